What follows belongs to an exercise in optimizing a design on an open flow for small area and a short achievable clock period; a production flow would make more cautious choices. Where RTL was checked, it was by simulation tests only, not by an equivalence proof against the original. The runs stand in the order in which they began. Some may have run side by side, so a run need not build on the results above it, and the first need not be the original design. Not every run is shown, and edits may drop behaviour that the tests do not exercise. Only the layout flow was run in runs 7, 9 to 12, 18 and 24; the RTL was not checked for function there. Power and IR drop assume default switching activity.

[design/flow/design.v]
module bcr # (parameter FIFO_WIDTH = 384, parameter ADDR_W = 15, parameter EDGE_W = 48, parameter Bank_Num_W = 3)
(
	input wire 						clk,	
	input wire						rst,
	input wire						input_valid,
	input wire	[FIFO_WIDTH-1:0]	input_data,
	input wire						stall,
	output reg 	[EDGE_W-1:0]		output_data0,
	output reg 	[EDGE_W-1:0]		output_data1,
	output reg 	[EDGE_W-1:0]		output_data2,
	output reg 	[EDGE_W-1:0]		output_data3,
	output reg 	[EDGE_W-1:0]		output_data4,
	output reg 	[EDGE_W-1:0]		output_data5,
	output reg 	[EDGE_W-1:0]		output_data6,
	output reg 	[EDGE_W-1:0]		output_data7,
	output reg						output_valid0,
	output reg						output_valid1,
	output reg						output_valid2,
	output reg						output_valid3,
	output reg						output_valid4,
	output reg						output_valid5,
	output reg						output_valid6,
	output reg						output_valid7,	
	output reg						inc
);
reg	data0_outputed;
reg	data1_outputed;
reg	data2_outputed;
reg	data3_outputed;
reg	data4_outputed;
reg	data5_outputed;
reg	data6_outputed;
reg	data7_outputed;
reg input_valid_reg;
reg [EDGE_W*8-1:0] input_data_reg;
wire valid0, valid1, valid2, valid3, valid4, valid5, valid6, valid7, inc_wire;
always @(posedge clk) begin
	if(rst) begin
		input_valid_reg 	<= 1'b0;		 
		input_data_reg 		<= {(EDGE_W*8){1'b0}};		
	end else begin 	
		if(stall) begin
			input_valid_reg <= input_valid_reg;
			input_data_reg <= input_data_reg;
		end else begin
			input_valid_reg <= input_valid;
			input_data_reg <= input_data;		
		end
	end
end
wire [EDGE_W-1:0] data0;
wire [EDGE_W-1:0] data1;
wire [EDGE_W-1:0] data2;
wire [EDGE_W-1:0] data3;
wire [EDGE_W-1:0] data4;
wire [EDGE_W-1:0] data5;
wire [EDGE_W-1:0] data6;
wire [EDGE_W-1:0] data7;
assign	data0 = input_data_reg[EDGE_W-1:0];
assign	data1 = input_data_reg[EDGE_W*2-1:EDGE_W*1];
assign	data2 = input_data_reg[EDGE_W*3-1:EDGE_W*2];
assign	data3 = input_data_reg[EDGE_W*4-1:EDGE_W*3];
assign	data4 = input_data_reg[EDGE_W*5-1:EDGE_W*4];
assign	data5 = input_data_reg[EDGE_W*6-1:EDGE_W*5];
assign	data6 = input_data_reg[EDGE_W*7-1:EDGE_W*6];
assign	data7 = input_data_reg[EDGE_W*8-1:EDGE_W*7];
wire conflict01, conflict02, conflict03, conflict04, conflict05, conflict06, conflict07;
wire conflict12, conflict13, conflict14, conflict15, conflict16, conflict17;
wire conflict23, conflict24, conflict25, conflict26, conflict27;
wire conflict34, conflict35, conflict36, conflict37;
wire conflict45, conflict46, conflict47;
wire conflict56, conflict57;
wire conflict67;
wire conflict_free;
assign conflict01 = (data0[Bank_Num_W-1:0] == data1[Bank_Num_W-1:0] || data0[Bank_Num_W-1+ADDR_W:ADDR_W] == data1[Bank_Num_W-1+ADDR_W:ADDR_W]);
assign conflict02 = (data0[Bank_Num_W-1:0] == data2[Bank_Num_W-1:0] || data0[Bank_Num_W-1+ADDR_W:ADDR_W] == data2[Bank_Num_W-1+ADDR_W:ADDR_W]);
assign conflict03 = (data0[Bank_Num_W-1:0] == data3[Bank_Num_W-1:0] || data0[Bank_Num_W-1+ADDR_W:ADDR_W] == data3[Bank_Num_W-1+ADDR_W:ADDR_W]);
assign conflict04 = (data0[Bank_Num_W-1:0] == data4[Bank_Num_W-1:0] || data0[Bank_Num_W-1+ADDR_W:ADDR_W] == data4[Bank_Num_W-1+ADDR_W:ADDR_W]);
assign conflict05 = (data0[Bank_Num_W-1:0] == data5[Bank_Num_W-1:0] || data0[Bank_Num_W-1+ADDR_W:ADDR_W] == data5[Bank_Num_W-1+ADDR_W:ADDR_W]);
assign conflict06 = (data0[Bank_Num_W-1:0] == data6[Bank_Num_W-1:0] || data0[Bank_Num_W-1+ADDR_W:ADDR_W] == data6[Bank_Num_W-1+ADDR_W:ADDR_W]);
assign conflict07 = (data0[Bank_Num_W-1:0] == data7[Bank_Num_W-1:0] || data0[Bank_Num_W-1+ADDR_W:ADDR_W] == data7[Bank_Num_W-1+ADDR_W:ADDR_W]);
assign conflict12 = (data1[Bank_Num_W-1:0] == data2[Bank_Num_W-1:0] || data1[Bank_Num_W-1+ADDR_W:ADDR_W] == data2[Bank_Num_W-1+ADDR_W:ADDR_W]);
assign conflict13 = (data1[Bank_Num_W-1:0] == data3[Bank_Num_W-1:0] || data1[Bank_Num_W-1+ADDR_W:ADDR_W] == data3[Bank_Num_W-1+ADDR_W:ADDR_W]);
assign conflict14 = (data1[Bank_Num_W-1:0] == data4[Bank_Num_W-1:0] || data1[Bank_Num_W-1+ADDR_W:ADDR_W] == data4[Bank_Num_W-1+ADDR_W:ADDR_W]);
assign conflict15 = (data1[Bank_Num_W-1:0] == data5[Bank_Num_W-1:0] || data1[Bank_Num_W-1+ADDR_W:ADDR_W] == data5[Bank_Num_W-1+ADDR_W:ADDR_W]);
assign conflict16 = (data1[Bank_Num_W-1:0] == data6[Bank_Num_W-1:0] || data1[Bank_Num_W-1+ADDR_W:ADDR_W] == data6[Bank_Num_W-1+ADDR_W:ADDR_W]);
assign conflict17 = (data1[Bank_Num_W-1:0] == data7[Bank_Num_W-1:0] || data1[Bank_Num_W-1+ADDR_W:ADDR_W] == data7[Bank_Num_W-1+ADDR_W:ADDR_W]);
assign conflict23 = (data2[Bank_Num_W-1:0] == data3[Bank_Num_W-1:0] || data2[Bank_Num_W-1+ADDR_W:ADDR_W] == data3[Bank_Num_W-1+ADDR_W:ADDR_W]);
assign conflict24 = (data2[Bank_Num_W-1:0] == data4[Bank_Num_W-1:0] || data2[Bank_Num_W-1+ADDR_W:ADDR_W] == data4[Bank_Num_W-1+ADDR_W:ADDR_W]);
assign conflict25 = (data2[Bank_Num_W-1:0] == data5[Bank_Num_W-1:0] || data2[Bank_Num_W-1+ADDR_W:ADDR_W] == data5[Bank_Num_W-1+ADDR_W:ADDR_W]);
assign conflict26 = (data2[Bank_Num_W-1:0] == data6[Bank_Num_W-1:0] || data2[Bank_Num_W-1+ADDR_W:ADDR_W] == data6[Bank_Num_W-1+ADDR_W:ADDR_W]);
assign conflict27 = (data2[Bank_Num_W-1:0] == data7[Bank_Num_W-1:0] || data2[Bank_Num_W-1+ADDR_W:ADDR_W] == data7[Bank_Num_W-1+ADDR_W:ADDR_W]);
assign conflict34 = (data3[Bank_Num_W-1:0] == data4[Bank_Num_W-1:0] || data3[Bank_Num_W-1+ADDR_W:ADDR_W] == data4[Bank_Num_W-1+ADDR_W:ADDR_W]);
assign conflict35 = (data3[Bank_Num_W-1:0] == data5[Bank_Num_W-1:0] || data3[Bank_Num_W-1+ADDR_W:ADDR_W] == data5[Bank_Num_W-1+ADDR_W:ADDR_W]);
assign conflict36 = (data3[Bank_Num_W-1:0] == data6[Bank_Num_W-1:0] || data3[Bank_Num_W-1+ADDR_W:ADDR_W] == data6[Bank_Num_W-1+ADDR_W:ADDR_W]);
assign conflict37 = (data3[Bank_Num_W-1:0] == data7[Bank_Num_W-1:0] || data3[Bank_Num_W-1+ADDR_W:ADDR_W] == data7[Bank_Num_W-1+ADDR_W:ADDR_W]);
assign conflict45 = (data4[Bank_Num_W-1:0] == data5[Bank_Num_W-1:0] || data4[Bank_Num_W-1+ADDR_W:ADDR_W] == data5[Bank_Num_W-1+ADDR_W:ADDR_W]);
assign conflict46 = (data4[Bank_Num_W-1:0] == data6[Bank_Num_W-1:0] || data4[Bank_Num_W-1+ADDR_W:ADDR_W] == data6[Bank_Num_W-1+ADDR_W:ADDR_W]);
assign conflict47 = (data4[Bank_Num_W-1:0] == data7[Bank_Num_W-1:0] || data4[Bank_Num_W-1+ADDR_W:ADDR_W] == data7[Bank_Num_W-1+ADDR_W:ADDR_W]);
assign conflict56 = (data5[Bank_Num_W-1:0] == data6[Bank_Num_W-1:0] || data5[Bank_Num_W-1+ADDR_W:ADDR_W] == data6[Bank_Num_W-1+ADDR_W:ADDR_W]);
assign conflict57 = (data5[Bank_Num_W-1:0] == data7[Bank_Num_W-1:0] || data5[Bank_Num_W-1+ADDR_W:ADDR_W] == data7[Bank_Num_W-1+ADDR_W:ADDR_W]);
assign conflict67 = (data6[Bank_Num_W-1:0] == data7[Bank_Num_W-1:0] || data6[Bank_Num_W-1+ADDR_W:ADDR_W] == data7[Bank_Num_W-1+ADDR_W:ADDR_W]);
assign conflict_free =(~conflict01 && ~conflict02 && ~conflict03 && ~conflict04 && ~conflict05 && ~conflict06 && ~conflict07 && 
					   ~conflict12 && ~conflict13 && ~conflict14 && ~conflict15 && ~conflict16 && ~conflict17 &&  
					   ~conflict23 && ~conflict24 && ~conflict25 && ~conflict26 && ~conflict27 &&
					   ~conflict34 && ~conflict35 && ~conflict36 && ~conflict37 &&
					   ~conflict45 && ~conflict46 && ~conflict47 && ~conflict56 && ~conflict57 && ~conflict67);
assign	inc_wire = ~input_valid_reg ? 1'b0 :
			   (valid0 || data0_outputed) && (valid1 || data1_outputed) && (valid2 || data2_outputed)&&(valid3 || data3_outputed) && (valid4 || data4_outputed) && (valid5 || data5_outputed) && (valid6 || data6_outputed)	
			   && (valid7 || data7_outputed) ? 1'b1 :
			   conflict_free ? 1'b1 : 1'b0;	 
assign	valid0 = input_valid_reg && ~data0_outputed;
assign	valid1 = input_valid_reg && ~data1_outputed && (~valid0 || (valid0 && ~conflict01));
assign	valid2 = input_valid_reg && ~data2_outputed && (~valid0 || (valid0 && ~conflict02)) && (~valid1 || (valid1 && ~conflict12));
assign	valid3 = input_valid_reg && ~data3_outputed && (~valid0 || (valid0 && ~conflict03)) && (~valid1 || (valid1 && ~conflict13)) && (~valid2 || (valid2 && ~conflict23));
assign	valid4 = input_valid_reg && ~data4_outputed && (~valid0 || (valid0 && ~conflict04)) && (~valid1 || (valid1 && ~conflict14)) && (~valid2 || (valid2 && ~conflict24)) && (~valid3 || (valid3 && ~conflict34));
assign	valid5 = input_valid_reg && ~data5_outputed && (~valid0 || (valid0 && ~conflict05)) && (~valid1 || (valid1 && ~conflict15)) && (~valid2 || (valid2 && ~conflict25)) && (~valid3 || (valid3 && ~conflict35))
			 && (~valid4 || (valid4 && ~conflict45));
assign	valid6 = input_valid_reg && ~data6_outputed && (~valid0 || (valid0 && ~conflict06)) && (~valid1 || (valid1 && ~conflict16)) && (~valid2 || (valid2 && ~conflict26)) && (~valid3 || (valid3 && ~conflict36))
			 && (~valid4 || (valid4 && ~conflict46)) && (~valid5 || (valid5 && ~conflict56));		 
assign	valid7 = input_valid_reg && ~data7_outputed && (~valid0 || (valid0 && ~conflict07)) && (~valid1 || (valid1 && ~conflict17)) && (~valid2 || (valid2 && ~conflict27)) && (~valid3 || (valid3 && ~conflict37))
			 && (~valid4 || (valid4 && ~conflict47)) && (~valid5 || (valid5 && ~conflict57)) && (~valid6 || (valid6 && ~conflict67));			 
always @(posedge clk) begin
	if(rst) begin
		output_data0 	<= 1'b0;		 
		output_data1 	<= 1'b0;
		output_data2 	<= 1'b0;		 
		output_data3 	<= 1'b0;
		output_data4 	<= 1'b0;		 
		output_data5 	<= 1'b0;
		output_data6 	<= 1'b0;		 
		output_data7 	<= 1'b0;
		output_valid0 	<= 1'b0;
		output_valid1	<= 1'b0;
		output_valid2 	<= 1'b0;
		output_valid3	<= 1'b0;
		output_valid4 	<= 1'b0;
		output_valid5	<= 1'b0;
		output_valid6 	<= 1'b0;
		output_valid7	<= 1'b0;
		data0_outputed 	<= 1'b0;
		data1_outputed  <= 1'b0;
		data2_outputed 	<= 1'b0;
		data3_outputed  <= 1'b0;
		data4_outputed 	<= 1'b0;
		data5_outputed  <= 1'b0;
		data6_outputed 	<= 1'b0;
		data7_outputed  <= 1'b0;
	end else begin 	
		output_data0 <= data0;
		output_data1 <= data1;
		output_data2 <= data2;
		output_data3 <= data3;
		output_data4 <= data4;
		output_data5 <= data5;
		output_data6 <= data6;
		output_data7 <= data7;		
		if(~stall) begin
			inc			 	<= inc_wire;
			output_valid0 	<= valid0;
			output_valid1 	<= valid1;
			output_valid2 	<= valid2;
			output_valid3 	<= valid3;
			output_valid4 	<= valid4;
			output_valid5 	<= valid5;
			output_valid6 	<= valid6;
			output_valid7 	<= valid7;
			data0_outputed  <= inc_wire ? 1'b0 : valid0   ? 1'b1 : data0_outputed;
			data1_outputed  <= inc_wire ? 1'b0 : valid1   ? 1'b1 : data1_outputed;
			data2_outputed  <= inc_wire ? 1'b0 : valid2   ? 1'b1 : data2_outputed;
			data3_outputed  <= inc_wire ? 1'b0 : valid3   ? 1'b1 : data3_outputed;
			data4_outputed  <= inc_wire ? 1'b0 : valid4   ? 1'b1 : data4_outputed;
			data5_outputed  <= inc_wire ? 1'b0 : valid5   ? 1'b1 : data5_outputed;
			data6_outputed  <= inc_wire ? 1'b0 : valid6   ? 1'b1 : data6_outputed;
			data7_outputed  <= inc_wire ? 1'b0 : valid7   ? 1'b1 : data7_outputed;			
		end else begin  
			output_valid0 	<= 1'b0;
			output_valid1	<= 1'b0;
			output_valid2 	<= 1'b0;
			output_valid3	<= 1'b0;
			output_valid4 	<= 1'b0;
			output_valid5	<= 1'b0;
			output_valid6 	<= 1'b0;
			output_valid7	<= 1'b0;
			data0_outputed 	<= data0_outputed;
			data1_outputed  <= data1_outputed;
			data2_outputed 	<= data2_outputed;
			data3_outputed  <= data3_outputed;
			data4_outputed 	<= data4_outputed;
			data5_outputed  <= data5_outputed;
			data6_outputed 	<= data6_outputed;
			data7_outputed  <= data7_outputed;
			inc				<= 1'b0;
		end
	end
end	
endmodule
[design/flow/run.sh]
#!/bin/bash
# synth_recipe.tcl (not shown) runs the flow's synth.tcl, then flattens the netlist and writes it again
# the make line also repeats each setting of config.mk as NAME=value (left out here)
make -C /OpenROAD-flow-scripts/flow DESIGN_CONFIG=/design/flow/config.mk WORK_HOME=/design/flow/orfs CLKGATE_MAP_FILE= SYNTH_SCRIPT=/design/flow/synth_recipe.tcl finish
[design/flow/config.mk]
export PLATFORM = sky130hd
export DESIGN_NAME = bcr
export DESIGN_NICKNAME = bcr
export VERILOG_FILES = /design/flow/design.v
export SDC_FILE = /design/flow/constraint.sdc
export NUM_CORES = 4
export LEC_CHECK = 0
export CAP_MARGIN = 20
export CORE_MARGIN = 2
export CORE_UTILIZATION = 40
export SLEW_MARGIN = 20
[design/flow/constraint.sdc]
create_clock -name core_clock -period 3.0 [get_ports {clk}]
set_input_delay 0.6000 -clock core_clock [delete_from_list [all_inputs] [get_ports {clk}]]
set_output_delay 0.6000 -clock core_clock [all_outputs]
set_load 0.01 [all_outputs]
==> results.yml, run 1 <==
cells_and_area:
  ff_latch_area_sq_um: 15800
  final_cell_mix: "778 x clkdlybuf4s50_1, 765 x dfxtp_1, 403 x nor2_1, 385 x mux2i_1, 385 x nor2b_1"
  largest_reg_flops: 384
  layout_commonest_cell: "clkdlybuf4s50_1"
  syn2layout_area_growth_pct: 44.1
  fillers: 5630
  stdcell_area_sq_um: 38600
  multi_input_area_sq_um: 10300
  fin_nets: 3627
  layout-drive-gt1-share_pct: 8.17
clock_network:
  clockBufferDepth: 3
  clock_latency_ns: 0.63
  cts_tree: "done"
  htree_levels: 3
  clk_pin_slew_worst_paths_ns: 0.06
  cts_buffers: 84
  clk_root_buffer_cell: "clkbuf_16"
  cts_sinks: 786
sta:
  rsz0062_at_grt: "true"
  report.final.slew_viol_count: 0
  max_slew_margin_pct: 30.0
  period_needed_ns: 2.85
  fin_skew_ns: 0.0199
  timing.hold.ws_ns: 0.312
  worst_pin_slew_ns: 1.05
  max_freq_ghz: 0.351
  fin_crit_sh_pct: 95.0
  hold_viol: 0
  finalSetupViolations: 0
detailed_routing:
  dr.first_iter.drc_count: 1062
  num_vias: 19500
  drtAntennaViolNets: 0
  drc_errors: 0
  wirelength_mm: 84.8
  routedWlPerCell_um: 20.3
  first_pass_iters: 5
  vias_per_cell: 4.66
power:
  clkPwrFrac_pct: 41.7
  finalPower_mw: 24.1
  intPower_mw: 18.4
  pwr-share-seq_pct: 46.6
  power_density_nw_per_um2: 623
  combPwrFrac_pct: 11.7
  peakVddDrop_mv: 0.516
  leakagePower_nw: 16.1
  power.switching_mw: 5.64
  p_sw_share_pct: 23.4
setup_path:
  crit_cells: 11
  r2r_cells: 11
  slowest_delay_ns: 0.49
  start_kind: "register"
  end_kind: "register"
  crit_family: "compound AO/OA/AOI/OAI gates"
  rr_startpoint: "input_data_reg[0]"
  cpMaxStageDelayCell: "or3_2"
  crit_fanout: 7
  cp_num_buf_inv: 2
  reg2reg_slack_ns: 0.15
  critPathKind: "reg2reg"
  path_cells: "buf_12, xnor2_4, nand4_2, and3_4, a2111oi_2, a211oi_2, buf_4, o211a_1, or3_2, o221a_2, o21ba_1"
  crit_required_ns: 3.51
  worstSetupStartpoint: "input_data_reg[0]"
  worst_ep_arrival_time_ns: 3.36
global_routing:
  globalRoute.totalOverflow: 0
  grt_pass1_vias: 19500
  antenna_found_initial: 18
  gr-usage-all-layers_pct: 23.9
  grt_pass1_wl_mm: 125
  grt_max_degree: 223
logic_synthesis:
  synth_compound_area_share_pct: 2.02
  synth_xor_area_share_pct: 5.78
  synthArstFlopShare_pct: 0
  synth_top_family_by_area: "simple AND/OR/NAND/NOR gates"
  ys_warn_count: 1
  synth_top_area_share_pct: 58.6
  synthTopCellsByArea: "dfxtp_1 59%, mux2i_1 14%, nor2b_1 9.0%, nor2_1 5.6%, xnor2_1 2.9%"
  synth_top_area_cell: "dfxtp_1"
  synthSimpleGateAreaFrac_pct: 16.1
  yosysUniqueCellTypes: 56
  synthFlopType: "dfxtp_1"
  synth.avg_cell_area_sq_um: 10.9
  ys_ff_latch: 786
  synth_edf_count: 1
  synth_fa_ha_area_share_pct: 0
  synth_cells: 2450
  synth.area.mux_share_pct: 14.4
  ys_seq_area_share_pct: 58.7
  synth.cell_area_sq_um: 26800
min_path:
  hold_path_startpoint: "rst"
  hp-class: "in2reg"
  hold_path_depth: 2
placement:
  gp_congestion: 0.837
  dpl_cell_area_sq_um: 35800
  portBuffers: 780
  post-dp-hpwl_mm: 63.3
die:
  die_x_um: 263
  start_util_pct: 40.6
  rows: 94
  io_pins: 781
  coreArea_sq_um: 66100
  dieArea_sq_um: 69100
  die_h_um: 263
flow_run:
  maxCapViolations: 0
status:
  status: "no timing/DRC/antenna violations"
cells in the mapped netlist, types with 2 or more instances:
cell	number
nand3_1	25
a31oi_1	10
a211oi_1	2
a21oi_1	7
xnor2_1	90
nor3_1	14
o211ai_1	3
mux2i_1	385
nor2b_1	385
o21ai_0	4
clkbuf_1	103
nand4_1	5
a2111o_1	2
inv_1	7
o31ai_1	13
a221oi_1	3
buf_4	8
buf_6	8
o221ai_1	2
xnor2_2	3
dfxtp_1	785
o211a_1	2
buf_1	44
xnor2_4	3
a2111oi_4	2
buf_2	16
xor2_1	72
nor2_1	403
nor4_1	4
a211o_1	2
nand2_1	13
cell families after synthesis:
| family | count (synthesis) |
|---|---|
| buffers and inverters | 188 |
| and+or+nand+nor | 858 |
| xor gates and xnor gates | 168 |
| DFF | 786 |
| muxes | 385 |
| AOI/OAI and AO/OA | 65 |
path summary, 6_finish.rpt:
kind                                            end
worst max-delay path                 data7_outputed
worst min-delay path            input_data_reg[144]
worst max register to register       data7_outputed
worst min register to register     output_data0[19]
power groups by stage:
stage | clock network (mW) | logic [mW] | registers [mW]
detailed placement | 0 | 2.80 | 11.4
global placement | 0 | 2.78 | 11.4
finish | 10.1 | 2.81 | 11.2
CTS | 10.3 | 2.82 | 11.2
global route | 10.8 | 3.02 | 11.3
floorplan | 0 | 1.35 | 11.4
worst reg2reg max path, stage by stage (launching register included):
cell and delay [ns]:
dfxtp_2 0.33, buf_12 0.15, xnor2_4 0.17, nand4_2 0.14
and3_4 0.23, a2111oi_2 0.42, a211oi_2 0.08, buf_4 0.16
o211a_1 0.13, or3_2 0.49, o221a_2 0.25, o21ba_1 0.18
layer usage:
metal  global-route usage, %  vias to the layer above  routed length, um  part of all wire, %
met5                       0                        -                107                 0.13
li1                        -                     9488                  -                    -
met2                    42.8                      523              43200                   51
met4                    6.04                       16               1600                  1.9
met1                    27.0                     9307              33400                   39
met3                    8.58                      119               6480                  7.6
layout make-up:
| type | instances | share of cell area (%) |
|---|---|---|
| multi-input combinational | 1476 | 26.7 |
| clock buffer | 135 | 6.54 |
| timing repair buffer | 882 | 22.6 |
| inverter | 9 | 0.0906 |
| sequential | 786 | 40.8 |
| clock inverter | 15 | 0.427 |
| antenna | 9 | 0.0583 |
| tap | 864 | 2.80 |
through the flow:
step                worst slack, ns  util [%]  cells  TNS, ns
global placement            -0.0383      54.2   4016  -0.0657
global route                -0.0220      58.5   4173  -0.0226
floorplan                     0.173         -   2450        0
detailed placement          -0.0889      54.2   4016   -0.200
finish                        0.150      58.5   4176        0
CTS                         0.00113      58.3   4166        0
repair_timing:
action / 4_1_cts / 5_1_grt
pin swaps: 0 / 5
setup buffers: 0 / 1
cloned: 0 / 0
hold buffers: 0 / 0
setup endpoints to repair: 8 / 9
gates resized for setup: 5 / 31
==> run 2: changes to the inputs <==
==> design/flow/design.v (replaced) <==
module bcr # (parameter FIFO_WIDTH = 384, parameter ADDR_W = 15, parameter EDGE_W = 48, parameter Bank_Num_W = 3)
(
	input wire 						clk,
	input wire						rst,
	input wire						input_valid,
	input wire	[FIFO_WIDTH-1:0]	input_data,
	input wire						stall,
	output reg 	[EDGE_W-1:0]		output_data0,
	output reg 	[EDGE_W-1:0]		output_data1,
	output reg 	[EDGE_W-1:0]		output_data2,
	output reg 	[EDGE_W-1:0]		output_data3,
	output reg 	[EDGE_W-1:0]		output_data4,
	output reg 	[EDGE_W-1:0]		output_data5,
	output reg 	[EDGE_W-1:0]		output_data6,
	output reg 	[EDGE_W-1:0]		output_data7,
	output reg						output_valid0,
	output reg						output_valid1,
	output reg						output_valid2,
	output reg						output_valid3,
	output reg						output_valid4,
	output reg						output_valid5,
	output reg						output_valid6,
	output reg						output_valid7,
	output reg						inc
);
localparam W8 = EDGE_W*8;
reg [W8-1:0] data_in_q;
reg          stall_q;
reg          rst_q;
always @(posedge clk) begin
	data_in_q <= input_data;
	stall_q   <= stall;
	rst_q     <= rst;
end
wire [W8-1:0] out_q = {output_data7, output_data6, output_data5, output_data4,
                       output_data3, output_data2, output_data1, output_data0};
wire [W8-1:0] w_held = stall_q ? out_q : data_in_q;
wire [W8-1:0] out_d  = (rst | rst_q) ? {W8{1'b0}} : w_held;
always @(posedge clk) begin
	{output_data7, output_data6, output_data5, output_data4,
	 output_data3, output_data2, output_data1, output_data0} <= out_d;
end
function conf_in;
	input integer i;
	input integer j;
	begin
		conf_in = (input_data[EDGE_W*i +: Bank_Num_W] == input_data[EDGE_W*j +: Bank_Num_W]) ||
		          (input_data[EDGE_W*i+ADDR_W +: Bank_Num_W] == input_data[EDGE_W*j+ADDR_W +: Bank_Num_W]);
	end
endfunction
reg        v_q;
reg [7:0]  o_q;
reg [63:0] c_q;          
integer a, b;
always @(posedge clk) begin
	if (!stall) begin
		for (a = 0; a < 8; a = a + 1)
			for (b = 0; b < 8; b = b + 1)
				if (a < b) c_q[8*a+b] <= conf_in(a, b);
	end
end
reg [7:0] g;
reg       blk;
always @(*) begin
	for (a = 0; a < 8; a = a + 1) begin
		blk = 1'b0;
		for (b = 0; b < 8; b = b + 1)
			if (b < a) blk = blk | (g[b] & c_q[8*b+a]);
		g[a] = ~o_q[a] & ~blk;
	end
end
reg all_done;
always @(*) begin
	all_done = 1'b1;
	for (a = 0; a < 8; a = a + 1)
		for (b = 0; b < 8; b = b + 1)
			if (a < b) all_done = all_done & (~c_q[8*a+b] | o_q[a] | o_q[b]);
end
wire [7:0] valid    = {8{v_q}} & g;
wire       inc_wire = v_q & all_done;
always @(posedge clk) begin
	if (rst) begin
		v_q <= 1'b0;
		o_q <= 8'd0;
		{output_valid7, output_valid6, output_valid5, output_valid4,
		 output_valid3, output_valid2, output_valid1, output_valid0} <= 8'd0;
	end else if (stall) begin
		{output_valid7, output_valid6, output_valid5, output_valid4,
		 output_valid3, output_valid2, output_valid1, output_valid0} <= 8'd0;
		inc <= 1'b0;
	end else begin
		v_q <= input_valid;
		o_q <= inc_wire ? 8'd0 : (o_q | valid);
		{output_valid7, output_valid6, output_valid5, output_valid4,
		 output_valid3, output_valid2, output_valid1, output_valid0} <= valid;
		inc <= inc_wire;
	end
end
endmodule
==> results.yml, run 2 <==
sta:
  finalSetupViolations: 0
  rsz0062_at_grt: "false"
  fin_ws_ns: 0.621
  fin_skew_ns: 0.0235
  fin_crit_sh_pct: 79.3
  max_slew_margin_pct: 51.6
  worst_pin_slew_ns: 0.725
  hold_viol: 0
  period_needed_ns: 2.38
  report.final.slew_viol_count: 0
  max_freq_ghz: 0.420
  finalSetupTns_ns: 0
logic_synthesis:
  synthFlopType: "dfxtp_1"
  synth.avg_cell_area_sq_um: 12.2
  yosysMostFrequentCell: "dfxtp_1"
  synth_cells: 2038
  synth_top_area_cell: "dfxtp_1"
  synth.cell_area_sq_um: 24900
  synthArstFlopShare_pct: 0
  ys_seq_area_share_pct: 66.9
  synthTopCellsByCount: "787 x dfxtp_1, 396 x nor2_1, 385 x mux2i_1, 91 x clkbuf_1"
  ys_ff_latch: 816
  synth_top_area_share_pct: 63.4
  synthTopCellsByArea: "dfxtp_1 63%, mux2i_1 16%, nor2_1 6.0%, edfxtp_1 3.5%, xnor2_1 3.0%"
  ys_warn_count: 1
  synth_edf_count: 29
  yosysUniqueCellTypes: 39
cells_and_area:
  largest_reg_flops: 384
  final_cell_mix: "786 x dfxtp_1, 780 x clkdlybuf4s50_1, 396 x nor2_1, 385 x mux2i_1, 88 x clkbuf_16"
  syn2layout_area_growth_pct: 46.3
  layout-drive-gt1-share_pct: 5.74
  fillers: 5098
  layout_commonest_cell: "dfxtp_1"
  fin_nets: 3176
detailed_routing:
  drc_errors: 0
  routedWlPerCell_um: 20.5
  num_vias: 17000
  wirelength_mm: 75.8
  drtAntennaViolNets: 0
  vias_per_cell: 4.58
  first_pass_iters: 5
  dr.first_iter.drc_count: 924
die:
  die_x_um: 253
  coreArea_sq_um: 61600
  die_h_um: 253
  dieArea_sq_um: 64200
  io_pins: 781
  rows: 91
  start_util_pct: 40.4
global_routing:
  grt_pass1_wl_mm: 109
  globalRoute.totalOverflow: 0
  grt_pass1_vias: 17100
  grt_max_degree: 109
  antenna_found_initial: 8
  gr-usage-all-layers_pct: 22.7
placement:
  post-dp-hpwl_mm: 55.5
  place_ws_ns: 0.561
  portBuffers: 780
  gp_congestion: 0.921
flow_run:
  maxCapViolations: 0
clock_network:
  post_cts_resized: 0
  clock_latency_ns: 0.62
  hold_buffers: 0
  clockBufferDepth: 3
  cts_setup_buffers: 0
  cts_buffers: 85
  cts_tree: "done"
  clk_pin_slew_worst_paths_ns: 0.06
  cts_sinks: 816
  htree_levels: 3
  clk_root_buffer_cell: "clkbuf_16"
power:
  pwr-share-seq_pct: 47.4
  combPwrFrac_pct: 8.7
  leakagePower_nw: 14.9
  finalPower_mw: 24.5
  power_density_nw_per_um2: 674
  clkPwrFrac_pct: 43.8
  p_sw_share_pct: 22.1
  power.switching_mw: 5.43
  intPower_mw: 19.1
  peakVddDrop_mv: 0.407
min_path:
  hold_path_startpoint: "input_data[330]"
  hp-class: "in2reg"
  hold_path_end: "data_in_q[330]"
  hold_path_depth: 1
setup_path:
  crit_required_ns: 3.49
  crit_fanout: 8
  critPathKind: "reg2reg"
  start_kind: "register"
  reg2reg_slack_ns: 0.62
  rr_startpoint: "o_q[1]"
  worst_ep_arrival_time_ns: 2.87
  r2r_cells: 7
  end_kind: "register"
  rr_endpoint: "o_q[7]"
status:
  status: "no timing/DRC/antenna violations"
==> run 2: through the flow <==
| stage | util, % | std cells | hold WS (ns) | cell area (sq um) |
|---|---|---|---|---|
| global route | 59.0 | 3699 | 0.395 | 36400 |
| detailed placement | 54.3 | 3538 | 0.449 | 33400 |
| CTS | 59.0 | 3693 | 0.381 | 36400 |
| finish | 59.1 | 3701 | 0.416 | 36400 |
| global placement | 54.3 | 3538 | 0.440 | 33400 |
| floorplan | - | 2038 | 0.437 | 24900 |
==> run 2: power by group through the flow <==
stage / sequential [mW] / clock, mW / combinational, mW
after floorplan: 11.9 / 0 / 0.944
after global placement: 11.8 / 0 / 2.10
after detailed placement: 11.9 / 0 / 2.14
after CTS: 11.6 / 11.0 / 2.15
after global routing: 11.7 / 11.4 / 2.29
final: 11.6 / 10.7 / 2.13
==> run 2: metal layers <==
metal | routed length [um] | track usage, % | up-vias
met2 | 39800 | 41.2 | 515
met3 | 5230 | 6.72 | 118
met5 | 23 | 0 | -
li1 | - | - | 8204
met1 | 28600 | 24.9 | 8128
met4 | 2100 | 8.57 | 4
==> run 2: worst max-delay path, cell delays in order (launching register included) <==
cell,delay (ns)
dfxtp_1,0.52
nor2b_1,0.12
a211oi_1,0.26
a21boi_4,0.34
a221oi_1,0.18
a311oi_1,0.51
a221o_1,0.27
a21oi_1,0.07
==> run 2: cells by family (layout without fill, tap and decap cells) <==
kind of cell	after synthesis	after routing	share of synthesized area [%]
AND/OR/NAND/NOR	458	458	7.40
buffers and inverters	145	963	2.19
multiplexers	385	385	15.5
XOR/XNOR	168	168	5.92
other	0	8	0
flip-flops	816	816	66.9
AO/OA/AOI/OAI	66	66	2.11
==> run 2: how the worst max path moves through the flow <==
| stage | to | depth (start not counted) | start |
|---|---|---|---|
| floorplan | o_q[7] | 7 | stall |
| global placement | o_q[7] | 8 | stall |
| detailed placement | o_q[7] | 8 | stall |
| CTS | o_q[7] | 7 | register |
| global route | o_q[7] | 7 | o_q[1] |
| finish | o_q[7] | 7 | o_q[1] |
==> run 2: layout make-up <==
type	instances	area [sq um]	area share, %
Antenna cell	8	20.0	0.0550
Clock buffer	125	2530	6.96
Clock inverter	30	378	1.04
Inverter	10	37.5	0.103
Multi-Input combinational cell	1077	7690	21.1
Sequential cell	816	16600	45.7
Tap cell	837	1050	2.88
Timing Repair Buffer	798	8040	22.1
==> run 3: changes to the inputs <==
==> design/flow/flow/run.sh (new file) <==
#!/bin/bash
# Standard layout, except that the port buffers are plain buffers instead of
# the delay cells buffer_ports picks by default.
set -euo pipefail
export BUFFER_PORTS_ARGS="-buffer_cell sky130_fd_sc_hd__buf_2"
bash standard.sh > standard.log 2>&1
==> design/flow/standard.sh (new file) <==
#!/bin/bash
# synth_recipe.tcl (not shown) runs the flow's synth.tcl, then flattens the netlist and writes it again
# the make line also repeats each setting of config.mk as NAME=value (left out here)
make -C /OpenROAD-flow-scripts/flow DESIGN_CONFIG=/design/flow/config.mk WORK_HOME=/design/flow/orfs CLKGATE_MAP_FILE= SYNTH_SCRIPT=/design/flow/synth_recipe.tcl "${@:-finish}"
--- a/design/flow/config.mk
+++ b/design/flow/config.mk
@@ -9,3 +9,4 @@
 export CORE_MARGIN = 2
 export CORE_UTILIZATION = 40
+export SETUP_SLACK_MARGIN = 1.3
 export SLEW_MARGIN = 20
removed: design/flow/run.sh
==> results.yml, run 3 <==
logic_synthesis:
  synth_top_area_share_pct: 63.4
  synth_edf_count: 29
  synthFlopType: "dfxtp_1"
  ys_ff_latch: 816
  yosysUniqueCellTypes: 39
  synth_cells: 2038
  yosysMostFrequentCell: "dfxtp_1"
  ys_seq_area_share_pct: 66.9
  synth.avg_cell_area_sq_um: 12.2
  ys_warn_count: 1
  synthTopCellsByArea: "dfxtp_1 63%, mux2i_1 16%, nor2_1 6.0%, edfxtp_1 3.5%, xnor2_1 3.0%"
  synth_top_area_cell: "dfxtp_1"
  synthArstFlopShare_pct: 0
  synthTopCellsByCount: "787 x dfxtp_1, 396 x nor2_1, 385 x mux2i_1, 91 x clkbuf_1"
  synth.cell_area_sq_um: 24900
die:
  coreArea_sq_um: 61600
  start_util_pct: 40.4
  io_pins: 781
  die_h_um: 253
  rows: 91
  die_x_um: 253
  dieArea_sq_um: 64200
placement:
  dp.cells: 3546
  place_ws_ns: 0.768
  post-dp-hpwl_mm: 52.3
  portBuffers: 780
  gp_congestion: 0.836
clock_network:
  clockBufferDepth: 3
  cts_tree: "done"
  clk_pin_slew_worst_paths_ns: 0.06
  clk_root_buffer_cell: "clkbuf_16"
  cts_sinks: 816
  hold_buffers: 0
  clock_latency_ns: 0.62
  htree_levels: 3
  cts_buffers: 84
setup_path:
  end_kind: "register"
  path_cells: "and2b_2, nor2_2, a211o_1, a211o_1, and2_4, a221o_1, a21oi_1"
  slowest_delay_ns: 0.38
  cpMaxStageDelayCell: "a221o_1"
  crit_fanout: 5
  rr_endpoint: "o_q[7]"
  reg2reg_slack_ns: 0.97
  worst_ep_arrival_time_ns: 2.57
  r2r_cells: 7
  critPathKind: "reg2reg"
  start_kind: "register"
  crit_required_ns: 3.54
  cpMostUsedCell: "a211o_1"
sta:
  fin_skew_ns: 0.0213
  rsz0062_at_grt: "true"
  fin_ws_ns: 0.969
  worst_pin_slew_ns: 0.545
  fin_crit_sh_pct: 67.7
  max_freq_ghz: 0.492
  period_needed_ns: 2.03
  report.final.slew_viol_count: 0
  timing.hold.ws_ns: 0.0682
  finalSetupViolations: 0
  hold_viol: 0
  max_slew_margin_pct: 63.4
  finalSetupTns_ns: 0
min_path:
  hp-class: "in2reg"
  hold_path_startpoint: "input_data[322]"
  hold_path_depth: 1
  hold_path_end: "data_in_q[322]"
detailed_routing:
  num_vias: 17300
  vias_per_cell: 4.62
  drtAntennaViolNets: 0
  dr.first_iter.drc_count: 633
  first_pass_iters: 5
  routedWlPerCell_um: 19.3
  drc_errors: 0
  wirelength_mm: 72.5
power:
  combPwrFrac_pct: 8.2
  power.switching_mw: 5.43
  peakVddDrop_mv: 0.537
  leakagePower_nw: 16.4
  clkPwrFrac_pct: 43.4
  intPower_mw: 18.8
  power_density_nw_per_um2: 675
  p_sw_share_pct: 22.5
  pwr-share-seq_pct: 48.3
cells_and_area:
  layout-drive-gt1-share_pct: 48.6
  fin_nets: 3232
  fin_cells: 3755
  fin_util_pct: 58.2
  syn2layout_area_growth_pct: 44.3
  largest_reg_flops: 384
  fillers: 5093
  final_cell_mix: "394 x nor2_1, 394 x dfxtp_1, 392 x buf_2, 391 x buf_6, 389 x dfxtp_2"
status:
  status: "no timing/DRC/antenna violations"
global_routing:
  gr-usage-all-layers_pct: 21.5
  antenna_found_initial: 16
  globalRoute.totalOverflow: 0
  grt_pass1_wl_mm: 105
  grt_max_degree: 96
  grt_pass1_vias: 17400
flow_run:
  maxCapViolations: 0
run 3: through the flow:
step / cell area (sq um) / power [mW]
floorplan: 24900 / 12.8
global placement: 29600 / 13.6
detailed placement: 29600 / 13.6
CTS: 35600 / 24.4
global route: 35900 / 25.1
finish: 35900 / 24.2
run 3: worst max-delay path by stage:
stage | to | slack, ns | cells past startpoint
2_1_floorplan | o_q[7] | 0.99 | 7
3_3_place_gp | o_q[7] | 0.77 | 7
3_5_place_dp | o_q[7] | 0.77 | 7
4_1_cts | o_q[7] | 0.99 | 8
5_1_grt | o_q[7] | 0.87 | 7
6_report | o_q[7] | 0.97 | 7
run 3: critical path, delay by kind of cell (launching register included):
| kind | cells | cell delay [ns] |
|---|---|---|
| AOI/OAI and AO/OA | 4 | 1.08 |
| and+or+nand+nor | 3 | 0.50 |
| DFF | 1 | 0.36 |
run 3: layout make-up:
cell class	count	area, sq um	share of cell area (%)
clock inverter	34	375	1.05
antenna	13	32.5	0.0907
tap	837	1050	2.92
clock buffer	113	2470	6.88
inverter	10	41.3	0.115
multi-input combinational	1077	7750	21.6
sequential	816	17100	47.8
timing repair buffer	855	7030	19.6
run 3: per-layer routing:
layer | vias up | track usage [%] | routed length [um]
li1 | 8305 | - | -
met1 | 8316 | 24.6 | 28000
met2 | 535 | 37.2 | 37000
met3 | 168 | 5.95 | 4620
met4 | 6 | 10.1 | 2810
met5 | - | 0 | 33
run 3: logic make-up (layout without fill, tap and decap cells):
| logic type | count (synthesis) | after routing | share of synthesized area [%] |
|---|---|---|---|
| simple gates | 458 | 458 | 7.40 |
| compound gates | 66 | 66 | 2.11 |
| other cells | 0 | 13 | 0 |
| mux | 385 | 385 | 15.5 |
| xor+xnor | 168 | 168 | 5.92 |
| buf+inv | 145 | 1012 | 2.19 |
| flops | 816 | 816 | 66.9 |
run 3: power by group through the flow:
| stage | clock network [mW] | logic (mW) | registers, mW |
|---|---|---|---|
| after floorplan | 0 | 0.952 | 11.9 |
| after global placement | 0 | 1.71 | 11.8 |
| after detailed placement | 0 | 1.74 | 11.9 |
| after CTS | 10.8 | 1.99 | 11.7 |
| after global routing | 11.2 | 2.15 | 11.7 |
| final | 10.5 | 1.99 | 11.7 |
run 3: timing repair:
item	4_1_cts	5_1_grt
setup buffers	35	14
setup endpoints to repair	458	300
resized for setup	860	30
pin swaps	15	3
==> run 4: changes to the inputs <==
--- a/design/flow/config.mk
+++ b/design/flow/config.mk
@@ -6,7 +6,8 @@
 export NUM_CORES = 4
 export LEC_CHECK = 0
+export ABC_CLOCK_PERIOD_IN_PS = 1500
 export CAP_MARGIN = 20
 export CORE_MARGIN = 2
-export CORE_UTILIZATION = 40
+export CORE_UTILIZATION = 55
 export SETUP_SLACK_MARGIN = 1.3
 export SLEW_MARGIN = 20
==> results.yml, run 4 <==
logic_synthesis:
  synthFlopType: "dfxtp_1"
  synthSimpleGateAreaFrac_pct: 7.40
  synth.avg_cell_area_sq_um: 12.2
  synthTopCellsByArea: "dfxtp_1 63%, mux2i_1 16%, nor2_1 6.0%, edfxtp_1 3.5%, xnor2_1 3.0%"
  synth_top_area_cell: "dfxtp_1"
  synth_edf_count: 29
  ys_seq_area_share_pct: 66.9
  synth_cells: 2038
  synth_fa_ha_area_share_pct: 0
  yosysUniqueCellTypes: 39
  synthTopCellsByCount: "787 x dfxtp_1, 396 x nor2_1, 385 x mux2i_1, 91 x clkbuf_1"
  synth_xor_area_share_pct: 5.92
  synth_top_family_by_area: "multiplexers"
  synth.area.mux_share_pct: 15.5
  synth.cell_area_sq_um: 24900
  synth_compound_area_share_pct: 2.11
  synthArstFlopShare_pct: 0
  ys_warn_count: 1
  synth_top_area_share_pct: 63.4
  ys_ff_latch: 816
  yosysMostFrequentCell: "dfxtp_1"
die:
  die_x_um: 217
  rows: 77
  start_util_pct: 56.0
  die_h_um: 217
status:
  lastStage: "3_2_place_iop"
  status: "aborted with a tool error"
  firstError: "[ERROR PPL-0024] Number of IO pins (781) exceeds maximum number of available positions (778). Increase the die perimeter from 866.42um to 1062.16um."
-- run 4: cell families after synthesis --
| logic type | Yosys count |
|---|---|
| AO/OA/AOI/OAI | 66 |
| flip-flops | 816 |
| XOR/XNOR | 168 |
| AND/OR/NAND/NOR | 458 |
| buffers and inverters | 145 |
| multiplexers | 385 |
==> run 5: changes to the inputs <==
==> design/flow/config.mk (replaced) <==
export PLATFORM = sky130hd
export DESIGN_NAME = bcr
export DESIGN_NICKNAME = bcr
export VERILOG_FILES = /design/flow/design.v
export SDC_FILE = /design/flow/constraint.sdc
export NUM_CORES = 4
export LEC_CHECK = 0
export CAP_MARGIN = 20
export CORE_MARGIN = 2
export CORE_UTILIZATION = 40
export CTS_BUF_LIST = sky130_fd_sc_hd__clkbuf_8 sky130_fd_sc_hd__clkbuf_16
export CTS_CLUSTER_DIAMETER = 60
export CTS_CLUSTER_SIZE = 30
export SETUP_SLACK_MARGIN = 1.2
export SLEW_MARGIN = 20
==> results.yml, run 5 <==
setup_path:
  crit_fanout: 7
  crit_required_ns: 3.54
  slowest_delay_ns: 0.37
  start_kind: "register"
  crit_family: "compound AO/OA/AOI/OAI gates"
  worst_ep_arrival_time_ns: 2.57
  path_cells: "nor2b_2, a211oi_2, a21boi_4, a21oi_2, a221o_1, a221o_1, a21oi_2"
  end_kind: "register"
  cpMaxStageDelayCell: "edfxtp_1"
  critPathKind: "reg2reg"
  cp_num_buf_inv: 0
placement:
  gp_congestion: 0.862
  place_ws_ns: 0.801
  post-dp-hpwl_mm: 53.3
  portBuffers: 780
clock_network:
  htree_levels: 2
  hold_buffers: 0
  clk_root_buffer_cell: "clkbuf_16"
  clock_latency_ns: 0.61
  cts_buffers: 48
  clk_pin_slew_worst_paths_ns: 0.10
  cts_tree: "done"
  clockBufferDepth: 3
  cts_sinks: 816
global_routing:
  grt_pass1_wl_mm: 103
  gr-usage-all-layers_pct: 21.0
  top_usage_layer: "met2"
  grt_max_degree: 85
  antenna_found_initial: 12
  grt_pass1_vias: 17000
  globalRoute.totalOverflow: 0
  grtUsageMet3_pct: 5.01
  gr-usage-met1_pct: 24.3
  met2_usage_pct: 38.0
cells_and_area:
  fin_nets: 3166
  layout-drive-gt1-share_pct: 33.5
  layout_commonest_cell: "dfxtp_1"
  largest_reg_flops: 384
  fin_util_pct: 51.5
  syn2layout_area_growth_pct: 27.6
  final_cell_mix: "778 x dfxtp_1, 777 x buf_2, 395 x nor2_1, 385 x mux2i_1"
die:
  io_pins: 781
  dieArea_sq_um: 64200
  die_x_um: 253
  coreArea_sq_um: 61600
  rows: 91
  start_util_pct: 40.4
  die_h_um: 253
flow_run:
  maxCapViolations: 0
logic_synthesis:
  ys_ff_latch: 816
  synth_top_area_cell: "dfxtp_1"
  yosysMostFrequentCell: "dfxtp_1"
  synth_fa_ha_area_share_pct: 0
  yosysUniqueCellTypes: 39
  synth_edf_count: 29
  synth_cells: 2038
  synth.cell_area_sq_um: 24900
  ys_warn_count: 1
  synth.avg_cell_area_sq_um: 12.2
  synthTopCellsByCount: "787 x dfxtp_1, 396 x nor2_1, 385 x mux2i_1, 91 x clkbuf_1"
  synthSimpleGateAreaFrac_pct: 7.40
  ys_seq_area_share_pct: 66.9
  synth_xor_area_share_pct: 5.92
  synthFlopType: "dfxtp_1"
  synthTopCellsByArea: "dfxtp_1 63%, mux2i_1 16%, nor2_1 6.0%, edfxtp_1 3.5%, xnor2_1 3.0%"
  synth.area.mux_share_pct: 15.5
  synthArstFlopShare_pct: 0
  synth_compound_area_share_pct: 2.11
  synth_top_area_share_pct: 63.4
  synth_top_family_by_area: "multiplexers"
status:
  status: "no timing/DRC/antenna violations"
power:
  peakVddDrop_mv: 0.479
  power.switching_mw: 5.16
  finalPower_mw: 21.0
  combPwrFrac_pct: 8.6
  intPower_mw: 15.8
  leakagePower_nw: 15.2
  p_sw_share_pct: 24.6
  pwr-share-seq_pct: 55.3
  clkPwrFrac_pct: 36.0
  power_density_nw_per_um2: 662
detailed_routing:
  drtAntennaViolNets: 0
  dr.first_iter.drc_count: 816
  num_vias: 16900
  first_pass_iters: 7
  vias_per_cell: 4.60
  drc_errors: 0
  wirelength_mm: 70.8
  routedWlPerCell_um: 19.3
sta:
  finalSetupViolations: 0
  rsz0062_at_grt: "true"
  hold_viol: 0
  fin_ws_ns: 0.967
  timing.hold.ws_ns: 0.0810
  fin_crit_sh_pct: 67.8
  max_slew_margin_pct: 63.7
  fin_skew_ns: 0.0222
  max_freq_ghz: 0.492
  worst_pin_slew_ns: 0.540
  period_needed_ns: 2.03
  report.final.slew_viol_count: 0
  finalSetupTns_ns: 0
min_path:
  hp-class: "in2reg"
==> run 5: cell counts after synthesis <==
No cell type changed its count.
==> run 5: cell families after synthesis <==
family,count (synthesis)
xor gates and xnor gates,168
DFF,816
muxes,385
and+or+nand+nor,458
AOI/OAI and AO/OA,66
buffers and inverters,145
==> run 5: worst register-to-register path: stages (launching register included) <==
cell      delay [ns]
edfxtp_1        0.37
nor2b_2         0.17
a211oi_2        0.21
a21boi_4        0.36
a21oi_2         0.12
a221o_1         0.32
a221o_1         0.31
a21oi_2         0.13
==> run 5: final timing paths <==
kind | from | end | slack (ns) | depth (start not counted)
setup reg to reg | c_q[11] | o_q[7] | 0.97 | 7
setup / recovery | c_q[11] | o_q[7] | 0.97 | 7
hold / removal | input_data[222] | data_in_q[222] | 0.08 | 1
hold reg to reg | data_in_q[179] | output_data3[35] | 0.47 | 2
==> run 5: power groups by stage <==
stage | Sequential [mW] | Clock [mW] | Combinational, mW
2_1_floorplan | 11.9 | 0 | 0.949
3_3_place_gp | 11.9 | 0 | 1.71
3_5_place_dp | 11.9 | 0 | 1.74
4_1_cts | 11.6 | 7.77 | 1.80
5_1_grt | 11.7 | 8.18 | 1.96
6_report | 11.6 | 7.56 | 1.81
==> run 5: what timing repair did <==
item | CTS | global route
pin swaps | 15 | 11
setup endpoints to repair | 19 | 71
resized for setup | 22 | 11
buffers inserted | 11 | 2
==> run 5: final cells by class <==
| class | instances | area [sq um] |
|---|---|---|
| diodes | 13 | 32.5 |
| clock buffers | 49 | 1230 |
| clock inverters | 37 | 524 |
| fillers | 5538 | 29900 |
| inverters | 10 | 41.3 |
| multi-input cells | 1077 | 7790 |
| flip-flops and latches | 816 | 16600 |
| well taps | 837 | 1050 |
| repair buffers | 825 | 4410 |
==> run 5: layer usage <==
metal / vias to the layer above / wire, um
li1: 8158 / -
met1: 8097 / 28200
met2: 482 / 36700
met3: 121 / 4070
met4: 2 / 1750
met5: - / 13
==> run 5: metrics by stage <==
stage                     std cells  area [sq um]
after floorplan                2038         24900
after global placement         3552         29700
after detailed placement       3552         29700
after CTS                      3649         31600
after global routing           3660         31700
final                          3664         31700
==> run 6: changes to the inputs <==
==> design/flow/flow/run.sh (replaced) <==
#!/bin/bash
# Standard layout, except that the port buffers are plain buffers instead of
# the delay cells buffer_ports picks by default.
set -euo pipefail
export BUFFER_PORTS_ARGS="-buffer_cell sky130_fd_sc_hd__buf_1"
bash standard.sh > standard.log 2>&1
==> design/flow/config.mk (replaced) <==
export PLATFORM = sky130hd
export DESIGN_NAME = bcr
export DESIGN_NICKNAME = bcr
export VERILOG_FILES = /design/flow/design.v
export SDC_FILE = /design/flow/constraint.sdc
export NUM_CORES = 4
export LEC_CHECK = 0
export ABC_CLOCK_PERIOD_IN_PS = 1000
export CAP_MARGIN = 20
export CORE_MARGIN = 2
export CORE_UTILIZATION = 40
export SETUP_SLACK_MARGIN = 1.2
export SLEW_MARGIN = 20
==> results.yml, run 6 <==
logic_synthesis:
  synth_xor_area_share_pct: 5.92
  synth_top_area_cell: "dfxtp_1"
  synth_top_family_by_area: "multiplexers"
  yosysMostFrequentCell: "dfxtp_1"
  synth_fa_ha_area_share_pct: 0
  ys_ff_latch: 816
  synth_top_area_share_pct: 63.4
  synthTopCellsByCount: "787 x dfxtp_1, 396 x nor2_1, 385 x mux2i_1, 91 x clkbuf_1"
  yosysUniqueCellTypes: 39
  synth_compound_area_share_pct: 2.11
  synthSimpleGateAreaFrac_pct: 7.40
  synthTopCellsByArea: "dfxtp_1 63%, mux2i_1 16%, nor2_1 6.0%, edfxtp_1 3.5%, xnor2_1 3.0%"
  synth.cell_area_sq_um: 24900
  ys_warn_count: 1
  synthFlopType: "dfxtp_1"
  synth_edf_count: 29
  synthArstFlopShare_pct: 0
  synth.area.mux_share_pct: 15.5
  ys_seq_area_share_pct: 66.9
  synth.avg_cell_area_sq_um: 12.2
  synth_cells: 2038
global_routing:
  grt_max_degree: 78
  gr-usage-all-layers_pct: 21.0
  antenna_found_initial: 9
  globalRoute.totalOverflow: 0
  grt_pass1_wl_mm: 103
  grt_pass1_vias: 17400
sta:
  worst_pin_slew_ns: 0.926
  period_needed_ns: 1.97
  finalSetupTns_ns: 0
  max_freq_ghz: 0.508
  report.final.slew_viol_count: 0
  fin_ws_ns: 1.03
  max_slew_margin_pct: 38.3
  fin_skew_ns: 0.0266
  finalSetupViolations: 0
  fin_crit_sh_pct: 65.6
  hold_viol: 0
  rsz0062_at_grt: "true"
power:
  power.switching_mw: 5.42
  clkPwrFrac_pct: 42.7
  power_density_nw_per_um2: 730
  leakagePower_nw: 13.5
  combPwrFrac_pct: 7.3
  intPower_mw: 17.8
  pwr-share-seq_pct: 50.1
  p_sw_share_pct: 23.3
  peakVddDrop_mv: 0.548
setup_path:
  rr_endpoint: "o_q[7]"
  cpMaxStageDelayCell: "edfxtp_1"
  end_kind: "register"
  crit_required_ns: 3.56
  worst_ep_arrival_time_ns: 2.52
  reg2reg_slack_ns: 1.03
  cpMostUsedCell: "a221o_1"
  start_kind: "register"
  path_cells: "and2b_2, nor2_2, a2111oi_2, nand2_1, a221o_1, a221o_1, a21oi_2"
  slowest_delay_ns: 0.41
  rr_startpoint: "c_q[1]"
  r2r_cells: 7
  critPathKind: "reg2reg"
  crit_fanout: 5
placement:
  place_ws_ns: 0.837
  portBuffers: 780
  post-dp-hpwl_mm: 52.2
  gp_congestion: 0.919
  dpl_cell_area_sq_um: 28800
min_path:
  hold_path_startpoint: "input_data[27]"
  hold_path_depth: 1
  hp-class: "in2reg"
  hold_path_end: "data_in_q[27]"
die:
  die_x_um: 253
  rows: 91
  dieArea_sq_um: 64200
  io_pins: 781
  die_h_um: 253
  coreArea_sq_um: 61600
  start_util_pct: 40.4
clock_network:
  htree_levels: 3
  clock_latency_ns: 0.63
  cts_tree: "done"
  cts_sinks: 816
  clockBufferDepth: 3
  cts_buffers: 84
  clk_pin_slew_worst_paths_ns: 0.06
  hold_buffers: 0
  clk_root_buffer_cell: "clkbuf_16"
detailed_routing:
  vias_per_cell: 4.62
  num_vias: 17200
  first_pass_iters: 6
  dr.first_iter.drc_count: 844
  drc_errors: 0
  drtAntennaViolNets: 0
  wirelength_mm: 71.0
  routedWlPerCell_um: 19.1
cells_and_area:
  final_cell_mix: "776 x dfxtp_1, 641 x buf_1, 394 x nor2_1, 385 x mux2i_1, 104 x buf_2"
  stdcell_area_sq_um: 31900
  layout-drive-gt1-share_pct: 12.1
  syn2layout_area_growth_pct: 28.2
  fillers: 5513
  largest_reg_flops: 384
  layout_commonest_cell: "dfxtp_1"
  fin_util_pct: 51.7
  fin_nets: 3207
status:
  status: "no timing/DRC/antenna violations"
flow_run:
  maxCapViolations: 0
==> run 6: worst max-delay path by stage <==
stage	slack [ns]	depth (start not counted)	end	start
global placement	0.89	7	o_q[7]	register
finish	1.03	7	o_q[7]	c_q[1]
detailed placement	0.84	7	o_q[7]	register
CTS	1.08	7	o_q[7]	register
global route	0.96	7	o_q[7]	register
floorplan	0.99	7	o_q[7]	stall
==> run 6: power by group through the flow <==
stage          clock network, mW  registers, mW  logic [mW]
2_1_floorplan                  0           11.9       0.949
3_3_place_gp                   0           11.9        1.60
3_5_place_dp                   0           11.9        1.63
4_1_cts                     10.2           11.6        1.69
5_1_grt                     10.6           11.7        1.84
6_report                    9.92           11.6        1.69
==> run 6: area by class of cell <==
cell class                      instances  area, sq um  share of cell area (%)
Antenna cell                           12         30.0                  0.0943
Timing Repair Buffer                  830         3680                    11.6
Multi-Input combinational cell       1077         7750                    24.3
Inverter                               10         41.3                   0.130
Tap cell                              837         1050                    3.29
Clock inverter                         30          283                   0.888
Sequential cell                       816        16700                    52.3
Clock buffer                          114         2380                    7.47
==> run 6: cell families after synthesis <==
| group | Yosys count |
|---|---|
| AOI/OAI and AO/OA | 66 |
| xor gates and xnor gates | 168 |
| buffers and inverters | 145 |
| DFF | 816 |
| muxes | 385 |
| and+or+nand+nor | 458 |
==> run 6: per-stage QoR <==
step | std cells | power, mW | hold slack, ns
final | 3726 | 23.3 | 0.0500
after CTS | 3713 | 23.6 | 0.00604
after global routing | 3723 | 24.1 | 0.0246
after global placement | 3559 | 13.5 | 0.439
after detailed placement | 3559 | 13.5 | 0.448
after floorplan | 2038 | 12.8 | 0.437
==> run 6: what timing repair did <==
| item | 4_1_cts | 5_1_grt |
|---|---|---|
| pin swaps | 18 | 2 |
| gates resized for setup | 138 | 33 |
| hold endpoints to repair | 0 | 0 |
| buffers inserted | 10 | 1 |
| setup endpoints to repair | 122 | 65 |
==> run 6: critical path: cells and delay by family (launching register included) <==
family	cells	cell delay (ns)
flip-flops	1	0.41
AO/OA/AOI/OAI	4	1.10
AND/OR/NAND/NOR	3	0.40
==> run 6: metal layers <==
metal	vias up	global-route usage, %	share of wire [%]
met2	598	36.9	51
li1	8267	-	-
met1	8187	24.1	39
met3	156	4.91	6.2
met4	0	10.1	3.4
met5	-	0	0
==> run 7: changes to the inputs <==
--- a/design/flow/design.v
+++ b/design/flow/design.v
@@ -61,11 +61,11 @@
 end
 reg [7:0] g;
-reg       blk;
+reg [7:0] early;
 always @(*) begin
 	for (a = 0; a < 8; a = a + 1) begin
-		blk = 1'b0;
+		early[a] = o_q[a];
 		for (b = 0; b < 8; b = b + 1)
-			if (b < a) blk = blk | (g[b] & c_q[8*b+a]);
-		g[a] = ~o_q[a] & ~blk;
+			if (b < a-2) early[a] = early[a] | (g[b] & c_q[8*b+a]);
+		g[a] = ~(early[a] | (a>=1 ? (g[a-1] & c_q[8*(a-1)+a]) : 1'b0) | (a>=2 ? (g[a-2] & c_q[8*(a-2)+a]) : 1'b0));
 	end
 end
--- a/design/flow/config.mk
+++ b/design/flow/config.mk
@@ -10,4 +10,4 @@
 export CORE_MARGIN = 2
 export CORE_UTILIZATION = 40
-export SETUP_SLACK_MARGIN = 1.2
+export SETUP_SLACK_MARGIN = 1.3
 export SLEW_MARGIN = 20
==> results.yml, run 7 <==
clock_network:
  hold_buffers: 0
  clock_latency_ns: 0.64
  clk_pin_slew_worst_paths_ns: 0.06
  clk_root_buffer_cell: "clkbuf_16"
  cts_tree: "done"
  htree_levels: 3
  clockBufferDepth: 3
  cts_sinks: 816
  cts_buffers: 83
logic_synthesis:
  synthTopCellsByArea: "dfxtp_1 63%, mux2i_1 16%, nor2_1 6.0%, edfxtp_1 3.5%, xnor2_1 3.0%"
  synth.cell_area_sq_um: 24800
  ys_warn_count: 1
  ys_seq_area_share_pct: 66.9
  ys_ff_latch: 816
  synthArstFlopShare_pct: 0
  synth_top_area_cell: "dfxtp_1"
  synth.avg_cell_area_sq_um: 12.2
  yosysUniqueCellTypes: 43
  synth_edf_count: 29
  yosysMostFrequentCell: "dfxtp_1"
  synthTopCellsByCount: "787 x dfxtp_1, 396 x nor2_1, 385 x mux2i_1, 96 x clkbuf_1"
  synthFlopType: "dfxtp_1"
  synth_top_area_share_pct: 63.4
  synth_cells: 2036
sta:
  report.final.slew_viol_count: 0
  fin_crit_sh_pct: 70.3
  fin_skew_ns: 0.0427
  hold_viol: 0
  finalSetupTns_ns: 0
  period_needed_ns: 2.11
  max_slew_margin_pct: 42.3
  rsz0062_at_grt: "true"
  worst_pin_slew_ns: 0.866
  max_freq_ghz: 0.474
  finalSetupViolations: 0
  timing.hold.ws_ns: 0.0484
  fin_ws_ns: 0.891
detailed_routing:
  routedWlPerCell_um: 19.1
  wirelength_mm: 72.0
  first_pass_iters: 4
  num_vias: 17400
  dr.first_iter.drc_count: 722
  vias_per_cell: 4.61
  drc_errors: 0
  drtAntennaViolNets: 0
setup_path:
  end_kind: "register"
  crit_family: "compound AO/OA/AOI/OAI gates"
  worst_ep_arrival_time_ns: 2.67
  crit_required_ns: 3.56
  start_kind: "register"
  cp_num_buf_inv: 0
  slowest_delay_ns: 0.39
  path_cells: "and2b_2, nor2_1, a211o_1, a211o_1, and2_1, a221o_1, a21oi_2"
  crit_fanout: 6
  cpMaxStageDelayCell: "a221o_1"
  critPathKind: "reg2reg"
  cpMostUsedCell: "a211o_1"
cells_and_area:
  largest_reg_flops: 384
  syn2layout_area_growth_pct: 42.7
  fin_nets: 3250
  fillers: 5079
  layout-drive-gt1-share_pct: 35.2
  final_cell_mix: "395 x nor2_1, 395 x dfxtp_1, 390 x dfxtp_2, 387 x buf_1, 385 x mux2i_1"
  multi_input_area_sq_um: 7750
  stdcell_area_sq_um: 35400
  ff_latch_area_sq_um: 17100
die:
  dieArea_sq_um: 64100
  start_util_pct: 40.3
  coreArea_sq_um: 61600
  rows: 91
  io_pins: 781
  die_h_um: 253
  die_x_um: 253
placement:
  post-dp-hpwl_mm: 52.0
  dpl_cell_area_sq_um: 28700
  gp_congestion: 0.883
  portBuffers: 780
  place_ws_ns: 0.778
min_path:
  hp-class: "in2reg"
status:
  status: "no timing/DRC/antenna violations"
global_routing:
  gr-usage-all-layers_pct: 21.4
  globalRoute.totalOverflow: 0
  antenna_found_initial: 17
  grt_pass1_wl_mm: 104
  grt_pass1_vias: 17800
  grt_max_degree: 63
flow_run:
  maxCapViolations: 0
power:
  leakagePower_nw: 15.4
  peakVddDrop_mv: 0.549
  power_density_nw_per_um2: 678
## run 7: per-stage QoR
stage / instances / util, % / power, mW
after floorplan: 2036 / - / 12.8
after global placement: 3549 / 46.6 / 13.4
after detailed placement: 3549 / 46.6 / 13.5
after CTS: 3734 / 57.0 / 24.3
after global routing: 3776 / 57.5 / 24.9
final: 3778 / 57.5 / 24.0
## run 7: cell families after synthesis
group / count (synthesis) / share of synthesized area (%)
compound gates: 64 / 2.05
xor+xnor: 168 / 5.92
buf+inv: 145 / 2.19
flops: 816 / 66.9
mux: 385 / 15.5
simple gates: 458 / 7.39
## run 7: worst paths after layout
kind	from	endpoint	slack (ns)	cells past startpoint
setup reg to reg	register	o_q[7]	0.89	7
hold reg to reg	data_in_q[65]	output_data1[17]	0.43	2
hold / removal	input_data[271]	data_in_q[271]	0.05	1
setup / recovery	register	o_q[7]	0.89	7
## run 7: layer usage
layer,GRT usage [%],routed length (um),up-vias
li1,-,-,8346
met1,23.4,27400,8269
met2,36.9,36100,618
met3,6.72,5470,183
met4,11.2,3070,4
met5,0,29,-
## run 7: power by group
group          switching [mW]  total (mW)  internal [mW]
Sequential              0.243        11.7           11.5
Clock                    4.33        10.4           6.10
Combinational           0.960        1.92          0.956
Total                    5.53        24.0           18.5
## run 7: worst reg2reg max path, stage by stage, from the launching register on
cell and delay (ns):
dfxtp_4 0.35, and2b_2 0.31, nor2_1 0.07, a211o_1 0.33, a211o_1 0.30, and2_1 0.17, a221o_1 0.39, a21oi_2 0.13
## run 7: final cells by class
class / instances / area share [%]
diodes: 16 / 0.113
clock buffers: 117 / 6.67
clock inverters: 31 / 1.26
inverters: 10 / 0.113
multi-input cells: 1075 / 21.9
flip-flops and latches: 816 / 48.3
well taps: 837 / 2.95
repair buffers: 876 / 18.7
## run 7: timing repair
item	in CTS	in global routing
buffers inserted	37	28
gates resized for setup	1228	21
endpoints found under the setup margin	414	358
pin swaps	4	8
==> run 8: changes to the inputs <==
--- a/design/flow/design.v
+++ b/design/flow/design.v
@@ -60,14 +60,33 @@
 	end
 end
-reg [7:0] g;
-reg [7:0] early;
-always @(*) begin
-	for (a = 0; a < 8; a = a + 1) begin
-		early[a] = o_q[a];
-		for (b = 0; b < 8; b = b + 1)
-			if (b < a-2) early[a] = early[a] | (g[b] & c_q[8*b+a]);
-		g[a] = ~(early[a] | (a>=1 ? (g[a-1] & c_q[8*(a-1)+a]) : 1'b0) | (a>=2 ? (g[a-2] & c_q[8*(a-2)+a]) : 1'b0));
+wire [7:0] g, ng;
+wire [7:0] e, ne;                  
+wire [63:0] nc_q = ~c_q;
+wire [7:0] no_q = ~o_q;
+assign g[0]  = no_q[0];
+assign ng[0] = o_q[0];
+bcr_a21oi u_g1  (.a(g[0]),  .b(c_q[8*0+1]),  .c(o_q[1]),  .y(g[1]));
+bcr_o21ai u_ng1 (.a(ng[0]), .b(nc_q[8*0+1]), .c(no_q[1]), .y(ng[1]));
+bcr_a21oi u_ne2 (.a(g[0]),  .b(c_q[8*0+2]),  .c(o_q[2]),  .y(ne[2]));
+bcr_o21ai u_e2  (.a(ng[0]), .b(nc_q[8*0+2]), .c(no_q[2]), .y(e[2]));
+genvar k, j;
+generate
+	for (k = 3; k < 8; k = k + 1) begin : lane
+		wire [k-3:0] gt, ct;
+		for (j = 0; j <= k-3; j = j + 1) begin : t
+			assign gt[j] = g[j];
+			assign ct[j] = c_q[8*j+k];
+		end
+		wire f, nf;
+		bcr_orterms  #(.N(k-2)) u_f  (.o(o_q[k]), .g(gt), .c(ct), .y(f));
+		bcr_norterms #(.N(k-2)) u_nf (.o(o_q[k]), .g(gt), .c(ct), .y(nf));
+		bcr_a21oi u_ne (.a(g[k-2]),  .b(c_q[8*(k-2)+k]),  .c(f),  .y(ne[k]));
+		bcr_o21ai u_e  (.a(ng[k-2]), .b(nc_q[8*(k-2)+k]), .c(nf), .y(e[k]));
 	end
-end
+	for (k = 2; k < 8; k = k + 1) begin : fin
+		bcr_a21oi u_g  (.a(g[k-1]),  .b(c_q[8*(k-1)+k]),  .c(e[k]),  .y(g[k]));
+		bcr_o21ai u_ng (.a(ng[k-1]), .b(nc_q[8*(k-1)+k]), .c(ne[k]), .y(ng[k]));
+	end
+endgenerate
 reg all_done;
 always @(*) begin
@@ -77,23 +96,42 @@
 			if (a < b) all_done = all_done & (~c_q[8*a+b] | o_q[a] | o_q[b]);
 end
+wire       inc_wire = v_q & all_done;
 wire [7:0] valid    = {8{v_q}} & g;
-wire       inc_wire = v_q & all_done;
+wire       upd_b = ~rst & ~stall & ~inc_wire & v_q;
+wire [7:0] upd_a = {8{~rst}} & o_q & {8{stall | ~inc_wire}};
+wire [7:0] o_d;
+wire       ov_p  = ~rst & ~stall & v_q;
+wire [7:0] ov_d;
+generate
+	for (k = 0; k < 8; k = k + 1) begin : upd
+		bcr_o21ai u_o  (.a(ng[k]), .b(~upd_b), .c(~upd_a[k]), .y(o_d[k]));
+		bcr_nor2  u_ov (.a(ng[k]), .b(~ov_p), .y(ov_d[k]));
+	end
+endgenerate
 always @(posedge clk) begin
-	if (rst) begin
+	o_q <= o_d;
+	{output_valid7, output_valid6, output_valid5, output_valid4,
+	 output_valid3, output_valid2, output_valid1, output_valid0} <= ov_d;
+	if (rst)
 		v_q <= 1'b0;
-		o_q <= 8'd0;
-		{output_valid7, output_valid6, output_valid5, output_valid4,
-		 output_valid3, output_valid2, output_valid1, output_valid0} <= 8'd0;
-	end else if (stall) begin
-		{output_valid7, output_valid6, output_valid5, output_valid4,
-		 output_valid3, output_valid2, output_valid1, output_valid0} <= 8'd0;
-		inc <= 1'b0;
-	end else begin
+	else if (!stall)
 		v_q <= input_valid;
-		o_q <= inc_wire ? 8'd0 : (o_q | valid);
-		{output_valid7, output_valid6, output_valid5, output_valid4,
-		 output_valid3, output_valid2, output_valid1, output_valid0} <= valid;
-		inc <= inc_wire;
-	end
+	if (!rst)
+		inc <= stall ? 1'b0 : inc_wire;
 end
 endmodule
+module bcr_a21oi (input wire a, input wire b, input wire c, output wire y);
+	assign y = ~((a & b) | c);
+endmodule
+module bcr_o21ai (input wire a, input wire b, input wire c, output wire y);
+	assign y = ~((a | b) & c);
+endmodule
+module bcr_nor2 (input wire a, input wire b, output wire y);
+	assign y = ~(a | b);
+endmodule
+module bcr_orterms #(parameter N = 1) (input wire o, input wire [N-1:0] g, input wire [N-1:0] c, output wire y);
+	assign y = o | (|(g & c));
+endmodule
+module bcr_norterms #(parameter N = 1) (input wire o, input wire [N-1:0] g, input wire [N-1:0] c, output wire y);
+	assign y = ~(o | (|(g & c)));
+endmodule
--- a/design/flow/config.mk
+++ b/design/flow/config.mk
@@ -10,4 +10,5 @@
 export CORE_MARGIN = 2
 export CORE_UTILIZATION = 40
-export SETUP_SLACK_MARGIN = 1.3
+export SETUP_SLACK_MARGIN = 1.45
 export SLEW_MARGIN = 20
+export SYNTH_HIERARCHICAL = 1
==> results.yml, run 8 <==
status:
  status: "no timing/DRC/antenna violations"
global_routing:
  grt_max_degree: 93
  gr-usage-all-layers_pct: 22.2
  grt_pass1_vias: 18300
  grt_pass1_wl_mm: 109
  globalRoute.totalOverflow: 0
  antenna_found_initial: 14
sta:
  hold_viol: 0
  finalSetupViolations: 0
  fin_crit_sh_pct: 61.1
  rsz0062_at_grt: "true"
  worst_pin_slew_ns: 0.900
  report.final.slew_viol_count: 0
  timing.hold.ws_ns: 0.0566
  fin_skew_ns: 0.0290
  period_needed_ns: 1.83
  max_slew_margin_pct: 40.0
  max_freq_ghz: 0.546
  finalSetupTns_ns: 0
power:
  finalPower_mw: 24.4
  leakagePower_nw: 15.7
  power_density_nw_per_um2: 675
  peakVddDrop_mv: 0.574
logic_synthesis:
  ys_ff_latch: 816
  synth_cells: 2065
  synthFlopType: "dfxtp_1"
  synth.avg_cell_area_sq_um: 12.1
  synth.cell_area_sq_um: 25000
  synthTopCellsByArea: "dfxtp_1 63%, mux2i_1 15%, nor2_1 5.9%, edfxtp_1 3.5%, xnor2_1 2.9%"
  synthArstFlopShare_pct: 0
  synth_top_area_share_pct: 63.0
  synth_top_area_cell: "dfxtp_1"
  yosysUniqueCellTypes: 33
  ys_warn_count: 71
  synthTopCellsByCount: "787 x dfxtp_1, 394 x nor2_1, 385 x mux2i_1, 84 x xnor2_1, 84 x xor2_1"
  synth_edf_count: 29
  yosysMostFrequentCell: "dfxtp_1"
  ys_seq_area_share_pct: 66.4
setup_path:
  worst_ep_arrival_time_ns: 2.35
  crit_fanout: 5
  cpMaxStageDelayCell: "edfxtp_1"
  cp_num_buf_inv: 0
  crit_required_ns: 3.52
  end_kind: "register"
  rr_startpoint: "c_q[1]"
  critPathKind: "reg2reg"
  slowest_delay_ns: 0.46
  path_cells: "a21oi_4, a21oi_4, a222oi_1, nand2_1, a21oi_2, o21ai_2, o21ai_2, o21ai_1"
  rr_endpoint: "o_q[7]"
  start_kind: "register"
  crit_family: "compound AO/OA/AOI/OAI gates"
  reg2reg_slack_ns: 1.17
  r2r_cells: 8
clock_network:
  htree_levels: 3
  clockBufferDepth: 3
  clock_latency_ns: 0.63
  clk_pin_slew_worst_paths_ns: 0.06
  cts_tree: "done"
  cts_sinks: 816
  clk_root_buffer_cell: "clkbuf_16"
  cts_buffers: 83
detailed_routing:
  drtAntennaViolNets: 0
  dr.first_iter.drc_count: 932
  vias_per_cell: 4.69
  drc_errors: 0
  num_vias: 18000
  routedWlPerCell_um: 19.6
  wirelength_mm: 75.4
  first_pass_iters: 5
die:
  coreArea_sq_um: 61800
  die_h_um: 254
  dieArea_sq_um: 64600
  rows: 91
  start_util_pct: 40.5
  io_pins: 781
  die_x_um: 254
placement:
  gp_congestion: 0.919
  dp.cells: 3581
  post-dp-hpwl_mm: 52.7
  portBuffers: 780
flow_run:
  maxCapViolations: 0
cells_and_area:
  fin_util_pct: 58.5
  layout_commonest_cell: "buf_6"
  syn2layout_area_growth_pct: 44.6
  final_cell_mix: "393 x buf_6, 392 x nor2_1, 391 x dfxtp_2, 389 x dfxtp_1, 386 x buf_1"
  largest_reg_flops: 384
  fin_nets: 3310
  layout-drive-gt1-share_pct: 37.0
  fin_cells: 3839
  multi_input_area_sq_um: 7960
  fillers: 4992
  ff_latch_area_sq_um: 17100
min_path:
  hold_path_startpoint: "input_data[122]"
  hp-class: "in2reg"
  hold_path_end: "data_in_q[122]"
  hold_path_depth: 1
[run 8: repair_timing]
action | CTS | global route
cloned | 2 | 0
pin swaps | 19 | 5
setup endpoints to repair | 775 | 422
buffers inserted | 60 | 31
hold buffers | 0 | 0
resized for setup | 1282 | 18
[run 8: logic make-up after synthesis]
kind of cell,share of synthesized area (%)
XOR/XNOR,5.88
buffers and inverters,2.52
flip-flops,66.4
multiplexers,15.4
AO/OA/AOI/OAI,2.45
AND/OR/NAND/NOR,7.31
[run 8: power by group]
part           internal (mW)  switching, mW
registers               11.4          0.273
logic                   1.03           1.04
clock network           6.29           4.35
total                   18.8           5.67
[run 8: cell type report]
class / instances / share of cell area [%]
Antenna cell: 13 / 0.0899
Clock buffer: 118 / 6.78
Clock inverter: 34 / 1.17
Inverter: 21 / 0.249
Multi-Input combinational cell: 1095 / 22.0
Sequential cell: 816 / 47.4
Tap cell: 837 / 2.89
Timing Repair Buffer: 904 / 19.5
Timing Repair inverter: 1 / 0.0207
[run 8: worst max-delay path by stage]
stage / startpoint / endpoint / slack (ns) / depth (start not counted)
6_report: c_q[1] / o_q[7] / 1.17 / 8
3_5_place_dp: stall / o_q[2] / 0.60 / 5
3_3_place_gp: stall / o_q[5] / 0.64 / 5
4_1_cts: inc / inc / 1.15 / 1
5_1_grt: o_q[0] / o_q[7] / 1.04 / 11
2_1_floorplan: c_q[1] / o_q[7] / 1.27 / 8
[run 8: modules after synthesis, one instance, submodules excluded, a selection]
module / flip-flops and latches / times used
bcr: 816 / 1
bcr_a21oi: 0 / 11
bcr_nor2: 0 / 8
bcr_o21ai: 0 / 19
[run 8: routing by layer]
| metal | global-route usage (%) | share of wire, % |
|---|---|---|
| met4 | 8.57 | 2.9 |
| met1 | 25.3 | 39 |
| met5 | 0 | 0.070 |
| met2 | 39.6 | 52 |
| met3 | 5.66 | 6.7 |
[run 8: metrics by stage]
step                      setup WS [ns]  instance area (sq um)
after global routing               1.04                  36200
after CTS                          1.15                  35900
after floorplan                    1.27                  25100
after detailed placement          0.605                  28900
after global placement            0.638                  28900
final                              1.17                  36200
==> run 9: changes to the inputs <==
--- a/design/flow/design.v
+++ b/design/flow/design.v
@@ -53,11 +53,18 @@
 reg [63:0] c_q;          
 integer a, b;
-always @(posedge clk) begin
-	if (!stall) begin
-		for (a = 0; a < 8; a = a + 1)
-			for (b = 0; b < 8; b = b + 1)
-				if (a < b) c_q[8*a+b] <= conf_in(a, b);
+wire [63:0] c_in;
+wire [63:0] c_d;
+genvar k, j;
+generate
+	for (k = 0; k < 8; k = k + 1) begin : cin_k
+		for (j = 0; j < 8; j = j + 1) begin : cin_j
+			if (k < j) begin : p
+				assign c_in[8*k+j] = conf_in(k, j);
+				bcr_mux2 u_m (.s(stall), .a0(c_in[8*k+j]), .a1(c_q[8*k+j]), .y(c_d[8*k+j]));
+				always @(posedge clk) c_q[8*k+j] <= c_d[8*k+j];
+			end
+		end
 	end
-end
+endgenerate
 wire [7:0] g, ng;
 wire [7:0] e, ne;                  
@@ -70,5 +77,4 @@
 bcr_a21oi u_ne2 (.a(g[0]),  .b(c_q[8*0+2]),  .c(o_q[2]),  .y(ne[2]));
 bcr_o21ai u_e2  (.a(ng[0]), .b(nc_q[8*0+2]), .c(no_q[2]), .y(e[2]));
-genvar k, j;
 generate
 	for (k = 3; k < 8; k = k + 1) begin : lane
@@ -136,2 +142,5 @@
 	assign y = ~(o | (|(g & c)));
 endmodule
+module bcr_mux2 (input wire s, input wire a0, input wire a1, output wire y);
+	assign y = s ? a1 : a0;
+endmodule
--- a/design/flow/config.mk
+++ b/design/flow/config.mk
@@ -10,5 +10,5 @@
 export CORE_MARGIN = 2
 export CORE_UTILIZATION = 40
-export SETUP_SLACK_MARGIN = 1.45
+export SETUP_SLACK_MARGIN = 1.2
 export SLEW_MARGIN = 20
 export SYNTH_HIERARCHICAL = 1
==> results.yml, run 9 <==
status:
  status: "no timing/DRC/antenna violations"
die:
  io_pins: 781
  dieArea_sq_um: 65000
  rows: 91
  coreArea_sq_um: 61900
  start_util_pct: 40.7
  die_x_um: 255
  die_h_um: 255
logic_synthesis:
  synth.cell_area_sq_um: 25200
  yosysUniqueCellTypes: 38
  synthSimpleGateAreaFrac_pct: 6.87
  synth_top_area_share_pct: 64.8
  synth_top_family_by_area: "multiplexers"
  synthTopCellsByArea: "dfxtp_1 65%, mux2i_1 15%, nor2_1 5.9%, xnor2_1 2.9%, xor2_1 2.9%"
  synthFlopType: "dfxtp_1"
  synth_cells: 2086
  ys_seq_area_share_pct: 64.9
  synthTopCellsByCount: "815 x dfxtp_1, 394 x nor2_1, 385 x mux2i_1, 88 x clkbuf_1"
  synth_fa_ha_area_share_pct: 0
  synth_compound_area_share_pct: 2.88
  synthArstFlopShare_pct: 0
  ys_warn_count: 71
  synth_top_area_cell: "dfxtp_1"
  synth_edf_count: 1
  synth_xor_area_share_pct: 5.84
  yosysMostFrequentCell: "dfxtp_1"
  synth.avg_cell_area_sq_um: 12.1
  synth.area.mux_share_pct: 17.0
  ys_ff_latch: 816
placement:
  portBuffers: 780
  gp_congestion: 0.878
  post-dp-hpwl_mm: 56.1
  place_ws_ns: 0.783
cells_and_area:
  layout_commonest_cell: "dfxtp_1"
  syn2layout_area_growth_pct: 28.7
  layout-drive-gt1-share_pct: 15.6
  fin_nets: 3258
  fillers: 5613
  largest_reg_flops: 384
  final_cell_mix: "800 x dfxtp_1, 594 x buf_1, 393 x nor2_1, 385 x mux2i_1, 131 x buf_2"
sta:
  fin_skew_ns: 0.0474
  finalSetupViolations: 0
  hold_viol: 0
  max_freq_ghz: 0.516
  rsz0062_at_grt: "true"
  worst_pin_slew_ns: 0.878
  fin_ws_ns: 1.06
  fin_crit_sh_pct: 64.7
  period_needed_ns: 1.94
  max_slew_margin_pct: 41.5
  report.final.slew_viol_count: 0
  finalSetupTns_ns: 0
power:
  clkPwrFrac_pct: 42.4
  combPwrFrac_pct: 8.9
  power.switching_mw: 5.69
  intPower_mw: 18.2
  p_sw_share_pct: 23.8
  peakVddDrop_mv: 0.420
  leakagePower_nw: 14.0
  pwr-share-seq_pct: 48.7
  power_density_nw_per_um2: 738
setup_path:
  start_kind: "register"
  rr_endpoint: "o_q[4]"
  end_kind: "register"
  reg2reg_slack_ns: 1.06
  critPathKind: "reg2reg"
  crit_fanout: 5
  r2r_cells: 6
  worst_ep_arrival_time_ns: 2.42
  crit_required_ns: 3.48
  rr_startpoint: "o_q[5]"
detailed_routing:
  num_vias: 17500
  wirelength_mm: 75.5
  first_pass_iters: 5
  routedWlPerCell_um: 19.9
  dr.first_iter.drc_count: 816
  vias_per_cell: 4.63
  drtAntennaViolNets: 0
  drc_errors: 0
global_routing:
  grt_max_degree: 68
  gr-usage-all-layers_pct: 21.7
  grt_pass1_vias: 17400
  antenna_found_initial: 20
  globalRoute.totalOverflow: 0
  grt_pass1_wl_mm: 106
clock_network:
  clock_latency_ns: 0.64
  cts_sinks: 816
  clockBufferDepth: 3
  clk_pin_slew_worst_paths_ns: 0.06
  cts_buffers: 83
  htree_levels: 3
  cts_tree: "done"
  hold_buffers: 0
  clk_root_buffer_cell: "clkbuf_16"
min_path:
  hold_path_end: "data_in_q[333]"
  hp-class: "in2reg"
  hold_path_startpoint: "input_data[333]"
  hold_path_depth: 1
flow_run:
  maxCapViolations: 0
-- run 9: repair_timing --
action | in CTS | in global routing
resized for setup | 178 | 74
pin swaps | 24 | 15
setup buffers | 7 | 11
gates cloned | 1 | 0
setup endpoints to repair | 157 | 71
-- run 9: area by class of cell --
cell class	instances	area (sq um)	share of cell area (%)
clock buffer	129	2470	7.62
clock inverter	22	251	0.776
multi-input combinational	1115	8370	25.8
inverter	20	90.1	0.278
tap	837	1050	3.23
antenna	15	37.5	0.116
timing repair buffer	834	3770	11.6
sequential	816	16400	50.5
-- run 9: metal layers --
| layer | global-route usage, % | routed length, um |
|---|---|---|
| met1 | 24.1 | 29100 |
| met2 | 36.9 | 37300 |
| met3 | 6.59 | 5440 |
| met4 | 12.5 | 3640 |
| met5 | 0 | 69 |
-- run 9: per-module statistics from Yosys, one instance, submodules excluded, a selection --
module     area, sq um  cells inside  flops+latches  times used
bcr              24400          2004            816           1
bcr_a21oi         8.76             1              0          11
bcr_mux2          15.0             1              0          28
bcr_nor2          3.75             1              0           8
bcr_o21ai         5.00             1              0          19
-- run 9: worst max path at each step --
stage	depth (start not counted)	slack, ns	from	end
final	6	1.06	o_q[5]	o_q[4]
after global routing	6	0.95	o_q[5]	o_q[4]
after CTS	6	1.08	o_q[5]	o_q[1]
after detailed placement	6	0.78	o_q[4]	o_q[1]
after global placement	6	0.77	o_q[4]	o_q[7]
after floorplan	7	1.16	c_q[14]	o_q[0]
-- run 9: cell families after synthesis --
kind of cell | Yosys count
XOR/XNOR | 168
buffers and inverters | 156
flip-flops | 816
AND/OR/NAND/NOR | 441
multiplexers | 413
AO/OA/AOI/OAI | 92
-- run 9: power groups by stage --
stage               clock network, mW  registers, mW  logic, mW
floorplan                           0           11.9       1.17
global placement                    0           11.9       1.89
detailed placement                  0           11.9       1.92
CTS                              10.4           11.6       2.02
global route                     10.8           11.7       2.31
finish                           10.1           11.6       2.14
-- run 9: per-stage QoR --
step	std cells	area [sq um]	power (mW)	util (%)	hold WS, ns
after floorplan	2086	25200	13.0	-	0.437
after global placement	3603	29100	13.8	46.9	0.441
after detailed placement	3603	29100	13.8	46.9	0.447
after CTS	3762	32100	24.1	51.8	0.00297
after global routing	3784	32400	24.8	52.3	0.0171
final	3788	32400	23.9	52.3	0.0488
-- run 9: critical path, cell delays in order, from the launching register on --
cell and delay, ns:
dfxtp_4 0.42, nor2b_4 0.05, o41ai_2 0.35, o221ai_2 0.16
or4b_4 0.56, o211ai_2 0.17, o21ai_1 0.08
==> run 10: changes to the inputs <==
--- a/design/flow/design.v
+++ b/design/flow/design.v
@@ -79,12 +79,19 @@
 generate
 	for (k = 3; k < 8; k = k + 1) begin : lane
-		wire [k-3:0] gt, ct;
-		for (j = 0; j <= k-3; j = j + 1) begin : t
-			assign gt[j] = g[j];
-			assign ct[j] = c_q[8*j+k];
+		wire f, nf, rr, nrr;
+		if (k == 3) begin : r3
+			assign rr  = o_q[k];
+			assign nrr = no_q[k];
+		end else begin : rn
+			wire [k-4:0] gt, ct;
+			for (j = 0; j <= k-4; j = j + 1) begin : t
+				assign gt[j] = g[j];
+				assign ct[j] = c_q[8*j+k];
+			end
+			bcr_orterms  #(.N(k-3)) u_r  (.o(o_q[k]), .g(gt), .c(ct), .y(rr));
+			bcr_norterms #(.N(k-3)) u_nr (.o(o_q[k]), .g(gt), .c(ct), .y(nrr));
 		end
-		wire f, nf;
-		bcr_orterms  #(.N(k-2)) u_f  (.o(o_q[k]), .g(gt), .c(ct), .y(f));
-		bcr_norterms #(.N(k-2)) u_nf (.o(o_q[k]), .g(gt), .c(ct), .y(nf));
+		bcr_a21oi u_nf (.a(g[k-3]),  .b(c_q[8*(k-3)+k]),  .c(rr),  .y(nf));
+		bcr_o21ai u_f  (.a(ng[k-3]), .b(nc_q[8*(k-3)+k]), .c(nrr), .y(f));
 		bcr_a21oi u_ne (.a(g[k-2]),  .b(c_q[8*(k-2)+k]),  .c(f),  .y(ne[k]));
 		bcr_o21ai u_e  (.a(ng[k-2]), .b(nc_q[8*(k-2)+k]), .c(nf), .y(e[k]));
@@ -95,15 +102,9 @@
 	end
 endgenerate
-reg all_done;
-always @(*) begin
-	all_done = 1'b1;
-	for (a = 0; a < 8; a = a + 1)
-		for (b = 0; b < 8; b = b + 1)
-			if (a < b) all_done = all_done & (~c_q[8*a+b] | o_q[a] | o_q[b]);
-end
-wire       inc_wire = v_q & all_done;
-wire [7:0] valid    = {8{v_q}} & g;
-wire       upd_b = ~rst & ~stall & ~inc_wire & v_q;
-wire [7:0] upd_a = {8{~rst}} & o_q & {8{stall | ~inc_wire}};
+wire       inc_wire;
+wire       nupd_b;
+wire [7:0] nupd_a;
+bcr_ctl u_ctl (.c(c_q), .o(o_q), .v(v_q), .rst(rst), .stall(stall),
+               .inc(inc_wire), .nupd_b(nupd_b), .nupd_a(nupd_a));
 wire [7:0] o_d;
 wire       ov_p  = ~rst & ~stall & v_q;
@@ -111,5 +112,5 @@
 generate
 	for (k = 0; k < 8; k = k + 1) begin : upd
-		bcr_o21ai u_o  (.a(ng[k]), .b(~upd_b), .c(~upd_a[k]), .y(o_d[k]));
+		bcr_o21ai u_o  (.a(ng[k]), .b(nupd_b), .c(nupd_a[k]), .y(o_d[k]));
 		bcr_nor2  u_ov (.a(ng[k]), .b(~ov_p), .y(ov_d[k]));
 	end
@@ -145,2 +146,16 @@
 	assign y = s ? a1 : a0;
 endmodule
+module bcr_ctl (input wire [63:0] c, input wire [7:0] o, input wire v, input wire rst,
+                input wire stall, output wire inc, output wire nupd_b, output wire [7:0] nupd_a);
+	reg bad;
+	integer i, j;
+	always @(*) begin
+		bad = 1'b0;
+		for (i = 0; i < 8; i = i + 1)
+			for (j = 0; j < 8; j = j + 1)
+				if (i < j) bad = bad | (c[8*i+j] & ~o[i] & ~o[j]);
+	end
+	assign inc    = v & ~bad;
+	assign nupd_b = ~(~rst & ~stall & ~inc & v);
+	assign nupd_a = ~({8{~rst}} & o & {8{stall | ~inc}});
+endmodule
==> results.yml, run 10 <==
status:
  status: "no timing/DRC/antenna violations"
placement:
  dpl_cell_area_sq_um: 29200
  gp_congestion: 0.912
  portBuffers: 780
  dp.cells: 3645
  post-dp-hpwl_mm: 53.5
clock_network:
  clockBufferDepth: 3
  cts_buffers: 83
  clk_root_buffer_cell: "clkbuf_16"
  clock_latency_ns: 0.63
  clk_pin_slew_worst_paths_ns: 0.06
  cts_sinks: 816
  cts_tree: "done"
  htree_levels: 3
detailed_routing:
  wirelength_mm: 72.3
  dr.first_iter.drc_count: 786
  first_pass_iters: 5
  drtAntennaViolNets: 0
  drc_errors: 0
  num_vias: 17700
  vias_per_cell: 4.62
  routedWlPerCell_um: 18.8
min_path:
  hold_path_depth: 1
  hold_path_startpoint: "input_data[179]"
  hp-class: "in2reg"
  hold_path_end: "data_in_q[179]"
global_routing:
  grt_pass1_wl_mm: 106
  grtUsageMet3_pct: 6.53
  met2_usage_pct: 36.7
  grt_pass1_vias: 18000
  top_usage_layer: "met2"
  grt_max_degree: 101
  globalRoute.totalOverflow: 0
  antenna_found_initial: 15
  gr-usage-all-layers_pct: 20.8
  gr-usage-met1_pct: 23.0
setup_path:
  crit_fanout: 5
  crit_required_ns: 3.49
  start_kind: "register"
  reg2reg_slack_ns: 1.02
  rr_endpoint: "o_q[6]"
  r2r_cells: 8
  worst_ep_arrival_time_ns: 2.46
  rr_startpoint: "o_q[5]"
  end_kind: "register"
  critPathKind: "reg2reg"
power:
  peakVddDrop_mv: 0.729
  leakagePower_nw: 14.1
  power_density_nw_per_um2: 750
sta:
  fin_skew_ns: 0.0430
  fin_crit_sh_pct: 65.9
  finalSetupViolations: 0
  timing.hold.ws_ns: 0.0619
  max_freq_ghz: 0.506
  hold_viol: 0
  period_needed_ns: 1.98
  max_slew_margin_pct: 38.4
  worst_pin_slew_ns: 0.923
  rsz0062_at_grt: "true"
  finalSetupTns_ns: 0
  report.final.slew_viol_count: 0
cells_and_area:
  fin_nets: 3293
  fillers: 5778
  fin_cells: 3839
  layout-drive-gt1-share_pct: 16.3
  layout_commonest_cell: "dfxtp_1"
  final_cell_mix: "796 x dfxtp_1, 607 x buf_1, 400 x nor2_1, 385 x mux2i_1, 86 x clkbuf_2"
  stdcell_area_sq_um: 32900
  syn2layout_area_growth_pct: 27.7
  largest_reg_flops: 384
die:
  start_util_pct: 40.2
  rows: 93
  die_h_um: 258
  coreArea_sq_um: 64100
  die_x_um: 258
  dieArea_sq_um: 66500
  io_pins: 781
logic_synthesis:
  synth_cells: 2109
  synth.cell_area_sq_um: 25800
  ys_warn_count: 80
  synth.avg_cell_area_sq_um: 12.2
flow_run:
  maxCapViolations: 0
[run 10: worst max-delay path by stage]
stage	startpoint	endpoint
after detailed placement	c_q[1]	o_q[7]
after floorplan	o_q[0]	o_q[7]
final	o_q[5]	o_q[6]
after CTS	c_q[12]	o_q[2]
after global routing	o_q[5]	o_q[7]
after global placement	o_q[5]	o_q[7]
[run 10: through the flow]
stage               utilization, %  power (mW)  setup WS (ns)
floorplan                        -        13.2           1.20
global placement              45.6        13.8          0.886
detailed placement            45.6        13.8          0.838
CTS                           50.8        24.9           1.08
global route                  51.3        25.6          0.978
finish                        51.4        24.7           1.02
[run 10: timing repair]
item                       4_1_cts  5_1_grt
resized for setup              129      121
buffers inserted                20       10
setup endpoints to repair      100      101
pin swaps                       19       16
hold buffers                     0        0
[run 10: critical path, cell delays in order, from the launching register on]
cell	delay [ns]
dfxtp_4	0.38
buf_6	0.11
and2b_4	0.18
o21ai_1	0.23
o211ai_1	0.20
buf_4	0.21
o311ai_4	0.30
buf_6	0.18
o21ai_2	0.06
[run 10: power by group]
group          switching (mW)  internal (mW)
registers               0.282           11.4
logic                    1.19           1.00
clock network            4.30           6.55
total                    5.77           18.9
[run 10: routing by layer]
| layer | up-vias | wire length [um] |
|---|---|---|
| li1 | 8530 | - |
| met1 | 8432 | 28000 |
| met2 | 588 | 36400 |
| met3 | 182 | 4950 |
| met4 | 8 | 2910 |
| met5 | - | 52 |
[run 10: area by class of cell]
type / count / area, sq um / share of cell area (%)
Multi-Input combinational cell: 1129 / 8560 / 26.0
Clock inverter: 38 / 561 / 1.70
Sequential cell: 816 / 16400 / 49.8
Antenna cell: 14 / 35.0 / 0.106
Timing Repair Buffer: 847 / 3820 / 11.6
Clock buffer: 112 / 2380 / 7.22
Inverter: 28 / 113 / 0.342
Tap cell: 855 / 1070 / 3.25
==> run 11: changes to the inputs <==
==> design/flow/flow/run.sh (replaced) <==
#!/bin/bash
# Standard layout, except that the port buffers are plain buffers instead of
# the delay cells buffer_ports picks by default, and the pins may sit on
# adjacent tracks so that the die can be smaller.
set -euo pipefail
export BUFFER_PORTS_ARGS="-buffer_cell sky130_fd_sc_hd__buf_1"
export PLACE_PINS_ARGS="-min_distance 1 -min_distance_in_tracks"
bash standard.sh > standard.log 2>&1
--- a/design/flow/config.mk
+++ b/design/flow/config.mk
@@ -9,5 +9,5 @@
 export CAP_MARGIN = 20
 export CORE_MARGIN = 2
-export CORE_UTILIZATION = 40
+export CORE_UTILIZATION = 60
 export SETUP_SLACK_MARGIN = 1.2
 export SLEW_MARGIN = 20
==> results.yml, run 11 <==
placement:
  post-dp-hpwl_mm: 47.8
  dp.cells: 3310
  place_ws_ns: 0.556
  portBuffers: 780
  gp_congestion: 0.927
detailed_routing:
  drc_errors: 0
  drtAntennaViolNets: 0
  routedWlPerCell_um: 19.4
  wirelength_mm: 68.1
  vias_per_cell: 5.17
  dr.first_iter.drc_count: 1041
  num_vias: 18100
  first_pass_iters: 5
flow_run:
  maxCapViolations: 0
clock_network:
  hold_buffers: 0
  cts_tree: "done"
  clk_root_buffer_cell: "clkbuf_16"
  htree_levels: 3
  clockBufferDepth: 3
  clock_latency_ns: 0.60
  cts_buffers: 78
  cts_sinks: 816
  clk_pin_slew_worst_paths_ns: 0.06
cells_and_area:
  layout_commonest_cell: "dfxtp_1"
  syn2layout_area_growth_pct: 23.3
  fin_cells: 3501
  multi_input_area_sq_um: 8580
  ff_latch_area_sq_um: 16400
  layout-drive-gt1-share_pct: 10.3
  fin_nets: 3270
  largest_reg_flops: 384
  fillers: 3007
  final_cell_mix: "801 x dfxtp_1, 740 x buf_1, 400 x nor2_1, 385 x mux2i_1"
logic_synthesis:
  synth_cells: 2109
  synth.avg_cell_area_sq_um: 12.2
  synth.cell_area_sq_um: 25800
  ys_warn_count: 80
die:
  start_util_pct: 61.1
  die_h_um: 211
  die_x_um: 211
  rows: 75
  coreArea_sq_um: 42200
  io_pins: 781
  dieArea_sq_um: 44600
setup_path:
  crit_required_ns: 3.47
  critPathKind: "reg2reg"
  slowest_delay_ns: 0.50
  cpMaxStageDelayCell: "a222oi_1"
  path_cells: "inv_1, a222oi_1, a31oi_4, buf_6, buf_4, o41ai_2, o21ai_2"
  crit_fanout: 5
  start_kind: "register"
  worst_ep_arrival_time_ns: 2.49
  end_kind: "register"
sta:
  max_freq_ghz: 0.496
  period_needed_ns: 2.02
  worst_pin_slew_ns: 0.757
  finalSetupTns_ns: 0
  finalSetupViolations: 0
  fin_ws_ns: 0.984
  rsz0062_at_grt: "true"
  fin_crit_sh_pct: 67.2
  max_slew_margin_pct: 49.5
  report.final.slew_viol_count: 0
  hold_viol: 0
  fin_skew_ns: 0.0129
global_routing:
  grt_pass1_vias: 17700
  antenna_found_initial: 30
  grt_pass1_wl_mm: 99.4
  gr-usage-all-layers_pct: 29.2
  globalRoute.totalOverflow: 0
  grt_max_degree: 85
power:
  peakVddDrop_mv: 0.484
  power_density_nw_per_um2: 732
  leakagePower_nw: 13.3
status:
  status: "no timing/DRC/antenna violations"
min_path:
  hp-class: "in2reg"
## run 11: final timing paths
| path | from | endpoint | slack, ns | cells past startpoint |
|---|---|---|---|---|
| setup / recovery | o_q[1] | o_q[5] | 0.98 | 7 |
| hold / removal | input_data[314] | data_in_q[314] | 0.09 | 1 |
| setup reg to reg | o_q[1] | o_q[5] | 0.98 | 7 |
| hold reg to reg | data_in_q[192] | output_data4[0] | 0.46 | 2 |
## run 11: per-stage QoR
step	area, sq um	hold slack, ns	util, %	total power, mW
finish	31800	0.0862	75.3	23.3
global route	31800	0.0575	75.2	24.1
CTS	31400	0.0605	74.4	23.3
detailed placement	28700	0.449	67.9	13.8
global placement	28700	0.440	67.9	13.7
floorplan	25800	0.437	-	13.2
## run 11: repair_timing
item                                    4_1_cts  5_1_grt
pin swaps                                    17       24
endpoints found under the setup margin       25       51
gates cloned                                  1        0
resized for setup                            45       62
setup buffers                                18       12
## run 11: routing by layer
metal  track usage [%]  share of wire (%)  vias to the layer above
met5                 0              0.038                        -
met4              25.1                8.6                        4
met2              46.9                 48                      789
li1                  -                  -                     8495
met1              31.7                 36                     8550
met3              8.65                7.3                      276
## run 11: area by class of cell
cell class | instances | share of cell area, %
sequential | 816 | 51.5
multi-input combinational | 1130 | 27.0
timing repair buffer | 828 | 11.0
clock buffer | 112 | 7.25
tap | 539 | 2.12
clock inverter | 18 | 0.531
inverter | 28 | 0.354
antenna | 30 | 0.236
## run 11: worst max-delay path: cells and delay by family, from the launching register on
family                 cells  cell delay (ns)
AO/OA/AOI/OAI              4             1.12
buffers and inverters      3             0.39
flip-flops                 1             0.38
## run 11: power breakdown
part	total (mW)	internal, mW	switching [mW]
clock	9.41	5.50	3.92
sequential	11.6	11.4	0.269
combinational	2.20	0.993	1.21
total	23.3	17.9	5.39
==> run 12: changes to the inputs <==
--- a/design/flow/design.v
+++ b/design/flow/design.v
@@ -148,14 +148,40 @@
 module bcr_ctl (input wire [63:0] c, input wire [7:0] o, input wire v, input wire rst,
                 input wire stall, output wire inc, output wire nupd_b, output wire [7:0] nupd_a);
-	reg bad;
-	integer i, j;
-	always @(*) begin
-		bad = 1'b0;
-		for (i = 0; i < 8; i = i + 1)
-			for (j = 0; j < 8; j = j + 1)
-				if (i < j) bad = bad | (c[8*i+j] & ~o[i] & ~o[j]);
+	wire [27:0] bad;
+	wire [7:0]  grp_ok;
+	genvar i, j;
+	generate
+		for (i = 0; i < 8; i = i + 1) begin : bi
+			for (j = i + 1; j < 8; j = j + 1) begin : bj
+				localparam integer N = i*7 - (i*(i-1))/2 + (j - i - 1);
+				bcr_nor3 u_bad (.a(~c[8*i+j]), .b(o[i]), .c(o[j]), .y(bad[N]));
+			end
+		end
+		for (i = 0; i < 7; i = i + 1) begin : gr
+			bcr_nor4 u_g (.a(bad[4*i]), .b(bad[4*i+1]), .c(bad[4*i+2]), .d(bad[4*i+3]), .y(grp_ok[i]));
+		end
+	endgenerate
+	assign grp_ok[7] = 1'b1;
+	wire na, nb;        
+	bcr_nand4 u_na (.a(grp_ok[0]), .b(grp_ok[1]), .c(grp_ok[2]), .d(grp_ok[3]), .y(na));
+	bcr_nand4 u_nb (.a(grp_ok[4]), .b(grp_ok[5]), .c(grp_ok[6]), .d(grp_ok[7]), .y(nb));
+	assign inc = v & ~(na | nb);
+	wire nx = ~rst & ~stall & v;
+	wire ny = ~(~stall & v);
+	bcr_o21ai u_b (.a(na), .b(nb), .c(nx), .y(nupd_b));
+	for (i = 0; i < 8; i = i + 1) begin : ua
+		bcr_o31ai u_a (.a(ny), .b(na), .c(nb), .d(~rst & o[i]), .y(nupd_a[i]));
 	end
-	assign inc    = v & ~bad;
-	assign nupd_b = ~(~rst & ~stall & ~inc & v);
-	assign nupd_a = ~({8{~rst}} & o & {8{stall | ~inc}});
 endmodule
+module bcr_nor3 (input wire a, input wire b, input wire c, output wire y);
+	assign y = ~(a | b | c);
+endmodule
+module bcr_nor4 (input wire a, input wire b, input wire c, input wire d, output wire y);
+	assign y = ~(a | b | c | d);
+endmodule
+module bcr_nand4 (input wire a, input wire b, input wire c, input wire d, output wire y);
+	assign y = ~(a & b & c & d);
+endmodule
+module bcr_o31ai (input wire a, input wire b, input wire c, input wire d, output wire y);
+	assign y = ~((a | b | c) & d);
+endmodule
==> design/flow/flow/run.sh (replaced) <==
#!/bin/bash
# Standard layout, except that the port buffers are plain buffers instead of
# the delay cells buffer_ports picks by default.
set -euo pipefail
export BUFFER_PORTS_ARGS="-buffer_cell sky130_fd_sc_hd__buf_1"
bash standard.sh > standard.log 2>&1
--- a/design/flow/config.mk
+++ b/design/flow/config.mk
@@ -9,5 +9,5 @@
 export CAP_MARGIN = 20
 export CORE_MARGIN = 2
-export CORE_UTILIZATION = 60
+export CORE_UTILIZATION = 40
 export SETUP_SLACK_MARGIN = 1.2
 export SLEW_MARGIN = 20
==> results.yml, run 12 <==
clock_network:
  htree_levels: 3
  clock_latency_ns: 0.64
  cts_sinks: 816
  cts_tree: "done"
  cts_buffers: 84
  clockBufferDepth: 3
  clk_pin_slew_worst_paths_ns: 0.06
  clk_root_buffer_cell: "clkbuf_16"
sta:
  fin_skew_ns: 0.0361
  fin_crit_sh_pct: 63.9
  worst_pin_slew_ns: 0.896
  rsz0062_at_grt: "true"
  max_slew_margin_pct: 40.3
  hold_viol: 0
  finalSetupViolations: 0
  timing.hold.ws_ns: 0.0486
  report.final.slew_viol_count: 0
  finalSetupTns_ns: 0
  max_freq_ghz: 0.522
  period_needed_ns: 1.92
cells_and_area:
  layout_commonest_cell: "dfxtp_1"
  layout-drive-gt1-share_pct: 16.7
  fillers: 5770
  fin_nets: 3321
  final_cell_mix: "800 x dfxtp_1, 597 x buf_1, 394 x nor2_1, 385 x mux2i_1, 112 x buf_2"
  syn2layout_area_growth_pct: 27.3
  largest_reg_flops: 384
global_routing:
  grt_max_degree: 77
  antenna_found_initial: 10
  globalRoute.totalOverflow: 0
  gr-usage-all-layers_pct: 21.9
  grt_pass1_vias: 18400
  grt_pass1_wl_mm: 113
detailed_routing:
  first_pass_iters: 4
  drtAntennaViolNets: 0
  drc_errors: 0
  dr.first_iter.drc_count: 884
  vias_per_cell: 4.63
  routedWlPerCell_um: 19.9
  wirelength_mm: 76.8
  num_vias: 17900
setup_path:
  crit_required_ns: 3.49
  cpMaxStageDelayCell: "dfxtp_4"
  cp_num_buf_inv: 1
  start_kind: "register"
  path_cells: "clkinvlp_4, a21oi_4, a21oi_4, a22o_1, a211oi_2, o21ai_1, a21oi_2, o21ai_2, o21ai_2, o21ai_1"
  end_kind: "register"
  slowest_delay_ns: 0.37
  crit_family: "compound AO/OA/AOI/OAI gates"
  worst_ep_arrival_time_ns: 2.41
  critPathKind: "reg2reg"
  crit_fanout: 4
die:
  start_util_pct: 40.5
  die_x_um: 259
  coreArea_sq_um: 64300
  dieArea_sq_um: 67200
  io_pins: 781
  rows: 93
  die_h_um: 259
power:
  power_density_nw_per_um2: 748
  combPwrFrac_pct: 9.0
  peakVddDrop_mv: 0.453
  p_sw_share_pct: 23.7
  intPower_mw: 18.9
  leakagePower_nw: 14.3
  pwr-share-seq_pct: 47.1
  clkPwrFrac_pct: 43.9
  power.switching_mw: 5.87
logic_synthesis:
  ys_warn_count: 79
  synth.avg_cell_area_sq_um: 12.2
  synth_cells: 2138
  synth.cell_area_sq_um: 26000
placement:
  post-dp-hpwl_mm: 56.7
  gp_congestion: 0.864
  portBuffers: 780
min_path:
  hp-class: "in2reg"
flow_run:
  maxCapViolations: 0
status:
  status: "no timing/DRC/antenna violations"
-- run 12: cell type report --
class	instances	area [sq um]	area share, %
antenna	9	22.5	0.0680
tap	855	1070	3.23
sequential	816	16400	49.5
timing repair buffer	843	3910	11.8
multi-input combinational	1139	8600	26.0
clock buffer	114	2360	7.11
clock inverter	43	602	1.82
inverter	49	188	0.566
-- run 12: through the flow --
| stage | utilization (%) | std cells | cell area (sq um) | total power, mW | worst slack [ns] |
|---|---|---|---|---|---|
| global placement | 45.9 | 3675 | 29500 | 13.9 | 0.705 |
| detailed placement | 45.9 | 3675 | 29500 | 13.9 | 0.603 |
| floorplan | - | 2138 | 26100 | 13.2 | 0.960 |
| CTS | 51.0 | 3845 | 32800 | 24.9 | 1.15 |
| finish | 51.5 | 3868 | 33100 | 24.8 | 1.08 |
| global route | 51.5 | 3866 | 33100 | 25.7 | 1.03 |
-- run 12: worst paths after layout --
| path | cells past startpoint | end | slack (ns) | from |
|---|---|---|---|---|
| max | 10 | o_q[7] | 1.08 | o_q[0] |
| min | 1 | data_in_q[272] | 0.05 | input_data[272] |
| max reg2reg | 10 | o_q[7] | 1.08 | o_q[0] |
| min reg2reg | 2 | output_data5[0] | 0.43 | data_in_q[240] |
-- run 12: power by group through the flow --
stage	clock [mW]	sequential (mW)	combinational [mW]
6_report	10.9	11.7	2.23
5_1_grt	11.6	11.7	2.41
4_1_cts	11.1	11.7	2.10
3_5_place_dp	0	11.9	2.01
3_3_place_gp	0	11.9	1.96
2_1_floorplan	0	11.9	1.34
-- run 12: what timing repair did --
item | in CTS | in global routing
hold buffers | 0 | 0
endpoints found under the setup margin | 160 | 79
gates cloned | 0 | 0
buffers inserted | 13 | 14
resized for setup | 148 | 95
pin swaps | 5 | 16
-- run 12: routing by layer --
metal / GRT usage [%] / part of all wire, % / vias to the layer above
met5: 0 / 0.016 / -
li1: - / - / 8592
met3: 6.05 / 7.1 / 168
met2: 39.2 / 51 / 609
met1: 24.4 / 38 / 8521
met4: 9.50 / 3.4 / 2
-- run 12: worst reg2reg max path: stages (launching register included) --
cell	delay, ns
dfxtp_4	0.37
clkinvlp_4	0.13
a21oi_4	0.20
a21oi_4	0.10
a22o_1	0.24
a211oi_2	0.16
o21ai_1	0.12
a21oi_2	0.13
o21ai_2	0.08
o21ai_2	0.17
o21ai_1	0.08
==> run 13: changes to the inputs <==
==> design/flow/design.v: back to that of run 8 <==
==> results.yml, run 13 <==
logic_synthesis:
  synth_fa_ha_area_share_pct: 0
  synth.area.mux_share_pct: 15.4
  synth_top_area_share_pct: 63.0
  synth_top_family_by_area: "multiplexers"
  ys_ff_latch: 816
  yosysUniqueCellTypes: 33
  ys_seq_area_share_pct: 66.4
  yosysMostFrequentCell: "dfxtp_1"
  synthSimpleGateAreaFrac_pct: 7.31
  synthFlopType: "dfxtp_1"
  synth_edf_count: 29
  synthArstFlopShare_pct: 0
  synthTopCellsByArea: "dfxtp_1 63%, mux2i_1 15%, nor2_1 5.9%, edfxtp_1 3.5%, xnor2_1 2.9%"
  ys_warn_count: 71
  synth.cell_area_sq_um: 25000
  synth_compound_area_share_pct: 2.45
  synthTopCellsByCount: "787 x dfxtp_1, 394 x nor2_1, 385 x mux2i_1, 84 x xnor2_1, 84 x xor2_1"
  synth.avg_cell_area_sq_um: 12.1
  synth_cells: 2065
  synth_top_area_cell: "dfxtp_1"
  synth_xor_area_share_pct: 5.88
global_routing:
  grt_pass1_wl_mm: 103
  globalRoute.totalOverflow: 0
  grt_pass1_vias: 17000
  grt_max_degree: 114
  gr-usage-all-layers_pct: 20.9
  antenna_found_initial: 9
detailed_routing:
  num_vias: 17300
  wl_met3_mm: 4.62
  vias_per_cell: 4.62
  wl_met2_mm: 36.9
  drtAntennaViolNets: 0
  routed.top_layer: "met5"
  wirelength_mm: 71.9
  dr.first_iter.drc_count: 909
  drc_errors: 0
  wl_met1_mm: 28.2
  first_pass_iters: 4
  routedWlPerCell_um: 19.2
setup_path:
  crit_fanout: 6
  start_kind: "register"
  end_kind: "register"
  crit_required_ns: 3.51
  cp_num_buf_inv: 1
  cpMaxStageDelayCell: "edfxtp_1"
  crit_family: "compound AO/OA/AOI/OAI gates"
  slowest_delay_ns: 0.48
  critPathKind: "reg2reg"
  path_cells: "buf_6, a21oi_4, a21oi_4, a21oi_1, nand2_1, a21oi_2, o21ai_2, o21ai_2, o21ai_1"
  worst_ep_arrival_time_ns: 2.36
cells_and_area:
  layout_commonest_cell: "dfxtp_1"
  syn2layout_area_growth_pct: 27.7
  stdcell_area_sq_um: 32000
  largest_reg_flops: 384
  fin_nets: 3219
  final_cell_mix: "780 x dfxtp_1, 659 x buf_1, 394 x nor2_1, 385 x mux2i_1, 87 x clkbuf_16"
  layout-drive-gt1-share_pct: 11.4
  fin_cells: 3737
min_path:
  hp-class: "in2reg"
sta:
  period_needed_ns: 1.85
  max_freq_ghz: 0.541
  max_slew_margin_pct: 35.6
  worst_pin_slew_ns: 0.966
  fin_crit_sh_pct: 61.6
  finalSetupTns_ns: 0
  fin_skew_ns: 0.0233
  rsz0062_at_grt: "true"
  hold_viol: 0
  finalSetupViolations: 0
  timing.hold.ws_ns: 0.0620
  report.final.slew_viol_count: 0
placement:
  post-dp-hpwl_mm: 52.9
  dp.cells: 3571
  portBuffers: 780
  gp_congestion: 0.891
  dpl_cell_area_sq_um: 28700
die:
  start_util_pct: 40.5
  die_x_um: 254
  coreArea_sq_um: 61800
  rows: 91
  die_h_um: 254
  dieArea_sq_um: 64600
  io_pins: 781
clock_network:
  htree_levels: 3
  cts_tree: "done"
  clockBufferDepth: 3
  clk_root_buffer_cell: "clkbuf_16"
  cts_buffers: 84
  clock_latency_ns: 0.63
  hold_buffers: 0
  clk_pin_slew_worst_paths_ns: 0.06
  cts_sinks: 816
power:
  peakVddDrop_mv: 0.473
  leakagePower_nw: 13.5
  finalPower_mw: 23.8
  power_density_nw_per_um2: 744
flow_run:
  maxCapViolations: 0
status:
  status: "no timing/DRC/antenna violations"
==> run 13: per-stage QoR <==
step	util, %	setup slack [ns]
final	51.7	1.15
after global routing	51.7	1.07
after global placement	46.5	0.896
after CTS	51.4	1.17
after floorplan	-	1.21
after detailed placement	46.5	0.819
==> run 13: timing repair <==
| action | CTS | global route |
|---|---|---|
| buffers inserted | 7 | 3 |
| resized for setup | 106 | 52 |
| pin swaps | 7 | 12 |
| setup endpoints to repair | 96 | 124 |
| cloned | 0 | 1 |
==> run 13: logic make-up after synthesis <==
group,Yosys count
and+or+nand+nor,457
AOI/OAI and AO/OA,84
DFF,816
buffers and inverters,155
xor gates and xnor gates,168
muxes,385
==> run 13: modules after synthesis, one instance, submodules excluded, excerpt <==
| module | flops+latches | area [sq um] | cells inside | times used |
|---|---|---|---|---|
| bcr | 816 | 24700 | 2011 | 1 |
| bcr_o21ai | 0 | 5.00 | 1 | 19 |
| bcr_a21oi | 0 | 8.76 | 1 | 11 |
| bcr_nor2 | 0 | 3.75 | 1 | 8 |
==> run 13: metal layers <==
layer | GRT usage, % | vias up
met3 | 5.24 | 130
met4 | 8.18 | 10
li1 | - | 8307
met5 | 0 | -
met1 | 24.1 | 8281
met2 | 37.1 | 534
==> run 13: where the power goes <==
part	leakage, nW	internal [mW]	switching, mW
Combinational	5.31	0.722	0.987
Clock	1.37	6.12	4.29
Sequential	6.81	11.4	0.240
Total	13.5	18.3	5.51
==> run 13: final timing paths <==
check / startpoint / endpoint / slack [ns] / depth (start not counted)
setup / recovery: c_q[10] / o_q[7] / 1.15 / 9
hold / removal: input_data[300] / data_in_q[300] / 0.06 / 1
setup reg to reg: c_q[10] / o_q[7] / 1.15 / 9
hold reg to reg: data_in_q[368] / output_data7[32] / 0.45 / 2
==> run 13: cell type report <==
type	count	area, sq um
Fill cell	5623	29900
Timing Repair Buffer	813	3440
Clock buffer	126	2480
Tap cell	837	1050
Antenna cell	4	10.0
Clock inverter	25	330
Sequential cell	816	16600
Multi-Input combinational cell	1095	7920
Inverter	21	87.6
==> run 14: changes to the inputs <==
--- a/design/flow/design.v
+++ b/design/flow/design.v
@@ -53,51 +53,42 @@
 reg [63:0] c_q;          
 integer a, b;
-always @(posedge clk) begin
-	if (!stall) begin
-		for (a = 0; a < 8; a = a + 1)
-			for (b = 0; b < 8; b = b + 1)
-				if (a < b) c_q[8*a+b] <= conf_in(a, b);
+wire [63:0] c_in;
+wire [63:0] c_d;
+genvar k, j;
+generate
+	for (k = 0; k < 8; k = k + 1) begin : cin_k
+		for (j = 0; j < 8; j = j + 1) begin : cin_j
+			if (k < j) begin : p
+				assign c_in[8*k+j] = conf_in(k, j);
+				bcr_mux2 u_m (.s(stall), .a0(c_in[8*k+j]), .a1(c_q[8*k+j]), .y(c_d[8*k+j]));
+				always @(posedge clk) c_q[8*k+j] <= c_d[8*k+j];
+			end
+		end
 	end
-end
+endgenerate
 wire [7:0] g, ng;
-wire [7:0] e, ne;                  
 wire [63:0] nc_q = ~c_q;
-wire [7:0] no_q = ~o_q;
+reg  [7:0] no_q;                   
 assign g[0]  = no_q[0];
 assign ng[0] = o_q[0];
-bcr_a21oi u_g1  (.a(g[0]),  .b(c_q[8*0+1]),  .c(o_q[1]),  .y(g[1]));
-bcr_o21ai u_ng1 (.a(ng[0]), .b(nc_q[8*0+1]), .c(no_q[1]), .y(ng[1]));
-bcr_a21oi u_ne2 (.a(g[0]),  .b(c_q[8*0+2]),  .c(o_q[2]),  .y(ne[2]));
-bcr_o21ai u_e2  (.a(ng[0]), .b(nc_q[8*0+2]), .c(no_q[2]), .y(e[2]));
-genvar k, j;
+genvar m;
 generate
-	for (k = 3; k < 8; k = k + 1) begin : lane
-		wire [k-3:0] gt, ct;
-		for (j = 0; j <= k-3; j = j + 1) begin : t
-			assign gt[j] = g[j];
-			assign ct[j] = c_q[8*j+k];
+	for (k = 1; k < 8; k = k + 1) begin : lane
+		wire [k-1:0] x, nx;        
+		bcr_a21oi u_nx0 (.a(g[0]),  .b(c_q[k]),  .c(o_q[k]),  .y(nx[0]));
+		bcr_o21ai u_x0  (.a(ng[0]), .b(nc_q[k]), .c(no_q[k]), .y(x[0]));
+		for (m = 1; m < k; m = m + 1) begin : step
+			bcr_a21oi u_nx (.a(g[m]),  .b(c_q[8*m+k]),  .c(x[m-1]),  .y(nx[m]));
+			bcr_o21ai u_x  (.a(ng[m]), .b(nc_q[8*m+k]), .c(nx[m-1]), .y(x[m]));
 		end
-		wire f, nf;
-		bcr_orterms  #(.N(k-2)) u_f  (.o(o_q[k]), .g(gt), .c(ct), .y(f));
-		bcr_norterms #(.N(k-2)) u_nf (.o(o_q[k]), .g(gt), .c(ct), .y(nf));
-		bcr_a21oi u_ne (.a(g[k-2]),  .b(c_q[8*(k-2)+k]),  .c(f),  .y(ne[k]));
-		bcr_o21ai u_e  (.a(ng[k-2]), .b(nc_q[8*(k-2)+k]), .c(nf), .y(e[k]));
-	end
-	for (k = 2; k < 8; k = k + 1) begin : fin
-		bcr_a21oi u_g  (.a(g[k-1]),  .b(c_q[8*(k-1)+k]),  .c(e[k]),  .y(g[k]));
-		bcr_o21ai u_ng (.a(ng[k-1]), .b(nc_q[8*(k-1)+k]), .c(ne[k]), .y(ng[k]));
+		assign g[k]  = nx[k-1];
+		assign ng[k] = x[k-1];
 	end
 endgenerate
-reg all_done;
-always @(*) begin
-	all_done = 1'b1;
-	for (a = 0; a < 8; a = a + 1)
-		for (b = 0; b < 8; b = b + 1)
-			if (a < b) all_done = all_done & (~c_q[8*a+b] | o_q[a] | o_q[b]);
-end
-wire       inc_wire = v_q & all_done;
-wire [7:0] valid    = {8{v_q}} & g;
-wire       upd_b = ~rst & ~stall & ~inc_wire & v_q;
-wire [7:0] upd_a = {8{~rst}} & o_q & {8{stall | ~inc_wire}};
+wire       inc_wire;
+wire       nupd_b;
+wire [7:0] nupd_a;
+bcr_ctl u_ctl (.c(c_q), .o(o_q), .v(v_q), .rst(rst), .stall(stall),
+               .inc(inc_wire), .nupd_b(nupd_b), .nupd_a(nupd_a));
 wire [7:0] o_d;
 wire       ov_p  = ~rst & ~stall & v_q;
@@ -105,5 +96,5 @@
 generate
 	for (k = 0; k < 8; k = k + 1) begin : upd
-		bcr_o21ai u_o  (.a(ng[k]), .b(~upd_b), .c(~upd_a[k]), .y(o_d[k]));
+		bcr_o21ai u_o  (.a(ng[k]), .b(nupd_b), .c(nupd_a[k]), .y(o_d[k]));
 		bcr_nor2  u_ov (.a(ng[k]), .b(~ov_p), .y(ov_d[k]));
 	end
@@ -111,4 +102,5 @@
 always @(posedge clk) begin
 	o_q <= o_d;
+	no_q <= ~o_d;
 	{output_valid7, output_valid6, output_valid5, output_valid4,
 	 output_valid3, output_valid2, output_valid1, output_valid0} <= ov_d;
@@ -130,8 +122,45 @@
 	assign y = ~(a | b);
 endmodule
-module bcr_orterms #(parameter N = 1) (input wire o, input wire [N-1:0] g, input wire [N-1:0] c, output wire y);
-	assign y = o | (|(g & c));
+module bcr_mux2 (input wire s, input wire a0, input wire a1, output wire y);
+	assign y = s ? a1 : a0;
 endmodule
-module bcr_norterms #(parameter N = 1) (input wire o, input wire [N-1:0] g, input wire [N-1:0] c, output wire y);
-	assign y = ~(o | (|(g & c)));
+module bcr_ctl (input wire [63:0] c, input wire [7:0] o, input wire v, input wire rst,
+                input wire stall, output wire inc, output wire nupd_b, output wire [7:0] nupd_a);
+	wire [27:0] bad;
+	wire [7:0]  grp_ok;
+	genvar i, j;
+	generate
+		for (i = 0; i < 8; i = i + 1) begin : bi
+			for (j = i + 1; j < 8; j = j + 1) begin : bj
+				localparam integer N = i*7 - (i*(i-1))/2 + (j - i - 1);
+				bcr_nor3 u_bad (.a(~c[8*i+j]), .b(o[i]), .c(o[j]), .y(bad[N]));
+			end
+		end
+		for (i = 0; i < 7; i = i + 1) begin : gr
+			bcr_nor4 u_g (.a(bad[4*i]), .b(bad[4*i+1]), .c(bad[4*i+2]), .d(bad[4*i+3]), .y(grp_ok[i]));
+		end
+	endgenerate
+	assign grp_ok[7] = 1'b1;
+	wire na, nb;        
+	bcr_nand4 u_na (.a(grp_ok[0]), .b(grp_ok[1]), .c(grp_ok[2]), .d(grp_ok[3]), .y(na));
+	bcr_nand4 u_nb (.a(grp_ok[4]), .b(grp_ok[5]), .c(grp_ok[6]), .d(grp_ok[7]), .y(nb));
+	assign inc = v & ~(na | nb);
+	wire nx = ~rst & ~stall & v;
+	wire ny = ~(~stall & v);
+	bcr_o21ai u_b (.a(na), .b(nb), .c(nx), .y(nupd_b));
+	for (i = 0; i < 8; i = i + 1) begin : ua
+		bcr_o31ai u_a (.a(ny), .b(na), .c(nb), .d(~rst & o[i]), .y(nupd_a[i]));
+	end
 endmodule
+module bcr_nor3 (input wire a, input wire b, input wire c, output wire y);
+	assign y = ~(a | b | c);
+endmodule
+module bcr_nor4 (input wire a, input wire b, input wire c, input wire d, output wire y);
+	assign y = ~(a | b | c | d);
+endmodule
+module bcr_nand4 (input wire a, input wire b, input wire c, input wire d, output wire y);
+	assign y = ~(a & b & c & d);
+endmodule
+module bcr_o31ai (input wire a, input wire b, input wire c, input wire d, output wire y);
+	assign y = ~((a | b | c) & d);
+endmodule
--- a/design/flow/config.mk
+++ b/design/flow/config.mk
@@ -10,4 +10,6 @@
 export CORE_MARGIN = 2
 export CORE_UTILIZATION = 40
+export CTS_CLUSTER_DIAMETER = 100
+export CTS_CLUSTER_SIZE = 30
 export SETUP_SLACK_MARGIN = 1.2
 export SLEW_MARGIN = 20
==> results.yml, run 14 <==
logic_synthesis:
  synth.cell_area_sq_um: 26200
  ys_warn_count: 79
  synth_cells: 2157
  synth.avg_cell_area_sq_um: 12.2
cells_and_area:
  stdcell_area_sq_um: 31300
  largest_reg_flops: 384
  final_cell_mix: "805 x dfxtp_1, 707 x buf_1, 393 x nor2_1, 385 x mux2i_1"
  syn2layout_area_growth_pct: 19.2
  layout-drive-gt1-share_pct: 10.7
  layout_commonest_cell: "dfxtp_1"
  fin_nets: 3291
detailed_routing:
  drc_errors: 0
  routedWlPerCell_um: 19.6
  wirelength_mm: 73.8
  first_pass_iters: 5
  drtAntennaViolNets: 0
  vias_per_cell: 4.63
  num_vias: 17400
  dr.first_iter.drc_count: 863
setup_path:
  start_kind: "register"
  end_kind: "register"
  slowest_delay_ns: 0.40
  critPathKind: "reg2reg"
  worst_ep_arrival_time_ns: 2.27
  reg2reg_slack_ns: 1.20
  path_cells: "a21oi_4, a21oi_4, a21oi_4, a21oi_2, a21oi_2, o21ai_2, o21ai_2, o21ai_4"
  crit_required_ns: 3.47
  cpMostUsedCell: "a21oi_4"
  cpMaxStageDelayCell: "dfxtp_4"
  crit_fanout: 6
status:
  status: "no timing/DRC/antenna violations"
power:
  leakagePower_nw: 13.0
  peakVddDrop_mv: 0.408
  power_density_nw_per_um2: 630
sta:
  max_freq_ghz: 0.556
  finalSetupTns_ns: 0
  max_slew_margin_pct: 43.1
  report.final.slew_viol_count: 0
  rsz0062_at_grt: "true"
  worst_pin_slew_ns: 0.853
  fin_skew_ns: 0.0344
  period_needed_ns: 1.80
  hold_viol: 0
  fin_crit_sh_pct: 59.9
  finalSetupViolations: 0
clock_network:
  clk_root_buffer_cell: "clkbuf_16"
  cts_sinks: 823
  clockBufferDepth: 3
  cts_buffers: 36
  htree_levels: 2
  clk_pin_slew_worst_paths_ns: 0.11
  clock_latency_ns: 0.57
  cts_tree: "done"
  hold_buffers: 0
die:
  die_h_um: 260
  rows: 93
  io_pins: 781
  coreArea_sq_um: 64600
  die_x_um: 260
  start_util_pct: 40.6
  dieArea_sq_um: 67600
placement:
  portBuffers: 780
  dpl_cell_area_sq_um: 29700
  gp_congestion: 0.900
  post-dp-hpwl_mm: 56.8
flow_run:
  maxCapViolations: 0
global_routing:
  grt_pass1_wl_mm: 106
  grt_pass1_vias: 17500
  globalRoute.totalOverflow: 0
  antenna_found_initial: 9
  grt_max_degree: 91
  gr-usage-all-layers_pct: 20.7
min_path:
  hp-class: "in2reg"
-- run 14: power by group --
group,switching (mW),internal [mW]
registers,0.290,11.5
clock network,3.41,2.36
logic,1.19,0.995
-- run 14: worst paths after layout --
kind / startpoint / cells past startpoint / to
max: no_q[0] / 8 / o_q[7]
min: input_data[343] / 1 / data_in_q[343]
max reg2reg: no_q[0] / 8 / o_q[7]
min reg2reg: data_in_q[159] / 2 / output_data3[15]
-- run 14: through the flow --
step | hold WS [ns] | power [mW] | utilization, % | setup WS [ns] | instances
floorplan | 0.437 | 13.3 | - | 1.16 | 2157
detailed placement | 0.447 | 14.0 | 46.0 | 0.686 | 3695
CTS | 0.0569 | 19.8 | 48.0 | 1.20 | 3755
global placement | 0.439 | 14.0 | 46.0 | 0.758 | 3695
global route | 0.0564 | 20.5 | 48.4 | 1.11 | 3768
finish | 0.104 | 19.7 | 48.4 | 1.20 | 3768
-- run 14: critical path, delay by kind of cell (launching register included) --
kind | cells | cell delay (ns)
flops | 1 | 0.40
compound gates | 8 | 1.28
-- run 14: repair_timing --
action                     in CTS  in global routing
setup endpoints to repair      62                 49
setup buffers                  13                 12
pin swaps                       4                 13
gates cloned                    0                  0
gates resized for setup        63                 61
-- run 14: cell type report --
type	instances	area (sq um)
Fill cell	6041	33300
Clock buffer	40	947
Multi-Input combinational cell	1142	8670
Tap cell	855	1070
Clock inverter	7	126
Sequential cell	823	16500
Inverter	58	218
Timing Repair Buffer	842	3700
Antenna cell	1	2.50
-- run 14: routing by layer --
metal / up-vias / global-route usage [%] / routed length, um
met5: - / 0 / 55
met4: 8 / 7.01 / 2350
met3: 115 / 5.00 / 4820
met2: 521 / 38.0 / 37700
met1: 8345 / 23.3 / 28900
li1: 8456 / - / -
==> run 15: changes to the inputs <==
--- a/design/flow/config.mk
+++ b/design/flow/config.mk
@@ -12,5 +12,5 @@
 export CTS_CLUSTER_DIAMETER = 100
 export CTS_CLUSTER_SIZE = 30
-export SETUP_SLACK_MARGIN = 1.2
+export SETUP_SLACK_MARGIN = 0.9
 export SLEW_MARGIN = 20
 export SYNTH_HIERARCHICAL = 1
==> results.yml, run 15 <==
min_path:
  hp-class: "in2reg"
status:
  status: "no timing/DRC/antenna violations"
sta:
  finalSetupTns_ns: 0
  timing.hold.ws_ns: 0.0869
  rsz0062_at_grt: "true"
  fin_crit_sh_pct: 66.5
  fin_skew_ns: 0.0387
  hold_viol: 0
  max_freq_ghz: 0.501
  report.final.slew_viol_count: 0
  finalSetupViolations: 0
  worst_pin_slew_ns: 0.834
  period_needed_ns: 1.99
  max_slew_margin_pct: 44.4
clock_network:
  cts_sinks: 823
  clk_pin_slew_worst_paths_ns: 0.11
  cts_buffers: 36
  cts_tree: "done"
  htree_levels: 2
  clock_latency_ns: 0.59
  clockBufferDepth: 3
  clk_root_buffer_cell: "clkbuf_16"
  hold_buffers: 0
cells_and_area:
  largest_reg_flops: 384
  fin_cells: 3758
  layout_commonest_cell: "dfxtp_1"
  fillers: 6068
  layout-drive-gt1-share_pct: 6.94
  fin_nets: 3274
  stdcell_area_sq_um: 30900
  final_cell_mix: "813 x dfxtp_1, 779 x buf_1, 393 x nor2_1, 385 x mux2i_1"
  multi_input_area_sq_um: 8560
  fin_util_pct: 47.8
  syn2layout_area_growth_pct: 17.7
  ff_latch_area_sq_um: 16500
detailed_routing:
  num_vias: 17500
  drc_errors: 0
  drtAntennaViolNets: 0
  routedWlPerCell_um: 19.6
  vias_per_cell: 4.65
  first_pass_iters: 5
  wirelength_mm: 73.7
  dr.first_iter.drc_count: 690
power:
  peakVddDrop_mv: 0.468
  leakagePower_nw: 12.5
  power_density_nw_per_um2: 636
global_routing:
  antenna_found_initial: 14
  grt_pass1_wl_mm: 107
  gr-usage-all-layers_pct: 20.8
  globalRoute.totalOverflow: 0
  grt_max_degree: 113
  grt_pass1_vias: 17700
setup_path:
  crit_fanout: 10
  crit_required_ns: 3.46
  slowest_delay_ns: 0.64
  path_cells: "nor3_2, nor4_2, nand4_1, buf_4, o21ai_4, o21ai_1"
  critPathKind: "reg2reg"
  worst_ep_arrival_time_ns: 2.45
  cpMaxStageDelayCell: "dfxtp_1"
  end_kind: "register"
  start_kind: "register"
logic_synthesis:
  synth_cells: 2157
  synth.cell_area_sq_um: 26200
  synth.avg_cell_area_sq_um: 12.2
  ys_warn_count: 79
placement:
  dpl_cell_area_sq_um: 29700
  post-dp-hpwl_mm: 57.1
  dp.cells: 3701
  gp_congestion: 0.923
  portBuffers: 780
die:
  start_util_pct: 40.6
  coreArea_sq_um: 64600
  die_h_um: 260
  die_x_um: 260
  dieArea_sq_um: 67600
  io_pins: 781
  rows: 93
flow_run:
  maxCapViolations: 0
[run 15: timing repair]
| item | in CTS | in global routing |
|---|---|---|
| endpoints found under the setup margin | 18 | 16 |
| buffers inserted | 1 | 1 |
| endpoints found under the hold margin | 0 | 0 |
| pin swaps | 0 | 0 |
| gates resized for setup | 10 | 9 |
[run 15: critical path: cells and delay by family, from the launching register on]
family | cells | cell delay (ns)
compound gates | 2 | 0.42
buf+inv | 1 | 0.23
simple gates | 3 | 0.57
flops | 1 | 0.64
[run 15: through the flow]
stage,setup slack [ns],power [mW]
CTS,0.921,19.8
floorplan,0.929,13.3
global placement,0.658,13.9
global route,0.863,20.5
finish,1.01,19.6
detailed placement,0.460,14.0
[run 15: metal layers]
layer	GRT usage, %	share of wire, %
met5	0	0.047
met4	8.13	3.5
met3	4.73	6.4
met2	37.5	51
met1	23.7	39
[run 15: area by class of cell]
type                            count  share of cell area (%)
Tap cell                          855                    3.47
Multi-Input combinational cell   1142                    27.7
Sequential cell                   823                    53.4
Inverter                           58                   0.705
Timing Repair Buffer              825                    11.0
Clock buffer                       40                    3.10
Clock inverter                      7                   0.466
Antenna cell                        8                  0.0648
[run 15: path summary, 6_finish.rpt]
check	start	end	slack, ns	depth (start not counted)
worst max-delay path	o_q[4]	o_q[0]	1.01	6
worst min-delay path	input_data[184]	data_in_q[184]	0.09	1
worst max register to register	o_q[4]	o_q[0]	1.01	6
worst min register to register	data_in_q[277]	output_data5[37]	0.43	2
[run 15: report_power, final]
group          internal [mW]  switching, mW
Combinational          0.906           1.15
Sequential              11.5          0.302
Clock                   2.40           3.43
Total                   14.8           4.88
==> run 16: changes to the inputs <==
--- a/design/flow/config.mk
+++ b/design/flow/config.mk
@@ -12,5 +12,5 @@
 export CTS_CLUSTER_DIAMETER = 100
 export CTS_CLUSTER_SIZE = 30
-export SETUP_SLACK_MARGIN = 0.9
+export SETUP_SLACK_MARGIN = 1.3
 export SLEW_MARGIN = 20
 export SYNTH_HIERARCHICAL = 1
==> results.yml, run 16 <==
cells_and_area:
  layout_commonest_cell: "dfxtp_1"
  multi_input_area_sq_um: 8610
  fin_nets: 3326
  layout-drive-gt1-share_pct: 35.0
  fin_util_pct: 52.9
  syn2layout_area_growth_pct: 30.4
  fillers: 5664
  ff_latch_area_sq_um: 17000
  largest_reg_flops: 384
  final_cell_mix: "438 x dfxtp_1, 392 x nor2_1, 386 x buf_1, 385 x mux2i_1, 372 x dfxtp_2"
global_routing:
  grt_pass1_wl_mm: 106
  gr-usage-all-layers_pct: 20.6
  antenna_found_initial: 9
  globalRoute.totalOverflow: 0
  grt_max_degree: 125
  grt_pass1_vias: 17500
clock_network:
  clk_root_buffer_cell: "clkbuf_16"
  cts_buffers: 36
  clockBufferDepth: 3
  clock_latency_ns: 0.59
  cts_tree: "done"
  clk_pin_slew_worst_paths_ns: 0.11
  cts_sinks: 823
  hold_buffers: 0
  htree_levels: 2
die:
  die_x_um: 260
  start_util_pct: 40.6
  coreArea_sq_um: 64600
  io_pins: 781
  rows: 93
  dieArea_sq_um: 67600
  die_h_um: 260
setup_path:
  crit_required_ns: 3.46
  slowest_delay_ns: 0.41
  cpMaxStageDelayCell: "dfxtp_4"
  critPathKind: "reg2reg"
  crit_fanout: 7
  cp_num_buf_inv: 3
  path_cells: "buf_12, nor3_4, nor4_2, nand4_1, buf_6, buf_4, o31ai_2, o21ai_1"
  end_kind: "register"
  r2r_cells: 8
  crit_family: "simple AND/OR/NAND/NOR gates"
  start_kind: "register"
  crit_cells: 8
  worst_ep_arrival_time_ns: 2.24
detailed_routing:
  first_pass_iters: 5
  routedWlPerCell_um: 19.5
  num_vias: 17700
  wirelength_mm: 74.1
  drc_errors: 0
  vias_per_cell: 4.64
  dr.first_iter.drc_count: 834
  drtAntennaViolNets: 0
sta:
  max_slew_margin_pct: 40.7
  fin_skew_ns: 0.0341
  worst_pin_slew_ns: 0.889
  fin_ws_ns: 1.22
  rsz0062_at_grt: "true"
  hold_viol: 0
  finalSetupViolations: 0
  finalSetupTns_ns: 0
  fin_crit_sh_pct: 59.4
  period_needed_ns: 1.78
  max_freq_ghz: 0.561
  report.final.slew_viol_count: 0
logic_synthesis:
  synth.avg_cell_area_sq_um: 12.2
  synth.cell_area_sq_um: 26200
  synth_cells: 2157
  ys_warn_count: 79
flow_run:
  maxCapViolations: 0
min_path:
  hold_path_depth: 1
  hp-class: "in2reg"
placement:
  post-dp-hpwl_mm: 54.7
  portBuffers: 780
  place_ws_ns: 0.651
  gp_congestion: 0.879
power:
  leakagePower_nw: 14.9
  power_density_nw_per_um2: 587
  peakVddDrop_mv: 0.456
status:
  status: "no timing/DRC/antenna violations"
run 16: metrics by stage:
stage                     area [sq um]  total power [mW]  cells  hold WS [ns]
after floorplan                  26300              13.3   2157         0.437
after global placement           29600              13.9   3689         0.441
after CTS                        33200              20.2   3773        0.0462
after detailed placement         29600              14.0   3689         0.448
final                            34200              20.1   3808        0.0839
after global routing             34200              20.9   3804        0.0513
run 16: layout make-up:
type | instances | share of cell area, %
Antenna cell | 6 | 0.0439
Clock buffer | 40 | 2.83
Clock inverter | 7 | 0.432
Inverter | 58 | 0.637
Multi-Input combinational cell | 1142 | 25.2
Sequential cell | 823 | 49.7
Tap cell | 855 | 3.13
Timing Repair Buffer | 877 | 18.0
run 16: path summary, 6_finish.rpt:
kind | start | end | slack [ns]
worst max-delay path | o_q[0] | o_q[2] | 1.22
worst min-delay path | input_data[171] | data_in_q[171] | 0.08
worst max register to register | o_q[0] | o_q[2] | 1.22
worst min register to register | data_in_q[256] | output_data5[16] | 0.46
run 16: where the power goes:
part	switching [mW]	internal, mW
Combinational	1.20	1.20
Clock	3.46	2.42
Sequential	0.315	11.5
run 16: what timing repair did:
item	CTS	global route
endpoints found under the setup margin	412	263
buffers inserted	37	29
resized for setup	1023	193
pin swaps	22	7
run 16: layer usage:
metal | global-route usage (%) | part of all wire, % | vias up
met2 | 37.9 | 52 | 530
met3 | 4.99 | 6.3 | 128
met1 | 22.7 | 38 | 8463
li1 | - | - | 8527
met4 | 7.57 | 3.6 | 10
met5 | 0 | 0.093 | -
==> run 17: changes to the inputs <==
--- a/design/flow/design.v
+++ b/design/flow/design.v
@@ -35,6 +35,13 @@
 wire [W8-1:0] out_q = {output_data7, output_data6, output_data5, output_data4,
                        output_data3, output_data2, output_data1, output_data0};
-wire [W8-1:0] w_held = stall_q ? out_q : data_in_q;
-wire [W8-1:0] out_d  = (rst | rst_q) ? {W8{1'b0}} : w_held;
+wire          sel_out = stall_q & ~(rst | rst_q);
+wire          sel_in  = ~stall_q & ~(rst | rst_q);
+wire [W8-1:0] out_d;
+genvar d;
+generate
+	for (d = 0; d < W8; d = d + 1) begin : dp
+		bcr_a22o u_d (.a(sel_out), .b(out_q[d]), .c(sel_in), .d(data_in_q[d]), .y(out_d[d]));
+	end
+endgenerate
 always @(posedge clk) begin
 	{output_data7, output_data6, output_data5, output_data4,
@@ -165,2 +172,5 @@
 	assign y = ~((a | b | c) & d);
 endmodule
+module bcr_a22o (input wire a, input wire b, input wire c, input wire d, output wire y);
+	assign y = (a & b) | (c & d);
+endmodule
--- a/design/flow/config.mk
+++ b/design/flow/config.mk
@@ -12,5 +12,5 @@
 export CTS_CLUSTER_DIAMETER = 100
 export CTS_CLUSTER_SIZE = 30
-export SETUP_SLACK_MARGIN = 1.3
+export SETUP_SLACK_MARGIN = 1.2
 export SLEW_MARGIN = 20
 export SYNTH_HIERARCHICAL = 1
==> results.yml, run 17 <==
status:
  status: "no timing/DRC/antenna violations"
sta:
  fin_skew_ns: 0.0197
  period_needed_ns: 1.83
  worst_pin_slew_ns: 0.878
  hold_viol: 0
  max_slew_margin_pct: 41.5
  max_freq_ghz: 0.547
  finalSetupViolations: 0
  rsz0062_at_grt: "true"
  fin_crit_sh_pct: 60.9
  report.final.slew_viol_count: 0
placement:
  portBuffers: 780
  post-dp-hpwl_mm: 61.1
  dpl_cell_area_sq_um: 27700
  gp_congestion: 0.965
  dp.cells: 3213
detailed_routing:
  vias_per_cell: 5.00
  dr.first_iter.drc_count: 920
  num_vias: 16600
  first_pass_iters: 5
  drc_errors: 0
  drtAntennaViolNets: 0
  wirelength_mm: 79.3
  routedWlPerCell_um: 24.0
cells_and_area:
  largest_reg_flops: 384
  layout-drive-gt1-share_pct: 15.5
  fin_cells: 3309
  layout_commonest_cell: "dfxtp_1"
  syn2layout_area_growth_pct: 23.7
  final_cell_mix: "798 x dfxtp_1, 650 x buf_1, 384 x a22o_1, 84 x xor2_1, 84 x xnor2_1"
  stdcell_area_sq_um: 29500
  fin_nets: 2899
power:
  peakVddDrop_mv: 0.578
  leakagePower_nw: 11.8
  power_density_nw_per_um2: 661
clock_network:
  hold_buffers: 0
  htree_levels: 2
  clockBufferDepth: 3
  cts_tree: "done"
  cts_buffers: 36
  clk_pin_slew_worst_paths_ns: 0.12
  cts_sinks: 823
  clock_latency_ns: 0.59
  clk_root_buffer_cell: "clkbuf_16"
setup_path:
  critPathKind: "reg2reg"
  slowest_delay_ns: 0.40
  crit_required_ns: 3.47
  worst_ep_arrival_time_ns: 2.30
  path_cells: "buf_4, a21oi_2, o21ai_2, o21ai_2, o21ai_4, o21ai_2, o21ai_2, o21ai_2, o21ai_2"
  cpMostUsedCell: "o21ai_2"
  crit_fanout: 6
  start_kind: "register"
  cpMaxStageDelayCell: "dfxtp_4"
  end_kind: "register"
die:
  dieArea_sq_um: 61600
  die_h_um: 248
  start_util_pct: 40.4
  io_pins: 781
  die_x_um: 248
  rows: 89
  coreArea_sq_um: 59000
flow_run:
  maxCapViolations: 0
logic_synthesis:
  ys_warn_count: 79
  synth.cell_area_sq_um: 23800
  synth_cells: 1688
  synth.avg_cell_area_sq_um: 14.1
min_path:
  hp-class: "in2reg"
global_routing:
  gr-usage-all-layers_pct: 24.2
  grt_max_degree: 79
  globalRoute.totalOverflow: 0
  grt_pass1_vias: 16000
  grt_pass1_wl_mm: 109
  antenna_found_initial: 53
[run 17: critical path, delay by kind of cell, from the launching register on]
family | cells | cell delay [ns]
flops | 1 | 0.40
buf+inv | 1 | 0.14
compound gates | 8 | 1.16
[run 17: layout make-up]
| type | count | area [sq um] |
|---|---|---|
| Antenna cell | 15 | 37.5 |
| Clock buffer | 39 | 922 |
| Clock inverter | 9 | 144 |
| Fill cell | 5367 | 29500 |
| Inverter | 58 | 218 |
| Multi-Input combinational cell | 759 | 6880 |
| Sequential cell | 823 | 16500 |
| Tap cell | 773 | 967 |
| Timing Repair Buffer | 833 | 3780 |
[run 17: timing repair]
item	CTS	global route
cloned	0	0
endpoints found under the setup margin	110	68
pin swaps	4	19
buffers inserted	15	18
gates resized for setup	119	84
[run 17: report_power, final]
group / internal (mW) / leakage, nW / switching (mW)
Clock: 2.33 / 0.515 / 3.50
Sequential: 11.5 / 6.84 / 0.315
Combinational: 0.848 / 4.40 / 1.05
Total: 14.6 / 11.8 / 4.86
[run 17: through the flow]
stage	util, %	hold slack (ns)	setup TNS [ns]	setup WS, ns	power (mW)
after floorplan	-	0.416	-2023.85	-5.27	13.1
after global placement	46.9	0.418	0	0.884	13.7
after detailed placement	46.9	0.421	0	0.894	13.8
after CTS	49.3	0.0516	0	1.20	19.6
after global routing	50.0	0.0552	0	1.09	20.3
final	50.0	0.0887	0	1.17	19.5
[run 17: final timing paths]
kind	from	to	slack (ns)	depth (start not counted)
worst min register to register	data_in_q[142]	output_data2[46]	0.43	1
worst max-delay path	o_q[2]	o_q[7]	1.17	9
worst min-delay path	input_data[109]	data_in_q[109]	0.09	1
worst max register to register	o_q[2]	o_q[7]	1.17	9
[run 17: per-layer routing]
metal | global-route usage (%) | share of wire (%) | vias up
met5 | 0 | 0.077 | -
li1 | - | - | 7692
met2 | 42.6 | 50 | 659
met1 | 28.1 | 38 | 8035
met4 | 9.19 | 4.0 | 10
met3 | 6.24 | 7.7 | 155
==> run 18: changes to the inputs <==
--- a/design/flow/design.v
+++ b/design/flow/design.v
@@ -77,13 +77,16 @@
 wire [63:0] nc_q = ~c_q;
 reg  [7:0] no_q;                   
+reg        g1_q, ng1_q;            
 assign g[0]  = no_q[0];
 assign ng[0] = o_q[0];
+assign g[1]  = g1_q;
+assign ng[1] = ng1_q;
 genvar m;
 generate
-	for (k = 1; k < 8; k = k + 1) begin : lane
-		wire [k-1:0] x, nx;        
-		bcr_a21oi u_nx0 (.a(g[0]),  .b(c_q[k]),  .c(o_q[k]),  .y(nx[0]));
-		bcr_o21ai u_x0  (.a(ng[0]), .b(nc_q[k]), .c(no_q[k]), .y(x[0]));
-		for (m = 1; m < k; m = m + 1) begin : step
+	for (k = 2; k < 8; k = k + 1) begin : lane
+		wire [k-1:1] x, nx;        
+		bcr_a221oi u_nx1 (.a1(g[0]),  .a2(c_q[k]),  .b1(g[1]),  .b2(c_q[8+k]),  .c(o_q[k]),  .y(nx[1]));
+		bcr_o221ai u_x1  (.a1(ng[0]), .a2(nc_q[k]), .b1(ng[1]), .b2(nc_q[8+k]), .c(no_q[k]), .y(x[1]));
+		for (m = 2; m < k; m = m + 1) begin : step
 			bcr_a21oi u_nx (.a(g[m]),  .b(c_q[8*m+k]),  .c(x[m-1]),  .y(nx[m]));
 			bcr_o21ai u_x  (.a(ng[m]), .b(nc_q[8*m+k]), .c(nx[m-1]), .y(x[m]));
@@ -98,5 +101,8 @@
 bcr_ctl u_ctl (.c(c_q), .o(o_q), .v(v_q), .rst(rst), .stall(stall),
                .inc(inc_wire), .nupd_b(nupd_b), .nupd_a(nupd_a));
-wire [7:0] o_d;
+wire [7:0] o_d, no_d;
+wire       g1_d = stall ? g1_q :
+                  inc_wire ? ~c_in[1] :
+                  (~(o_q[1] | (v_q & g1_q)) & (o_q[0] | v_q | ~c_in[1]));
 wire       ov_p  = ~rst & ~stall & v_q;
 wire [7:0] ov_d;
@@ -104,4 +110,5 @@
 	for (k = 0; k < 8; k = k + 1) begin : upd
 		bcr_o21ai u_o  (.a(ng[k]), .b(nupd_b), .c(nupd_a[k]), .y(o_d[k]));
+		bcr_a21oi u_no (.a(g[k]), .b(~nupd_b), .c(~nupd_a[k]), .y(no_d[k]));
 		bcr_nor2  u_ov (.a(ng[k]), .b(~ov_p), .y(ov_d[k]));
 	end
@@ -109,5 +116,7 @@
 always @(posedge clk) begin
 	o_q <= o_d;
-	no_q <= ~o_d;
+	no_q <= no_d;
+	g1_q <= g1_d;
+	ng1_q <= ~g1_d;
 	{output_valid7, output_valid6, output_valid5, output_valid4,
 	 output_valid3, output_valid2, output_valid1, output_valid0} <= ov_d;
@@ -175,2 +184,8 @@
 	assign y = (a & b) | (c & d);
 endmodule
+module bcr_a221oi (input wire a1, input wire a2, input wire b1, input wire b2, input wire c, output wire y);
+	assign y = ~((a1 & a2) | (b1 & b2) | c);
+endmodule
+module bcr_o221ai (input wire a1, input wire a2, input wire b1, input wire b2, input wire c, output wire y);
+	assign y = ~((a1 | a2) & (b1 | b2) & c);
+endmodule
==> results.yml, run 18 <==
status:
  status: "no timing/DRC/antenna violations"
sta:
  fin_crit_sh_pct: 65.4
  rsz0062_at_grt: "true"
  timing.hold.ws_ns: 0.0928
  period_needed_ns: 1.96
  report.final.slew_viol_count: 0
  hold_viol: 0
  fin_skew_ns: 0.0165
  finalSetupTns_ns: 0
  finalSetupViolations: 0
  max_freq_ghz: 0.510
  fin_ws_ns: 1.04
  max_slew_margin_pct: 41.5
  worst_pin_slew_ns: 0.877
setup_path:
  crit_fanout: 5
  reg2reg_slack_ns: 1.04
  end_kind: "register"
  critPathKind: "reg2reg"
  worst_ep_arrival_time_ns: 2.48
  crit_required_ns: 3.52
  start_kind: "register"
power:
  peakVddDrop_mv: 0.497
  power_density_nw_per_um2: 664
  finalPower_mw: 19.8
  leakagePower_nw: 12.0
detailed_routing:
  wl_met1_mm: 30.1
  drc_errors: 0
  routedWlPerCell_um: 23.5
  wirelength_mm: 78.6
  dr.first_iter.drc_count: 784
  wl_met2_mm: 37.7
  drtAntennaViolNets: 0
  num_vias: 16600
  wl_met3_mm: 7.18
  routed.top_layer: "met5"
  vias_per_cell: 4.96
  first_pass_iters: 5
die:
  rows: 89
  dieArea_sq_um: 61300
  die_h_um: 248
  start_util_pct: 40.4
  io_pins: 781
  die_x_um: 248
  coreArea_sq_um: 58800
flow_run:
  maxCapViolations: 0
clock_network:
  clk_pin_slew_worst_paths_ns: 0.11
  cts_tree: "done"
  clk_root_buffer_cell: "clkbuf_16"
  htree_levels: 2
  clockBufferDepth: 3
  cts_buffers: 36
  hold_buffers: 0
  clock_latency_ns: 0.58
  cts_sinks: 824
logic_synthesis:
  ys_warn_count: 79
  synth.avg_cell_area_sq_um: 14.0
  synth_cells: 1697
  synth.cell_area_sq_um: 23700
cells_and_area:
  fin_nets: 2928
  final_cell_mix: "804 x dfxtp_1, 649 x buf_1, 384 x a22o_1, 84 x xnor2_1, 83 x xor2_1"
  syn2layout_area_growth_pct: 25.6
  largest_reg_flops: 384
  fillers: 5214
  stdcell_area_sq_um: 29800
  layout_commonest_cell: "dfxtp_1"
  layout-drive-gt1-share_pct: 15.4
global_routing:
  grt_pass1_wl_mm: 108
  grt_pass1_vias: 15800
  antenna_found_initial: 35
  gr-usage-all-layers_pct: 23.9
  globalRoute.totalOverflow: 0
  grt_max_degree: 151
placement:
  gp_congestion: 0.929
  dpl_cell_area_sq_um: 27800
  post-dp-hpwl_mm: 59.5
  portBuffers: 780
  place_ws_ns: 0.840
min_path:
  hp-class: "in2reg"
==> run 18: worst paths after layout <==
path,startpoint,end,depth (start not counted)
hold / removal,input_data[355],data_in_q[355],1
setup / recovery,o_q[7],no_q[4],9
setup reg to reg,o_q[7],no_q[4],9
hold reg to reg,data_in_q[0],output_data0[0],1
==> run 18: layer usage <==
| layer | track usage (%) | vias to the layer above |
|---|---|---|
| li1 | - | 7800 |
| met1 | 27.5 | 7976 |
| met2 | 39.5 | 627 |
| met3 | 8.87 | 166 |
| met4 | 11.1 | 6 |
| met5 | 0 | - |
==> run 18: area by class of cell <==
type | count | area [sq um] | area share, %
antenna | 13 | 32.5 | 0.109
timing repair buffer | 853 | 3980 | 13.3
clock inverter | 11 | 140 | 0.470
tap | 773 | 967 | 3.24
inverter | 60 | 233 | 0.780
clock buffer | 40 | 968 | 3.25
multi-input combinational | 765 | 6940 | 23.3
sequential | 824 | 16600 | 55.5
==> run 18: worst max-delay path: stages (launching register included) <==
cell and delay, ns:
dfxtp_4 0.39, buf_12 0.12, nor3_2 0.04, nor4_2 0.34
nand4_1 0.15, buf_6 0.16, buf_8 0.13, o31ai_2 0.35
inv_1 0.10, a21oi_2 0.12
==> run 18: through the flow <==
stage / util [%] / cells
final: 50.7 / 3339
after global routing: 50.7 / 3336
after CTS: 50.1 / 3312
after detailed placement: 47.2 / 3226
after global placement: 47.2 / 3226
after floorplan: - / 1697
==> run 18: where the power goes <==
| part | switching [mW] | internal (mW) | leakage (nW) |
|---|---|---|---|
| combinational | 1.10 | 0.927 | 4.56 |
| sequential | 0.320 | 11.5 | 6.84 |
| clock | 3.53 | 2.44 | 0.545 |
==> run 18: repair_timing <==
| action | CTS | global route |
|---|---|---|
| gates resized for setup | 138 | 90 |
| pin swaps | 13 | 14 |
| setup buffers | 34 | 14 |
| setup endpoints to repair | 107 | 75 |
| cloned | 1 | 0 |
==> run 19: changes to the inputs <==
--- a/design/flow/design.v
+++ b/design/flow/design.v
@@ -77,16 +77,13 @@
 wire [63:0] nc_q = ~c_q;
 reg  [7:0] no_q;                   
-reg        g1_q, ng1_q;            
 assign g[0]  = no_q[0];
 assign ng[0] = o_q[0];
-assign g[1]  = g1_q;
-assign ng[1] = ng1_q;
 genvar m;
 generate
-	for (k = 2; k < 8; k = k + 1) begin : lane
-		wire [k-1:1] x, nx;        
-		bcr_a221oi u_nx1 (.a1(g[0]),  .a2(c_q[k]),  .b1(g[1]),  .b2(c_q[8+k]),  .c(o_q[k]),  .y(nx[1]));
-		bcr_o221ai u_x1  (.a1(ng[0]), .a2(nc_q[k]), .b1(ng[1]), .b2(nc_q[8+k]), .c(no_q[k]), .y(x[1]));
-		for (m = 2; m < k; m = m + 1) begin : step
+	for (k = 1; k < 8; k = k + 1) begin : lane
+		wire [k-1:0] x, nx;        
+		bcr_a21oi u_nx0 (.a(g[0]),  .b(c_q[k]),  .c(o_q[k]),  .y(nx[0]));
+		bcr_o21ai u_x0  (.a(ng[0]), .b(nc_q[k]), .c(no_q[k]), .y(x[0]));
+		for (m = 1; m < k; m = m + 1) begin : step
 			bcr_a21oi u_nx (.a(g[m]),  .b(c_q[8*m+k]),  .c(x[m-1]),  .y(nx[m]));
 			bcr_o21ai u_x  (.a(ng[m]), .b(nc_q[8*m+k]), .c(nx[m-1]), .y(x[m]));
@@ -101,8 +98,5 @@
 bcr_ctl u_ctl (.c(c_q), .o(o_q), .v(v_q), .rst(rst), .stall(stall),
                .inc(inc_wire), .nupd_b(nupd_b), .nupd_a(nupd_a));
-wire [7:0] o_d, no_d;
-wire       g1_d = stall ? g1_q :
-                  inc_wire ? ~c_in[1] :
-                  (~(o_q[1] | (v_q & g1_q)) & (o_q[0] | v_q | ~c_in[1]));
+wire [7:0] o_d;
 wire       ov_p  = ~rst & ~stall & v_q;
 wire [7:0] ov_d;
@@ -110,5 +104,4 @@
 	for (k = 0; k < 8; k = k + 1) begin : upd
 		bcr_o21ai u_o  (.a(ng[k]), .b(nupd_b), .c(nupd_a[k]), .y(o_d[k]));
-		bcr_a21oi u_no (.a(g[k]), .b(~nupd_b), .c(~nupd_a[k]), .y(no_d[k]));
 		bcr_nor2  u_ov (.a(ng[k]), .b(~ov_p), .y(ov_d[k]));
 	end
@@ -116,7 +109,5 @@
 always @(posedge clk) begin
 	o_q <= o_d;
-	no_q <= no_d;
-	g1_q <= g1_d;
-	ng1_q <= ~g1_d;
+	no_q <= ~o_d;
 	{output_valid7, output_valid6, output_valid5, output_valid4,
 	 output_valid3, output_valid2, output_valid1, output_valid0} <= ov_d;
@@ -184,8 +175,2 @@
 	assign y = (a & b) | (c & d);
 endmodule
-module bcr_a221oi (input wire a1, input wire a2, input wire b1, input wire b2, input wire c, output wire y);
-	assign y = ~((a1 & a2) | (b1 & b2) | c);
-endmodule
-module bcr_o221ai (input wire a1, input wire a2, input wire b1, input wire b2, input wire c, output wire y);
-	assign y = ~((a1 | a2) & (b1 | b2) & c);
-endmodule
--- a/design/flow/config.mk
+++ b/design/flow/config.mk
@@ -12,5 +12,5 @@
 export CTS_CLUSTER_DIAMETER = 100
 export CTS_CLUSTER_SIZE = 30
-export SETUP_SLACK_MARGIN = 1.2
+export SETUP_SLACK_MARGIN = 1.25
 export SLEW_MARGIN = 20
 export SYNTH_HIERARCHICAL = 1
==> results.yml, run 19 <==
detailed_routing:
  drtAntennaViolNets: 0
  dr.first_iter.drc_count: 942
  vias_per_cell: 5.04
  routedWlPerCell_um: 24.1
  wirelength_mm: 79.7
  first_pass_iters: 5
  drc_errors: 0
  num_vias: 16600
clock_network:
  cts_buffers: 36
  clock_latency_ns: 0.59
  clk_pin_slew_worst_paths_ns: 0.12
  cts_tree: "done"
  cts_sinks: 823
  htree_levels: 2
  clockBufferDepth: 3
  hold_buffers: 0
  clk_root_buffer_cell: "clkbuf_16"
setup_path:
  crit_required_ns: 3.45
  cpMaxStageDelayCell: "dfxtp_4"
  slowest_delay_ns: 0.43
  crit_family: "compound AO/OA/AOI/OAI gates"
  cpMostUsedCell: "buf_6"
  start_kind: "register"
  path_cells: "buf_6, buf_6, nor3_4, nor4_2, nand4_1, buf_6, o21ai_4, o21ai_1"
  critPathKind: "reg2reg"
  cp_num_buf_inv: 3
  reg2reg_slack_ns: 1.18
  worst_ep_arrival_time_ns: 2.27
  end_kind: "register"
  crit_fanout: 8
placement:
  gp_congestion: 0.965
  post-dp-hpwl_mm: 61.1
  place_ws_ns: 0.894
  dpl_cell_area_sq_um: 27700
  dp.cells: 3213
  portBuffers: 780
cells_and_area:
  multi_input_area_sq_um: 6890
  fin_cells: 3304
  fin_nets: 2896
  fin_util_pct: 51.0
  final_cell_mix: "717 x dfxtp_1, 424 x buf_1, 384 x a22o_1, 157 x buf_2, 124 x clkbuf_2"
  syn2layout_area_growth_pct: 26.3
  stdcell_area_sq_um: 30100
  layout_commonest_cell: "dfxtp_1"
  layout-drive-gt1-share_pct: 27.5
  fillers: 5330
  largest_reg_flops: 384
  ff_latch_area_sq_um: 16700
logic_synthesis:
  synth.cell_area_sq_um: 23800
  ys_warn_count: 79
  synth_cells: 1688
  synth.avg_cell_area_sq_um: 14.1
power:
  power_density_nw_per_um2: 650
  combPwrFrac_pct: 9.9
  leakagePower_nw: 12.7
  intPower_mw: 14.7
  power.switching_mw: 4.88
  clkPwrFrac_pct: 29.9
  p_sw_share_pct: 24.9
  pwr-share-seq_pct: 60.2
  peakVddDrop_mv: 0.571
status:
  status: "no timing/DRC/antenna violations"
sta:
  finalSetupTns_ns: 0
  max_freq_ghz: 0.549
  rsz0062_at_grt: "true"
  fin_crit_sh_pct: 60.7
  worst_pin_slew_ns: 0.856
  max_slew_margin_pct: 43.0
  hold_viol: 0
  period_needed_ns: 1.82
  fin_skew_ns: 0.0213
  finalSetupViolations: 0
  report.final.slew_viol_count: 0
  fin_ws_ns: 1.18
die:
  coreArea_sq_um: 59000
  start_util_pct: 40.4
  io_pins: 781
  rows: 89
  dieArea_sq_um: 61600
  die_h_um: 248
  die_x_um: 248
global_routing:
  grt_pass1_vias: 16100
  gr-usage-all-layers_pct: 24.3
  grt_pass1_wl_mm: 110
  grt_max_degree: 79
  antenna_found_initial: 51
  globalRoute.totalOverflow: 0
flow_run:
  maxCapViolations: 0
min_path:
  hp-class: "in2reg"
-- run 19: power groups by stage --
stage	logic (mW)	clock network (mW)	registers (mW)
floorplan	1.06	0	12.0
finish	1.94	5.84	11.8
CTS	1.88	6.00	11.8
global route	2.09	6.40	11.8
global placement	1.69	0	12.0
detailed placement	1.73	0	12.0
-- run 19: path summary, 6_finish.rpt --
path,start,end,depth (start not counted)
max,o_q[0],o_q[1],8
min,input_data[109],data_in_q[109],1
max reg2reg,o_q[0],o_q[1],8
min reg2reg,data_in_q[142],output_data2[46],1
-- run 19: worst register-to-register path, cell delays in order, from the launching register on --
cell and delay [ns]:
dfxtp_4 0.43, buf_6 0.12, buf_6 0.09, nor3_4 0.03, nor4_2 0.27, nand4_1 0.13, buf_6 0.16, o21ai_4 0.29
o21ai_1 0.17
-- run 19: routing by layer --
layer / track usage, % / share of wire (%) / up-vias
met4: 9.61 / 4.0 / 10
met1: 28.1 / 38 / 8133
li1: - / - / 7687
met3: 6.36 / 7.8 / 168
met5: 0 / 0.088 / -
met2: 42.8 / 50 / 650
-- run 19: area by class of cell --
class	count	area share, %
multi-input cells	759	22.9
inverters	58	0.723
well taps	773	3.21
diodes	13	0.108
flip-flops and latches	823	55.3
clock buffers	39	3.06
repair buffers	830	14.2
clock inverters	9	0.478
-- run 19: timing repair --
item / 4_1_cts / 5_1_grt
setup endpoints to repair: 251 / 224
pin swaps: 14 / 17
cloned: 0 / 0
buffers inserted: 24 / 6
gates resized for setup: 359 / 235
-- run 19: stage by stage --
stage / total power [mW] / hold WS, ns
6_report: 19.6 / 0.0867
5_1_grt: 20.3 / 0.0573
4_1_cts: 19.7 / 0.0516
3_5_place_dp: 13.8 / 0.421
3_3_place_gp: 13.7 / 0.418
2_1_floorplan: 13.1 / 0.416
==> run 20: changes to the inputs <==
--- a/design/flow/config.mk
+++ b/design/flow/config.mk
@@ -12,5 +12,5 @@
 export CTS_CLUSTER_DIAMETER = 100
 export CTS_CLUSTER_SIZE = 30
-export SETUP_SLACK_MARGIN = 1.25
+export SETUP_SLACK_MARGIN = 1.15
 export SLEW_MARGIN = 20
 export SYNTH_HIERARCHICAL = 1
==> results.yml, run 20 <==
cells_and_area:
  layout-drive-gt1-share_pct: 11.5
  fin_nets: 2880
  layout_commonest_cell: "dfxtp_1"
  final_cell_mix: "805 x dfxtp_1, 725 x buf_1, 384 x a22o_1, 84 x xor2_1, 84 x xnor2_1"
  fin_cells: 3299
  largest_reg_flops: 384
  syn2layout_area_growth_pct: 22.5
  fillers: 5420
  fin_util_pct: 49.5
setup_path:
  path_cells: "nor3_2, nor4_2, nand4_1, buf_6, o21ai_4, o21ai_1"
  cpMaxStageDelayCell: "dfxtp_4"
  slowest_delay_ns: 0.47
  end_kind: "register"
  critPathKind: "reg2reg"
  start_kind: "register"
  crit_fanout: 10
  worst_ep_arrival_time_ns: 2.27
  crit_required_ns: 3.46
flow_run:
  maxCapViolations: 0
sta:
  hold_viol: 0
  report.final.slew_viol_count: 0
  worst_pin_slew_ns: 0.897
  period_needed_ns: 1.82
  fin_skew_ns: 0.0246
  finalSetupViolations: 0
  max_freq_ghz: 0.551
  rsz0062_at_grt: "true"
  timing.hold.ws_ns: 0.0896
  max_slew_margin_pct: 40.2
  fin_crit_sh_pct: 60.5
  finalSetupTns_ns: 0
global_routing:
  globalRoute.totalOverflow: 0
  antenna_found_initial: 52
  gr-usage-all-layers_pct: 23.6
  grt_pass1_wl_mm: 106
  grt_max_degree: 94
  grt_pass1_vias: 15800
die:
  die_h_um: 248
  dieArea_sq_um: 61600
  rows: 89
  die_x_um: 248
  io_pins: 781
  coreArea_sq_um: 59000
  start_util_pct: 40.4
detailed_routing:
  drc_errors: 0
  routedWlPerCell_um: 23.5
  dr.first_iter.drc_count: 831
  wirelength_mm: 77.6
  first_pass_iters: 5
  num_vias: 16400
  vias_per_cell: 4.97
  drtAntennaViolNets: 0
logic_synthesis:
  synth_cells: 1688
  synth.avg_cell_area_sq_um: 14.1
  ys_warn_count: 79
  synth.cell_area_sq_um: 23800
clock_network:
  cts_buffers: 38
  htree_levels: 2
  clockBufferDepth: 3
  cts_sinks: 823
  clk_pin_slew_worst_paths_ns: 0.12
  clk_root_buffer_cell: "clkbuf_16"
  hold_buffers: 0
  cts_tree: "done"
  clock_latency_ns: 0.59
power:
  finalPower_mw: 19.9
  power_density_nw_per_um2: 681
  peakVddDrop_mv: 0.650
  leakagePower_nw: 11.4
status:
  status: "no timing/DRC/antenna violations"
placement:
  post-dp-hpwl_mm: 60.2
  dp.cells: 3213
  portBuffers: 780
  gp_congestion: 0.920
min_path:
  hp-class: "in2reg"
-- run 20: cell types whose count changed in the layout (fill, tap and decap cells not counted), moves of 5 or more --
cell	change
o31ai_2	+5
dfxtp_4	-5
diode_2	+8
dfxtp_1	+88
buf_4	-57
o31ai_4	-5
dfxtp_2	-83
buf_6	-30
clkbuf_2	-111
buf_1	+301
buf_2	-116
-- run 20: path summary, 6_finish.rpt --
check | cells after the start | endpoint | start | slack [ns]
setup reg to reg | 6 | o_q[6] | o_q[3] | 1.18
hold / removal | 1 | data_in_q[35] | input_data[35] | 0.09
hold reg to reg | 1 | output_data0[40] | data_in_q[40] | 0.43
setup / recovery | 6 | o_q[6] | o_q[3] | 1.18
-- run 20: power by group --
part / total (mW) / internal [mW] / switching (mW)
registers: 11.8 / 11.5 / 0.306
clock network: 6.34 / 2.70 / 3.64
logic: 1.79 / 0.781 / 1.01
total: 19.9 / 14.9 / 4.95
-- run 20: per-layer routing --
| metal | track usage [%] | part of all wire [%] | routed length, um |
|---|---|---|---|
| met1 | 25.7 | 37 | 28400 |
| met2 | 40.8 | 50 | 38600 |
| met3 | 8.67 | 9.3 | 7220 |
| met4 | 11.0 | 4.1 | 3180 |
| met5 | 0 | 0.18 | 137 |
-- run 20: worst max-delay path, delay by kind of cell (launching register included) --
| kind | cells | cell delay [ns] |
|---|---|---|
| simple gates | 3 | 0.57 |
| compound gates | 2 | 0.43 |
| flops | 1 | 0.47 |
| buf+inv | 1 | 0.19 |
-- run 20: timing repair --
item	CTS	global route
endpoints found under the hold margin	0	0
setup endpoints to repair	62	33
pin swaps	1	6
buffers inserted	6	6
resized for setup	55	30
-- run 20: per-stage QoR --
stage	worst slack, ns	cell area [sq um]
4_1_cts	1.12	29000
2_1_floorplan	-5.27	23900
6_report	1.18	29200
5_1_grt	1.13	29200
3_5_place_dp	0.860	27700
3_3_place_gp	0.901	27700
-- run 20: final cells by class --
type | count | area, sq um | area share [%]
inverters | 58 | 218 | 0.745
clock buffers | 41 | 983 | 3.37
repair buffers | 812 | 3400 | 11.6
flip-flops and latches | 823 | 16500 | 56.6
well taps | 773 | 967 | 3.31
diodes | 21 | 52.6 | 0.180
clock inverters | 12 | 256 | 0.878
multi-input cells | 759 | 6810 | 23.3
==> run 21: changes to the inputs <==
--- a/design/flow/design.v
+++ b/design/flow/design.v
@@ -68,5 +68,5 @@
 			if (k < j) begin : p
 				assign c_in[8*k+j] = conf_in(k, j);
-				bcr_mux2 u_m (.s(stall), .a0(c_in[8*k+j]), .a1(c_q[8*k+j]), .y(c_d[8*k+j]));
+				bcr_a22o u_m (.a(stall), .b(c_q[8*k+j]), .c(~stall), .d(c_in[8*k+j]), .y(c_d[8*k+j]));
 				always @(posedge clk) c_q[8*k+j] <= c_d[8*k+j];
 			end
@@ -76,5 +76,6 @@
 wire [7:0] g, ng;
 wire [63:0] nc_q = ~c_q;
-reg  [7:0] no_q;                   
+reg        no_q0;                  
+wire [7:0] no_q = {~o_q[7:1], no_q0};
 assign g[0]  = no_q[0];
 assign ng[0] = o_q[0];
@@ -109,5 +110,5 @@
 always @(posedge clk) begin
 	o_q <= o_d;
-	no_q <= ~o_d;
+	no_q0 <= ~o_d[0];
 	{output_valid7, output_valid6, output_valid5, output_valid4,
 	 output_valid3, output_valid2, output_valid1, output_valid0} <= ov_d;
@@ -128,7 +129,4 @@
 module bcr_nor2 (input wire a, input wire b, output wire y);
 	assign y = ~(a | b);
-endmodule
-module bcr_mux2 (input wire s, input wire a0, input wire a1, output wire y);
-	assign y = s ? a1 : a0;
 endmodule
 module bcr_ctl (input wire [63:0] c, input wire [7:0] o, input wire v, input wire rst,
--- a/design/flow/config.mk
+++ b/design/flow/config.mk
@@ -12,5 +12,5 @@
 export CTS_CLUSTER_DIAMETER = 100
 export CTS_CLUSTER_SIZE = 30
-export SETUP_SLACK_MARGIN = 1.15
+export SETUP_SLACK_MARGIN = 1.0
 export SLEW_MARGIN = 20
 export SYNTH_HIERARCHICAL = 1
==> results.yml, run 21 <==
power:
  p_sw_share_pct: 24.6
  leakagePower_nw: 10.9
  power.switching_mw: 4.71
  pwr-share-seq_pct: 60.9
  clkPwrFrac_pct: 30.2
  combPwrFrac_pct: 8.9
  peakVddDrop_mv: 0.556
  finalPower_mw: 19.1
  power_density_nw_per_um2: 669
  intPower_mw: 14.4
detailed_routing:
  dr.first_iter.drc_count: 998
  vias_per_cell: 4.97
  drtAntennaViolNets: 0
  wirelength_mm: 76.8
  num_vias: 16300
  first_pass_iters: 5
  drc_errors: 0
  routedWlPerCell_um: 23.5
die:
  io_pins: 781
  die_x_um: 247
  rows: 88
  coreArea_sq_um: 57900
  dieArea_sq_um: 60800
  start_util_pct: 40.6
  die_h_um: 247
placement:
  portBuffers: 780
  gp_congestion: 0.931
  post-dp-hpwl_mm: 59.8
global_routing:
  grt_max_degree: 91
  gr-usage-all-layers_pct: 24.0
  globalRoute.totalOverflow: 0
  grt_pass1_wl_mm: 108
  grt_pass1_vias: 15800
  antenna_found_initial: 44
setup_path:
  reg2reg_slack_ns: 1.12
  r2r_cells: 11
  crit_required_ns: 2.40
  rr_startpoint: "c_q[1]"
  start_kind: "register"
  slowest_delay_ns: 0.39
  path_cells: "buf_1"
  crit_family: "buffers and inverters"
  rr_endpoint: "o_q[7]"
  cp_num_buf_inv: 1
  end_kind: "primary output"
  worst_ep_arrival_time_ns: 1.34
  critPathKind: "reg2out"
  cpMaxStageDelayCell: "buf_1"
  crit_cells: 1
  crit_fanout: 2
clock_network:
  cts_buffers: 35
  clockBufferDepth: 3
  hold_buffers: 0
  htree_levels: 2
  clk_pin_slew_worst_paths_ns: 0.11
  cts_sinks: 817
  cts_tree: "done"
  clk_root_buffer_cell: "clkbuf_16"
  clock_latency_ns: 0.59
cells_and_area:
  syn2layout_area_growth_pct: 21.4
  final_cell_mix: "808 x dfxtp_1, 776 x buf_1, 412 x a22o_1, 84 x xor2_1, 84 x xnor2_1"
  fin_nets: 2876
  layout-drive-gt1-share_pct: 7.77
  layout_commonest_cell: "dfxtp_1"
  largest_reg_flops: 384
logic_synthesis:
  synth.avg_cell_area_sq_um: 14.0
  ys_warn_count: 79
  synth.cell_area_sq_um: 23500
  synth_cells: 1683
sta:
  fin_crit_sh_pct: 64.8
  max_freq_ghz: 0.515
  fin_skew_ns: 0.0238
  finalSetupTns_ns: 0
  period_needed_ns: 1.94
  hold_viol: 0
  worst_pin_slew_ns: 0.857
  timing.hold.ws_ns: 0.0852
  rsz0062_at_grt: "true"
  report.final.slew_viol_count: 0
  max_slew_margin_pct: 42.9
  finalSetupViolations: 0
flow_run:
  maxCapViolations: 0
status:
  status: "no timing/DRC/antenna violations"
min_path:
  hold_path_depth: 1
  hold_path_startpoint: "input_data[334]"
  hp-class: "in2reg"
  hold_path_end: "data_in_q[334]"
## run 21: changes by cell type in the layout (fill, tap and decap cells not counted), moves of 7 or more
cell	delta
a22o_1	+28
buf_4	+7
buf_2	-38
clkbuf_2	-12
buf_1	+51
mux2_4	-28
dfxtp_4	-7
diode_2	-13
## run 21: power by group through the flow
stage / Combinational, mW / Sequential (mW) / Clock (mW)
after global placement: 1.63 / 11.9 / 0
after global routing: 1.84 / 11.7 / 6.31
after CTS: 1.66 / 11.6 / 5.93
final: 1.70 / 11.6 / 5.78
after floorplan: 0.964 / 11.9 / 0
after detailed placement: 1.64 / 11.9 / 0
## run 21: worst max-delay path by stage
stage	slack (ns)	start	end
after CTS	1.01	output_data1[45]	output_data1[45]
after global routing	0.98	c_q[1]	o_q[7]
after global placement	0.80	rst	output_data3[3]
final	1.06	output_data7[37]	output_data7[37]
after floorplan	-5.27	rst	output_data0[0]
after detailed placement	0.74	rst	output_data3[14]
## run 21: cell type report
type | instances | area [sq um]
antenna | 8 | 20.0
clock buffer | 39 | 933
clock inverter | 7 | 119
fill | 5343 | 29300
inverter | 59 | 221
multi-input combinational | 759 | 6600
sequential | 817 | 16400
tap | 765 | 957
timing repair buffer | 816 | 3330
## run 21: routing by layer
metal | share of wire, % | up-vias | routed length, um | global-route usage, %
li1 | - | 7676 | - | -
met2 | 51 | 586 | 39100 | 42.9
met5 | 0.090 | - | 69 | 0
met3 | 7.6 | 149 | 5850 | 6.73
met1 | 39 | 7834 | 29800 | 28.0
met4 | 2.5 | 10 | 1920 | 6.50
## run 21: through the flow
| step | setup slack [ns] | std cells | utilization (%) | instance area (sq um) |
|---|---|---|---|---|
| 2_1_floorplan | -5.27 | 1683 | - | 23600 |
| 3_3_place_gp | 0.795 | 3205 | 47.2 | 27400 |
| 3_5_place_dp | 0.742 | 3205 | 47.2 | 27400 |
| 4_1_cts | 1.01 | 3255 | 49.1 | 28500 |
| 5_1_grt | 0.981 | 3267 | 49.3 | 28600 |
| 6_report | 1.06 | 3270 | 49.3 | 28600 |
## run 21: repair_timing
action | 4_1_cts | 5_1_grt
pin swaps | 1 | 2
endpoints found under the setup margin | 14 | 7
resized for setup | 12 | 10
setup buffers | 4 | 7
==> run 22: changes to the inputs <==
--- a/design/flow/config.mk
+++ b/design/flow/config.mk
@@ -12,5 +12,5 @@
 export CTS_CLUSTER_DIAMETER = 100
 export CTS_CLUSTER_SIZE = 30
-export SETUP_SLACK_MARGIN = 1.0
+export SETUP_SLACK_MARGIN = 1.1
 export SLEW_MARGIN = 20
 export SYNTH_HIERARCHICAL = 1
==> results.yml, run 22 <==
status:
  status: "no timing/DRC/antenna violations"
global_routing:
  grt_pass1_wl_mm: 107
  gr-usage-all-layers_pct: 24.0
  globalRoute.totalOverflow: 0
  grt_max_degree: 88
  antenna_found_initial: 41
  grt_pass1_vias: 15700
min_path:
  hold_path_depth: 1
  hold_path_end: "data_in_q[233]"
  hold_path_startpoint: "input_data[233]"
  hp-class: "in2reg"
power:
  intPower_mw: 14.5
  power_density_nw_per_um2: 671
  leakagePower_nw: 11.1
  combPwrFrac_pct: 8.6
  clkPwrFrac_pct: 30.9
  finalPower_mw: 19.3
  pwr-share-seq_pct: 60.5
  p_sw_share_pct: 24.7
  power.switching_mw: 4.75
  peakVddDrop_mv: 0.563
cells_and_area:
  fin_nets: 2874
  syn2layout_area_growth_pct: 22.0
  fin_cells: 3282
  final_cell_mix: "804 x dfxtp_1, 752 x buf_1, 412 x a22o_1, 84 x xor2_1, 84 x xnor2_1"
  fillers: 5278
  ff_latch_area_sq_um: 16400
  layout_commonest_cell: "dfxtp_1"
  layout-drive-gt1-share_pct: 8.89
  multi_input_area_sq_um: 6610
  largest_reg_flops: 384
sta:
  period_needed_ns: 1.85
  worst_pin_slew_ns: 0.755
  finalSetupViolations: 0
  fin_ws_ns: 1.15
  fin_crit_sh_pct: 61.5
  fin_skew_ns: 0.0351
  max_freq_ghz: 0.542
  hold_viol: 0
  timing.hold.ws_ns: 0.0887
  report.final.slew_viol_count: 0
  finalSetupTns_ns: 0
  rsz0062_at_grt: "true"
  max_slew_margin_pct: 49.7
setup_path:
  worst_ep_arrival_time_ns: 2.31
  rr_endpoint: "o_q[4]"
  end_kind: "register"
  path_cells: "buf_4, nor3_2, nor4_2, nand4_1, buf_4, buf_4, o31ai_2, o21ai_1"
  crit_required_ns: 3.46
  r2r_cells: 8
  critPathKind: "reg2reg"
  cpMaxStageDelayCell: "dfxtp_4"
  rr_startpoint: "o_q[0]"
  crit_fanout: 9
  slowest_delay_ns: 0.43
  reg2reg_slack_ns: 1.15
  start_kind: "register"
  cpMostUsedCell: "buf_4"
clock_network:
  clk_root_buffer_cell: "clkbuf_16"
  clockBufferDepth: 3
  cts_tree: "done"
  cts_sinks: 817
  clk_pin_slew_worst_paths_ns: 0.11
  hold_buffers: 0
  clock_latency_ns: 0.59
  htree_levels: 2
  cts_buffers: 36
detailed_routing:
  wirelength_mm: 77.1
  vias_per_cell: 5.01
  first_pass_iters: 4
  routed.top_layer: "met5"
  wl_met2_mm: 38.4
  num_vias: 16500
  drc_errors: 0
  routedWlPerCell_um: 23.5
  dr.first_iter.drc_count: 929
  wl_met3_mm: 6.57
  wl_met1_mm: 28.5
  drtAntennaViolNets: 0
placement:
  place_ws_ns: 0.845
  gp_congestion: 0.909
  post-dp-hpwl_mm: 59.7
  portBuffers: 780
  dp.cells: 3203
die:
  start_util_pct: 40.6
  dieArea_sq_um: 60800
  die_x_um: 247
  io_pins: 781
  die_h_um: 247
  coreArea_sq_um: 57900
  rows: 88
logic_synthesis:
  synth.avg_cell_area_sq_um: 14.0
  synth.cell_area_sq_um: 23500
  ys_warn_count: 79
  synth_cells: 1683
flow_run:
  maxCapViolations: 0
run 22: cell types whose count changed in the layout (fill, tap and decap cells not counted), sizes merged:
cell / before / now
buf: 815 / 809
clkbuf: 40 / 46
clkinv: 3 / 5
diode: 8 / 19
inv: 63 / 62
run 22: metrics by stage:
step	instance area [sq um]	util (%)
6_report	28700	49.6
5_1_grt	28700	49.5
4_1_cts	28600	49.4
3_5_place_dp	27400	47.2
3_3_place_gp	27400	47.2
2_1_floorplan	23600	-
run 22: how the worst max path moves through the flow:
stage,start,endpoint,cells after the start
final,o_q[0],o_q[4],8
after global routing,o_q[0],o_q[4],8
after CTS,c_q[1],o_q[7],10
after detailed placement,rst,output_data2[47],5
after global placement,o_q[2],o_q[0],5
after floorplan,rst,output_data0[0],2
run 22: per-layer routing:
metal,up-vias,track usage [%]
met1,7986,26.6
met5,-,0
met3,168,8.07
met2,611,41.5
met4,8,10.7
li1,7678,-
run 22: power by group through the flow:
stage	combinational, mW	sequential, mW	clock, mW
3_3_place_gp	1.59	11.9	0
6_report	1.66	11.7	5.96
3_5_place_dp	1.62	11.9	0
4_1_cts	1.65	11.7	6.13
2_1_floorplan	0.965	11.9	0
5_1_grt	1.80	11.7	6.53
run 22: final cells by class:
type	instances	share of cell area (%)
antenna	19	0.166
clock buffer	42	3.43
clock inverter	8	0.519
inverter	59	0.771
multi-input combinational	759	23.0
sequential	817	57.1
tap	765	3.33
timing repair buffer	813	11.7
run 22: timing repair:
item	in CTS	in global routing
buffers inserted	4	6
resized for setup	32	14
endpoints found under the setup margin	37	15
pin swaps	3	1
run 22: worst max-delay path: cells and delay by family, from the launching register on:
family | cells | cell delay, ns
flip-flops | 1 | 0.43
AND/OR/NAND/NOR | 3 | 0.43
buffers and inverters | 3 | 0.51
AO/OA/AOI/OAI | 2 | 0.37
==> run 23: changes to the inputs <==
--- a/design/flow/config.mk
+++ b/design/flow/config.mk
@@ -12,5 +12,5 @@
 export CTS_CLUSTER_DIAMETER = 100
 export CTS_CLUSTER_SIZE = 30
-export SETUP_SLACK_MARGIN = 1.1
+export SETUP_SLACK_MARGIN = 1.15
 export SLEW_MARGIN = 20
 export SYNTH_HIERARCHICAL = 1
==> results.yml, run 23 <==
status:
  status: "no timing/DRC/antenna violations"
detailed_routing:
  drc_errors: 0
  vias_per_cell: 4.98
  dr.first_iter.drc_count: 846
  drtAntennaViolNets: 0
  first_pass_iters: 5
  routedWlPerCell_um: 23.2
  num_vias: 16400
  wirelength_mm: 76.1
min_path:
  hold_path_startpoint: "input_data[87]"
  hp-class: "in2reg"
logic_synthesis:
  synth.cell_area_sq_um: 23500
  synth_cells: 1683
  synth.avg_cell_area_sq_um: 14.0
  ys_warn_count: 79
sta:
  max_freq_ghz: 0.542
  period_needed_ns: 1.85
  fin_crit_sh_pct: 61.5
  fin_ws_ns: 1.15
  hold_viol: 0
  finalSetupViolations: 0
  max_slew_margin_pct: 37.9
  finalSetupTns_ns: 0
  worst_pin_slew_ns: 0.931
  timing.hold.ws_ns: 0.0870
  fin_skew_ns: 0.0265
  report.final.slew_viol_count: 0
  rsz0062_at_grt: "true"
flow_run:
  maxCapViolations: 0
global_routing:
  grt_max_degree: 160
  top_usage_layer: "met2"
  grtUsageMet3_pct: 7.84
  gr-usage-met1_pct: 26.6
  antenna_found_initial: 43
  met2_usage_pct: 39.8
  grt_pass1_wl_mm: 106
  grt_pass1_vias: 15900
  globalRoute.totalOverflow: 0
  gr-usage-all-layers_pct: 23.6
die:
  rows: 88
  io_pins: 781
  dieArea_sq_um: 60800
  die_x_um: 247
  die_h_um: 247
  coreArea_sq_um: 57900
  start_util_pct: 40.6
setup_path:
  path_cells: "buf_6, nor3_2, nor4_2, nand4_1, buf_6, o31ai_2, o21ai_1"
  end_kind: "register"
  crit_fanout: 6
  reg2reg_slack_ns: 1.15
  crit_end: "o_q[6]"
  worst_ep_arrival_time_ns: 2.32
  rr_startpoint: "o_q[1]"
  cpMaxStageDelayCell: "dfxtp_4"
  worstSetupStartpoint: "o_q[1]"
  r2r_cells: 7
  start_kind: "register"
  critPathKind: "reg2reg"
  rr_endpoint: "o_q[6]"
  crit_cells: 7
  cp_num_buf_inv: 2
  cpMostUsedCell: "buf_6"
  crit_required_ns: 3.47
  crit_family: "simple AND/OR/NAND/NOR gates"
  slowest_delay_ns: 0.40
clock_network:
  hold_buffers: 0
  clk_pin_slew_worst_paths_ns: 0.11
  clockBufferDepth: 3
  htree_levels: 2
  cts_sinks: 817
  clock_latency_ns: 0.59
  cts_tree: "done"
  clk_root_buffer_cell: "clkbuf_16"
  cts_buffers: 36
placement:
  post-dp-hpwl_mm: 58.5
  place_ws_ns: 0.759
  gp_congestion: 0.955
  portBuffers: 780
cells_and_area:
  fin_nets: 2879
  final_cell_mix: "803 x dfxtp_1, 735 x buf_1, 412 x a22o_1, 84 x xor2_1, 84 x xnor2_1"
  syn2layout_area_growth_pct: 22.3
  layout_commonest_cell: "dfxtp_1"
  largest_reg_flops: 384
  layout-drive-gt1-share_pct: 9.84
  fillers: 5369
power:
  power_density_nw_per_um2: 666
  peakVddDrop_mv: 0.611
  leakagePower_nw: 11.1
run 23: power breakdown:
part	total (mW)	internal [mW]	leakage [nW]	switching, mW
Sequential	11.6	11.4	6.78	0.287
Clock	5.80	2.31	0.519	3.49
Combinational	1.73	0.727	3.83	1.01
run 23: area by class of cell:
| type | instances | area, sq um | share of cell area [%] |
|---|---|---|---|
| inverters | 59 | 221 | 0.769 |
| well taps | 765 | 957 | 3.32 |
| clock inverters | 10 | 164 | 0.569 |
| multi-input cells | 759 | 6660 | 23.1 |
| diodes | 23 | 57.6 | 0.200 |
| repair buffers | 818 | 3430 | 11.9 |
| flip-flops and latches | 817 | 16400 | 57.0 |
| clock buffers | 37 | 905 | 3.14 |
run 23: timing repair:
item                       in CTS  in global routing
gates resized for setup        49                 32
buffers inserted                8                 11
pin swaps                       3                  9
setup endpoints to repair      51                 21
run 23: how the worst min path moves through the flow:
stage               depth (start not counted)               end
floorplan                                   1   output_data0[0]
CTS                                         1     data_in_q[87]
global placement                            1   output_data2[7]
finish                                      1     data_in_q[87]
global route                                1    data_in_q[105]
detailed placement                          1  output_data3[33]
run 23: metal layers:
| layer | part of all wire, % | vias to the layer above |
|---|---|---|
| li1 | - | 7683 |
| met1 | 38 | 7905 |
| met2 | 49 | 616 |
| met3 | 8.6 | 157 |
| met4 | 4.9 | 8 |
| met5 | 0.075 | - |
run 23: per-stage QoR:
| stage | power (mW) | util, % | cell area, sq um | instances |
|---|---|---|---|---|
| final | 19.2 | 49.7 | 28800 | 3288 |
| after detailed placement | 13.5 | 47.2 | 27300 | 3199 |
| after global placement | 13.5 | 47.2 | 27300 | 3199 |
| after global routing | 19.9 | 49.7 | 28800 | 3281 |
| after CTS | 19.3 | 49.3 | 28600 | 3254 |
| after floorplan | 12.9 | - | 23600 | 1683 |
==> run 24: changes to the inputs <==
--- a/design/flow/design.v
+++ b/design/flow/design.v
@@ -147,13 +147,16 @@
 	endgenerate
 	assign grp_ok[7] = 1'b1;
-	wire na, nb;        
-	bcr_nand4 u_na (.a(grp_ok[0]), .b(grp_ok[1]), .c(grp_ok[2]), .d(grp_ok[3]), .y(na));
-	bcr_nand4 u_nb (.a(grp_ok[4]), .b(grp_ok[5]), .c(grp_ok[6]), .d(grp_ok[7]), .y(nb));
-	assign inc = v & ~(na | nb);
+	wire [2:0] na, nb;
+	genvar r;
+	for (r = 0; r < 3; r = r + 1) begin : cp
+		bcr_nand4 u_na (.a(grp_ok[0]), .b(grp_ok[1]), .c(grp_ok[2]), .d(grp_ok[3]), .y(na[r]));
+		bcr_nand4 u_nb (.a(grp_ok[4]), .b(grp_ok[5]), .c(grp_ok[6]), .d(grp_ok[7]), .y(nb[r]));
+	end
+	assign inc = v & ~(na[2] | nb[2]);
 	wire nx = ~rst & ~stall & v;
 	wire ny = ~(~stall & v);
-	bcr_o21ai u_b (.a(na), .b(nb), .c(nx), .y(nupd_b));
+	bcr_o21ai u_b (.a(na[2]), .b(nb[2]), .c(nx), .y(nupd_b));
 	for (i = 0; i < 8; i = i + 1) begin : ua
-		bcr_o31ai u_a (.a(ny), .b(na), .c(nb), .d(~rst & o[i]), .y(nupd_a[i]));
+		bcr_o31ai u_a (.a(ny), .b(na[i/4]), .c(nb[i/4]), .d(~rst & o[i]), .y(nupd_a[i]));
 	end
 endmodule
--- a/design/flow/config.mk
+++ b/design/flow/config.mk
@@ -12,5 +12,5 @@
 export CTS_CLUSTER_DIAMETER = 100
 export CTS_CLUSTER_SIZE = 30
-export SETUP_SLACK_MARGIN = 1.15
+export SETUP_SLACK_MARGIN = 1.1
 export SLEW_MARGIN = 20
 export SYNTH_HIERARCHICAL = 1
==> results.yml, run 24 <==
status:
  status: "no timing/DRC/antenna violations"
flow_run:
  maxCapViolations: 0
clock_network:
  cts_buffers: 35
  clk_root_buffer_cell: "clkbuf_16"
  htree_levels: 2
  clockBufferDepth: 3
  clock_latency_ns: 0.59
  clk_pin_slew_worst_paths_ns: 0.11
  cts_tree: "done"
  cts_sinks: 817
sta:
  timing.hold.ws_ns: 0.0935
  hold_viol: 0
  fin_crit_sh_pct: 62.4
  period_needed_ns: 1.87
  finalSetupViolations: 0
  max_freq_ghz: 0.534
  fin_skew_ns: 0.0357
  worst_pin_slew_ns: 0.860
  rsz0062_at_grt: "true"
  fin_ws_ns: 1.13
  report.final.slew_viol_count: 0
  max_slew_margin_pct: 42.6
detailed_routing:
  first_pass_iters: 5
  vias_per_cell: 5.01
  drc_errors: 0
  wirelength_mm: 76.6
  num_vias: 16500
  drtAntennaViolNets: 0
  routedWlPerCell_um: 23.3
  dr.first_iter.drc_count: 988
power:
  leakagePower_nw: 11.0
  power_density_nw_per_um2: 665
  finalPower_mw: 19.1
  peakVddDrop_mv: 0.646
global_routing:
  grt_pass1_vias: 16000
  grt_max_degree: 110
  grt_pass1_wl_mm: 107
  gr-usage-all-layers_pct: 23.9
  antenna_found_initial: 50
  globalRoute.totalOverflow: 0
placement:
  place_ws_ns: 0.705
  gp_congestion: 0.944
  portBuffers: 780
  dpl_cell_area_sq_um: 27400
  post-dp-hpwl_mm: 59.4
setup_path:
  end_kind: "register"
  crit_required_ns: 3.46
  start_kind: "register"
  reg2reg_slack_ns: 1.13
  critPathKind: "reg2reg"
  crit_fanout: 8
  worst_ep_arrival_time_ns: 2.33
  rr_endpoint: "o_q[7]"
  rr_startpoint: "o_q[0]"
  r2r_cells: 7
min_path:
  hold_path_startpoint: "input_data[283]"
  hp-class: "in2reg"
  hold_path_end: "data_in_q[283]"
  hold_path_depth: 1
logic_synthesis:
  synth.avg_cell_area_sq_um: 14.0
  synth_cells: 1687
  synth.cell_area_sq_um: 23600
  ys_warn_count: 79
die:
  start_util_pct: 40.6
  rows: 88
  die_x_um: 247
  dieArea_sq_um: 60900
  coreArea_sq_um: 58000
  die_h_um: 247
  io_pins: 781
cells_and_area:
  final_cell_mix: "805 x dfxtp_1, 761 x buf_1, 412 x a22o_1, 84 x xor2_1, 84 x xnor2_1"
  layout-drive-gt1-share_pct: 8.49
  fin_nets: 2880
  syn2layout_area_growth_pct: 21.8
  largest_reg_flops: 384
  layout_commonest_cell: "dfxtp_1"
  stdcell_area_sq_um: 28700
-- run 24: worst max-delay path, stage by stage (launching register included) --
cell,delay [ns]
dfxtp_4,0.36
buf_6,0.13
buf_4,0.12
nor3_2,0.04
nor4_4,0.35
nand4_1,0.27
o21ai_4,0.36
o21ai_1,0.12
-- run 24: final cells by class --
cell class                      instances  area (sq um)
Tap cell                              765           957
Inverter                               59           221
Timing Repair Buffer                  814          3350
Sequential cell                       817         16400
Clock buffer                           35           876
Fill cell                            5292         29300
Antenna cell                           25          62.6
Multi-Input combinational cell        765          6690
Clock inverter                          8           133
-- run 24: repair_timing --
item,4_1_cts,5_1_grt
pin swaps,0,15
cloned,0,0
resized for setup,24,31
setup endpoints to repair,23,20
setup buffers,0,10
hold buffers,0,0
-- run 24: metal layers --
layer / part of all wire (%) / global-route usage [%] / vias to the layer above
met2: 50 / 41.1 / 631
met5: 0.11 / 0 / -
met1: 38 / 27.4 / 7999
met3: 7.9 / 6.95 / 151
li1: - / - / 7692
met4: 3.7 / 10.9 / 12
-- run 24: power by group --
group / switching [mW] / leakage, nW / internal, mW / total [mW]
sequential: 0.285 / 6.78 / 11.4 / 11.6
combinational: 1.01 / 3.71 / 0.725 / 1.73
clock: 3.41 / 0.491 / 2.29 / 5.70
-- run 24: per-stage QoR --
stage | setup TNS (ns) | cells | utilization, %
floorplan | -2023.85 | 1689 | -
global placement | 0 | 3210 | 47.2
detailed placement | 0 | 3210 | 47.2
CTS | 0 | 3253 | 49.0
global route | 0 | 3279 | 49.4
finish | 0 | 3288 | 49.4
-- run 24: worst max path at each step --
stage | from | to | slack, ns | depth (start not counted)
6_report | o_q[0] | o_q[7] | 1.13 | 7
2_1_floorplan | rst | output_data0[0] | -5.27 | 2
3_3_place_gp | o_q[6] | o_q[0] | 0.75 | 5
5_1_grt | o_q[0] | o_q[2] | 1.06 | 7
4_1_cts | o_q[6] | o_q[0] | 1.09 | 5
3_5_place_dp | rst | output_data7[44] | 0.70 | 5
==> run 25: changes to the inputs <==
--- a/design/flow/design.v
+++ b/design/flow/design.v
@@ -147,16 +147,13 @@
 	endgenerate
 	assign grp_ok[7] = 1'b1;
-	wire [2:0] na, nb;
-	genvar r;
-	for (r = 0; r < 3; r = r + 1) begin : cp
-		bcr_nand4 u_na (.a(grp_ok[0]), .b(grp_ok[1]), .c(grp_ok[2]), .d(grp_ok[3]), .y(na[r]));
-		bcr_nand4 u_nb (.a(grp_ok[4]), .b(grp_ok[5]), .c(grp_ok[6]), .d(grp_ok[7]), .y(nb[r]));
-	end
-	assign inc = v & ~(na[2] | nb[2]);
+	wire na, nb;        
+	bcr_nand4 u_na (.a(grp_ok[0]), .b(grp_ok[1]), .c(grp_ok[2]), .d(grp_ok[3]), .y(na));
+	bcr_nand4 u_nb (.a(grp_ok[4]), .b(grp_ok[5]), .c(grp_ok[6]), .d(grp_ok[7]), .y(nb));
+	assign inc = v & ~(na | nb);
 	wire nx = ~rst & ~stall & v;
 	wire ny = ~(~stall & v);
-	bcr_o21ai u_b (.a(na[2]), .b(nb[2]), .c(nx), .y(nupd_b));
+	bcr_o21ai u_b (.a(na), .b(nb), .c(nx), .y(nupd_b));
 	for (i = 0; i < 8; i = i + 1) begin : ua
-		bcr_o31ai u_a (.a(ny), .b(na[i/4]), .c(nb[i/4]), .d(~rst & o[i]), .y(nupd_a[i]));
+		bcr_o31ai u_a (.a(ny), .b(na), .c(nb), .d(~rst & o[i]), .y(nupd_a[i]));
 	end
 endmodule
--- a/design/flow/config.mk
+++ b/design/flow/config.mk
@@ -12,5 +12,6 @@
 export CTS_CLUSTER_DIAMETER = 100
 export CTS_CLUSTER_SIZE = 30
-export SETUP_SLACK_MARGIN = 1.1
+export PLACE_DENSITY = 0.75
+export SETUP_SLACK_MARGIN = 1.15
 export SLEW_MARGIN = 20
 export SYNTH_HIERARCHICAL = 1
==> results.yml, run 25 <==
status:
  status: "no timing/DRC/antenna violations"
sta:
  rsz0062_at_grt: "true"
  max_slew_margin_pct: 44.6
  finalSetupViolations: 0
  finalSetupTns_ns: 0
  period_needed_ns: 1.92
  max_freq_ghz: 0.520
  worst_pin_slew_ns: 0.830
  hold_viol: 0
  fin_skew_ns: 0.0238
  report.final.slew_viol_count: 0
  fin_crit_sh_pct: 64.2
  fin_ws_ns: 1.08
setup_path:
  slowest_delay_ns: 0.50
  crit_required_ns: 3.43
  critPathKind: "reg2reg"
  end_kind: "register"
  cpMostUsedCell: "buf_6"
  worst_ep_arrival_time_ns: 2.36
  crit_fanout: 9
  start_kind: "register"
  path_cells: "nor3_2, nor4_2, nand4_1, buf_6, buf_6, o31ai_2, o21ai_2"
  cpMaxStageDelayCell: "dfxtp_2"
clock_network:
  clock_latency_ns: 0.57
  cts_sinks: 817
  htree_levels: 2
  clk_pin_slew_worst_paths_ns: 0.11
  cts_tree: "done"
  hold_buffers: 0
  clk_root_buffer_cell: "clkbuf_16"
  clockBufferDepth: 3
  cts_buffers: 34
detailed_routing:
  wirelength_mm: 70.8
  routedWlPerCell_um: 21.5
  vias_per_cell: 5.05
  dr.first_iter.drc_count: 905
  first_pass_iters: 5
  num_vias: 16600
  drtAntennaViolNets: 0
  drc_errors: 0
cells_and_area:
  fin_nets: 2885
  layout-drive-gt1-share_pct: 9.31
  ff_latch_area_sq_um: 16400
  largest_reg_flops: 384
  multi_input_area_sq_um: 6690
  syn2layout_area_growth_pct: 22.0
  layout_commonest_cell: "dfxtp_1"
  fin_cells: 3286
  fillers: 5015
  final_cell_mix: "802 x dfxtp_1, 758 x buf_1, 412 x a22o_1, 84 x xor2_1, 84 x xnor2_1"
placement:
  post-dp-hpwl_mm: 54.4
  place_ws_ns: 0.649
  gp_congestion: 0.937
  dp.cells: 3208
  portBuffers: 780
global_routing:
  grt_max_degree: 83
  grt_pass1_vias: 16100
  gr-usage-all-layers_pct: 21.7
  grt_pass1_wl_mm: 100
  globalRoute.totalOverflow: 0
  antenna_found_initial: 30
die:
  rows: 88
  coreArea_sq_um: 57900
  dieArea_sq_um: 60800
  die_x_um: 247
  start_util_pct: 40.6
  die_h_um: 247
  io_pins: 781
power:
  power_density_nw_per_um2: 657
  leakagePower_nw: 11.0
  peakVddDrop_mv: 0.626
logic_synthesis:
  synth_cells: 1683
  synth.cell_area_sq_um: 23500
  ys_warn_count: 79
  synth.avg_cell_area_sq_um: 14.0
flow_run:
  maxCapViolations: 0
min_path:
  hp-class: "in2reg"
==> run 25: final timing paths <==
check / from / slack (ns) / end / cells after the start
setup reg to reg: o_q[7] / 1.08 / o_q[7] / 7
hold reg to reg: data_in_q[172] / 0.44 / output_data3[28] / 1
hold / removal: input_data[217] / 0.10 / data_in_q[217] / 1
setup / recovery: o_q[7] / 1.08 / o_q[7] / 7
==> run 25: final cells by class <==
cell class              instances  area share [%]
flip-flops and latches        817            57.1
multi-input cells             759            23.3
repair buffers                826            12.0
well taps                     765            3.33
clock buffers                  37            3.07
inverters                      59           0.771
clock inverters                 4           0.244
diodes                         19           0.166
==> run 25: per-layer routing <==
layer	GRT usage (%)	vias up	part of all wire, %
li1	-	7695	-
met3	4.66	151	7.0
met1	25.6	8029	39
met4	9.62	4	4.8
met5	0	-	0.035
met2	37.7	728	49
==> run 25: power by group <==
group | leakage (nW) | switching [mW] | internal (mW) | total, mW
registers | 6.78 | 0.301 | 11.4 | 11.7
clock network | 0.466 | 3.24 | 2.18 | 5.42
logic | 3.79 | 1.04 | 0.765 | 1.80
==> run 25: through the flow <==
stage | hold WS, ns | utilization (%) | area [sq um] | total power [mW]
floorplan | 0.416 | - | 23600 | 12.9
global placement | 0.418 | 47.3 | 27400 | 13.5
detailed placement | 0.422 | 47.3 | 27400 | 13.5
CTS | 0.0674 | 49.2 | 28500 | 18.9
global route | 0.0690 | 49.6 | 28700 | 19.5
finish | 0.105 | 49.6 | 28700 | 18.9
==> run 25: worst max-delay path: cells and delay by family, from the launching register on <==
| kind | cells | cell delay, ns |
|---|---|---|
| flip-flops | 1 | 0.50 |
| buffers and inverters | 2 | 0.31 |
| AND/OR/NAND/NOR | 3 | 0.61 |
| AO/OA/AOI/OAI | 2 | 0.39 |
==> run 25: repair_timing <==
| item | in CTS | in global routing |
|---|---|---|
| resized for setup | 34 | 35 |
| endpoints found under the hold margin | 0 | 0 |
| pin swaps | 6 | 15 |
| setup buffers | 9 | 9 |
| cloned | 0 | 0 |
| setup endpoints to repair | 31 | 18 |
==> run 26: changes to the inputs <==
==> design/flow/flow/run.sh (replaced) <==
#!/bin/bash
# Standard layout, except that the port buffers are plain buffers instead of
# the delay cells buffer_ports picks by default, and the pins may sit on
# adjacent tracks so that the die can be smaller.
set -euo pipefail
export BUFFER_PORTS_ARGS="-buffer_cell sky130_fd_sc_hd__buf_1"
export PLACE_PINS_ARGS="-min_distance 1 -min_distance_in_tracks"
bash standard.sh > standard.log 2>&1
--- a/design/flow/config.mk
+++ b/design/flow/config.mk
@@ -9,8 +9,7 @@
 export CAP_MARGIN = 20
 export CORE_MARGIN = 2
-export CORE_UTILIZATION = 40
+export CORE_UTILIZATION = 55
 export CTS_CLUSTER_DIAMETER = 100
 export CTS_CLUSTER_SIZE = 30
-export PLACE_DENSITY = 0.75
 export SETUP_SLACK_MARGIN = 1.15
 export SLEW_MARGIN = 20
==> results.yml, run 26 <==
status:
  status: "no timing/DRC/antenna violations"
die:
  io_pins: 781
  die_h_um: 211
  dieArea_sq_um: 44500
  die_x_um: 211
  start_util_pct: 55.9
  coreArea_sq_um: 42100
  rows: 75
logic_synthesis:
  synth_cells: 1683
  synth.cell_area_sq_um: 23500
  synth.avg_cell_area_sq_um: 14.0
  ys_warn_count: 79
sta:
  hold_viol: 0
  period_needed_ns: 1.84
  rsz0062_at_grt: "true"
  finalSetupViolations: 0
  fin_skew_ns: 0.0149
  max_slew_margin_pct: 38.5
  timing.hold.ws_ns: 0.0581
  worst_pin_slew_ns: 0.921
  report.final.slew_viol_count: 0
  fin_crit_sh_pct: 61.2
  finalSetupTns_ns: 0
  max_freq_ghz: 0.545
cells_and_area:
  layout_commonest_cell: "dfxtp_1"
  fin_nets: 2872
  largest_reg_flops: 384
  syn2layout_area_growth_pct: 20.2
  layout-drive-gt1-share_pct: 10.2
  fillers: 3410
  final_cell_mix: "804 x dfxtp_1, 715 x buf_1, 412 x a22o_1, 84 x xor2_1, 84 x xnor2_1"
setup_path:
  slowest_delay_ns: 0.43
  critPathKind: "reg2reg"
  end_kind: "register"
  cpMostUsedCell: "buf_4"
  path_cells: "buf_4, nor3_2, nor4_2, nand4_1, buf_6, buf_4, o31ai_4, o21ai_1"
  start_kind: "register"
  cpMaxStageDelayCell: "dfxtp_4"
  worst_ep_arrival_time_ns: 2.34
  crit_fanout: 7
  crit_required_ns: 3.51
  crit_family: "buffers and inverters"
  cp_num_buf_inv: 3
detailed_routing:
  wirelength_mm: 70.1
  drtAntennaViolNets: 0
  num_vias: 16800
  first_pass_iters: 6
  routedWlPerCell_um: 22.8
  drc_errors: 0
  vias_per_cell: 5.48
  dr.first_iter.drc_count: 1244
placement:
  gp_congestion: 0.929
  post-dp-hpwl_mm: 50.6
  portBuffers: 780
power:
  power_density_nw_per_um2: 652
  peakVddDrop_mv: 0.511
  leakagePower_nw: 11.1
  finalPower_mw: 18.4
global_routing:
  grt_pass1_vias: 16200
  grt_max_degree: 122
  grt_pass1_wl_mm: 100
  gr-usage-all-layers_pct: 30.2
  antenna_found_initial: 43
  globalRoute.totalOverflow: 0
clock_network:
  hold_buffers: 0
  cts_sinks: 817
  htree_levels: 1
  clk_root_buffer_cell: "clkbuf_16"
  clockBufferDepth: 3
  clk_pin_slew_worst_paths_ns: 0.11
  cts_tree: "done"
  cts_buffers: 31
  clock_latency_ns: 0.62
min_path:
  hp-class: "in2reg"
flow_run:
  maxCapViolations: 0
==> run 26: area by class of cell <==
class	instances	area, sq um	share of cell area [%]
diodes	45	113	0.398
clock buffers	33	805	2.84
clock inverters	3	55.1	0.195
inverters	59	221	0.783
multi-input cells	759	6640	23.5
flip-flops and latches	817	16400	58.0
well taps	539	674	2.38
repair buffers	816	3370	11.9
==> run 26: where the power goes <==
part           switching [mW]  internal (mW)
combinational           0.969          0.717
clock                    3.11           2.03
sequential              0.268           11.4
total                    4.35           14.1
==> run 26: final timing paths <==
path,cells past startpoint,start,to,slack [ns]
worst max-delay path,8,o_q[0],o_q[6],1.16
worst min-delay path,1,input_data[187],data_in_q[187],0.06
worst max register to register,8,o_q[0],o_q[6],1.16
worst min register to register,1,data_in_q[191],output_data3[47],0.44
==> run 26: timing repair <==
item | in CTS | in global routing
gates resized for setup | 40 | 56
pin swaps | 3 | 8
endpoints found under the setup margin | 44 | 47
setup buffers | 5 | 13
==> run 26: stage by stage <==
step           worst slack (ns)  instance area (sq um)  cells  util (%)
3_3_place_gp              0.845                  27000   2972      64.1
3_5_place_dp              0.789                  27000   2972      64.1
2_1_floorplan             -5.27                  23600   1683         -
6_report                   1.16                  28300   3071      67.1
4_1_cts                    1.15                  28000   3013      66.4
5_1_grt                    1.06                  28300   3064      67.1
==> run 26: worst reg2reg max path: stages, from the launching register on <==
cell and delay (ns):
dfxtp_4 0.43, buf_4 0.13, nor3_2 0.04, nor4_2 0.27, nand4_1 0.15, buf_6 0.17
buf_4 0.18, o31ai_4 0.25, o21ai_1 0.10
==> run 26: routing by layer <==
| layer | wire, um | global-route usage [%] | vias to the layer above |
|---|---|---|---|
| met5 | 38 | 0.334 | - |
| met4 | 7300 | 30.2 | 6 |
| met3 | 4980 | 8.88 | 305 |
| met2 | 32400 | 47.0 | 769 |
| met1 | 25400 | 32.2 | 8049 |
| li1 | - | - | 7685 |
==> run 27: changes to the inputs <==
--- a/design/flow/config.mk
+++ b/design/flow/config.mk
@@ -9,5 +9,5 @@
 export CAP_MARGIN = 20
 export CORE_MARGIN = 2
-export CORE_UTILIZATION = 55
+export CORE_UTILIZATION = 62
 export CTS_CLUSTER_DIAMETER = 100
 export CTS_CLUSTER_SIZE = 30
==> results.yml, run 27 <==
setup_path:
  critPathKind: "reg2reg"
  worst_ep_arrival_time_ns: 2.40
  end_kind: "register"
  start_kind: "register"
  cpMaxStageDelayCell: "dfxtp_4"
  worstSetupStartpoint: "o_q[2]"
  slowest_delay_ns: 0.42
  r2r_cells: 7
  crit_required_ns: 3.50
  rr_startpoint: "o_q[2]"
  rr_endpoint: "inc"
  crit_fanout: 6
  crit_end: "inc"
  cpMostUsedCell: "buf_6"
  reg2reg_slack_ns: 1.10
  path_cells: "buf_6, nor3_2, nor4_2, nand4_1, buf_6, nor3b_1, nor2b_1"
die:
  rows: 71
  dieArea_sq_um: 39500
  io_pins: 781
  die_h_um: 199
  die_x_um: 199
  start_util_pct: 62.8
  coreArea_sq_um: 37500
detailed_routing:
  vias_per_cell: 5.58
  first_pass_iters: 7
  dr.first_iter.drc_count: 1121
  drc_errors: 0
  drtAntennaViolNets: 0
  routedWlPerCell_um: 22.5
  num_vias: 17100
  wirelength_mm: 68.9
cells_and_area:
  layout-drive-gt1-share_pct: 12.1
  syn2layout_area_growth_pct: 21.6
  fillers: 2580
  fin_util_pct: 76.3
  layout_commonest_cell: "dfxtp_1"
  final_cell_mix: "802 x dfxtp_1, 696 x buf_1, 412 x a22o_1, 84 x xor2_1, 84 x xnor2_1"
  largest_reg_flops: 384
  stdcell_area_sq_um: 28600
  fin_nets: 2903
clock_network:
  cts_sinks: 817
  clk_pin_slew_worst_paths_ns: 0.12
  cts_tree: "done"
  clk_root_buffer_cell: "clkbuf_16"
  htree_levels: 1
  clockBufferDepth: 3
  cts_buffers: 31
  hold_buffers: 0
  clock_latency_ns: 0.63
sta:
  fin_skew_ns: 0.0221
  hold_viol: 0
  fin_ws_ns: 1.10
  report.final.slew_viol_count: 0
  max_freq_ghz: 0.526
  worst_pin_slew_ns: 0.880
  fin_crit_sh_pct: 63.3
  finalSetupViolations: 0
  max_slew_margin_pct: 41.4
  timing.hold.ws_ns: 0.0463
  finalSetupTns_ns: 0
  period_needed_ns: 1.90
  rsz0062_at_grt: "true"
placement:
  dpl_cell_area_sq_um: 27000
  post-dp-hpwl_mm: 50.2
  place_ws_ns: 0.680
  portBuffers: 780
  gp_congestion: 0.938
logic_synthesis:
  synth.avg_cell_area_sq_um: 14.0
  synth_cells: 1683
  synth.cell_area_sq_um: 23500
  ys_warn_count: 79
power:
  power_density_nw_per_um2: 646
  peakVddDrop_mv: 0.606
  leakagePower_nw: 11.3
status:
  status: "no timing/DRC/antenna violations"
global_routing:
  grt_pass1_wl_mm: 96.8
  antenna_found_initial: 28
  gr-usage-all-layers_pct: 32.5
  grt_max_degree: 102
  globalRoute.totalOverflow: 0
  grt_pass1_vias: 16100
flow_run:
  maxCapViolations: 0
min_path:
  hp-class: "in2reg"
-- run 27: worst min path at each step --
stage | start | endpoint | slack (ns) | cells past startpoint
after CTS | input_data[23] | data_in_q[23] | 0.02 | 1
after global routing | input_data[58] | data_in_q[58] | 0.02 | 1
after floorplan | data_in_q[0] | output_data0[0] | 0.42 | 1
after detailed placement | data_in_q[181] | output_data3[37] | 0.42 | 1
after global placement | data_in_q[38] | output_data0[38] | 0.42 | 1
final | input_data[244] | data_in_q[244] | 0.05 | 1
-- run 27: area by class of cell --
type                       count  area [sq um]  area share [%]
antenna                       31          77.6           0.271
clock buffer                  33           783            2.74
clock inverter                 2          38.8           0.136
inverter                      59           221           0.774
multi-input combinational    759          6720            23.5
sequential                   817         16400            57.3
tap                          511           639            2.23
timing repair buffer         847          3730            13.0
-- run 27: per-stage QoR --
| step | std cells | total power, mW |
|---|---|---|
| 6_report | 3059 | 18.5 |
| 5_1_grt | 3044 | 19.1 |
| 4_1_cts | 2993 | 18.3 |
| 3_5_place_dp | 2949 | 13.5 |
| 3_3_place_gp | 2949 | 13.4 |
| 2_1_floorplan | 1683 | 12.9 |
-- run 27: critical path, delay by kind of cell (launching register included) --
kind	cells	cell delay (ns)
buffers and inverters	2	0.35
and+or+nand+nor	5	1.00
DFF	1	0.42
-- run 27: repair_timing --
action / CTS / global route
setup buffers: 9 / 35
endpoints found under the setup margin: 43 / 69
pin swaps: 5 / 21
resized for setup: 40 / 99
-- run 27: where the power goes --
part           total [mW]  internal, mW  leakage [nW]  switching (mW)
Combinational        1.86         0.816          4.12            1.04
Sequential           11.6          11.4          6.78           0.266
Clock                5.01          1.89         0.401            3.12
-- run 27: metal layers --
layer,vias to the layer above,routed length [um],track usage (%)
met5,-,49,0
met2,893,30700,50.1
li1,7712,-,-
met1,8187,25600,36.6
met3,278,7210,12.7
met4,8,5380,24.4

-- separate check: timing with driven ports --
The flow's constraints put no driver on any port. The routed layouts listed below were extracted and timed again, unchanged, in two steps. Step 1 assumes that a clkbuf_16 drives the clock port and a buf_2 every other input. Step 2 also shifts input and output timing later by t, the mid clock arrival at the registers, as if the neighbouring blocks saw the same clock. Three values: ideal ports, drivers, drivers and shift; two values: the first two.
run	t (ns)	setup WS [ns]	worst setup path at the end	slew at the worst register clock pin (ns)	cell pins on the clock port's net
run 1	0.683	0.150 / 0.150 / 0.150	register to register	0.06 / 0.06	1
run 2	0.663	0.621 / 0.621 / 0.486	input to register	0.07 / 0.07	1
run 3	0.669	0.969 / 0.969 / 0.969	register to register	0.06 / 0.06	1
run 5	0.657	0.967 / 0.967 / 0.967	register to register	0.10 / 0.10	1
run 6	0.680	1.033 / 1.033 / 0.876	input to register	0.06 / 0.06	1
run 7	0.680	0.891 / 0.891 / 0.838	input to register	0.06 / 0.06	1
run 8	0.670	1.167 / 1.153 / 0.639	input to register	0.07 / 0.07	1
run 9	0.672	1.060 / 1.060 / 0.823	input to register	0.07 / 0.07	1
run 10	0.668	1.023 / 1.023 / 0.805	input to register	0.07 / 0.07	1
run 11	0.650	0.984 / 0.984 / 0.881	input to register	0.06 / 0.06	1
run 12	0.670	1.083 / 1.083 / 0.878	input to register	0.07 / 0.07	1
run 13	0.667	1.152 / 1.152 / 0.922	input to register	0.06 / 0.06	1
run 14	0.626	1.202 / 1.175 / 0.746	input to register	0.11 / 0.11	1
run 15	0.640	1.005 / 1.005 / 0.899	input to register	0.11 / 0.11	1
run 16	0.637	1.218 / 1.218 / 0.985	input to register	0.11 / 0.11	1
run 17	0.643	1.172 / 1.167 / 0.871	input to register	0.12 / 0.12	1
run 18	0.638	1.038 / 1.038 / 0.832	input to register	0.11 / 0.11	1
run 19	0.644	1.180 / 1.180 / 0.882	input to register	0.12 / 0.12	1
run 20	0.646	1.184 / 1.132 / 0.885	input to register	0.12 / 0.12	1
run 21	0.642	1.057 / 0.995 / 0.733	input to register	0.12 / 0.12	1
run 22	0.634	1.155 / 1.110 / 0.834	input to register	0.11 / 0.11	1
run 23	0.639	1.154 / 1.134 / 0.752	input to register	0.11 / 0.11	1
run 24	0.635	1.128 / 1.086 / 0.638	input to register	0.11 / 0.11	1
run 25	0.619	1.075 / 1.075 / 0.673	input to register	0.11 / 0.11	1
run 26	0.675	1.164 / 1.107 / 0.778	input to register	0.12 / 0.12	1
run 27	0.679	1.100 / 1.100 / 0.772	input to register	0.12 / 0.12	1
After both steps setup and hold are still met in every run listed. For run 8, which loses most, drivers alone change the setup slack by -0.014 ns; drivers and shift together by -0.528 ns.
